From an optimization exercise on the open Yosys and OpenROAD flow, aimed at small area, a short achievable clock period and few clock cycles per item; shortcuts taken in it are not production practice.
Where RTL was checked, it was by simulation tests only, not by an equivalence proof against the original.
Order is by start time. A run may have started before the one above it ended, and the first run may already hold edits.
Not every run is shown, and edits may drop behaviour that the tests do not exercise.
Only the layout flow was run in runs 2 to 11, 13, 14 and 18; the RTL was not checked for function there.
Power and IR drop assume default switching activity.

[design/flow/run.sh]
#!/bin/bash
# synth_recipe.tcl (not shown) runs the flow's synth.tcl, then flattens the netlist and writes it again
# the make line also repeats each setting of config.mk as NAME=value (left out here)
make -C /OpenROAD-flow-scripts/flow DESIGN_CONFIG=/design/flow/config.mk WORK_HOME=/design/flow/orfs CLKGATE_MAP_FILE= SYNTH_SCRIPT=/design/flow/synth_recipe.tcl finish
[design/flow/config.mk]
export PLATFORM = sky130hd
export DESIGN_NAME = div
export DESIGN_NICKNAME = div
export VERILOG_FILES = /design/flow/design.v
export SDC_FILE = /design/flow/constraint.sdc
export NUM_CORES = 4
export LEC_CHECK = 0
export CAP_MARGIN = 20
export CORE_MARGIN = 2
export CORE_UTILIZATION = 45
export PLACE_DENSITY = 0.6
export SLEW_MARGIN = 20
[design/flow/constraint.sdc]
create_clock -name core_clock -period 20.0 [get_ports {i_clk}]
set_input_delay 4.0000 -clock core_clock [delete_from_list [all_inputs] [get_ports {i_clk}]]
set_output_delay 4.0000 -clock core_clock [all_outputs]
set_load 0.01 [all_outputs]
[design/flow/design.v]
module div#(
  parameter WIDTH = 64
)(
  input                     i_clk         ,
  input                     i_rst_n       ,
  input                     i_flush       ,
  input                     i_divw        ,
  input                     i_start       ,
  output                    o_busy        ,
  output logic              o_end_valid   ,
  input                     i_end_ready   ,
  input                     i_signed      ,
  input  logic [WIDTH-1:0]  i_dividend    ,
  input  logic [WIDTH-1:0]  i_divisor     ,
  output logic [WIDTH-1:0]  o_quotient    ,
  output logic [WIDTH-1:0]  o_remainder
);
  localparam CNT_W = $clog2(WIDTH);
  logic [CNT_W-1:0] cnt;
  wire cntneq0 = |cnt;
  assign o_busy = (cntneq0) | o_end_valid;
  always@(posedge i_clk or negedge i_rst_n)begin
    if(!i_rst_n)begin
      cnt <= {CNT_W{1'b0}};
    end else if(i_flush) begin
      cnt <= {CNT_W{1'b0}};
    end else if(i_start) begin
      cnt <= i_divw ? {1'b0,{(CNT_W-1){1'b1}}} : {CNT_W{1'b1}};  
    end else if(cntneq0) begin  
      cnt <= cnt - 1;
    end
  end
  always@(posedge i_clk or negedge i_rst_n)begin
    if(!i_rst_n)begin
      o_end_valid <= 1'b0;
    end else if(i_flush)begin
      o_end_valid <= 1'b0;
    end else if(cnt == {{(CNT_W-1){1'b0}},1'b1}) begin
      o_end_valid <= 1'b1;
    end else if(i_end_ready) begin
      o_end_valid <= 1'b0;
    end
  end
  wire [WIDTH-1:0] i_dividend_wrapper = i_divw ? {{(WIDTH/2){i_signed & i_dividend[WIDTH/2-1]}}, i_dividend[WIDTH/2-1:0]} : i_dividend;
  wire [WIDTH-1:0] i_divisor_wrapper  = i_divw ? {{(WIDTH/2){i_signed & i_divisor [WIDTH/2-1]}}, i_divisor [WIDTH/2-1:0]} : i_divisor ;
  wire dividend_positive = i_signed ? ~i_dividend_wrapper[WIDTH-1] : 1;
  wire divisor_positive  = i_signed ? ~i_divisor_wrapper [WIDTH-1] : 1;
  wire [WIDTH-1:0] i_dividend_abs = dividend_positive ? i_dividend_wrapper : ~i_dividend_wrapper + 1'b1;
  wire [WIDTH-1:0] i_divisor_abs  = divisor_positive  ? i_divisor_wrapper  : ~i_divisor_wrapper  + 1'b1;
  logic [WIDTH-1  :0] divisor_r;
  logic [2*WIDTH-1:0] dividend , dividend_r , dividend_r_shift ;
  logic [WIDTH-1  :0] quotient , quotient_r ;
  always@(posedge i_clk or negedge i_rst_n)begin
    if(!i_rst_n)begin
      dividend_r  <= {2*WIDTH{1'b0}};
      divisor_r   <= {  WIDTH{1'b0}};
      quotient_r  <= {  WIDTH{1'b0}};
    end else if(i_flush) begin
      dividend_r  <= {2*WIDTH{1'b0}};
      divisor_r   <= {  WIDTH{1'b0}};
      quotient_r  <= {  WIDTH{1'b0}};
    end else if(i_start) begin
      dividend_r  <= {{WIDTH{1'b0}}, i_dividend_abs};
      divisor_r   <= i_divisor_abs;
      quotient_r  <= {WIDTH{1'b0}};
    end else if(cntneq0) begin
      dividend_r  <= dividend ;
      quotient_r  <= quotient ;
    end
  end
  logic [WIDTH-1:0] div_sub, mask;
  logic sub_positive, sub_negative;
  assign dividend_r_shift = {dividend_r >> cnt};
  assign {sub_negative,div_sub} = dividend_r_shift[WIDTH:0] - {1'b0,divisor_r};
  assign sub_positive = ~sub_negative;
  assign mask = ~({WIDTH{1'b1}} << cnt);  
  assign dividend = sub_negative ? dividend_r : {{WIDTH{1'b0}}, {(div_sub<<cnt) | (dividend_r[WIDTH-1:0] & mask)}};
  for(genvar i=0; i<WIDTH; i++)begin
    assign quotient[i]  = (i == cnt) ? sub_positive : quotient_r[i];
  end
  wire divisor_zero = ~|i_divisor_wrapper;
  wire [WIDTH-1:0] quotient_res  = divisor_zero ? {WIDTH{1'b1}} : (~(dividend_positive^divisor_positive) ? quotient : ~quotient + 1'b1);
  wire [WIDTH-1:0] remainder_res = dividend_positive ? dividend[WIDTH-1:0] : ~dividend[WIDTH-1:0] + 1'b1;
  wire [WIDTH-1:0] quotient_w    = i_divw ? {{(WIDTH/2){quotient_res [WIDTH/2-1]}}, quotient_res [WIDTH/2-1:0]} : quotient_res ;
  wire [WIDTH-1:0] remainder_w   = i_divw ? {{(WIDTH/2){remainder_res[WIDTH/2-1]}}, remainder_res[WIDTH/2-1:0]} : remainder_res;
  assign o_quotient  = cntneq0 ? {WIDTH{1'b0}} : quotient_w ;
  assign o_remainder = cntneq0 ? {WIDTH{1'b0}} : remainder_w;
endmodule
==> flow_summary.json, run 1 <==
{
  "outcome": "complete, no violations",
  "critPathCaptureType": "output port",
  "hold_class": "register to register",
  "antenna_found_initial": 14,
  "initial_core_util": 0.4530,
  "place.gp.congestion": 1.138,
  "critPathMaxFanout": 52,
  "yosysUniqueCellTypes": 120,
  "final_common_cell": "nor2_1",
  "power.leakage_uw": 0.01458,
  "cts_hold_buf": 0,
  "critPathRequiredTime_ns": 16.00,
  "cts_max_level": 4,
  "placeableCoreArea_um2": 75570,
  "skew_ns": 0.02592,
  "synth_seq_cells": 199,
  "fin_nets": 5309,
  "fmax_mhz": 62.92,
  "dieArea_um2": 78300,
  "synth_fp_nets": 5307,
  "synth_top_family_by_area": "compound AO/OA/AOI/OAI gates",
  "total_power_uw": 4199,
  "rsz0062_at_grt": "no",
  "tns_ns": 0,
  "synth_xor_area_frac": 0.06319,
  "drt_wl_total_um": 199500,
  "root_buffer": "clkbuf_16",
  "hold_violations": 0,
  "synth_top_area_share": 0.1455,
  "cts_resized": 0,
  "drive_above_1_share": 0.06868,
  "die_h_um": 279.8,
  "num_rows": 101,
  "first_iter_violations": 7345,
  "syn_area_per_cell_um2": 6.718,
  "synth_compound_area_frac": 0.3561,
  "synth_edf_count": 0,
  "crit_type": "register to output port",
  "cts_max_path_buffers": 2,
  "finalMaxSlewViolations": 0,
  "finalCritPeriodShare": 0.7947,
  "final_cell_mix": "768 x nor2_1, 542 x nand2_1, 485 x a21oi_1",
  "grt_max_degree": 117,
  "dp.cells": 6057,
  "crit_path_start_kind": "register",
  "async_flop_share": 1.000,
  "synthCells": 5096,
  "ys_warn_count": 1,
  "cts_sinks": 199,
  "yosysSeqAreaShare": 0.1455,
  "fin_cells": 6096,
  "peakVddDrop_v": 0.00006779,
  "reg2reg_slack_ns": 10.10,
  "grt_pass1_wl_um": 283000,
  "fin_hold_ws_ns": 0.5278,
  "yosys.area.top_type": "dfrtp_1",
  "vias": 44530,
  "die_w_um": 279.8,
  "synthMuxAreaShare": 0.06878,
  "crit_arrival_ns": 11.89,
  "wire_per_inst_um": 32.73,
  "drv_cap": 0,
  "drc": 0,
  "clk_pin_slew_worst_paths_ns": 0.10,
  "insertion_delay_ns": 0.54,
  "holdPathStages": 2,
  "synth_adder_area_share": 0.02800,
  "cts_tree": "built",
  "yosys.area_share.simple": 0.2804,
  "slew_headroom": 0.05768,
  "reg2reg_depth": 22,
  "grt_usage": 0.4905,
  "hpwl_um": 155000,
  "firstDrtPassIters": 10,
  "globalRouteOverflowTotal": 0,
  "ios": 265,
  "ant_nets": 0,
  "synthToLayoutAreaGrowth_pct": 11.34,
  "portBuffers": 264,
  "power_density_nw_per_um2": 110.1,
  "synth-main-ff-cell": "dfrtp_1",
  "netlist_area_um2": 34230,
  "grt_pass1_vias": 40160,
  "setup_viol": 0,
  "fin_util": 0.5044,
  "via_per_inst": 7.305,
  "period_minus_slack_ns": 15.89,
  "cts_setup_buffers": 0,
  "cts_made_buffers": 17,
  "ys_top_cells_by_area": "dfrtp_1 15%, nor2_1 8.5%, a21oi_1 7.1%",
  "tightestPinTransition_ns": 1.404
}
final timing paths:
| check | end | startpoint |
|---|---|---|
| max | o_remainder[57] | cnt[0] |
| min | divisor_r[37] | divisor_r[37] |
| max reg2reg | dividend_r[59] | cnt[0] |
| min reg2reg | divisor_r[37] | divisor_r[37] |
| max in group asynchronous | cnt[0] | i_rst_n |
| min in group asynchronous | divisor_r[9] | i_rst_n |
where the power goes:
part / total [µW] / internal, µW / leakage (µW) / switching (µW)
Combinational: 3330 / 932 / 0.0116 / 2390
Sequential: 493 / 429 / 0.00268 / 63.9
Clock: 380 / 168 / 0.000285 / 212
Total: 4200 / 1530 / 0.0146 / 2670
critical path, cell delays in order, from the launching register on:
cell and delay (ns):
dfrtp_4 0.93, buf_4 0.74, mux2_2 0.30, mux2i_1 0.09
o21ai_0 0.42, mux2i_1 0.24, nor2_1 0.16, a21oi_1 0.06
o21ai_0 0.96, ha_1 0.54, nand3_1 0.20, and2_1 0.27
a21oi_2 0.62, o21ai_0 0.38, nand3_1 0.16, and4_1 0.55
mux2i_1 0.15, a211oi_1 1.14, o221ai_1 0.60, a21boi_1 0.44
nand4_1 0.24, nor4_1 0.86, a41oi_1 0.25, xor2_1 0.23
a21oi_1 0.19, clkdlybuf4s50_1 0.57
layer usage:
metal | track usage | wire length (µm) | up-vias
li1 | - | - | 19070
met1 | 0.6364 | 77470 | 21160
met2 | 0.6894 | 78880 | 3461
met3 | 0.1749 | 27680 | 825
met4 | 0.2967 | 15150 | 22
met5 | 0.01876 | 307 | -
cell type report:
class | instances | area (µm²)
Sequential cell | 199 | 4997
Multi-Input combinational cell | 4392 | 27370
Clock buffer | 18 | 429.2
Tap cell | 978 | 1224
Antenna cell | 7 | 17.52
Fill cell | 7812 | 37450
Inverter | 111 | 417.9
Clock inverter | 14 | 157.7
Timing Repair Buffer | 377 | 3502
sequential cells by signal (all words and copies together), names as in the netlist:
| register | flops |
|---|---|
| cnt | 6 |
| dividend_r | 64 |
| divisor_r | 64 |
| o_end_valid | 1 |
| quotient_r | 64 |
cells by family after synthesis:
| group | count (synthesis) |
|---|---|
| AO/OA/AOI/OAI | 1812 |
| adder cells (fa/ha/maj) | 76 |
| AND/OR/NAND/NOR | 2071 |
| buffers and inverters | 505 |
| flip-flops | 199 |
| multiplexers | 186 |
| XOR/XNOR | 247 |
cell usage after synthesis (all sizes together), types with 23 or more instances:
library cell,instances
a2111oi,28
a211oi,135
a21boi,33
a21o,48
a21oi,501
a221oi,38
a22oi,31
a31oi,82
and2,47
and3,46
and4,33
buf,106
clkbuf,288
dfrtp,199
ha,75
inv,109
mux2,28
mux2i,122
mux4,36
nand2,545
nand2b,24
nand3,124
nand4,79
nor2,777
nor2b,32
nor3,173
nor4,58
o2111ai,26
o211a,23
o211ai,59
o21a,49
o21ai,366
o22ai,46
o31ai,71
or3,49
or4,31
xnor2,112
xor2,135
stage by stage:
stage	worst slack [ns]	area, µm²
after floorplan	5.704	34230
after global placement	5.504	37480
after detailed placement	5.388	37490
after CTS	4.776	38080
after global routing	3.788	38110
final	4.106	38120
Testbench counts, summed over its fixed seeds: cycles 44,996, items 900.
==> inputs of run 2 (changes only) <==
==> design/flow/design.v (replaced) <==
module div_lzc64 (
  input  logic [63:0] a,
  output logic [6:0]  n       
);
  logic [1:0] z2 [32];
  logic [2:0] z4 [16];
  logic [3:0] z8 [8];
  logic [4:0] z16[4];
  logic [5:0] z32[2];
  for (genvar i = 0; i < 32; i++) begin : g2
    wire h = a[2*i+1], l = a[2*i];
    assign z2[i] = h ? 2'd0 : (l ? 2'd1 : 2'd2);
  end
  for (genvar i = 0; i < 16; i++) begin : g4
    wire [1:0] h = z2[2*i+1], l = z2[2*i];
    assign z4[i] = h[1] ? {l[1], ~l[1], l[0]} : {1'b0, h};
  end
  for (genvar i = 0; i < 8; i++) begin : g8
    wire [2:0] h = z4[2*i+1], l = z4[2*i];
    assign z8[i] = h[2] ? {l[2], ~l[2], l[1:0]} : {1'b0, h};
  end
  for (genvar i = 0; i < 4; i++) begin : g16
    wire [3:0] h = z8[2*i+1], l = z8[2*i];
    assign z16[i] = h[3] ? {l[3], ~l[3], l[2:0]} : {1'b0, h};
  end
  for (genvar i = 0; i < 2; i++) begin : g32
    wire [4:0] h = z16[2*i+1], l = z16[2*i];
    assign z32[i] = h[4] ? {l[4], ~l[4], l[3:0]} : {1'b0, h};
  end
  assign n = z32[1][5] ? {z32[0][5], ~z32[0][5], z32[0][4:0]} : {1'b0, z32[1]};
endmodule
module div#(
  parameter WIDTH = 64
)(
  input                     i_clk         ,
  input                     i_rst_n       ,
  input                     i_flush       ,
  input                     i_divw        ,
  input                     i_start       ,
  output                    o_busy        ,
  output logic              o_end_valid   ,
  input                     i_end_ready   ,
  input                     i_signed      ,
  input  logic [WIDTH-1:0]  i_dividend    ,
  input  logic [WIDTH-1:0]  i_divisor     ,
  output logic [WIDTH-1:0]  o_quotient    ,
  output logic [WIDTH-1:0]  o_remainder
);
  localparam K  = 2;           
  localparam WB = 66 + K;      
  localparam WT = WB + 1;      
  localparam [1:0] S_IDLE = 2'd0, S_PREP = 2'd1, S_ITER = 2'd2, S_FIX = 2'd3;
  logic [1:0] state;
  logic [5:0] cnt;
  logic       w_r, sx_r, sd_r, sq_r, fix_r;
  logic [63:0]   rem_r;      
  logic [63:0]   dvr_r;      
  logic [WB-1:0] b_r;        
  logic [63:0]   quo_r;
  assign o_busy      = (state != S_IDLE) | o_end_valid;
  assign o_quotient  = quo_r;
  assign o_remainder = rem_r;
  wire [63:0] x_in = i_divw ? {{32{i_signed & i_dividend[31]}}, i_dividend[31:0]} : i_dividend;
  wire [63:0] d_in = i_divw ? {{32{i_signed & i_divisor [31]}}, i_divisor [31:0]} : i_divisor;
  wire        dz = ~|dvr_r;
  wire [63:0] xa = sx_r ? ~rem_r : rem_r;    
  wire [63:0] da = sd_r ? ~dvr_r : dvr_r;    
  logic [6:0] lzx, lzd;
  div_lzc64 u_lzx (.a(xa), .n(lzx));
  div_lzc64 u_lzd (.a(da), .n(lzd));
  wire signed [8:0] s_ub = $signed({2'b0, lzd}) - $signed({2'b0, lzx}) + $signed({8'b0, sx_r});
  wire        q_zero = s_ub[8];             
  wire [7:0]  s_pos  = s_ub[7:0];
  wire [7:0]  n_steps = s_pos + 8'd1;
  wire [7:0]  n_iter  = (n_steps + 8'(K-1)) / K;
  wire [7:0]  s_use   = n_iter * K - 8'd1;
  wire [WB-1:0] d_ext = {{(WB-64){sd_r}}, dvr_r};
  wire [WB-1:0] d_sh  = d_ext << s_use[6:0];
  wire [WB-1:0] b_init = d_sh ^ {WB{~sd_r}};
  logic [63:0] r_st [K+1];
  logic [K-1:0] qb;
  assign r_st[0] = rem_r;
  for (genvar j = 0; j < K; j++) begin : g_st
    wire [WB-1:0] bj = $signed(b_r) >>> j;
    wire [WT-1:0] t  = {{(WT-64){1'b0}}, r_st[j]} + {bj[WB-1], bj} + {{(WT-1){1'b0}}, ~sd_r};
    assign qb[K-1-j] = ~t[WT-1];
    assign r_st[j+1] = t[WT-1] ? r_st[j] : t[63:0];
  end
  wire        neg_r = (state == S_FIX) ? sx_r : (sx_r & ~q_zero & ~dz);
  wire [63:0] r_neg = neg_r ? (~rem_r + 64'd1) : rem_r;
  wire        ext_r = w_r & ((state == S_FIX) | q_zero | dz);
  wire [63:0] r_fix = ext_r ? {{32{r_neg[31]}}, r_neg[31:0]} : r_neg;
  wire [63:0] q_neg = sq_r ? (~quo_r + 64'd1) : quo_r;
  wire [63:0] q_fix = w_r ? {{32{q_neg[31]}}, q_neg[31:0]} : q_neg;
  always_ff @(posedge i_clk or negedge i_rst_n) begin
    if (!i_rst_n) begin
      state       <= S_IDLE;
      o_end_valid <= 1'b0;
    end else if (i_flush) begin
      state       <= S_IDLE;
      o_end_valid <= 1'b0;
    end else begin
      case (state)
        S_IDLE: begin
          if (i_start) state <= S_PREP;
          if (i_end_ready) o_end_valid <= 1'b0;
        end
        S_PREP: begin
          if (q_zero | dz) begin
            state <= S_IDLE;
            o_end_valid <= 1'b1;
          end else state <= S_ITER;
        end
        S_ITER: begin
          if (cnt == 6'd1) begin
            if (fix_r) state <= S_FIX;
            else begin
              state <= S_IDLE;
              o_end_valid <= 1'b1;
            end
          end
        end
        S_FIX: begin
          state <= S_IDLE;
          o_end_valid <= 1'b1;
        end
      endcase
    end
  end
  always_ff @(posedge i_clk) begin
    case (state)
      S_IDLE: if (i_start) begin
        rem_r <= x_in;
        dvr_r <= d_in;
        w_r   <= i_divw;
        sx_r  <= i_signed & x_in[63];
        sd_r  <= i_signed & d_in[63];
        sq_r  <= i_signed & (x_in[63] ^ d_in[63]);
        fix_r <= i_divw | (i_signed & (x_in[63] | d_in[63]));
      end
      S_PREP: begin
        rem_r <= r_fix;
        quo_r <= {64{dz}};
        b_r   <= b_init;
        cnt   <= n_iter[5:0];
      end
      S_ITER: begin
        rem_r <= r_st[K];
        quo_r <= {quo_r[63-K:0], qb};
        b_r   <= $signed(b_r) >>> K;
        cnt   <= cnt - 6'd1;
      end
      S_FIX: begin
        rem_r <= r_fix;
        quo_r <= q_fix;
      end
    endcase
  end
endmodule
==> run 2 against run 1 <==
Against the previous run:
- still clean
- non-clock buffer count decreased by 61
- maximum frequency increased by 62%
- clock-buffer cell count up 26
- worst hold slack improved by 0.034 ns
- first-iteration DRC count decreased by 50%
- die area is 9.4% lower
- setup slack improved by 6.1 ns
- sequential share of layout area increased by 10 points
- clock skew grew 0.0038 ns
- register-to-register slack improved by 0.11 ns
- design area is 7.4% lower
==> flow_summary.json, run 2 <==
{
  "synth_fp_nets": 4355,
  "crit_type": "register to register",
  "fin_hold_ws_ns": 0.5618,
  "synthToLayoutAreaGrowth_pct": 13.99,
  "synth_common_cells": "460 x nand2_1, 439 x a21oi_1, 361 x o21ai_0, 335 x nor2_1, 271 x edfxtp_1",
  "vias": 32390,
  "die_w_um": 266.4,
  "yosysUniqueCellTypes": 83,
  "reg2reg_slack_ns": 10.21,
  "insertion_delay_ns": 0.61,
  "clk_pin_slew_worst_paths_ns": 0.06,
  "cts_resized": 0,
  "die_h_um": 266.4,
  "slew_headroom": 0.2670,
  "period_minus_slack_ns": 9.792,
  "globalRouteOverflowTotal": 0,
  "dp_slack_ns": 10.45,
  "ys_warn_count": 8,
  "critPathMaxStageDelay_ns": 0.93,
  "synth_seq_cells": 274,
  "drive_above_1_share": 0.05028,
  "synth_compound_area_frac": 0.2606,
  "synth-main-ff-cell": "edfxtp_1",
  "yosysSeqAreaShare": 0.2652,
  "synthMuxAreaShare": 0.06181,
  "dieArea_um2": 70950,
  "synth_top_area_share": 0.2627,
  "syn_area_per_cell_um2": 7.614,
  "cts_made_buffers": 37,
  "ios": 265,
  "regMostFlops": "b_r",
  "portBuffers": 264,
  "critPathRequiredTime_ns": 20.42,
  "crit_top_cell": "o21ai_0",
  "drv_cap": 0,
  "crit_arrival_ns": 10.21,
  "via_per_inst": 6.454,
  "num_rows": 96,
  "min_from": "o_end_valid",
  "reg2reg_depth": 25,
  "critPathSlowestCell": "nor2_1",
  "grt_pass1_wl_um": 190100,
  "finalMaxSlewViolations": 0,
  "place.gp.congestion": 1.052,
  "ys_top_cells_by_area": "edfxtp_1 26%, a21oi_1 7.1%, ha_1 5.9%",
  "hpwl_um": 97640,
  "grt_usage": 0.3494,
  "placeableCoreArea_um2": 68350,
  "synth_adder_area_share": 0.06261,
  "min_delay_worst_endpoint": "o_end_valid",
  "drt_wl_total_um": 127600,
  "setup_viol": 0,
  "wire_per_inst_um": 25.42,
  "cts_sinks": 274,
  "synth_top_family_by_area": "compound AO/OA/AOI/OAI gates",
  "initial_core_util": 0.4532,
  "firstDrtPassIters": 6,
  "yosys.area.top_type": "edfxtp_1",
  "cts_tree": "built",
  "ant_nets": 0,
  "rsz0062_at_grt": "no",
  "final_cell_mix": "459 x nand2_1, 436 x a21oi_1, 361 x o21ai_0",
  "grt_max_degree": 91,
  "root_buffer": "clkbuf_16",
  "tns_ns": 0,
  "grt_pass1_vias": 29770,
  "synth.most_common_cell": "nand2_1",
  "dp.cells": 4952,
  "setup_ws_ns": 10.21,
  "critPathCaptureType": "register",
  "hold_violations": 0,
  "hold_class": "register to register",
  "critPathMaxFanout": 64,
  "netlist_area_um2": 30970,
  "synthCells": 4068,
  "r2r_end": "rem_r[59]",
  "cts_max_level": 2,
  "holdPathStages": 2,
  "fmax_mhz": 102.1,
  "r2r_start": "rem_r[0]",
  "synth_edf_count": 271,
  "crit_path_start_kind": "register",
  "fin_cells": 5019,
  "cts_setup_buffers": 0,
  "skew_ns": 0.02969,
  "antennaDiodeCount": 0,
  "fillerInstances": 6692,
  "synth_xor_area_frac": 0.08192,
  "final_common_cell": "nand2_1",
  "tightestPinTransition_ns": 1.090,
  "async_flop_share": 0.01095,
  "finalCritPeriodShare": 0.4896,
  "fin_nets": 4396,
  "cts_hold_buf": 0,
  "largest_register_ff_count": 68,
  "yosys.area_share.simple": 0.2102,
  "cts_max_path_buffers": 3,
  "antenna_found_initial": 2,
  "first_iter_violations": 3687,
  "drc": 0,
  "outcome": "complete, no violations"
}
run 2: changes by cell type after synthesis, sizes merged, moves of 37 or more:
cell,before,now
dfrtp,199,3
a21oi,501,439
nor2,777,335
inv,109,157
buf,106,41
nor3,173,131
a211oi,135,63
nand2,545,461
xnor2,112,168
edfxtp,0,271
o31ai,71,34
nand3,124,162
ha,75,147
run 2: cell families after synthesis:
group / after synthesis
simple gates: 1394
fa+ha+maj: 152
xor+xnor: 285
flops: 274
compound gates: 1323
mux: 168
buf+inv: 472
run 2: worst max path at each step:
stage | slack [ns] | endpoint | depth (start not counted) | startpoint
2_1_floorplan | 13.14 | rem_r[2] | 29 | sd_r
3_3_place_gp | 10.54 | rem_r[63] | 25 | rem_r[0]
3_5_place_dp | 10.45 | rem_r[59] | 25 | rem_r[0]
4_1_cts | 10.41 | rem_r[59] | 25 | rem_r[0]
5_1_grt | 9.77 | rem_r[59] | 25 | rem_r[0]
6_report | 10.21 | rem_r[59] | 25 | rem_r[0]
run 2: stage by stage:
step                        util  instance area (µm²)
final                     0.5166                35310
after global routing      0.5166                35310
after CTS                 0.5166                35310
after detailed placement  0.4986                34080
after global placement    0.4985                34070
after floorplan                -                30970
run 2: layer usage:
| layer | GRT usage | vias to the layer above | routed length [µm] |
|---|---|---|---|
| li1 | - | 15140 | - |
| met1 | 0.4911 | 15440 | 55210 |
| met2 | 0.5388 | 1547 | 56090 |
| met3 | 0.04344 | 261 | 10200 |
| met4 | 0.1503 | 2 | 6049 |
| met5 | 0 | - | 13 |
run 2: critical path: cells and delay by family (launching register included):
kind                     cells  cell delay [ns]
flip-flops                   1             0.66
AND/OR/NAND/NOR              7             2.55
adder cells (fa/ha/maj)      3             1.24
AO/OA/AOI/OAI               12             3.93
buffers and inverters        3             1.11
run 2: layout make-up:
type	instances	area [µm²]	area share
repair buffers	316	3033	0.08590
inverters	158	593.1	0.01680
clock inverters	23	275.3	0.007796
flip-flops and latches	274	8213	0.2326
clock buffers	44	952.2	0.02697
multi-input cells	3322	21140	0.5987
well taps	882	1104	0.03126
Power of run 2 is not shown: default switching activity piles up to over one toggle a cycle in this logic, so the estimate is an artifact.
==> inputs of run 3 (changes only) <==
==> design/flow/design.v (replaced) <==
module div_lzc64 (
  input  logic [63:0] a,
  output logic [6:0]  n       
);
  logic [1:0] z2 [32];
  logic [2:0] z4 [16];
  logic [3:0] z8 [8];
  logic [4:0] z16[4];
  logic [5:0] z32[2];
  for (genvar i = 0; i < 32; i++) begin : g2
    wire h = a[2*i+1], l = a[2*i];
    assign z2[i] = h ? 2'd0 : (l ? 2'd1 : 2'd2);
  end
  for (genvar i = 0; i < 16; i++) begin : g4
    wire [1:0] h = z2[2*i+1], l = z2[2*i];
    assign z4[i] = h[1] ? {l[1], ~l[1], l[0]} : {1'b0, h};
  end
  for (genvar i = 0; i < 8; i++) begin : g8
    wire [2:0] h = z4[2*i+1], l = z4[2*i];
    assign z8[i] = h[2] ? {l[2], ~l[2], l[1:0]} : {1'b0, h};
  end
  for (genvar i = 0; i < 4; i++) begin : g16
    wire [3:0] h = z8[2*i+1], l = z8[2*i];
    assign z16[i] = h[3] ? {l[3], ~l[3], l[2:0]} : {1'b0, h};
  end
  for (genvar i = 0; i < 2; i++) begin : g32
    wire [4:0] h = z16[2*i+1], l = z16[2*i];
    assign z32[i] = h[4] ? {l[4], ~l[4], l[3:0]} : {1'b0, h};
  end
  assign n = z32[1][5] ? {z32[0][5], ~z32[0][5], z32[0][4:0]} : {1'b0, z32[1]};
endmodule
module div#(
  parameter WIDTH = 64
)(
  input                     i_clk         ,
  input                     i_rst_n       ,
  input                     i_flush       ,
  input                     i_divw        ,
  input                     i_start       ,
  output                    o_busy        ,
  output logic              o_end_valid   ,
  input                     i_end_ready   ,
  input                     i_signed      ,
  input  logic [WIDTH-1:0]  i_dividend    ,
  input  logic [WIDTH-1:0]  i_divisor     ,
  output logic [WIDTH-1:0]  o_quotient    ,
  output logic [WIDTH-1:0]  o_remainder
);
  localparam WB = 67;          
  localparam WT = WB + 1;      
  logic       busy_r, prep_r, iter_r;
  logic [6:0] cnt;
  logic       last;
  logic       w_r, sx_r, sd_r, sq_r;
  logic [63:0]   rem_r;      
  logic [WB-1:0] b_r;        
  logic [63:0]   quo_r;
  assign o_busy      = busy_r;
  assign o_quotient  = quo_r;
  assign o_remainder = rem_r;
  wire [63:0] x_in = i_divw ? {{32{i_signed & i_dividend[31]}}, i_dividend[31:0]} : i_dividend;
  wire [63:0] d_in = i_divw ? {{32{i_signed & i_divisor [31]}}, i_divisor [31:0]} : i_divisor;
  wire [63:0] draw = b_r[63:0];
  wire        dz = ~|draw;
  wire [63:0] xa = rem_r ^ {sx_r, rem_r[63:1]};
  wire [63:0] da = draw  ^ {sd_r, draw[63:1]};
  logic [6:0] lzx, lzd;
  div_lzc64 u_lzx (.a(xa), .n(lzx));
  div_lzc64 u_lzd (.a(da), .n(lzd));
  wire signed [8:0] s_ub = $signed({2'b0, lzd}) - $signed({2'b0, lzx}) + $signed({8'b0, sx_r});
  wire        q_zero = s_ub[8];             
  wire [6:0]  s_pos  = s_ub[6:0];
  wire [63:0] nd = sd_r ? (draw - 64'd1) : ~draw;
  wire [WB-1:0] nd_sh = ~({{(WB-64){1'b0}}, ~nd} << s_pos);
  wire        neg_r = last & sx_r;
  wire        neg_q = last & sq_r;
  wire        ext   = last & w_r;
  wire [WT-1:0] t   = {{(WT-64){1'b0}}, rem_r} + {b_r[WB-1], b_r} + {{(WT-1){1'b0}}, ~neg_r};
  wire        ones  = &({{(WT-64){1'b0}}, rem_r} ^ {b_r[WB-1], b_r});
  wire        acc   = ~t[WT-1] | (neg_r & ones);
  wire [63:0] r_neg = ~rem_r + 64'd1;
  wire [63:0] q_neg = ~quo_r + 64'd1;
  wire [63:0] r_it  = acc ? (t[63:0] ^ {64{neg_r}}) : (neg_r ? r_neg : rem_r);
  wire [63:0] q_it  = neg_q ? (acc ? {~quo_r[62:0], 1'b1} : {q_neg[62:0], 1'b0}) : {quo_r[62:0], acc};
  wire [63:0] r_ext = ext ? {{32{r_it[31]}}, r_it[31:0]} : r_it;
  wire [63:0] q_ext = ext ? {{32{q_it[31]}}, q_it[31:0]} : q_it;
  wire        short = dz | q_zero;
  wire [63:0] r_short = w_r ? {{32{rem_r[31]}}, rem_r[31:0]} : rem_r;
  wire [63:0] r_abs   = sx_r ? r_neg : rem_r;
  always_ff @(posedge i_clk or negedge i_rst_n) begin
    if (!i_rst_n) begin
      busy_r      <= 1'b0;
      prep_r      <= 1'b0;
      iter_r      <= 1'b0;
      o_end_valid <= 1'b0;
    end else if (i_flush) begin
      busy_r      <= 1'b0;
      prep_r      <= 1'b0;
      iter_r      <= 1'b0;
      o_end_valid <= 1'b0;
    end else begin
      prep_r <= i_start;
      if (i_start) busy_r <= 1'b1;
      else if (o_end_valid & i_end_ready) busy_r <= 1'b0;
      if (prep_r) iter_r <= ~short;
      else if (iter_r & last) iter_r <= 1'b0;
      if ((prep_r & short) | (iter_r & last)) o_end_valid <= 1'b1;
      else if (i_end_ready) o_end_valid <= 1'b0;
    end
  end
  always_ff @(posedge i_clk) begin
    if (!busy_r) begin
      rem_r <= x_in;
      b_r   <= {{(WB-64){i_signed & d_in[63]}}, d_in};
      w_r   <= i_divw;
      sx_r  <= i_signed & x_in[63];
      sd_r  <= i_signed & d_in[63];
      sq_r  <= i_signed & (x_in[63] ^ d_in[63]);
    end else if (prep_r) begin
      rem_r <= short ? r_short : r_abs;
      quo_r <= {64{dz}};
      b_r   <= nd_sh;
      cnt   <= s_pos;
      last  <= (s_pos == 7'd0);
    end else if (iter_r) begin
      rem_r <= r_ext;
      quo_r <= q_ext;
      b_r   <= $signed(b_r) >>> 1;
      cnt   <= cnt - 7'd1;
      last  <= (cnt == 7'd1);
    end
  end
endmodule
==> run 3 against run 2 <==
Against the previous run:
- utilization is 0.63 points higher
- via count is 0.77% higher
- synthesized cell count is 8.6% lower
- non-clock buffer count is 11 higher
- sequential cell count is 63 lower
- die area is 6.1% lower
- setup slack better by 1.0 ns
- worst hold slack better by 0.066 ns
- synthesized area is 6.2% lower
- first-iteration DRC count is 28% higher
- critical path type unchanged
==> flow_summary.json, run 3 <==
{
  "critPathMaxFanout": 58,
  "hold_violations": 0,
  "synthCells": 3718,
  "insertion_delay_ns": 0.63,
  "slew_headroom": 0.2003,
  "fmax_mhz": 113.8,
  "initial_core_util": 0.4531,
  "netlist_area_um2": 29050,
  "cts_sinks": 211,
  "fin_util": 0.5229,
  "dieArea_um2": 66610,
  "largest_register_ff_count": 67,
  "fillerInstances": 6351,
  "ys_warn_count": 7,
  "crit_type": "register to register",
  "grt_pass1_wl_um": 213800,
  "fin_hold_ws_ns": 0.6275,
  "synthToLayoutAreaGrowth_pct": 15.40,
  "drv_cap": 0,
  "num_rows": 93,
  "antenna_found_initial": 4,
  "die_w_um": 258.1,
  "setup_viol": 0,
  "postPlaceCellArea_um2": 32560,
  "ios": 265,
  "crit_path_start_kind": "register",
  "grt_max_degree": 67,
  "tns_ns": 0,
  "synth_seq_cells": 211,
  "drc": 0,
  "placeableCoreArea_um2": 64120,
  "cts_tree": "built",
  "hpwl_um": 117600,
  "cts_max_path_buffers": 3,
  "reg2reg_slack_ns": 11.22,
  "fin_nets": 4221,
  "cts_hold_buf": 0,
  "synth_edf_count": 207,
  "ys_top_cells_by_area": "edfxtp_1 21%, ha_1 9.3%, xnor2_1 7.8%",
  "async_flop_share": 0.01896,
  "rsz0062_at_grt": "no",
  "critPathRequiredTime_ns": 20.31,
  "place.gp.congestion": 1.102,
  "crit_arrival_ns": 9.10,
  "cts_made_buffers": 29,
  "hold_class": "register to register",
  "yosys.area.top_type": "edfxtp_1",
  "reg.largest.list": "b_r (67), quo_r (64), rem_r (64)",
  "ant_nets": 0,
  "outcome": "complete, no violations",
  "synth_fp_nets": 4072,
  "die_h_um": 258.1,
  "critPathCaptureType": "register",
  "finalMaxSlewViolations": 0,
  "cts_max_level": 1,
  "wire_per_inst_um": 31.62,
  "skew_ns": 0.02961,
  "vias": 32640,
  "yosysUniqueCellTypes": 109,
  "cts_resized": 0,
  "drt_wl_total_um": 150200,
  "tightestPinTransition_ns": 1.195,
  "portBuffers": 264,
  "yosysSeqAreaShare": 0.2174,
  "via_per_inst": 6.870,
  "clk_pin_slew_worst_paths_ns": 0.07,
  "syn_area_per_cell_um2": 7.814,
  "root_buffer": "clkbuf_16",
  "first_iter_violations": 4727,
  "post-route-cell-area_um2": 33520,
  "grt_pass1_vias": 30310,
  "grt_usage": 0.4351,
  "final_common_cell": "nor2_1",
  "cts_setup_buffers": 0,
  "synth_common_cells": "362 x nor2_1, 324 x nand2_1, 278 x a21oi_1, 258 x xnor2_1, 241 x o21ai_0",
  "period_minus_slack_ns": 8.784,
  "regMostFlops": "b_r",
  "synth.most_common_cell": "nor2_1",
  "final_cell_mix": "360 x nor2_1, 322 x nand2_1, 278 x a21oi_1",
  "firstDrtPassIters": 7,
  "finalCritPeriodShare": 0.4392,
  "globalRouteOverflowTotal": 0,
  "drive_above_1_share": 0.06067,
  "synth-main-ff-cell": "edfxtp_1",
  "synth_top_area_share": 0.2140
}
run 3: cell count changes after synthesis, moves of 79 or more:
cell,before,now
a21oi_1,439,278
clkbuf_1,266,159
inv_1,155,234
o21ai_0,361,241
nand2_1,460,324
xnor2_1,168,258
run 3: layout make-up:
type	instances	area [µm²]	area share
timing repair buffer	327	3115	0.09293
sequential	211	6321	0.1885
tap	855	1070	0.03191
clock inverter	23	198.9	0.005934
inverter	240	900.9	0.02687
antenna	6	15.01	0.0004479
clock buffer	31	733.2	0.02187
multi-input combinational	3058	21170	0.6315
run 3: cells by family (layout without fill, tap and decap cells):
logic type | after synthesis | count (layout) | synth area share
adders and majority gates | 219 | 219 | 0.09484
xor gates and xnor gates | 298 | 298 | 0.09031
buffers and inverters | 449 | 621 | 0.05887
other | 0 | 6 | 0
muxes | 133 | 133 | 0.05965
and+or+nand+nor | 1188 | 1188 | 0.1942
DFF | 211 | 211 | 0.2174
AOI/OAI and AO/OA | 1220 | 1220 | 0.2847
run 3: final timing paths:
kind,from,end,cells past startpoint
worst max-delay path,b_r[28],b_r[37],19
worst min-delay path,iter_r,iter_r,2
worst max register to register,b_r[28],b_r[37],19
worst min register to register,iter_r,iter_r,2
max in group asynchronous,i_rst_n,busy_r,1
min in group asynchronous,i_rst_n,iter_r,1
run 3: worst max-delay path, cell delays in order (launching register included):
cell,delay [ns]
edfxtp_1,0.56
clkinv_1,0.39
ha_1,0.43
nor4_1,0.49
nand2_1,0.21
nor3_1,0.44
o311ai_0,0.21
o21ai_0,0.43
a22oi_1,0.21
o32ai_1,0.21
inv_1,0.12
fa_1,0.48
xnor2_1,0.69
xnor2_2,0.19
buf_4,0.62
nand2_1,0.46
o22ai_1,0.94
a21oi_1,0.17
a2111oi_0,0.91
o221ai_1,0.23
run 3: per-stage QoR:
| stage | setup slack [ns] | cells |
|---|---|---|
| 6_report | 11.22 | 4751 |
| 5_1_grt | 11.09 | 4746 |
| 4_1_cts | 11.76 | 4745 |
| 3_5_place_dp | 11.79 | 4691 |
| 3_3_place_gp | 11.62 | 4691 |
| 2_1_floorplan | 12.23 | 3718 |
run 3: metal layers:
layer,up-vias,part of all wire,GRT usage,wire length (µm)
li1,14260,-,-,-
met2,2273,0.41,0.6358,62130
met4,6,0.079,0.2864,11940
met1,15540,0.39,0.5662,58380
met3,562,0.12,0.1108,17680
met5,-,0.00058,0.007123,87
Power of run 3 is left out for the same reason.
==> inputs of run 4 (changes only) <==
==> design/flow/flow/run.sh (new file) <==
#!/bin/bash
set -euo pipefail
bash standard.sh SETUP_SLACK_MARGIN=14.5 finish > standard_flow.log 2>&1
==> design/flow/standard.sh (new file) <==
#!/bin/bash
# synth_recipe.tcl (not shown) runs the flow's synth.tcl, then flattens the netlist and writes it again
# the make line also repeats each setting of config.mk as NAME=value (left out here)
make -C /OpenROAD-flow-scripts/flow DESIGN_CONFIG=/design/flow/config.mk WORK_HOME=/design/flow/orfs CLKGATE_MAP_FILE= SYNTH_SCRIPT=/design/flow/synth_recipe.tcl "${@:-finish}"
removed: design/flow/run.sh
==> run 4 against run 3 <==
Against the previous run:
- utilization rose by 9.9 points
- global-route usage grew 5.3 points
- register-to-register slack improved by 3.0 ns
- clock-buffer cell count up 6
- design area is 19% higher
- synthesized area is the same
- critical endpoint is now b_r[40]
- highest routed layer unchanged
==> flow_summary.json, run 4 <==
{
  "finalMaxSlewViolations": 0,
  "dieArea_um2": 66610,
  "holdPathStages": 2,
  "min_from": "o_end_valid",
  "period_minus_slack_ns": 5.825,
  "die_w_um": 258.1,
  "hold_violations": 0,
  "insertion_delay_ns": 0.66,
  "async_flop_share": 0.01896,
  "cts_tree": "built",
  "wire_per_inst_um": 33.40,
  "cts_sinks": 211,
  "drt_wl_total_um": 171800,
  "cts_made_buffers": 29,
  "vias": 36240,
  "cts_max_level": 1,
  "dp_slack_ns": 11.65,
  "synth-main-ff-cell": "edfxtp_1",
  "yosysSeqAreaShare": 0.2174,
  "critPathCaptureType": "register",
  "drc": 0,
  "cts_max_path_buffers": 3,
  "crit_type": "register to register",
  "final_cell_mix": "383 x buf_4, 330 x nor2_1, 294 x nand2_1",
  "firstDrtPassIters": 11,
  "r2r_start": "b_r[26]",
  "die_h_um": 258.1,
  "portBuffers": 264,
  "placeableCoreArea_um2": 64120,
  "r2r_end": "b_r[40]",
  "final_common_cell": "buf_4",
  "fin_hold_ws_ns": 0.6207,
  "hold_class": "register to register",
  "outcome": "complete, no violations",
  "root_buffer": "clkbuf_16",
  "critPathMaxFanout": 26,
  "via_per_inst": 7.047,
  "num_rows": 93,
  "ys_warn_count": 7,
  "slew_headroom": 0.1939,
  "fmax_mhz": 171.7,
  "synth_top_area_share": 0.2140,
  "tns_ns": 0,
  "synth_fp_nets": 4072,
  "reg2reg_depth": 23,
  "grt_usage": 0.4878,
  "synth_edf_count": 207,
  "synth_common_cells": "362 x nor2_1, 324 x nand2_1, 278 x a21oi_1, 258 x xnor2_1, 241 x o21ai_0",
  "largest_register_ff_count": 67,
  "min_delay_worst_endpoint": "o_end_valid",
  "hpwl_um": 120300,
  "ant_nets": 0,
  "synthCells": 3718,
  "yosysUniqueCellTypes": 109,
  "regMostFlops": "b_r",
  "initial_core_util": 0.4531,
  "first_iter_violations": 6427,
  "globalRouteOverflowTotal": 0,
  "fin_cells": 5143,
  "yosys.area.top_type": "edfxtp_1",
  "antenna_found_initial": 10,
  "cts_hold_buf": 0,
  "fillerInstances": 5666,
  "grt_pass1_wl_um": 236800,
  "drive_above_1_share": 0.2278,
  "synthToLayoutAreaGrowth_pct": 37.16,
  "synth_seq_cells": 211,
  "syn_area_per_cell_um2": 7.814,
  "grt_max_degree": 76,
  "setup_ws_ns": 14.18,
  "place.gp.congestion": 1.120,
  "dp.cells": 4689,
  "reg.largest.list": "b_r (67), quo_r (64), rem_r (64)",
  "tightestPinTransition_ns": 1.201,
  "fin_nets": 4612,
  "finalCritPeriodShare": 0.2912,
  "rsz0062_at_grt": "yes",
  "drv_cap": 0,
  "setup_viol": 0,
  "crit_arrival_ns": 6.26,
  "crit_path_start_kind": "register",
  "clk_pin_slew_worst_paths_ns": 0.07,
  "critPathRequiredTime_ns": 20.43,
  "synth.most_common_cell": "nor2_1",
  "skew_ns": 0.01729,
  "ios": 265,
  "ys_top_cells_by_area": "edfxtp_1 21%, ha_1 9.3%, xnor2_1 7.8%",
  "reg2reg_slack_ns": 14.18,
  "grt_pass1_vias": 32690,
  "netlist_area_um2": 29050
}
run 4: changes by cell type in the layout (fill, tap and decap cells not counted), sizes merged, moves of 4 or more:
cell	before	now
bufinv	2	6
bufbuf	0	11
inv	243	238
clkinv	16	12
clkdlybuf4s50	264	130
buf	63	436
dlygate4sd2	0	131
clkbuf	31	43
run 4: cell families after synthesis:
group / Yosys count / synth area share
compound gates: 1220 / 0.2847
xor+xnor: 298 / 0.09031
fa+ha+maj: 219 / 0.09484
buf+inv: 449 / 0.05887
flops: 211 / 0.2174
mux: 133 / 0.05965
simple gates: 1188 / 0.1942
run 4: layout make-up:
class,instances,area [µm²],area share
Sequential cell,211,6321,0.1586
Inverter,240,945.9,0.02374
Tap cell,855,1070,0.02685
Timing Repair inverter,2,17.52,0.0004396
Clock inverter,17,252.7,0.006343
Timing Repair Buffer,715,6739,0.1691
Multi-Input combinational cell,3059,23730,0.5955
Antenna cell,7,17.52,0.0004396
Clock buffer,37,755.7,0.01897
run 4: worst max path at each step:
stage,start,end,cells past startpoint
after detailed placement,b_r[28],b_r[37],19
after global routing,b_r[29],b_r[64],24
final,b_r[26],b_r[40],23
after CTS,b_r[15],b_r[37],19
after floorplan,sd_r,rem_r[0],23
after global placement,b_r[28],b_r[37],19
run 4: worst max-delay path: stages (launching register included):
cell and delay (ns):
edfxtp_1 0.54, inv_2 0.18, ha_4 0.23, nor4_4 0.35, nand2_2 0.14, nor3_4 0.23
o311ai_2 0.16, o21ai_4 0.22, a22oi_2 0.13, o32ai_2 0.17, inv_1 0.11, fa_2 0.45
xnor2_4 0.18, buf_12 0.16, and3_1 0.28, xnor2_2 0.12, buf_4 0.16, buf_12 0.15
nor2_1 0.41, nand2_1 0.14, o211a_1 0.19, o221ai_4 0.35, nor2_1 0.11, nor3_2 0.34
run 4: repair_timing:
item,in CTS,in global routing
resized for setup,512,222
endpoints found under the setup margin,335,207
buffers inserted,255,115
cloned,16,5
pin swaps,60,66
run 4: routing by layer:
metal	global-route usage	routed length, µm	vias to the layer above
met5	0	110	-
met1	0.6126	62880	17180
li1	-	-	15080
met2	0.6891	67420	3029
met4	0.3428	16670	8
met3	0.1791	24690	952
run 4: metrics by stage:
step | util | area (µm²)
3_3_place_gp | 0.5094 | 32660
2_1_floorplan | - | 29190
5_1_grt | 0.6214 | 39840
6_report | 0.6215 | 39850
4_1_cts | 0.5877 | 37680
3_5_place_dp | 0.5095 | 32660
Power of run 4 is left out for the same reason.
==> inputs of run 5 (changes only) <==
--- a/design/flow/design.v
+++ b/design/flow/design.v
@@ -47,8 +47,8 @@
   output logic [WIDTH-1:0]  o_remainder
 );
-  localparam WB = 67;          
+  localparam WB = 68;          
   localparam WT = WB + 1;      
-  logic       busy_r, prep_r, iter_r;
-  logic [6:0] cnt;
+  logic       busy_r, prep_r, iter_r, fix_r;
+  logic [5:0] cnt;
   logic       last;
   logic       w_r, sx_r, sd_r, sq_r;
@@ -70,19 +70,24 @@
   wire signed [8:0] s_ub = $signed({2'b0, lzd}) - $signed({2'b0, lzx}) + $signed({8'b0, sx_r});
   wire        q_zero = s_ub[8];             
-  wire [6:0]  s_pos  = s_ub[6:0];
+  wire [6:0]  s_use  = s_ub[6:0] | 7'd1;    
   wire [63:0] nd = sd_r ? (draw - 64'd1) : ~draw;
-  wire [WB-1:0] nd_sh = ~({{(WB-64){1'b0}}, ~nd} << s_pos);
-  wire        neg_r = last & sx_r;
+  wire [WB-1:0] nd_sh = ~({{(WB-64){1'b0}}, ~nd} << s_use);
+  wire [WB-1:0] b1 = $signed(b_r) >>> 1;
+  wire [WT-1:0] t0 = {{(WT-64){1'b0}}, rem_r} + {b_r[WB-1], b_r} + {{(WT-1){1'b0}}, 1'b1};
+  wire          a0 = ~t0[WT-1];
+  wire [63:0]   r1 = a0 ? t0[63:0] : rem_r;
+  wire [WT-1:0] t1 = {{(WT-64){1'b0}}, r1} + {b1[WB-1], b1} + {{(WT-1){1'b0}}, 1'b1};
+  wire          a1 = ~t1[WT-1];
+  wire [63:0]   r2 = a1 ? t1[63:0] : r1;
   wire        neg_q = last & sq_r;
   wire        ext   = last & w_r;
-  wire [WT-1:0] t   = {{(WT-64){1'b0}}, rem_r} + {b_r[WB-1], b_r} + {{(WT-1){1'b0}}, ~neg_r};
-  wire        ones  = &({{(WT-64){1'b0}}, rem_r} ^ {b_r[WB-1], b_r});
-  wire        acc   = ~t[WT-1] | (neg_r & ones);
+  wire [63:0] q_neg = ~quo_r + 64'd1;
+  wire [63:0] q_it  = ~neg_q ? {quo_r[61:0], a0, a1} :
+                      a1     ? {~quo_r[61:0], ~a0, 1'b1} :
+                      a0     ? {~quo_r[61:0], 2'b10} : {q_neg[61:0], 2'b00};
+  wire [63:0] r_ext = ext ? {{32{r2[31]}}, r2[31:0]} : r2;
+  wire [63:0] q_ext = ext ? {{32{q_it[31]}}, q_it[31:0]} : q_it;
   wire [63:0] r_neg = ~rem_r + 64'd1;
-  wire [63:0] q_neg = ~quo_r + 64'd1;
-  wire [63:0] r_it  = acc ? (t[63:0] ^ {64{neg_r}}) : (neg_r ? r_neg : rem_r);
-  wire [63:0] q_it  = neg_q ? (acc ? {~quo_r[62:0], 1'b1} : {q_neg[62:0], 1'b0}) : {quo_r[62:0], acc};
-  wire [63:0] r_ext = ext ? {{32{r_it[31]}}, r_it[31:0]} : r_it;
-  wire [63:0] q_ext = ext ? {{32{q_it[31]}}, q_it[31:0]} : q_it;
+  wire [63:0] r_fix = w_r ? {{32{r_neg[31]}}, r_neg[31:0]} : r_neg;
   wire        short = dz | q_zero;
   wire [63:0] r_short = w_r ? {{32{rem_r[31]}}, rem_r[31:0]} : rem_r;
@@ -93,4 +98,5 @@
       prep_r      <= 1'b0;
       iter_r      <= 1'b0;
+      fix_r       <= 1'b0;
       o_end_valid <= 1'b0;
     end else if (i_flush) begin
@@ -98,4 +104,5 @@
       prep_r      <= 1'b0;
       iter_r      <= 1'b0;
+      fix_r       <= 1'b0;
       o_end_valid <= 1'b0;
     end else begin
@@ -105,5 +112,6 @@
       if (prep_r) iter_r <= ~short;
       else if (iter_r & last) iter_r <= 1'b0;
-      if ((prep_r & short) | (iter_r & last)) o_end_valid <= 1'b1;
+      fix_r <= iter_r & last & sx_r;
+      if ((prep_r & short) | (iter_r & last & ~sx_r) | fix_r) o_end_valid <= 1'b1;
       else if (i_end_ready) o_end_valid <= 1'b0;
     end
@@ -121,12 +129,14 @@
       quo_r <= {64{dz}};
       b_r   <= nd_sh;
-      cnt   <= s_pos;
-      last  <= (s_pos == 7'd0);
+      cnt   <= s_use[6:1];
+      last  <= (s_use[6:1] == 6'd0);
     end else if (iter_r) begin
       rem_r <= r_ext;
       quo_r <= q_ext;
-      b_r   <= $signed(b_r) >>> 1;
-      cnt   <= cnt - 7'd1;
-      last  <= (cnt == 7'd1);
+      b_r   <= $signed(b_r) >>> 2;
+      cnt   <= cnt - 6'd1;
+      last  <= (cnt == 6'd1);
+    end else if (fix_r) begin
+      rem_r <= r_fix;
     end
   end
==> design/flow/flow/run.sh (replaced) <==
#!/bin/bash
set -euo pipefail
bash standard.sh SETUP_SLACK_MARGIN=13.5 finish > standard_flow.log 2>&1
==> run 5 against run 4 <==
Against the previous run:
- sequential share of layout area decreased by 0.42 points
- clock-buffer cell count decreased by 2
- utilization decreased by 3.7 points
- largest cell class unchanged
- highest routed layer unchanged
==> flow_summary.json, run 5 <==
{
  "outcome": "complete, no violations",
  "r2r_end": "b_r[33]",
  "drive_above_1_share": 0.1649,
  "hold_class": "register to register",
  "globalRouteOverflowTotal": 0,
  "grt_pass1_wl_um": 240400,
  "initial_core_util": 0.4565,
  "async_flop_share": 0.02358,
  "placeableCoreArea_um2": 70390,
  "reg.largest.list": "b_r (68), quo_r (64), rem_r (64)",
  "synth_fp_nets": 4723,
  "critPathMaxStageDelay_ns": 0.79,
  "wire_per_inst_um": 30.56,
  "reg2reg_slack_ns": 13.35,
  "grt_max_degree": 72,
  "synth_seq_cells": 212,
  "final_cell_mix": "426 x a21oi_1, 411 x nand2_1, 335 x nor2_1",
  "synth.most_common_cell": "a21oi_1",
  "syn_area_per_cell_um2": 7.438,
  "synth_edf_count": 207,
  "ios": 265,
  "critPathSlowestCell": "a2111oi_1",
  "clk_pin_slew_worst_paths_ns": 0.07,
  "yosysSeqAreaShare": 0.1973,
  "ys_top_cells_by_area": "edfxtp_1 19%, ha_1 10%, a21oi_1 7.1%",
  "hpwl_um": 127200,
  "place.gp.congestion": 1.044,
  "fin_nets": 5068,
  "via_per_inst": 6.930,
  "min_from": "fix_r",
  "finalCritPeriodShare": 0.3324,
  "num_rows": 97,
  "die_w_um": 271.2,
  "dieArea_um2": 73560,
  "drt_wl_total_um": 172100,
  "synthCells": 4320,
  "fillerInstances": 6610,
  "r2r_start": "rem_r[18]",
  "ant_nets": 0,
  "drv_cap": 0,
  "ys_warn_count": 7,
  "grt_pass1_vias": 34880,
  "setup_viol": 0,
  "largest_register_ff_count": 68,
  "regMostFlops": "b_r",
  "cts_tree": "built",
  "crit_arrival_ns": 7.06,
  "skew_ns": 0.04249,
  "synth_common_cells": "457 x a21oi_1, 424 x nand2_1, 358 x nor2_1, 306 x o21ai_0, 265 x ha_1",
  "firstDrtPassIters": 8,
  "fmax_mhz": 150.4,
  "period_minus_slack_ns": 6.648,
  "hold_violations": 0,
  "vias": 39030,
  "first_iter_violations": 5933,
  "root_buffer": "clkbuf_16",
  "holdPathStages": 4,
  "cts_hold_buf": 0,
  "finalMaxSlewViolations": 0,
  "cts_made_buffers": 29,
  "synth-main-ff-cell": "edfxtp_1",
  "portBuffers": 264,
  "min_delay_worst_endpoint": "o_end_valid",
  "yosys.area.top_type": "edfxtp_1",
  "rsz0062_at_grt": "yes",
  "dp.cells": 5348,
  "netlist_area_um2": 32130,
  "cts_sinks": 212,
  "cts_max_level": 1,
  "cts_max_path_buffers": 3,
  "critPathRequiredTime_ns": 20.41,
  "critPathMaxFanout": 50,
  "final_common_cell": "a21oi_1",
  "critPathCaptureType": "register",
  "tightestPinTransition_ns": 1.137,
  "reg2reg_depth": 21,
  "tns_ns": 0,
  "insertion_delay_ns": 0.66,
  "crit_start": "rem_r[18]",
  "fin_cells": 5632,
  "grt_usage": 0.4363,
  "yosysUniqueCellTypes": 99,
  "synthToLayoutAreaGrowth_pct": 27.97,
  "crit_type": "register to register",
  "drc": 0,
  "synth_top_area_share": 0.1935,
  "antenna_found_initial": 11,
  "crit_chain": "inv_4, ha_1, nor4_4, nand4_1, buf_4, a21oi_4, o21ai_2, o2111ai_2, o31a_1, ha_2, inv_2, fa_2, ha_4, buf_16, a2111oi_1, nor3_1, a31o_2, o21a_1, mux2i_1, o21ai_0, a221oi_1",
  "slew_headroom": 0.2412,
  "crit_path_start_kind": "register",
  "die_h_um": 271.2
}
-- run 5: changes by cell type in the layout (fill, tap and decap cells not counted), moves of 32 or more --
cell             before  now
clkdlybuf4s50_1     130  264
inv_1               193  234
xnor2_1             250  218
nand2_1             294  411
a21oi_1             253  426
o21ai_0             200  257
nor3_1               83  139
buf_4               383  249
dlygate4sd2_1       131    0
mux2i_1              55   89
-- run 5: logic make-up (layout without fill, tap and decap cells) --
kind of cell    count (synthesis)  in the layout  synth area share
fa+ha+maj                     268            268            0.1051
buf+inv                       507            870           0.06098
mux                           133            133           0.04692
compound gates               1476           1477            0.2963
xor+xnor                      284            284           0.07784
simple gates                 1440           1444            0.2156
flops                         212            212            0.1973
other cells                     0              4                 0
-- run 5: per-stage QoR --
step	instance area [µm²]	util	hold slack, ns	setup slack [ns]
after floorplan	32140	-	0.5559	13.58
after global placement	35740	0.5077	0.6013	10.78
after detailed placement	35740	0.5077	0.6262	10.53
after CTS	38680	0.5496	0.6409	13.46
after global routing	41110	0.5840	0.6913	13.24
final	41120	0.5842	0.6457	13.35
-- run 5: cell type report --
| cell class | instances | area (µm²) | area share |
|---|---|---|---|
| multi-input cells | 3606 | 26250 | 0.6384 |
| flip-flops and latches | 212 | 6349 | 0.1544 |
| repair buffers | 564 | 5398 | 0.1313 |
| well taps | 940 | 1176 | 0.02860 |
| inverters | 252 | 952.2 | 0.02316 |
| clock buffers | 35 | 748.2 | 0.01820 |
| clock inverters | 19 | 236.5 | 0.005751 |
| diodes | 4 | 10.01 | 0.0002434 |
-- run 5: critical path: cells and delay by family, from the launching register on --
kind,cells,cell delay (ns)
buffers and inverters,4,0.55
adders and majority gates,4,1.46
muxes,1,0.23
AOI/OAI and AO/OA,9,2.87
and+or+nand+nor,3,0.62
DFF,1,0.60
-- run 5: worst max path at each step --
stage | to | slack, ns | cells past startpoint
final | b_r[33] | 13.35 | 21
after global routing | rem_r[63] | 13.24 | 26
after CTS | quo_r[40] | 13.46 | 25
after detailed placement | quo_r[61] | 10.53 | 23
after global placement | quo_r[59] | 10.78 | 23
after floorplan | quo_r[28] | 13.58 | 24
-- run 5: metal layers --
metal,GRT usage,vias up,part of all wire
met1,0.6056,18550,0.39
met5,0,-,0.00038
met2,0.6190,2901,0.40
met3,0.1291,563,0.14
met4,0.1995,10,0.062
li1,-,17010,-
-- run 5: repair_timing --
action	CTS	global route
gates cloned	6	9
setup endpoints to repair	264	257
pin swaps	23	54
buffers inserted	95	116
resized for setup	240	291
endpoints found under the hold margin	0	0
Power of run 5 is left out for the same reason.
==> inputs of run 6 (changes only) <==
==> design/flow/flow/run.sh (replaced) <==
#!/bin/bash
set -euo pipefail
bash standard.sh SETUP_SLACK_MARGIN=12.5 finish > standard_flow.log 2>&1
==> run 6 against run 5 <==
Against the previous run:
- utilization shrank 5.2 points
- non-clock buffer count is 187 lower
- design area fell by 8.8%
- highest routed layer unchanged
- routed wire length fell by 6.7%
- critical path depth grew 4
- register-to-register slack worse by 0.84 ns
- final cell count is 3.4% lower
- still clean
- via count is 4.8% lower
- maximum frequency is 11% lower
==> flow_summary.json, run 6 <==
{
  "synth_common_cells": "457 x a21oi_1, 424 x nand2_1, 358 x nor2_1, 306 x o21ai_0, 265 x ha_1",
  "reg2reg_slack_ns": 12.51,
  "skew_ns": 0.01764,
  "crit_path_start_kind": "register",
  "outcome": "complete, no violations",
  "final_common_cell": "a21oi_1",
  "fin_nets": 4880,
  "synthToLayoutAreaGrowth_pct": 16.67,
  "regMostFlops": "b_r",
  "reg2reg_depth": 25,
  "first_iter_violations": 5644,
  "cts_max_level": 1,
  "synth_fp_nets": 4723,
  "hold_violations": 0,
  "yosysUniqueCellTypes": 99,
  "root_buffer": "clkbuf_16",
  "placeableCoreArea_um2": 70390,
  "ys_top_cells_by_area": "edfxtp_1 19%, ha_1 10%, a21oi_1 7.1%",
  "hold_class": "register to register",
  "period_minus_slack_ns": 7.487,
  "synth.most_common_cell": "a21oi_1",
  "async_flop_share": 0.02358,
  "critPathMaxStageDelay_ns": 0.83,
  "r2r_start": "rem_r[31]",
  "dieArea_um2": 73560,
  "hpwl_um": 125100,
  "place.gp.congestion": 1.081,
  "critPathRequiredTime_ns": 20.25,
  "cts_hold_buf": 0,
  "slew_headroom": 0.2779,
  "num_rows": 97,
  "synth-main-ff-cell": "edfxtp_1",
  "vias": 37170,
  "endpoint": "b_r[45]",
  "portBuffers": 264,
  "crit_type": "register to register",
  "fillerInstances": 6979,
  "grt_pass1_vias": 33640,
  "setup_viol": 0,
  "grt_usage": 0.4156,
  "synth_seq_cells": 212,
  "syn_area_per_cell_um2": 7.438,
  "firstDrtPassIters": 7,
  "synth_edf_count": 207,
  "crit_start": "rem_r[31]",
  "tightestPinTransition_ns": 1.079,
  "clk_pin_slew_worst_paths_ns": 0.07,
  "ios": 265,
  "min_from": "fix_r",
  "die_w_um": 271.2,
  "grt_max_degree": 75,
  "r2r_end": "b_r[45]",
  "critPathSlowestCell": "nor2_1",
  "final_cell_mix": "450 x a21oi_1, 420 x nand2_1, 346 x nor2_1",
  "critPathMaxFanout": 11,
  "grt_pass1_wl_um": 230200,
  "rsz0062_at_grt": "no",
  "largest_register_ff_count": 68,
  "initial_core_util": 0.4565,
  "fin_hold_ws_ns": 0.6263,
  "drive_above_1_share": 0.07443,
  "cts_max_path_buffers": 3,
  "critPathCaptureType": "register",
  "tns_ns": 0,
  "finalCritPeriodShare": 0.3744,
  "insertion_delay_ns": 0.64,
  "yosys.area.top_type": "edfxtp_1",
  "cts_sinks": 212,
  "ant_nets": 0,
  "yosysSeqAreaShare": 0.1973,
  "drv_cap": 0,
  "via_per_inst": 6.830,
  "drc": 0,
  "crit_arrival_ns": 7.74,
  "drt_wl_total_um": 160600,
  "antenna_found_initial": 6,
  "fmax_mhz": 133.6,
  "cts_made_buffers": 30,
  "netlist_area_um2": 32130,
  "cts_tree": "built",
  "reg.largest.list": "b_r (68), quo_r (64), rem_r (64)",
  "ys_warn_count": 7,
  "synth_top_area_share": 0.1935,
  "crit_top_cell": "o21ai_0",
  "die_h_um": 271.2,
  "finalMaxSlewViolations": 0,
  "globalRouteOverflowTotal": 0,
  "fin_util": 0.5325,
  "synthCells": 4320,
  "wire_per_inst_um": 29.51
}
==> run 6: cell counts after synthesis <==
Identical to the previous run, type by type.
==> run 6: repair_timing <==
| item | in CTS | in global routing |
|---|---|---|
| resized for setup | 48 | 38 |
| hold endpoints to repair | 0 | 0 |
| cloned | 1 | 3 |
| endpoints found under the setup margin | 242 | 242 |
| setup buffers | 6 | 31 |
| pin swaps | 4 | 8 |
==> run 6: cell type report <==
class | instances | area, µm² | area share
antenna | 2 | 5.005 | 0.0001335
multi-input combinational | 3604 | 24430 | 0.6516
clock buffer | 37 | 777.0 | 0.02073
timing repair buffer | 377 | 3572 | 0.09529
tap | 940 | 1176 | 0.03137
sequential | 212 | 6349 | 0.1694
clock inverter | 19 | 231.5 | 0.006175
inverter | 252 | 949.7 | 0.02533
==> run 6: how the worst min path moves through the flow <==
stage,to,cells after the start
2_1_floorplan,o_end_valid,4
3_3_place_gp,o_end_valid,4
3_5_place_dp,o_end_valid,4
4_1_cts,o_end_valid,4
5_1_grt,o_end_valid,4
6_report,o_end_valid,4
==> run 6: cells by family after synthesis <==
logic type / count (synthesis) / synth area share
compound gates: 1476 / 0.2963
simple gates: 1440 / 0.2156
buf+inv: 507 / 0.06098
xor+xnor: 284 / 0.07784
fa+ha+maj: 268 / 0.1051
flops: 212 / 0.1973
mux: 133 / 0.04692
==> run 6: metal layers <==
metal	vias to the layer above	track usage	wire (µm)
met1	17600	0.5904	66160
met5	-	0	62
li1	16620	-	-
met3	387	0.1000	21400
met2	2558	0.6013	65120
met4	8	0.1670	7905
==> run 6: worst max-delay path: cells and delay by family, from the launching register on <==
| family | cells | cell delay (ns) |
|---|---|---|
| XOR/XNOR | 2 | 0.36 |
| flip-flops | 1 | 0.58 |
| AO/OA/AOI/OAI | 9 | 1.89 |
| buffers and inverters | 4 | 0.73 |
| adder cells (fa/ha/maj) | 3 | 1.00 |
| AND/OR/NAND/NOR | 7 | 2.52 |
==> run 6: through the flow <==
step                      std cells  setup WS, ns  cell area, µm²
after floorplan                4320         13.02           32130
after global placement         5341         10.92           35690
after detailed placement       5343         10.77           35700
after CTS                      5406         12.48           36980
after global routing           5441         12.50           37480
final                          5443         12.51           37490
Power of run 6 is left out for the same reason.
==> inputs of run 7 (changes only) <==
--- a/design/flow/design.v
+++ b/design/flow/design.v
@@ -71,11 +71,10 @@
   wire        q_zero = s_ub[8];             
   wire [6:0]  s_use  = s_ub[6:0] | 7'd1;    
-  wire [63:0] nd = sd_r ? (draw - 64'd1) : ~draw;
-  wire [WB-1:0] nd_sh = ~({{(WB-64){1'b0}}, ~nd} << s_use);
+  wire [WB-1:0] nd_sh = $signed(b_r << s_use) ^ {WB{~sd_r}};
   wire [WB-1:0] b1 = $signed(b_r) >>> 1;
-  wire [WT-1:0] t0 = {{(WT-64){1'b0}}, rem_r} + {b_r[WB-1], b_r} + {{(WT-1){1'b0}}, 1'b1};
+  wire [WT-1:0] t0 = {{(WT-64){1'b0}}, rem_r} + {b_r[WB-1], b_r} + {{(WT-1){1'b0}}, ~sd_r};
   wire          a0 = ~t0[WT-1];
   wire [63:0]   r1 = a0 ? t0[63:0] : rem_r;
-  wire [WT-1:0] t1 = {{(WT-64){1'b0}}, r1} + {b1[WB-1], b1} + {{(WT-1){1'b0}}, 1'b1};
+  wire [WT-1:0] t1 = {{(WT-64){1'b0}}, r1} + {b1[WB-1], b1} + {{(WT-1){1'b0}}, ~sd_r};
   wire          a1 = ~t1[WT-1];
   wire [63:0]   r2 = a1 ? t1[63:0] : r1;
@@ -120,5 +119,4 @@
     if (!busy_r) begin
       rem_r <= x_in;
-      b_r   <= {{(WB-64){i_signed & d_in[63]}}, d_in};
       w_r   <= i_divw;
       sx_r  <= i_signed & x_in[63];
@@ -128,5 +126,4 @@
       rem_r <= short ? r_short : r_abs;
       quo_r <= {64{dz}};
-      b_r   <= nd_sh;
       cnt   <= s_use[6:1];
       last  <= (s_use[6:1] == 6'd0);
@@ -134,5 +131,4 @@
       rem_r <= r_ext;
       quo_r <= q_ext;
-      b_r   <= $signed(b_r) >>> 2;
       cnt   <= cnt - 6'd1;
       last  <= (cnt == 6'd1);
@@ -141,3 +137,8 @@
     end
   end
+  always_ff @(posedge i_clk) begin
+    if (!busy_r)     b_r <= {{(WB-64){i_signed & d_in[63]}}, d_in};
+    else if (prep_r) b_r <= nd_sh;
+    else             b_r <= $signed(b_r) >>> 2;
+  end
 endmodule
==> design/flow/flow/run.sh (replaced) <==
#!/bin/bash
set -euo pipefail
bash standard.sh SETUP_SLACK_MARGIN=13 finish > standard_flow.log 2>&1
==> run 7 against run 6 <==
Against the previous run:
- design area fell by 4.0%
- utilization rose by 1.6 points
- global-route usage fell by 3.1 points
- worst hold slack improved by 0.024 ns
- still clean on timing, DRC and antenna
- maximum frequency rose by 7.4%
- setup slack improved by 0.52 ns
- clock skew rose by 0.0026 ns
- largest cell class unchanged
- critical endpoint is now b_r[67]
- synthesized area fell by 7.4%
- via count fell by 12%
- critical path depth fell by 4
- sequential share of layout area fell by 1.1 points
==> flow_summary.json, run 7 <==
{
  "place.gp.congestion": 1.062,
  "fin_nets": 4602,
  "holdPathStages": 2,
  "antenna_found_initial": 4,
  "finalMaxSlewViolations": 0,
  "num_rows": 94,
  "cts_made_buffers": 28,
  "grt_max_degree": 77,
  "cts_tree": "built",
  "ios": 265,
  "critPathCaptureType": "register",
  "yosys.area.top_type": "edfxtp_1",
  "crit_path_start_kind": "register",
  "die_w_um": 261.2,
  "wire_per_inst_um": 27.01,
  "synth_seq_cells": 212,
  "reg2reg_depth": 21,
  "synth_common_cells": "482 x a21oi_1, 393 x nor2_1, 354 x nand2_1, 284 x o21ai_0, 247 x xnor2_1",
  "grt_usage": 0.3847,
  "hold_violations": 0,
  "cts_sinks": 212,
  "syn_area_per_cell_um2": 7.382,
  "crit_arrival_ns": 7.35,
  "synthToLayoutAreaGrowth_pct": 20.91,
  "vias": 32850,
  "reg2reg_slack_ns": 13.03,
  "firstDrtPassIters": 8,
  "placeableCoreArea_um2": 65630,
  "reg.largest.list": "b_r (68), quo_r (64), rem_r (64)",
  "grt_pass1_vias": 30600,
  "met3_length_um": 12900,
  "outcome": "complete, no violations",
  "drv_cap": 0,
  "r2r_start": "rem_r[31]",
  "r2r_end": "b_r[67]",
  "regMostFlops": "b_r",
  "synthCells": 4032,
  "synth_edf_count": 140,
  "final_cell_mix": "469 x a21oi_1, 383 x nor2_1, 349 x nand2_1",
  "largest_register_ff_count": 68,
  "cts_max_level": 1,
  "yosysUniqueCellTypes": 104,
  "insertion_delay_ns": 0.63,
  "yosysSeqAreaShare": 0.1905,
  "finalCritPeriodShare": 0.3485,
  "drt_wl_total_um": 138300,
  "via_per_inst": 6.418,
  "netlist_area_um2": 29770,
  "critPathMaxFanout": 36,
  "die_h_um": 261.2,
  "crit_type": "register to register",
  "dr_wl_met2_um": 61070,
  "cts_max_path_buffers": 3,
  "first_iter_violations": 3889,
  "drive_above_1_share": 0.09593,
  "root_buffer": "clkbuf_16",
  "synth-main-ff-cell": "edfxtp_1",
  "min_from": "b_r[66]",
  "synth_fp_nets": 4403,
  "critPathRequiredTime_ns": 20.38,
  "slew_headroom": 0.2763,
  "hold_class": "register to register",
  "tns_ns": 0,
  "fin_util": 0.5484,
  "post-route-cell-area_um2": 35990,
  "grt_pass1_wl_um": 198000,
  "globalRouteOverflowTotal": 0,
  "drc": 0,
  "synth.most_common_cell": "a21oi_1",
  "fin_hold_ws_ns": 0.6501,
  "portBuffers": 264,
  "setup_viol": 0,
  "async_flop_share": 0.02358,
  "clk_pin_slew_worst_paths_ns": 0.07,
  "fmax_mhz": 143.5,
  "ant_nets": 0,
  "skew_ns": 0.02027,
  "dieArea_um2": 68220,
  "hpwl_um": 103700,
  "tightestPinTransition_ns": 1.076,
  "ys_top_cells_by_area": "edfxtp_1 14%, ha_1 9.7%, a21oi_1 8.1%",
  "synth_top_area_share": 0.1412,
  "period_minus_slack_ns": 6.969,
  "postPlaceCellArea_um2": 33230,
  "rsz0062_at_grt": "yes",
  "min_delay_worst_endpoint": "b_r[64]",
  "met1_length_um": 55340,
  "final_common_cell": "a21oi_1",
  "ys_warn_count": 7,
  "initial_core_util": 0.4536,
  "top_layer": "met5"
}
-- run 7: cell count changes after synthesis, moves of 34 or more --
cell / change
nand2_1: -70
ha_1: -34
nor3_1: -67
mux2i_1: +140
edfxtp_1: -67
nor2_1: +35
dfxtp_1: +67
-- run 7: layout make-up --
class,instances,area (µm²)
Timing Repair Buffer,410,4204
Clock inverter,10,111.4
Multi-Input combinational cell,3337,23080
Antenna cell,2,5.005
Clock buffer,42,900.9
Inverter,242,925.9
Fill cell,6532,29640
Tap cell,864,1081
Sequential cell,212,5682
-- run 7: how the worst max path moves through the flow --
stage	to	startpoint	slack, ns	cells past startpoint
floorplan	quo_r[45]	sd_r	13.00	32
global placement	rem_r[54]	sd_r	10.67	30
detailed placement	rem_r[54]	sd_r	10.47	28
CTS	b_r[33]	rem_r[31]	12.96	23
global route	b_r[43]	rem_r[33]	12.95	18
finish	b_r[67]	rem_r[31]	13.03	21
-- run 7: critical path, cell delays in order (launching register included) --
cell	delay, ns
edfxtp_1	0.33
buf_4	0.30
inv_4	0.16
ha_1	0.43
nor4_4	0.39
nand2_1	0.15
nand4b_1	0.25
o21ai_0	0.29
o21ai_0	0.29
a31oi_2	0.45
ha_1	0.25
inv_1	0.05
fa_1	0.47
xor2_4	0.33
and3_1	0.39
xnor3_4	0.45
buf_8	0.25
nor4_2	0.52
mux2i_1	0.13
o22ai_1	0.29
xnor2_1	0.11
o21ai_0	0.38
-- run 7: repair_timing --
action / in CTS / in global routing
endpoints found under the setup margin: 264 / 239
pin swaps: 8 / 26
buffers inserted: 18 / 34
hold buffers: 0 / 0
gates cloned: 7 / 9
gates resized for setup: 91 / 127
-- run 7: kinds of logic (layout without fill, tap and decap cells) --
| group | count (synthesis) | count (layout) | synth area share |
|---|---|---|---|
| DFF | 212 | 212 | 0.1905 |
| AOI/OAI and AO/OA | 1241 | 1241 | 0.2547 |
| buffers and inverters | 487 | 704 | 0.06477 |
| adders and majority gates | 236 | 236 | 0.1005 |
| and+or+nand+nor | 1257 | 1260 | 0.1991 |
| xor gates and xnor gates | 338 | 339 | 0.1006 |
| other | 0 | 2 | 0 |
| muxes | 261 | 261 | 0.08987 |
-- run 7: per-layer routing --
metal,GRT usage,up-vias
met4,0.2077,4
met5,0,-
met1,0.4970,15540
li1,-,15090
met2,0.6098,1794
met3,0.06823,418
-- run 7: stage by stage --
| step | cells | worst slack [ns] |
|---|---|---|
| 4_1_cts | 5073 | 12.96 |
| 5_1_grt | 5118 | 12.95 |
| 3_5_place_dp | 4996 | 10.47 |
| 3_3_place_gp | 4996 | 10.67 |
| 2_1_floorplan | 4032 | 13.00 |
| 6_report | 5119 | 13.03 |
Power of run 7 is left out for the same reason.
==> inputs of run 8 (changes only) <==
==> design/flow/flow/run.sh (replaced) <==
#!/bin/bash
set -euo pipefail
bash standard.sh SETUP_SLACK_MARGIN=14 finish > standard_flow.log 2>&1
==> run 8 against run 7 <==
Against the previous run:
- synthesized cell count unchanged
- worst hold slack got worse by 0.0071 ns
- final cell count increased by 5.1%
- first-iteration DRC count increased by 13%
- critical path depth increased by 11
- die area unchanged
- design area increased by 16%
- routed wire length increased by 12%
- non-clock buffer count increased by 250
- largest cell class unchanged
==> flow_summary.json, run 8 <==
{
  "outcome": "complete, no violations",
  "antenna_found_initial": 4,
  "reg.largest.list": "b_r (68), quo_r (64), rem_r (64)",
  "netlist_area_um2": 29770,
  "wire_per_inst_um": 28.89,
  "firstDrtPassIters": 6,
  "synth_seq_cells": 212,
  "vias": 35580,
  "synth_fp_nets": 4403,
  "finalCritPeriodShare": 0.3304,
  "grt_max_degree": 82,
  "synth.most_common_cell": "a21oi_1",
  "drv_cap": 0,
  "synth_common_cells": "482 x a21oi_1, 393 x nor2_1, 354 x nand2_1, 284 x o21ai_0, 247 x xnor2_1",
  "ys_warn_count": 7,
  "num_rows": 94,
  "slew_headroom": 0.08392,
  "final_common_cell": "a21oi_1",
  "globalRouteOverflowTotal": 0,
  "drc": 0,
  "placeableCoreArea_um2": 65630,
  "seqCellArea_um2": 5708,
  "crit_top_cell": "fa_2",
  "hold_class": "register to register",
  "rsz0062_at_grt": "yes",
  "fmax_mhz": 151.3,
  "place.gp.congestion": 1.031,
  "critPathRequiredTime_ns": 20.38,
  "tightestPinTransition_ns": 1.371,
  "grt_usage": 0.4155,
  "portBuffers": 264,
  "grt_pass1_vias": 31930,
  "finalMaxSlewViolations": 0,
  "drt_wl_total_um": 155400,
  "largest_register_ff_count": 68,
  "root_buffer": "clkbuf_16",
  "cts_made_buffers": 29,
  "hold_violations": 0,
  "cts_sinks": 212,
  "cts_hold_buf": 0,
  "period_minus_slack_ns": 6.608,
  "synthToLayoutAreaGrowth_pct": 40.23,
  "tns_ns": 0,
  "die_h_um": 261.2,
  "async_flop_share": 0.02358,
  "drive_above_1_share": 0.2465,
  "ys_top_cells_by_area": "edfxtp_1 14%, ha_1 9.7%, a21oi_1 8.1%",
  "critPathSlowestCell": "edfxtp_1",
  "cts_max_path_buffers": 3,
  "dieArea_um2": 68220,
  "skew_ns": 0.02809,
  "final_cell_mix": "385 x a21oi_1, 363 x nor2_1, 334 x nand2_1",
  "die_w_um": 261.2,
  "synth-main-ff-cell": "edfxtp_1",
  "insertion_delay_ns": 0.66,
  "yosysUniqueCellTypes": 104,
  "yosys.area.top_type": "edfxtp_1",
  "grt_pass1_wl_um": 210900,
  "crit_arrival_ns": 6.99,
  "via_per_inst": 6.613,
  "crit_type": "register to register",
  "initial_core_util": 0.4536,
  "clk_pin_slew_worst_paths_ns": 0.07,
  "critPathMaxStageDelay_ns": 0.40,
  "met3_length_um": 17450,
  "hpwl_um": 106000,
  "yosysSeqAreaShare": 0.1905,
  "top_layer": "met5",
  "critPathCaptureType": "register",
  "dr_wl_met2_um": 66840,
  "fin_nets": 4860,
  "cts_max_level": 1,
  "crit_path_start_kind": "register",
  "cts_tree": "built",
  "setup_viol": 0,
  "critPathMaxFanout": 6,
  "synthCells": 4032,
  "ios": 265,
  "synth_top_area_share": 0.1412,
  "first_iter_violations": 4397,
  "syn_area_per_cell_um2": 7.382,
  "ant_nets": 0,
  "multi_input_area_um2": 26070,
  "regMostFlops": "b_r",
  "synth_edf_count": 140,
  "fillerInstances": 5749,
  "met1_length_um": 59450
}
==> run 8: cell types whose count changed in the layout (fill, tap and decap cells not counted), sizes merged, moves of 2 or more <==
cell	before	now
buf	134	380
bufinv	1	5
or2	6	10
clkbuf	50	44
diode	2	4
clkinvlp	0	5
nor2	395	397
inv	245	247
==> run 8: cell families after synthesis <==
| logic type | count (synthesis) | share of synthesized area |
|---|---|---|
| xor gates and xnor gates | 338 | 0.1006 |
| DFF | 212 | 0.1905 |
| adders and majority gates | 236 | 0.1005 |
| and+or+nand+nor | 1257 | 0.1991 |
| buffers and inverters | 487 | 0.06477 |
| muxes | 261 | 0.08987 |
| AOI/OAI and AO/OA | 1241 | 0.2547 |
==> run 8: cell type report <==
class	count	share of cell area
diodes	4	0.0002398
clock buffers	33	0.01876
clock inverters	21	0.006265
inverters	242	0.02272
multi-input cells	3343	0.6246
flip-flops and latches	212	0.1367
well taps	864	0.02590
repair buffers	660	0.1645
repair inverters	1	0.0002098
==> run 8: through the flow <==
step | cell area, µm² | setup slack [ns] | instances | util | hold WS, ns
2_1_floorplan | 29990 | 13.59 | 4032 | - | 0.4860
3_3_place_gp | 33350 | 11.35 | 4996 | 0.5082 | 0.6229
3_5_place_dp | 33350 | 11.23 | 4996 | 0.5082 | 0.6131
4_1_cts | 38110 | 13.60 | 5231 | 0.5808 | 0.6448
5_1_grt | 41730 | 13.30 | 5376 | 0.6359 | 0.6771
6_report | 41740 | 13.39 | 5380 | 0.6360 | 0.6429
==> run 8: worst paths after layout <==
check                             start         to  slack, ns  cells after the start
worst max-delay path               sd_r  rem_r[62]      13.39                     32
worst min-delay path             cnt[0]     cnt[0]       0.64                      1
worst max register to register     sd_r  rem_r[62]      13.39                     32
worst min register to register   cnt[0]     cnt[0]       0.64                      1
max in group asynchronous       i_rst_n     prep_r      16.14                      1
min in group asynchronous       i_rst_n     busy_r       3.60                      1
==> run 8: worst max-delay path: cells and delay by family, from the launching register on <==
kind / cells / cell delay (ns)
flops: 1 / 0.40
buf+inv: 8 / 0.98
fa+ha+maj: 4 / 1.08
simple gates: 7 / 1.16
compound gates: 13 / 2.65
==> run 8: timing repair <==
action / in CTS / in global routing
setup endpoints to repair: 267 / 261
cloned: 28 / 15
gates resized for setup: 472 / 470
setup buffers: 153 / 130
pin swaps: 150 / 163
==> run 8: routing by layer <==
metal,vias up,global-route usage
li1,15660,-
met1,16790,0.5337
met2,2430,0.6552
met3,691,0.08449
met4,6,0.2230
met5,-,0
Power of run 8 is left out for the same reason.
==> inputs of run 9 (changes only) <==
--- a/design/flow/design.v
+++ b/design/flow/design.v
@@ -47,5 +47,5 @@
   output logic [WIDTH-1:0]  o_remainder
 );
-  localparam WB = 68;          
+  localparam WB = 66;          
   localparam WT = WB + 1;      
   logic       busy_r, prep_r, iter_r, fix_r;
@@ -68,5 +68,7 @@
   div_lzc64 u_lzx (.a(xa), .n(lzx));
   div_lzc64 u_lzd (.a(da), .n(lzd));
-  wire signed [8:0] s_ub = $signed({2'b0, lzd}) - $signed({2'b0, lzx}) + $signed({8'b0, sx_r});
+  wire        px = sx_r & ~|(~rem_r[63:1] & rem_r[62:0]);
+  wire        pd = sd_r & ~|(~draw[63:1]  & draw[62:0]);
+  wire signed [8:0] s_ub = $signed({2'b0, lzd}) - $signed({2'b0, lzx}) + $signed({8'b0, px}) - $signed({8'b0, pd});
   wire        q_zero = s_ub[8];             
   wire [6:0]  s_use  = s_ub[6:0] | 7'd1;    
==> design/flow/flow/run.sh (replaced) <==
#!/bin/bash
set -euo pipefail
bash standard.sh SETUP_SLACK_MARGIN=13.5 finish > standard_flow.log 2>&1
==> run 9 against run 8 <==
Against the previous run:
- still clean
- worst hold slack worse by 0.13 ns
- clock skew is 0.038 ns higher
- clock-buffer cell count is 12 higher
- die area is 0.25% lower
==> flow_summary.json, run 9 <==
{
  "critPathRequiredTime_ns": 20.46,
  "wire_per_inst_um": 29.98,
  "largest_register_ff_count": 66,
  "async_flop_share": 0.02381,
  "cts_tree": "built",
  "hpwl_um": 109600,
  "grt_pass1_wl_um": 223700,
  "grt_max_degree": 72,
  "grt_pass1_vias": 33690,
  "yosysUniqueCellTypes": 92,
  "rsz0062_at_grt": "yes",
  "slew_headroom": 0.06137,
  "fillerInstances": 5452,
  "period_minus_slack_ns": 7.007,
  "drive_above_1_share": 0.2914,
  "setup_viol": 0,
  "skew_ns": 0.06587,
  "synthToLayoutAreaGrowth_pct": 47.21,
  "crit_arrival_ns": 7.46,
  "synth.most_common_cell": "nand2_1",
  "finalMaxSlewViolations": 0,
  "critPathMaxStageDelay_ns": 0.49,
  "cts_sinks": 210,
  "outcome": "complete, no violations",
  "num_rows": 94,
  "drt_wl_total_um": 164600,
  "finalCritPeriodShare": 0.3504,
  "drc": 0,
  "drv_cap": 0,
  "final_common_cell": "nand2_1",
  "crit_type": "register to register",
  "hold_class": "register to register",
  "critPathSlowestCell": "mux2i_2",
  "synth_seq_cells": 210,
  "yosysSeqAreaShare": 0.1896,
  "hold_violations": 0,
  "firstDrtPassIters": 12,
  "fmax_mhz": 142.7,
  "critPathCaptureType": "register",
  "place.gp.congestion": 1.078,
  "final_cell_mix": "400 x nand2_1, 360 x buf_4, 290 x nor2_1",
  "clk_pin_slew_worst_paths_ns": 0.07,
  "regMostFlops": "b_r",
  "die_h_um": 260.9,
  "ios": 265,
  "cts_max_level": 1,
  "synth-main-ff-cell": "edfxtp_1",
  "crit_top_cell": "nor2_1",
  "insertion_delay_ns": 0.67,
  "fin_nets": 4980,
  "cts_max_path_buffers": 3,
  "synth_top_area_share": 0.1416,
  "globalRouteOverflowTotal": 0,
  "synth_edf_count": 140,
  "grt_usage": 0.4417,
  "root_buffer": "clkbuf_16",
  "netlist_area_um2": 29690,
  "tns_ns": 0,
  "reg.largest.list": "b_r (66), quo_r (64), rem_r (64)",
  "ys_top_cells_by_area": "edfxtp_1 14%, ha_1 10%, a21oi_1 6.2%",
  "via_per_inst": 6.820,
  "yosys.area.top_type": "edfxtp_1",
  "tightestPinTransition_ns": 1.405,
  "vias": 37430,
  "synth_common_cells": "424 x nand2_1, 366 x a21oi_1, 347 x nor2_1, 277 x o21ai_0, 240 x ha_1",
  "dieArea_um2": 68050,
  "ys_warn_count": 7,
  "die_w_um": 260.9,
  "ant_nets": 0,
  "portBuffers": 264,
  "placeableCoreArea_um2": 65510,
  "critPathMaxFanout": 15,
  "initial_core_util": 0.4532,
  "synth_fp_nets": 4390,
  "cts_made_buffers": 29,
  "syn_area_per_cell_um2": 7.406,
  "synthCells": 4009,
  "antenna_found_initial": 3,
  "first_iter_violations": 5481,
  "crit_path_start_kind": "register"
}
run 9: cell types whose count changed after synthesis, moves of 24 or more:
cell      previous run  this run
clkbuf_1           168       205
xnor2_1            247       187
xor2_1              88       118
nor2_1             393       347
a32oi_1              2        29
buf_2               43        10
mux2i_1            240       169
nand2_1            354       424
nand3_1            113        77
a21boi_0             4        28
a21oi_1            482       366
nor2b_1             30        67
run 9: metrics by stage:
stage,util,hold slack [ns],setup slack (ns),instances,cell area (µm²)
6_report,0.6672,0.5174,12.99,5488,43710
5_1_grt,0.6671,0.5218,12.87,5487,43700
4_1_cts,0.6032,0.5100,13.33,5304,39520
3_5_place_dp,0.5081,0.4975,11.07,4987,33290
3_3_place_gp,0.5081,0.4731,11.25,4987,33280
2_1_floorplan,-,0.4955,13.50,4009,29800
run 9: kinds of logic (layout without fill, tap and decap cells):
logic type,after synthesis,after routing,share of synthesized area
other,0,2,0
and+or+nand+nor,1276,1281,0.2022
muxes,186,186,0.06342
DFF,210,210,0.1896
AOI/OAI and AO/OA,1327,1330,0.2905
xor gates and xnor gates,305,305,0.08997
buffers and inverters,459,1064,0.05908
adders and majority gates,246,246,0.1052
run 9: area by class of cell:
cell class                      count  area [µm²]  share of cell area
Clock inverter                      9       66.31            0.001517
Timing Repair Buffer              786        8242              0.1886
Antenna cell                        2       5.005           0.0001145
Tap cell                          864        1081             0.02473
Sequential cell                   210        5717              0.1308
Clock buffer                       45       880.8             0.02015
Multi-Input combinational cell   3348       26780              0.6128
Inverter                          224       930.9             0.02130
run 9: repair_timing:
| action | in CTS | in global routing |
|---|---|---|
| hold buffers | 0 | 0 |
| setup endpoints to repair | 263 | 259 |
| buffers inserted | 231 | 167 |
| pin swaps | 161 | 230 |
| resized for setup | 599 | 624 |
| gates cloned | 32 | 15 |
run 9: worst paths after layout:
path / start / to / slack [ns] / cells after the start
worst max register to register: b_r[43] / b_r[55] / 12.99 / 33
worst min-delay path: b_r[24] / b_r[22] / 0.52 / 2
min in group asynchronous: i_rst_n / busy_r / 3.64 / 1
worst max-delay path: b_r[43] / b_r[55] / 12.99 / 33
worst min register to register: b_r[24] / b_r[22] / 0.52 / 2
max in group asynchronous: i_rst_n / busy_r / 16.09 / 1
run 9: critical path, delay by kind of cell, from the launching register on:
family | cells | cell delay (ns)
adder cells (fa/ha/maj) | 4 | 1.30
multiplexers | 3 | 0.88
buffers and inverters | 8 | 1.18
XOR/XNOR | 1 | 0.19
AO/OA/AOI/OAI | 6 | 1.16
flip-flops | 1 | 0.33
AND/OR/NAND/NOR | 11 | 1.80
run 9: metal layers:
layer / vias to the layer above / GRT usage / wire, µm
met5: - / 0 / 0
met4: 0 / 0.2654 / 13750
met3: 829 / 0.1250 / 22210
met2: 2884 / 0.6466 / 67110
met1: 17670 / 0.5740 / 61490
li1: 16040 / - / -
Power of run 9 is left out for the same reason.
==> inputs of run 10 (changes only) <==
==> design/flow/flow/run.sh (replaced) <==
#!/bin/bash
set -euo pipefail
bash standard.sh SETUP_SLACK_MARGIN=13 'BUFFER_PORTS_ARGS=-buffer_cell sky130_fd_sc_hd__buf_2' finish > standard_flow.log 2>&1
==> run 10 against run 9 <==
Against the previous run:
- via count is 5.8% lower
- setup slack lost 0.013 ns
- clock skew is 0.047 ns lower
- worst hold slack worse by 0.012 ns
- final cell count shrank 3.8%
- design area shrank 15%
- sequential cell count unchanged
- non-clock buffer count shrank 207
==> flow_summary.json, run 10 <==
{
  "cts_max_level": 1,
  "crit_path_start_kind": "register",
  "critPathCaptureType": "register",
  "rsz0062_at_grt": "yes",
  "regMostFlops": "b_r",
  "ys_warn_count": 7,
  "hpwl_um": 111500,
  "reg2reg_slack_ns": 12.98,
  "place.gp.congestion": 1.036,
  "initial_core_util": 0.4532,
  "die_w_um": 260.9,
  "via_per_inst": 6.673,
  "synth.most_common_cell": "nand2_1",
  "drive_above_1_share": 0.2291,
  "critPathMaxStageDelay_ns": 0.48,
  "final_common_cell": "nand2_1",
  "grt_max_degree": 114,
  "drc": 0,
  "dieArea_um2": 68050,
  "ios": 265,
  "synth-main-ff-cell": "edfxtp_1",
  "synth_common_cells": "424 x nand2_1, 366 x a21oi_1, 347 x nor2_1, 277 x o21ai_0, 240 x ha_1",
  "placeableCoreArea_um2": 65510,
  "synthCells": 4009,
  "min_delay_worst_endpoint": "b_r[18]",
  "drv_cap": 0,
  "insertion_delay_ns": 0.65,
  "crit_type": "register to register",
  "fmax_mhz": 142.4,
  "grt_pass1_vias": 31250,
  "critPathRequiredTime_ns": 20.48,
  "setup_viol": 0,
  "r2r_start": "b_r[13]",
  "drt_wl_total_um": 154000,
  "globalRouteOverflowTotal": 0,
  "portBuffers": 264,
  "tns_ns": 0,
  "cts_max_path_buffers": 3,
  "crit_top_cell": "ha_4",
  "reg.largest.list": "b_r (66), quo_r (64), rem_r (64)",
  "grt_usage": 0.4223,
  "slew_headroom": 0.2452,
  "clk_pin_slew_worst_paths_ns": 0.06,
  "finalCritPeriodShare": 0.3510,
  "root_buffer": "clkbuf_16",
  "finalMaxSlewViolations": 0,
  "dp_slack_ns": 10.27,
  "yosysSeqAreaShare": 0.1896,
  "ant_nets": 0,
  "hold_violations": 0,
  "fillerInstances": 6325,
  "crit_arrival_ns": 7.50,
  "outcome": "complete, no violations",
  "holdPathStages": 2,
  "synth_fp_nets": 4390,
  "wire_per_inst_um": 29.16,
  "setup_ws_ns": 12.98,
  "synthToLayoutAreaGrowth_pct": 24.88,
  "reg2reg_depth": 30,
  "antenna_found_initial": 1,
  "critPathMaxFanout": 31,
  "final_cell_mix": "417 x nand2_1, 340 x a21oi_1, 325 x nor2_1",
  "grt_pass1_wl_um": 212600,
  "yosys.area.top_type": "edfxtp_1",
  "vias": 35240,
  "fin_nets": 4771,
  "skew_ns": 0.01845,
  "first_iter_violations": 5087,
  "cts_sinks": 210,
  "critPathSlowestCell": "fa_4",
  "period_minus_slack_ns": 7.020,
  "tightestPinTransition_ns": 1.129,
  "min_from": "b_r[20]",
  "hold_class": "register to register",
  "fin_util": 0.5660,
  "async_flop_share": 0.02381,
  "syn_area_per_cell_um2": 7.406,
  "num_rows": 94,
  "die_h_um": 260.9,
  "r2r_end": "b_r[41]",
  "yosysUniqueCellTypes": 92,
  "firstDrtPassIters": 8,
  "cts_made_buffers": 30,
  "largest_register_ff_count": 66,
  "ys_top_cells_by_area": "edfxtp_1 14%, ha_1 10%, a21oi_1 6.2%",
  "cts_tree": "built",
  "synth_top_area_share": 0.1416,
  "synth_edf_count": 140,
  "synth_seq_cells": 210,
  "netlist_area_um2": 29690
}
run 10: cell counts after synthesis:
Identical to the previous run, type by type.
run 10: repair_timing:
action | 4_1_cts | 5_1_grt
hold buffers | 0 | 0
setup endpoints to repair | 262 | 244
gates resized for setup | 208 | 268
cloned | 14 | 8
pin swaps | 41 | 85
buffers inserted | 86 | 123
run 10: logic make-up (layout without fill, tap and decap cells):
kind of cell / Yosys count / count (layout) / synth area share
other: 0 / 4 / 0
xor gates and xnor gates: 305 / 305 / 0.08997
muxes: 186 / 186 / 0.06342
and+or+nand+nor: 1276 / 1278 / 0.2022
AOI/OAI and AO/OA: 1327 / 1330 / 0.2905
DFF: 210 / 210 / 0.1896
adders and majority gates: 246 / 246 / 0.1052
buffers and inverters: 459 / 858 / 0.05908
run 10: cell type report:
| class | count | area [µm²] | area share |
|---|---|---|---|
| Clock inverter | 11 | 102.6 | 0.002767 |
| Multi-Input combinational cell | 3345 | 24030 | 0.6482 |
| Clock buffer | 44 | 895.9 | 0.02416 |
| Tap cell | 864 | 1081 | 0.02916 |
| Sequential cell | 210 | 5692 | 0.1535 |
| Timing Repair Buffer | 579 | 4365 | 0.1177 |
| Antenna cell | 4 | 10.01 | 0.0002700 |
| Inverter | 224 | 897.1 | 0.02420 |
run 10: how the worst max path moves through the flow:
stage,cells past startpoint,startpoint,end,slack (ns)
4_1_cts,31,rem_r[31],rem_r[44],12.91
3_3_place_gp,25,rem_r[0],rem_r[35],10.46
6_report,30,b_r[13],b_r[41],12.98
3_5_place_dp,25,rem_r[0],rem_r[35],10.27
2_1_floorplan,26,rem_r[62],rem_r[10],13.00
5_1_grt,30,rem_r[39],b_r[51],12.89
run 10: per-stage QoR:
stage	area, µm²	hold WS [ns]	std cells
after CTS	34880	0.5060	5146
final	37080	0.5052	5281
after global placement	31950	0.4699	4991
after detailed placement	31960	0.4917	4991
after floorplan	29710	0.4955	4009
after global routing	37070	0.5811	5277
run 10: routing by layer:
metal	part of all wire	routed length, µm	track usage
met1	0.40	61060	0.5754
met2	0.42	63930	0.6306
met3	0.12	18710	0.08615
met4	0.067	10260	0.2111
met5	0.00037	57	0
run 10: critical path, delay by kind of cell (launching register included):
family	cells	cell delay (ns)
flops	1	0.43
simple gates	12	2.66
xor+xnor	1	0.38
fa+ha+maj	4	1.16
buf+inv	5	0.80
compound gates	8	1.38
Power of run 10 is left out for the same reason.
==> inputs of run 11 (changes only) <==
--- a/design/flow/design.v
+++ b/design/flow/design.v
@@ -30,4 +30,25 @@
   assign n = z32[1][5] ? {z32[0][5], ~z32[0][5], z32[0][4:0]} : {1'b0, z32[1]};
 endmodule
+module div_qz #(
+  parameter W = 64
+)(
+  input  logic [W-1:0] x,
+  input  logic [W-1:0] d,
+  input  logic         sg,
+  output logic         qz
+);
+  wire         sx = sg & x[W-1];
+  wire         sd = sg & d[W-1];
+  wire [W-1:0] xa = x ^ {sx, x[W-1:1]};
+  wire [W-1:0] da = d ^ {sd, d[W-1:1]};
+  logic [W:0]  td;                          
+  always_comb begin
+    td[W] = 1'b0;
+    for (int i = W-1; i >= 0; i--) td[i] = td[i+1] | da[i];
+  end
+  wire         qz1 = td[0] & ~|(xa & ~td[W:1]);
+  wire         qz2 = td[1] & ~|(xa & ~{1'b0, td[W:2]});
+  assign qz = ~|d | (sx ? qz2 : qz1);
+endmodule
 module div#(
   parameter WIDTH = 64
@@ -52,5 +73,5 @@
   logic [5:0] cnt;
   logic       last;
-  logic       w_r, sx_r, sd_r, sq_r;
+  logic       w_r, uw_r, sx_r, sd_r, sq_r;
   logic [63:0]   rem_r;      
   logic [WB-1:0] b_r;        
@@ -59,14 +80,21 @@
   assign o_quotient  = quo_r;
   assign o_remainder = rem_r;
-  wire [63:0] x_in = i_divw ? {{32{i_signed & i_dividend[31]}}, i_dividend[31:0]} : i_dividend;
-  wire [63:0] d_in = i_divw ? {{32{i_signed & i_divisor [31]}}, i_divisor [31:0]} : i_divisor;
+  wire [63:0] x_out = i_divw ? {{32{i_dividend[31]}}, i_dividend[31:0]} : i_dividend;
+  wire [63:0] d_in  = i_divw ? {{32{i_signed & i_divisor [31]}}, i_divisor [31:0]} : i_divisor;
+  wire        sx_in = i_signed & x_out[63];
+  wire        sd_in = i_signed & d_in[63];
+  wire        qz64, qz32;
+  div_qz #(64) u_qz64 (.x(i_dividend), .d(i_divisor), .sg(i_signed), .qz(qz64));
+  div_qz #(32) u_qz32 (.x(i_dividend[31:0]), .d(i_divisor[31:0]), .sg(i_signed), .qz(qz32));
+  wire        qz_in = i_divw ? qz32 : qz64;
   wire [63:0] draw = b_r[63:0];
   wire        dz = ~|draw;
-  wire [63:0] xa = rem_r ^ {sx_r, rem_r[63:1]};
+  wire [63:0] xr = {rem_r[63:32] & {32{~uw_r}}, rem_r[31:0]};
+  wire [63:0] xa = xr ^ {sx_r, xr[63:1]};
   wire [63:0] da = draw  ^ {sd_r, draw[63:1]};
   logic [6:0] lzx, lzd;
   div_lzc64 u_lzx (.a(xa), .n(lzx));
   div_lzc64 u_lzd (.a(da), .n(lzd));
-  wire        px = sx_r & ~|(~rem_r[63:1] & rem_r[62:0]);
+  wire        px = sx_r & ~|(~xr[63:1] & xr[62:0]);
   wire        pd = sd_r & ~|(~draw[63:1]  & draw[62:0]);
   wire signed [8:0] s_ub = $signed({2'b0, lzd}) - $signed({2'b0, lzx}) + $signed({8'b0, px}) - $signed({8'b0, pd});
@@ -92,6 +120,5 @@
   wire [63:0] r_fix = w_r ? {{32{r_neg[31]}}, r_neg[31:0]} : r_neg;
   wire        short = dz | q_zero;
-  wire [63:0] r_short = w_r ? {{32{rem_r[31]}}, rem_r[31:0]} : rem_r;
-  wire [63:0] r_abs   = sx_r ? r_neg : rem_r;
+  wire [63:0] r_abs   = sx_r ? r_neg : xr;
   always_ff @(posedge i_clk or negedge i_rst_n) begin
     if (!i_rst_n) begin
@@ -108,5 +135,5 @@
       o_end_valid <= 1'b0;
     end else begin
-      prep_r <= i_start;
+      prep_r <= i_start & ~qz_in;
       if (i_start) busy_r <= 1'b1;
       else if (o_end_valid & i_end_ready) busy_r <= 1'b0;
@@ -114,5 +141,5 @@
       else if (iter_r & last) iter_r <= 1'b0;
       fix_r <= iter_r & last & sx_r;
-      if ((prep_r & short) | (iter_r & last & ~sx_r) | fix_r) o_end_valid <= 1'b1;
+      if ((i_start & qz_in) | (prep_r & short) | (iter_r & last & ~sx_r) | fix_r) o_end_valid <= 1'b1;
       else if (i_end_ready) o_end_valid <= 1'b0;
     end
@@ -120,11 +147,13 @@
   always_ff @(posedge i_clk) begin
     if (!busy_r) begin
-      rem_r <= x_in;
+      rem_r <= x_out;
+      quo_r <= {64{~|d_in}};
+      uw_r  <= i_divw & ~i_signed;
       w_r   <= i_divw;
-      sx_r  <= i_signed & x_in[63];
-      sd_r  <= i_signed & d_in[63];
-      sq_r  <= i_signed & (x_in[63] ^ d_in[63]);
+      sx_r  <= sx_in;
+      sd_r  <= sd_in;
+      sq_r  <= sx_in ^ sd_in;
     end else if (prep_r) begin
-      rem_r <= short ? r_short : r_abs;
+      if (!short) rem_r <= r_abs;
       quo_r <= {64{dz}};
       cnt   <= s_use[6:1];
==> run 11 against run 10 <==
Against the previous run:
- still clean
- via count rose by 11%
- worst hold slack better by 0.15 ns
- sequential cell count is 1 higher
- register-to-register slack lost 0.06 ns
- synthesized cell count increased by 12%
- design area rose by 5.0%
- clock-buffer cell count shrank 7
- final cell count rose by 8.6%
- synthesized area grew 9.3%
- sequential share of layout area is 0.56 points lower
- critical path depth rose by 3
- non-clock buffer count down 80
- highest routed layer unchanged
==> flow_summary.json, run 11 <==
{
  "first_iter_violations": 5998,
  "globalRouteOverflowTotal": 0,
  "synth.most_common_cell": "a21oi_1",
  "placeableCoreArea_um2": 71490,
  "grt_usage": 0.4282,
  "critical_path_cell_count": 33,
  "synth_common_cells": "487 x a21oi_1, 373 x nand2_1, 369 x nor2_1, 362 x o21ai_0, 288 x inv_1",
  "met3_length_um": 21520,
  "drive_above_1_share": 0.1913,
  "synth_seq_cells": 211,
  "drt_wl_total_um": 170500,
  "synth_top_area_share": 0.1304,
  "dieArea_um2": 74300,
  "place.gp.congestion": 1.049,
  "hpwl_um": 123300,
  "num_rows": 98,
  "cts_max_level": 1,
  "synth_fp_nets": 4857,
  "die_w_um": 272.6,
  "ys_top_cells_by_area": "edfxtp_1 13%, ha_1 9.3%, a21oi_1 7.5%",
  "synthCells": 4475,
  "fin_nets": 5142,
  "critPathMaxFanout": 7,
  "drv_cap": 0,
  "insertion_delay_ns": 0.65,
  "top_layer": "met5",
  "skew_ns": 0.02789,
  "critPathCaptureType": "register",
  "grt_max_degree": 103,
  "r2r_start": "sd_r",
  "async_flop_share": 0.02370,
  "initial_core_util": 0.4541,
  "syn_area_per_cell_um2": 7.254,
  "ios": 265,
  "grt_pass1_vias": 35310,
  "cpLargestDelayFamily": "compound AO/OA/AOI/OAI gates",
  "tns_ns": 0,
  "reg2reg_depth": 33,
  "critPathMaxStageDelay_ns": 0.59,
  "clk_pin_slew_worst_paths_ns": 0.07,
  "hold_class": "register to register",
  "synthToLayoutAreaGrowth_pct": 19.98,
  "fin_util": 0.5448,
  "synth-main-ff-cell": "edfxtp_1",
  "largest_register_ff_count": 66,
  "fin_cells": 5737,
  "met1_length_um": 64960,
  "vias": 39240,
  "netlist_area_um2": 32460,
  "crit_buf_inv": 12,
  "tightestPinTransition_ns": 1.168,
  "setup_viol": 0,
  "crit_path_start_kind": "register",
  "root_buffer": "clkbuf_16",
  "cts_max_path_buffers": 3,
  "reg2reg_slack_ns": 12.92,
  "finalCritPeriodShare": 0.3539,
  "fmax_mhz": 141.3,
  "hold_violations": 0,
  "antenna_found_initial": 7,
  "via_per_inst": 6.840,
  "critPathRequiredTime_ns": 20.40,
  "cts_made_buffers": 30,
  "yosys.area.top_type": "edfxtp_1",
  "wire_per_inst_um": 29.71,
  "cts_tree": "built",
  "portBuffers": 264,
  "dr_wl_met2_um": 70650,
  "fin_hold_ws_ns": 0.6564,
  "drc": 0,
  "reg.largest.list": "b_r (66), quo_r (64), rem_r (64)",
  "holdPathStages": 2,
  "min_delay_worst_endpoint": "b_r[5]",
  "final_common_cell": "a21oi_1",
  "finalMaxSlewViolations": 0,
  "critPathSlowestCell": "a2111oi_4",
  "firstDrtPassIters": 10,
  "outcome": "complete, no violations",
  "final_cell_mix": "463 x a21oi_1, 370 x nand2_1, 352 x nor2_1",
  "regMostFlops": "b_r",
  "rsz0062_at_grt": "yes",
  "crit_arrival_ns": 7.48,
  "die_h_um": 272.6,
  "ys_warn_count": 9,
  "synth_edf_count": 141,
  "ant_nets": 0,
  "period_minus_slack_ns": 7.078,
  "r2r_end": "rem_r[41]",
  "yosysSeqAreaShare": 0.1744,
  "grt_pass1_wl_um": 238400,
  "crit_type": "register to register",
  "min_from": "b_r[7]",
  "cts_sinks": 211,
  "crit_top_cell": "buf_4",
  "yosysUniqueCellTypes": 112,
  "slew_headroom": 0.2193,
  "dp.cells": 5496
}
## run 11: repair_timing
item                                   CTS  global route
setup endpoints to repair              256           226
endpoints found under the hold margin    0             0
cloned                                  12            11
pin swaps                               34            47
gates resized for setup                147           214
hold buffers                             0             0
setup buffers                           74            85
## run 11: cell families (layout without fill, tap and decap cells)
kind of cell,Yosys count,after routing,share of synthesized area
buf+inv,550,847,0.06603
compound gates,1565,1567,0.3055
mux,174,174,0.05624
simple gates,1375,1385,0.2056
xor+xnor,353,353,0.09571
other cells,0,3,0
flops,211,211,0.1744
fa+ha+maj,247,247,0.09659
## run 11: stage by stage
stage | worst slack (ns) | area, µm²
2_1_floorplan | 10.97 | 32730
3_3_place_gp | 10.43 | 34770
3_5_place_dp | 10.22 | 34770
4_1_cts | 12.90 | 37240
5_1_grt | 12.86 | 38940
6_report | 12.92 | 38950
## run 11: cell type report
class / instances / area (µm²)
multi-input combinational: 3726 / 26270
clock buffer: 37 / 839.6
fill: 7038 / 32540
clock inverter: 19 / 242.7
antenna: 3 / 7.507
inverter: 292 / 1120
timing repair buffer: 499 / 3516
tap: 950 / 1189
sequential: 211 / 5759
## run 11: routing by layer
metal | up-vias | track usage
met1 | 18480 | 0.5550
met4 | 10 | 0.2431
met2 | 2797 | 0.6464
met5 | - | 0
li1 | 17210 | -
met3 | 747 | 0.1076
## run 11: worst max path at each step
stage                     end    from
finish              rem_r[41]    sd_r
CTS                 rem_r[63]    sd_r
global route        rem_r[57]    sd_r
floorplan           rem_r[10]  b_r[3]
detailed placement  rem_r[42]    sd_r
global placement    rem_r[42]    sd_r
## run 11: tightest hold or removal path: cells and delay by family, from the launching register on
family / cells / cell delay, ns
flip-flops: 1 / 0.40
multiplexers: 1 / 0.14
AO/OA/AOI/OAI: 1 / 0.07
Power of run 11 is left out for the same reason.
==> inputs of run 12 (changes only) <==
--- a/design/flow/design.v
+++ b/design/flow/design.v
@@ -30,25 +30,4 @@
   assign n = z32[1][5] ? {z32[0][5], ~z32[0][5], z32[0][4:0]} : {1'b0, z32[1]};
 endmodule
-module div_qz #(
-  parameter W = 64
-)(
-  input  logic [W-1:0] x,
-  input  logic [W-1:0] d,
-  input  logic         sg,
-  output logic         qz
-);
-  wire         sx = sg & x[W-1];
-  wire         sd = sg & d[W-1];
-  wire [W-1:0] xa = x ^ {sx, x[W-1:1]};
-  wire [W-1:0] da = d ^ {sd, d[W-1:1]};
-  logic [W:0]  td;                          
-  always_comb begin
-    td[W] = 1'b0;
-    for (int i = W-1; i >= 0; i--) td[i] = td[i+1] | da[i];
-  end
-  wire         qz1 = td[0] & ~|(xa & ~td[W:1]);
-  wire         qz2 = td[1] & ~|(xa & ~{1'b0, td[W:2]});
-  assign qz = ~|d | (sx ? qz2 : qz1);
-endmodule
 module div#(
   parameter WIDTH = 64
@@ -68,10 +47,10 @@
   output logic [WIDTH-1:0]  o_remainder
 );
-  localparam WB = 66;          
+  localparam WB = 68;          
   localparam WT = WB + 1;      
   logic       busy_r, prep_r, iter_r, fix_r;
   logic [5:0] cnt;
   logic       last;
-  logic       w_r, uw_r, sx_r, sd_r, sq_r;
+  logic       w_r, sx_r, sd_r, sq_r;
   logic [63:0]   rem_r;      
   logic [WB-1:0] b_r;        
@@ -80,27 +59,18 @@
   assign o_quotient  = quo_r;
   assign o_remainder = rem_r;
-  wire [63:0] x_out = i_divw ? {{32{i_dividend[31]}}, i_dividend[31:0]} : i_dividend;
-  wire [63:0] d_in  = i_divw ? {{32{i_signed & i_divisor [31]}}, i_divisor [31:0]} : i_divisor;
-  wire        sx_in = i_signed & x_out[63];
-  wire        sd_in = i_signed & d_in[63];
-  wire        qz64, qz32;
-  div_qz #(64) u_qz64 (.x(i_dividend), .d(i_divisor), .sg(i_signed), .qz(qz64));
-  div_qz #(32) u_qz32 (.x(i_dividend[31:0]), .d(i_divisor[31:0]), .sg(i_signed), .qz(qz32));
-  wire        qz_in = i_divw ? qz32 : qz64;
+  wire [63:0] x_in = i_divw ? {{32{i_signed & i_dividend[31]}}, i_dividend[31:0]} : i_dividend;
+  wire [63:0] d_in = i_divw ? {{32{i_signed & i_divisor [31]}}, i_divisor [31:0]} : i_divisor;
   wire [63:0] draw = b_r[63:0];
   wire        dz = ~|draw;
-  wire [63:0] xr = {rem_r[63:32] & {32{~uw_r}}, rem_r[31:0]};
-  wire [63:0] xa = xr ^ {sx_r, xr[63:1]};
+  wire [63:0] xa = rem_r ^ {sx_r, rem_r[63:1]};
   wire [63:0] da = draw  ^ {sd_r, draw[63:1]};
   logic [6:0] lzx, lzd;
   div_lzc64 u_lzx (.a(xa), .n(lzx));
   div_lzc64 u_lzd (.a(da), .n(lzd));
-  wire        px = sx_r & ~|(~xr[63:1] & xr[62:0]);
-  wire        pd = sd_r & ~|(~draw[63:1]  & draw[62:0]);
-  wire signed [8:0] s_ub = $signed({2'b0, lzd}) - $signed({2'b0, lzx}) + $signed({8'b0, px}) - $signed({8'b0, pd});
+  wire [8:0]  s_ub = {2'b0, lzd} - {2'b0, lzx} + {8'b0, sx_r};
   wire        q_zero = s_ub[8];             
   wire [6:0]  s_use  = s_ub[6:0] | 7'd1;    
-  wire [WB-1:0] nd_sh = $signed(b_r << s_use) ^ {WB{~sd_r}};
-  wire [WB-1:0] b1 = $signed(b_r) >>> 1;
+  wire [WB-1:0] nd_sh = (b_r << s_use) ^ {WB{~sd_r}};
+  wire [WB-1:0] b1 = {b_r[WB-1], b_r[WB-1:1]};
   wire [WT-1:0] t0 = {{(WT-64){1'b0}}, rem_r} + {b_r[WB-1], b_r} + {{(WT-1){1'b0}}, ~sd_r};
   wire          a0 = ~t0[WT-1];
@@ -120,5 +90,6 @@
   wire [63:0] r_fix = w_r ? {{32{r_neg[31]}}, r_neg[31:0]} : r_neg;
   wire        short = dz | q_zero;
-  wire [63:0] r_abs   = sx_r ? r_neg : xr;
+  wire [63:0] r_short = w_r ? {{32{rem_r[31]}}, rem_r[31:0]} : rem_r;
+  wire [63:0] r_abs   = sx_r ? r_neg : rem_r;
   always_ff @(posedge i_clk or negedge i_rst_n) begin
     if (!i_rst_n) begin
@@ -135,5 +106,5 @@
       o_end_valid <= 1'b0;
     end else begin
-      prep_r <= i_start & ~qz_in;
+      prep_r <= i_start;
       if (i_start) busy_r <= 1'b1;
       else if (o_end_valid & i_end_ready) busy_r <= 1'b0;
@@ -141,5 +112,5 @@
       else if (iter_r & last) iter_r <= 1'b0;
       fix_r <= iter_r & last & sx_r;
-      if ((i_start & qz_in) | (prep_r & short) | (iter_r & last & ~sx_r) | fix_r) o_end_valid <= 1'b1;
+      if ((prep_r & short) | (iter_r & last & ~sx_r) | fix_r) o_end_valid <= 1'b1;
       else if (i_end_ready) o_end_valid <= 1'b0;
     end
@@ -147,13 +118,11 @@
   always_ff @(posedge i_clk) begin
     if (!busy_r) begin
-      rem_r <= x_out;
-      quo_r <= {64{~|d_in}};
-      uw_r  <= i_divw & ~i_signed;
+      rem_r <= x_in;
       w_r   <= i_divw;
-      sx_r  <= sx_in;
-      sd_r  <= sd_in;
-      sq_r  <= sx_in ^ sd_in;
+      sx_r  <= i_signed & x_in[63];
+      sd_r  <= i_signed & d_in[63];
+      sq_r  <= i_signed & (x_in[63] ^ d_in[63]);
     end else if (prep_r) begin
-      if (!short) rem_r <= r_abs;
+      rem_r <= short ? r_short : r_abs;
       quo_r <= {64{dz}};
       cnt   <= s_use[6:1];
@@ -171,5 +140,5 @@
     if (!busy_r)     b_r <= {{(WB-64){i_signed & d_in[63]}}, d_in};
     else if (prep_r) b_r <= nd_sh;
-    else             b_r <= $signed(b_r) >>> 2;
+    else             b_r <= {{2{b_r[WB-1]}}, b_r[WB-1:2]};
   end
 endmodule
==> design/flow/flow/run.sh (replaced) <==
#!/bin/bash
set -euo pipefail
bash standard.sh SETUP_SLACK_MARGIN=13 finish > standard_flow.log 2>&1
==> run 12 against run 11 <==
Against the previous run:
- utilization up 0.36 points
- synthesized cell count fell by 9.9%
- register-to-register slack better by 0.11 ns
- highest routed layer unchanged
- first-iteration DRC count is 35% lower
- routed wire length is 19% lower
- sequential share of layout area increased by 1.0 points
- still clean on timing, DRC and antenna
- design area is 7.6% lower
- synthesized area shrank 8.3%
- sequential cell count increased by 1
- maximum frequency increased by 1.6%
- largest cell class unchanged
- die area down 8.2%
==> flow_summary.json, run 12 <==
{
  "critPathRequiredTime_ns": 20.38,
  "ios": 265,
  "slew_headroom": 0.2763,
  "crit_start": "rem_r[31]",
  "reg2reg_depth": 21,
  "crit_buf_inv": 4,
  "grt_usage": 0.3847,
  "hpwl_um": 103700,
  "grt_pass1_wl_um": 198000,
  "drc": 0,
  "r2r_start": "rem_r[31]",
  "final_common_cell": "a21oi_1",
  "rsz0062_at_grt": "yes",
  "hold_class": "register to register",
  "async_flop_share": 0.02358,
  "hold_violations": 0,
  "drv_cap": 0,
  "vias": 32850,
  "netlist_area_um2": 29770,
  "insertion_delay_ns": 0.63,
  "reg2reg_slack_ns": 13.03,
  "synth_edf_count": 140,
  "period_minus_slack_ns": 6.969,
  "finalCritPeriodShare": 0.3485,
  "portBuffers": 264,
  "synth_top_area_share": 0.1412,
  "reg.largest.list": "b_r (68), quo_r (64), rem_r (64)",
  "critPathMaxStageDelay_ns": 0.52,
  "via_per_inst": 6.418,
  "yosysUniqueCellTypes": 104,
  "fmax_mhz": 143.5,
  "firstDrtPassIters": 8,
  "crit_arrival_ns": 7.35,
  "finalMaxSlewViolations": 0,
  "wire_per_inst_um": 27.01,
  "cts_sinks": 212,
  "tightestPinTransition_ns": 1.076,
  "die_h_um": 261.2,
  "synthCells": 4032,
  "place.gp.congestion": 1.062,
  "dieArea_um2": 68220,
  "cts_hold_buf": 0,
  "initial_core_util": 0.4536,
  "r2r_end": "b_r[67]",
  "crit_chain": "buf_4, inv_4, ha_1, nor4_4, nand2_1, nand4b_1, o21ai_0, o21ai_0, a31oi_2, ha_1, inv_1, fa_1, xor2_4, and3_1, xnor3_4, buf_8, nor4_2, mux2i_1, o22ai_1, xnor2_1, o21ai_0",
  "ant_nets": 0,
  "antenna_found_initial": 4,
  "clk_pin_slew_worst_paths_ns": 0.07,
  "grt_pass1_vias": 30600,
  "drt_wl_total_um": 138300,
  "placeableCoreArea_um2": 65630,
  "largest_register_ff_count": 68,
  "tns_ns": 0,
  "root_buffer": "clkbuf_16",
  "crit_type": "register to register",
  "critPathSlowestCell": "nor4_2",
  "outcome": "complete, no violations",
  "setup_viol": 0,
  "crit_top_cell": "o21ai_0",
  "grt_max_degree": 77,
  "num_rows": 94,
  "cts_max_path_buffers": 3,
  "regMostFlops": "b_r",
  "fin_nets": 4602,
  "critPathMaxFanout": 36,
  "yosysSeqAreaShare": 0.1905,
  "first_iter_violations": 3889,
  "synth.most_common_cell": "a21oi_1",
  "fin_hold_ws_ns": 0.6501,
  "synth_fp_nets": 4403,
  "ys_top_cells_by_area": "edfxtp_1 14%, ha_1 9.7%, a21oi_1 8.1%",
  "syn_area_per_cell_um2": 7.382,
  "yosys.area.top_type": "edfxtp_1",
  "synth_seq_cells": 212,
  "cpLargestDelayFamily": "simple AND/OR/NAND/NOR gates",
  "critPathCaptureType": "register",
  "cts_max_level": 1,
  "crit_path_start_kind": "register",
  "synth-main-ff-cell": "edfxtp_1",
  "min_delay_worst_endpoint": "b_r[64]",
  "holdPathStages": 2,
  "min_from": "b_r[66]",
  "ys_warn_count": 7,
  "cts_tree": "built",
  "drive_above_1_share": 0.09593,
  "synth_common_cells": "482 x a21oi_1, 393 x nor2_1, 354 x nand2_1, 284 x o21ai_0, 247 x xnor2_1",
  "critical_path_cell_count": 21,
  "globalRouteOverflowTotal": 0,
  "cts_made_buffers": 28,
  "final_cell_mix": "469 x a21oi_1, 383 x nor2_1, 349 x nand2_1",
  "skew_ns": 0.02027,
  "synthToLayoutAreaGrowth_pct": 20.91,
  "die_w_um": 261.2
}
## run 12: changes by cell type in the layout (fill, tap and decap cells not counted), sizes merged, moves of 46 or more
cell | before | now
mux2i | 155 | 241
nor3 | 162 | 88
clkdlybuf4s50 | 0 | 264
inv | 291 | 245
o21ai | 376 | 291
buf | 490 | 134
## run 12: cells by family after synthesis
family                     count (synthesis)  share of synthesized area
AOI/OAI and AO/OA                       1241                     0.2547
adders and majority gates                236                     0.1005
DFF                                      212                     0.1905
buffers and inverters                    487                    0.06477
xor gates and xnor gates                 338                     0.1006
and+or+nand+nor                         1257                     0.1991
muxes                                    261                    0.08987
## run 12: worst max-delay path by stage
stage,to,slack (ns)
after floorplan,quo_r[45],13.00
after global placement,rem_r[54],10.67
after detailed placement,rem_r[54],10.47
after CTS,b_r[33],12.96
after global routing,b_r[43],12.95
final,b_r[67],13.03
## run 12: worst reg2reg max path: stages (launching register included)
cell      delay, ns
edfxtp_1       0.33
buf_4          0.30
inv_4          0.17
ha_1           0.43
nor4_4         0.39
nand2_1        0.16
nand4b_1       0.25
o21ai_0        0.29
o21ai_0        0.29
a31oi_2        0.45
ha_1           0.25
inv_1          0.06
fa_1           0.47
xor2_4         0.33
and3_1         0.39
xnor3_4        0.45
buf_8          0.25
nor4_2         0.53
mux2i_1        0.13
o22ai_1        0.29
xnor2_1        0.12
o21ai_0        0.38
## run 12: cell type report
cell class	count	area [µm²]
multi-input cells	3337	23080
well taps	864	1081
clock buffers	42	900.9
repair buffers	410	4204
fillers	6532	29640
flip-flops and latches	212	5682
diodes	2	5.005
clock inverters	10	111.4
inverters	242	925.9
## run 12: timing repair
action / in CTS / in global routing
setup buffers: 18 / 34
resized for setup: 91 / 127
setup endpoints to repair: 264 / 239
pin swaps: 8 / 26
endpoints found under the hold margin: 0 / 0
gates cloned: 7 / 9
## run 12: metrics by stage
stage	setup slack (ns)	util	instance area (µm²)	std cells
6_report	13.03	0.5484	35990	5119
5_1_grt	12.95	0.5484	35990	5118
4_1_cts	12.96	0.5324	34940	5073
3_5_place_dp	10.47	0.5063	33230	4996
3_3_place_gp	10.67	0.5063	33230	4996
2_1_floorplan	13.00	-	29770	4032
## run 12: routing by layer
metal	track usage	vias up	wire, µm
li1	-	15090	-
met1	0.4970	15540	55340
met5	0	-	27
met4	0.2077	4	8937
met2	0.6098	1794	61070
met3	0.06823	418	12900
Testbench counts for the RTL of run 12, summed over its fixed seeds: cycles 6,959, items 900.
Power of run 12 is left out for the same reason.
==> inputs of run 13 (changes only) <==
--- a/design/flow/design.v
+++ b/design/flow/design.v
@@ -47,10 +47,10 @@
   output logic [WIDTH-1:0]  o_remainder
 );
-  localparam WB = 68;          
+  localparam WB = 66;          
   localparam WT = WB + 1;      
   logic       busy_r, prep_r, iter_r, fix_r;
   logic [5:0] cnt;
   logic       last;
-  logic       w_r, sx_r, sd_r, sq_r;
+  logic       w_r, uw_r, sx_r, sd_r, sq_r;
   logic [63:0]   rem_r;      
   logic [WB-1:0] b_r;        
@@ -59,14 +59,28 @@
   assign o_quotient  = quo_r;
   assign o_remainder = rem_r;
-  wire [63:0] x_in = i_divw ? {{32{i_signed & i_dividend[31]}}, i_dividend[31:0]} : i_dividend;
-  wire [63:0] d_in = i_divw ? {{32{i_signed & i_divisor [31]}}, i_divisor [31:0]} : i_divisor;
+  wire [63:0] x_out = i_divw ? {{32{i_dividend[31]}}, i_dividend[31:0]} : i_dividend;
+  wire [63:0] d_in  = i_divw ? {{32{i_signed & i_divisor [31]}}, i_divisor [31:0]} : i_divisor;
+  wire        sx_in = i_signed & x_out[63];
+  wire        sd_in = i_signed & d_in[63];
+  wire [63:0] xa_in = x_out ^ {sx_in, x_out[63:1]};
+  wire [63:0] da_in = d_in  ^ {sd_in, d_in[63:1]};
+  logic [64:0] td_in;                       
+  always_comb begin
+    td_in[64] = 1'b0;
+    for (int i = 63; i >= 0; i--) td_in[i] = td_in[i+1] | da_in[i];
+  end
+  wire [63:0] td_n  = sx_in ? {2'b0, td_in[63:2]} : {1'b0, td_in[63:1]};
+  wire        qz_in = ~|d_in | ((sx_in ? td_in[1] : td_in[0]) & ~|(xa_in & ~td_n));
   wire [63:0] draw = b_r[63:0];
   wire        dz = ~|draw;
-  wire [63:0] xa = rem_r ^ {sx_r, rem_r[63:1]};
+  wire [63:0] xr = {rem_r[63:32] & {32{~uw_r}}, rem_r[31:0]};
+  wire [63:0] xa = xr ^ {sx_r, xr[63:1]};
   wire [63:0] da = draw  ^ {sd_r, draw[63:1]};
   logic [6:0] lzx, lzd;
   div_lzc64 u_lzx (.a(xa), .n(lzx));
   div_lzc64 u_lzd (.a(da), .n(lzd));
-  wire [8:0]  s_ub = {2'b0, lzd} - {2'b0, lzx} + {8'b0, sx_r};
+  wire        px = sx_r & ~|(~xr[63:1] & xr[62:0]);
+  wire        pd = sd_r & ~|(~draw[63:1]  & draw[62:0]);
+  wire [8:0]  s_ub = {2'b0, lzd} - {2'b0, lzx} + {8'b0, px} - {8'b0, pd};
   wire        q_zero = s_ub[8];             
   wire [6:0]  s_use  = s_ub[6:0] | 7'd1;    
@@ -90,6 +104,5 @@
   wire [63:0] r_fix = w_r ? {{32{r_neg[31]}}, r_neg[31:0]} : r_neg;
   wire        short = dz | q_zero;
-  wire [63:0] r_short = w_r ? {{32{rem_r[31]}}, rem_r[31:0]} : rem_r;
-  wire [63:0] r_abs   = sx_r ? r_neg : rem_r;
+  wire [63:0] r_abs   = sx_r ? r_neg : xr;
   always_ff @(posedge i_clk or negedge i_rst_n) begin
     if (!i_rst_n) begin
@@ -106,5 +119,5 @@
       o_end_valid <= 1'b0;
     end else begin
-      prep_r <= i_start;
+      prep_r <= i_start & ~qz_in;
       if (i_start) busy_r <= 1'b1;
       else if (o_end_valid & i_end_ready) busy_r <= 1'b0;
@@ -112,5 +125,5 @@
       else if (iter_r & last) iter_r <= 1'b0;
       fix_r <= iter_r & last & sx_r;
-      if ((prep_r & short) | (iter_r & last & ~sx_r) | fix_r) o_end_valid <= 1'b1;
+      if ((i_start & qz_in) | (prep_r & short) | (iter_r & last & ~sx_r) | fix_r) o_end_valid <= 1'b1;
       else if (i_end_ready) o_end_valid <= 1'b0;
     end
@@ -118,11 +131,13 @@
   always_ff @(posedge i_clk) begin
     if (!busy_r) begin
-      rem_r <= x_in;
+      rem_r <= x_out;
+      quo_r <= {64{~|d_in}};
+      uw_r  <= i_divw & ~i_signed;
       w_r   <= i_divw;
-      sx_r  <= i_signed & x_in[63];
-      sd_r  <= i_signed & d_in[63];
-      sq_r  <= i_signed & (x_in[63] ^ d_in[63]);
+      sx_r  <= sx_in;
+      sd_r  <= sd_in;
+      sq_r  <= sx_in ^ sd_in;
     end else if (prep_r) begin
-      rem_r <= short ? r_short : r_abs;
+      if (!short) rem_r <= r_abs;
       quo_r <= {64{dz}};
       cnt   <= s_use[6:1];
==> design/flow/flow/run.sh (replaced) <==
#!/bin/bash
set -euo pipefail
bash standard.sh SETUP_SLACK_MARGIN=13 'BUFFER_PORTS_ARGS=-buffer_cell sky130_fd_sc_hd__buf_2' finish > standard_flow.log 2>&1
==> run 13 against run 12 <==
Against the previous run:
- critical path depth increased by 3
- final cell count increased by 9.1%
- via count increased by 15%
- sequential cell count decreased by 1
- critical endpoint is now b_r[64]
- synthesized cell count increased by 5.6%
- setup slack got worse by 0.27 ns
- clock skew increased by 0.026 ns
- routed wire length increased by 18%
- largest cell class unchanged
- synthesized area increased by 5.5%
- global-route usage increased by 3.4 points
- utilization increased by 3.0 points
- non-clock buffer count increased by 168
==> flow_summary.json, run 13 <==
{
  "ys_warn_count": 7,
  "firstDrtPassIters": 7,
  "cts_tree": "built",
  "postPlaceCellArea_um2": 33680,
  "synth_top_area_share": 0.1348,
  "cts_max_path_buffers": 3,
  "cts_hold_buf": 0,
  "tns_ns": 0,
  "synth_edf_count": 141,
  "crit_arrival_ns": 7.74,
  "netlist_area_um2": 31400,
  "critPathSlowestCell": "a221oi_1",
  "cts_sinks": 211,
  "skew_ns": 0.04622,
  "vias": 37890,
  "portBuffers": 264,
  "crit_buf_inv": 6,
  "critPathCaptureType": "register",
  "wire_per_inst_um": 29.12,
  "synth_xor_area_frac": 0.1007,
  "final_common_cell": "nor2_1",
  "fmax_mhz": 138.1,
  "synth_compound_area_frac": 0.2865,
  "setup_viol": 0,
  "yosysUniqueCellTypes": 101,
  "dp_slack_ns": 10.66,
  "hold_class": "register to register",
  "crit_chain": "buf_4, inv_1, o22ai_1, a221oi_1, nand4_1, nor4_2, ha_4, or3_4, nor4_4, nand4b_1, buf_6, or2_4, fa_2, xor2_4, buf_12, buf_4, clkbuf_16, a21oi_4, a21oi_4, mux2i_2, mux2i_1, a32oi_2, mux2i_1, nand3_1",
  "initial_core_util": 0.4562,
  "cts_max_level": 1,
  "place.gp.congestion": 1.102,
  "die_h_um": 268.2,
  "async_flop_share": 0.02370,
  "finalMaxSlewViolations": 0,
  "die_w_um": 268.2,
  "synth_common_cells": "432 x o21ai_0, 388 x a21oi_1, 385 x nor2_1, 359 x nand2_1, 241 x ha_1",
  "synthMuxAreaShare": 0.07371,
  "synth_top_family_by_area": "compound AO/OA/AOI/OAI gates",
  "crit_type": "register to register",
  "synth_seq_cells": 211,
  "grt_pass1_vias": 33930,
  "crit_path_start_kind": "register",
  "cpLargestDelayFamily": "simple AND/OR/NAND/NOR gates",
  "hold_violations": 0,
  "globalRouteOverflowTotal": 0,
  "via_per_inst": 6.787,
  "cts_made_buffers": 30,
  "syn_area_per_cell_um2": 7.376,
  "insertion_delay_ns": 0.66,
  "antenna_found_initial": 3,
  "outcome": "complete, no violations",
  "fin_nets": 5009,
  "ant_nets": 0,
  "tightestPinTransition_ns": 1.334,
  "num_rows": 96,
  "largest_register_ff_count": 66,
  "ys_top_cells_by_area": "edfxtp_1 13%, ha_1 9.6%, o21ai_0 6.9%",
  "synth_fp_nets": 4639,
  "drc": 0,
  "regMostFlops": "b_r",
  "ios": 265,
  "grt_pass1_wl_um": 223500,
  "critPathMaxStageDelay_ns": 0.75,
  "fillerInstances": 6502,
  "multi_input_area_um2": 26390,
  "rsz0062_at_grt": "yes",
  "yosys.area.top_type": "edfxtp_1",
  "dieArea_um2": 71910,
  "yosysSeqAreaShare": 0.1803,
  "root_buffer": "clkbuf_16",
  "synthCells": 4257,
  "grt_max_degree": 73,
  "slew_headroom": 0.1036,
  "critPathMaxFanout": 13,
  "synthToLayoutAreaGrowth_pct": 26.77,
  "drive_above_1_share": 0.2385,
  "placeableCoreArea_um2": 68830,
  "critPathRequiredTime_ns": 20.49,
  "hpwl_um": 116300,
  "post-route-cell-area_um2": 39810,
  "yosys.area_share.simple": 0.1995,
  "clk_pin_slew_worst_paths_ns": 0.06,
  "finalCritPeriodShare": 0.3622,
  "drt_wl_total_um": 162600,
  "first_iter_violations": 5535,
  "grt_usage": 0.4184,
  "final_cell_mix": "366 x nor2_1, 343 x nand2_1, 338 x o21ai_0",
  "synth-main-ff-cell": "edfxtp_1",
  "period_minus_slack_ns": 7.243,
  "setup_ws_ns": 12.76,
  "seqCellArea_um2": 5736,
  "drv_cap": 0,
  "synth_adder_area_share": 0.09985,
  "reg.largest.list": "b_r (66), quo_r (64), rem_r (64)",
  "synth.most_common_cell": "o21ai_0"
}
[run 13: metal layers]
layer  vias up  wire [µm]  track usage
li1      16540          -            -
met1     17930      59970       0.5293
met2      2713      67110       0.6255
met3       715      22270       0.1189
met4         2      13190       0.2618
met5         -         10            0
[run 13: repair_timing]
item | CTS | global route
resized for setup | 237 | 452
gates cloned | 12 | 12
pin swaps | 40 | 107
endpoints found under the setup margin | 260 | 251
buffers inserted | 104 | 116
[run 13: cells by family (layout without fill, tap and decap cells)]
logic type,Yosys count,in the layout
other,0,2
adder cells (fa/ha/maj),247,247
AO/OA/AOI/OAI,1429,1433
AND/OR/NAND/NOR,1329,1330
buffers and inverters,481,869
flip-flops,211,211
XOR/XNOR,361,361
multiplexers,199,199
[run 13: final cells by class]
type | instances | share of cell area
diodes | 2 | 0.0001257
repair buffers | 578 | 0.1152
clock inverters | 17 | 0.004998
inverters | 236 | 0.02285
clock buffers | 38 | 0.02062
multi-input cells | 3570 | 0.6629
well taps | 931 | 0.02926
flip-flops and latches | 211 | 0.1441
[run 13: path summary, 6_finish.rpt]
check                           depth (start not counted)    start  slack, ns  endpoint
worst min-delay path                                    2  b_r[64]       0.61   b_r[62]
worst max register to register                         24  b_r[30]      12.76   b_r[64]
min in group asynchronous                               1  i_rst_n       3.19    iter_r
worst max-delay path                                   24  b_r[30]      12.76   b_r[64]
worst min register to register                          2  b_r[64]       0.61   b_r[62]
max in group asynchronous                               1  i_rst_n      16.60    prep_r
[run 13: tightest hold or removal path: stages (launching register included)]
cell and delay (ns):
dfxtp_1 0.40, nand2_1 0.10, nand3_1 0.07
[run 13: through the flow]
| stage | utilization | hold WS, ns | std cells |
|---|---|---|---|
| after floorplan | - | 0.4902 | 4257 |
| after global placement | 0.4894 | 0.5775 | 5282 |
| after detailed placement | 0.4894 | 0.5854 | 5282 |
| after CTS | 0.5348 | 0.5902 | 5453 |
| after global routing | 0.5783 | 0.6238 | 5581 |
| final | 0.5784 | 0.6054 | 5583 |
Power of run 13 is left out for the same reason.
==> inputs of run 14 (changes only) <==
==> design/flow/flow/run.sh (replaced) <==
#!/bin/bash
set -euo pipefail
bash standard.sh SETUP_SLACK_MARGIN=12.5 'BUFFER_PORTS_ARGS=-buffer_cell sky130_fd_sc_hd__buf_2' finish > standard_flow.log 2>&1
==> run 14 against run 13 <==
Against the previous run:
- die area is the same
- synthesized area is the same
- setup slack lost 0.49 ns
- via count shrank 3.3%
- non-clock buffer count shrank 114
- sequential share of layout area grew 1.0 points
- maximum frequency shrank 6.4%
- utilization shrank 4.2 points
==> flow_summary.json, run 14 <==
{
  "finalCritPeriodShare": 0.3869,
  "cts_max_level": 1,
  "synth_seq_cells": 211,
  "rsz0062_at_grt": "yes",
  "fin_nets": 4896,
  "tns_ns": 0,
  "critPathRequiredTime_ns": 20.46,
  "yosys.area.top_type": "edfxtp_1",
  "seqCellArea_um2": 5694,
  "num_rows": 96,
  "antenna_found_initial": 4,
  "cts_made_buffers": 30,
  "vias": 36630,
  "critPathMaxStageDelay_ns": 0.70,
  "yosysSeqAreaShare": 0.1803,
  "synth_common_cells": "432 x o21ai_0, 388 x a21oi_1, 385 x nor2_1, 359 x nand2_1, 241 x ha_1",
  "via_per_inst": 6.694,
  "drive_above_1_share": 0.1717,
  "drc": 0,
  "outcome": "complete, no violations",
  "regMostFlops": "b_r",
  "drt_wl_total_um": 154300,
  "crit_type": "register to register",
  "critPathMaxFanout": 52,
  "ys_warn_count": 7,
  "ys_top_cells_by_area": "edfxtp_1 13%, ha_1 9.6%, o21ai_0 6.9%",
  "placeableCoreArea_um2": 68830,
  "ant_nets": 0,
  "tightestPinTransition_ns": 1.228,
  "synth_top_area_share": 0.1348,
  "async_flop_share": 0.02370,
  "skew_ns": 0.03133,
  "multi_input_area_um2": 25000,
  "synth_edf_count": 141,
  "syn_area_per_cell_um2": 7.376,
  "hold_violations": 0,
  "cts_max_path_buffers": 3,
  "reg.largest.list": "b_r (66), quo_r (64), rem_r (64)",
  "synth-main-ff-cell": "edfxtp_1",
  "yosysUniqueCellTypes": 101,
  "place.gp.congestion": 1.070,
  "synthCells": 4257,
  "cts_tree": "built",
  "grt_pass1_wl_um": 217400,
  "first_iter_violations": 5092,
  "clk_pin_slew_worst_paths_ns": 0.06,
  "dieArea_um2": 71910,
  "dp.cells": 5289,
  "ios": 265,
  "insertion_delay_ns": 0.64,
  "final_common_cell": "o21ai_0",
  "crit_arrival_ns": 8.19,
  "die_w_um": 268.2,
  "crit_path_start_kind": "register",
  "globalRouteOverflowTotal": 0,
  "drv_cap": 0,
  "final_cell_mix": "401 x o21ai_0, 375 x nor2_1, 365 x a21oi_1",
  "firstDrtPassIters": 9,
  "crit_buf_inv": 3,
  "slew_headroom": 0.1751,
  "setup_viol": 0,
  "fillerInstances": 6802,
  "portBuffers": 264,
  "largest_register_ff_count": 66,
  "synthToLayoutAreaGrowth_pct": 17.48,
  "wire_per_inst_um": 28.19,
  "grt_pass1_vias": 32970,
  "synth.most_common_cell": "o21ai_0",
  "cts_sinks": 211,
  "hold_class": "register to register",
  "initial_core_util": 0.4562,
  "crit_top_cell": "a21oi_1",
  "root_buffer": "clkbuf_16",
  "period_minus_slack_ns": 7.738,
  "grt_usage": 0.4052,
  "critPathCaptureType": "register",
  "cpLargestDelayFamily": "compound AO/OA/AOI/OAI gates",
  "die_h_um": 268.2,
  "finalMaxSlewViolations": 0,
  "cts_hold_buf": 0,
  "netlist_area_um2": 31400,
  "setup_ws_ns": 12.26,
  "fmax_mhz": 129.2,
  "fin_cells": 5472,
  "grt_max_degree": 106,
  "hpwl_um": 116700,
  "critPathSlowestCell": "a21oi_1",
  "dp_slack_ns": 10.02,
  "synth_fp_nets": 4639
}
-- run 14: cell type report --
class                      instances  share of cell area
antenna                            4           0.0002713
clock buffer                      39             0.02238
clock inverter                    16            0.003629
inverter                         236             0.02428
multi-input combinational       3571              0.6777
sequential                       211              0.1543
tap                              931             0.03158
timing repair buffer             464             0.08581
-- run 14: worst register-to-register path, cell delays in order, from the launching register on --
cell and delay (ns):
dfxtp_2 0.51, inv_1 0.27, ha_1 0.41, nor4_4 0.36, o21ai_0 0.19, o22ai_2 0.23
a21oi_1 0.09, o31ai_1 0.33, nand2_1 0.19, ha_1 0.31, ha_1 0.30, or3_1 0.44
nor4_1 0.22, nand4b_1 0.13, buf_4 0.18, or2_4 0.26, fa_2 0.45, xor2_4 0.30
clkbuf_8 0.43, a21oi_1 0.18, a21oi_2 0.40, a21oi_1 0.13, a21oi_1 0.70, a32oi_1 0.28
mux2i_1 0.21, o211ai_1 0.10
-- run 14: cells by family (layout without fill, tap and decap cells) --
group	Yosys count	count (layout)	synth area share
AO/OA/AOI/OAI	1429	1435	0.2865
XOR/XNOR	361	361	0.1007
adder cells (fa/ha/maj)	247	247	0.09985
buffers and inverters	481	755	0.05949
flip-flops	211	211	0.1803
multiplexers	199	199	0.07371
other	0	4	0
AND/OR/NAND/NOR	1329	1329	0.1995
-- run 14: layer usage --
layer,track usage,vias to the layer above,wire length [µm]
li1,-,16270,-
met1,0.5253,17300,59580
met2,0.6025,2489,63700
met3,0.09851,574,18880
met4,0.2541,0,12110
met5,0,-,0
-- run 14: worst paths after layout --
kind	slack (ns)	end	from	depth (start not counted)
worst max register to register	12.26	b_r[56]	b_r[47]	25
max in group asynchronous	16.60	prep_r	i_rst_n	1
worst min register to register	0.58	b_r[62]	b_r[64]	2
min in group asynchronous	3.20	busy_r	i_rst_n	1
worst min-delay path	0.58	b_r[62]	b_r[64]	2
worst max-delay path	12.26	b_r[56]	b_r[47]	25
-- run 14: what timing repair did --
action                                  CTS  global route
setup buffers                            27            82
gates resized for setup                  93           174
endpoints found under the hold margin     0             0
pin swaps                                12            44
gates cloned                              5             8
endpoints found under the setup margin  227           205
-- run 14: per-stage QoR --
| stage | utilization | hold WS [ns] | instance area (µm²) |
|---|---|---|---|
| 4_1_cts | 0.5138 | 0.5684 | 35360 |
| 6_report | 0.5360 | 0.5839 | 36890 |
| 3_5_place_dp | 0.4902 | 0.5600 | 33740 |
| 3_3_place_gp | 0.4900 | 0.5567 | 33730 |
| 2_1_floorplan | - | 0.4902 | 31500 |
| 5_1_grt | 0.5359 | 0.6078 | 36880 |
Power of run 14 is left out for the same reason.
==> inputs of run 15 (changes only) <==
==> design/flow/design.v: back to that of run 12 <==
==> design/flow/flow/run.sh (replaced) <==
#!/bin/bash
set -euo pipefail
bash standard.sh SETUP_SLACK_MARGIN=13 finish > standard_flow.log 2>&1
--- a/design/flow/config.mk
+++ b/design/flow/config.mk
@@ -8,5 +8,5 @@
 export CAP_MARGIN = 20
 export CORE_MARGIN = 2
-export CORE_UTILIZATION = 45
-export PLACE_DENSITY = 0.6
+export CORE_UTILIZATION = 50
+export PLACE_DENSITY = 0.65
 export SLEW_MARGIN = 20
==> run 15 against run 14 <==
Against the previous run:
- synthesized area shrank 5.2%
- synthesized cell count shrank 5.3%
- global-route usage grew 0.70 points
- highest routed layer is now met5
==> flow_summary.json, run 15 <==
{
  "num_rows": 89,
  "crit_path_start_kind": "register",
  "final_cell_mix": "465 x a21oi_1, 381 x nor2_1, 348 x nand2_1",
  "yosysUniqueCellTypes": 104,
  "placeableCoreArea_um2": 58910,
  "period_minus_slack_ns": 6.923,
  "cts_tree": "built",
  "drv_cap": 0,
  "met3_length_um": 13680,
  "portBuffers": 264,
  "clk_pin_slew_worst_paths_ns": 0.07,
  "slew_headroom": 0.2068,
  "cts_made_buffers": 28,
  "synth_fp_nets": 4403,
  "ios": 265,
  "dr_wl_met2_um": 58110,
  "largest_register_ff_count": 68,
  "critPathMaxFanout": 61,
  "synth.most_common_cell": "a21oi_1",
  "synth_edf_count": 140,
  "critPathRequiredTime_ns": 20.50,
  "setup_viol": 0,
  "drive_above_1_share": 0.08880,
  "grt_pass1_vias": 30550,
  "via_per_inst": 6.611,
  "dieArea_um2": 61500,
  "synth-main-ff-cell": "edfxtp_1",
  "cts_max_path_buffers": 3,
  "rsz0062_at_grt": "yes",
  "syn_area_per_cell_um2": 7.382,
  "ant_nets": 0,
  "die_w_um": 248.0,
  "hpwl_um": 99460,
  "synth_common_cells": "482 x a21oi_1, 393 x nor2_1, 354 x nand2_1, 284 x o21ai_0, 247 x xnor2_1",
  "place.gp.congestion": 1.066,
  "top_layer": "met5",
  "grt_max_degree": 83,
  "drc": 0,
  "finalMaxSlewViolations": 0,
  "final_common_cell": "a21oi_1",
  "regMostFlops": "b_r",
  "crit_type": "register to register",
  "firstDrtPassIters": 6,
  "reg.largest.list": "b_r (68), quo_r (64), rem_r (64)",
  "crit_arrival_ns": 7.42,
  "ys_top_cells_by_area": "edfxtp_1 14%, ha_1 9.7%, a21oi_1 8.1%",
  "synth_seq_cells": 212,
  "antenna_found_initial": 1,
  "die_h_um": 248.0,
  "synthToLayoutAreaGrowth_pct": 19.00,
  "first_iter_violations": 3735,
  "cts_max_level": 1,
  "insertion_delay_ns": 0.65,
  "globalRouteOverflowTotal": 0,
  "cts_sinks": 212,
  "hold_class": "register to register",
  "outcome": "complete, no violations",
  "critPathCaptureType": "register",
  "vias": 33110,
  "ys_warn_count": 7,
  "finalCritPeriodShare": 0.3462,
  "initial_core_util": 0.5053,
  "synth_top_area_share": 0.1412,
  "fmax_mhz": 144.4,
  "grt_usage": 0.4122,
  "tns_ns": 0,
  "wire_per_inst_um": 26.43,
  "async_flop_share": 0.02358,
  "cts_hold_buf": 0,
  "yosys.area.top_type": "edfxtp_1",
  "met1_length_um": 51810,
  "drt_wl_total_um": 132300,
  "hold_violations": 0,
  "skew_ns": 0.02874,
  "netlist_area_um2": 29770,
  "synthCells": 4032,
  "grt_pass1_wl_um": 191600,
  "yosysSeqAreaShare": 0.1905,
  "tightestPinTransition_ns": 1.187,
  "fillerInstances": 5531,
  "fin_nets": 4584,
  "root_buffer": "clkbuf_16"
}
## run 15: cell count changes in the layout (fill, tap and decap cells not counted), moves of 26 or more
| cell | change |
|---|---|
| xnor2_1 | +46 |
| o21ai_0 | -134 |
| a221oi_1 | -29 |
| o211ai_1 | -59 |
| dfxtp_1 | +26 |
| xor2_1 | -74 |
| mux2i_1 | +85 |
| a21oi_1 | +100 |
| buf_2 | -263 |
| nand2b_1 | -56 |
| clkdlybuf4s50_1 | +264 |
| nor3_1 | -31 |
| buf_4 | -70 |
## run 15: cells by family (layout without fill, tap and decap cells)
kind of cell,count (synthesis),after routing,synth area share
mux,261,261,0.08987
buf+inv,487,684,0.06477
other cells,0,1,0
fa+ha+maj,236,236,0.1005
flops,212,212,0.1905
xor+xnor,338,338,0.1006
compound gates,1241,1241,0.2547
simple gates,1257,1262,0.1991
## run 15: final timing paths
kind / from / endpoint / depth (start not counted) / slack, ns
setup reg to reg: rem_r[12] / b_r[34] / 20 / 13.08
min in group asynchronous: i_rst_n / prep_r / 1 / 3.60
max in group asynchronous: i_rst_n / busy_r / 1 / 16.18
setup / recovery: rem_r[12] / b_r[34] / 20 / 13.08
hold reg to reg: b_r[66] / b_r[64] / 2 / 0.62
hold / removal: b_r[66] / b_r[64] / 2 / 0.62
## run 15: per-layer routing
layer | vias to the layer above | global-route usage
li1 | 15070 | -
met1 | 15560 | 0.5357
met2 | 2026 | 0.6498
met3 | 454 | 0.07083
met4 | 2 | 0.2230
met5 | - | 0
## run 15: final cells by class
cell class	count	area, µm²	area share
antenna	1	2.502	0.00007065
tap	773	967.2	0.02731
clock inverter	14	137.6	0.003886
sequential	212	5678	0.1603
inverter	242	939.7	0.02653
timing repair inverter	1	11.26	0.0003179
timing repair buffer	390	3913	0.1105
clock buffer	37	798.3	0.02254
multi-input combinational	3338	22970	0.6486
## run 15: timing repair
| action | 4_1_cts | 5_1_grt |
|---|---|---|
| cloned | 8 | 3 |
| resized for setup | 74 | 120 |
| setup buffers | 16 | 38 |
| setup endpoints to repair | 264 | 256 |
| pin swaps | 10 | 29 |
## run 15: worst max-delay path, stage by stage, from the launching register on
cell	delay [ns]
edfxtp_1	0.46
inv_1	0.19
ha_1	0.29
nor4_2	0.50
and2_2	0.35
nand3_1	0.22
a21oi_4	0.32
o21ai_1	0.26
a31oi_4	0.34
ha_1	0.22
inv_1	0.06
fa_1	0.43
xor2_2	0.43
and3_1	0.30
xnor3_2	0.28
buf_6	0.27
nor4_1	0.87
mux2i_1	0.26
or3_1	0.37
a31oi_1	0.22
a21oi_1	0.06
## run 15: per-stage QoR
stage          hold slack [ns]  cells  cell area, µm²    util  setup WS [ns]
6_report                0.6180   5008           35420  0.6013          13.08
5_1_grt                 0.6289   5007           35420  0.6012          12.80
4_1_cts                 0.6135   4966           34590  0.5872          13.01
3_5_place_dp            0.6013   4891           33010  0.5603          10.61
3_3_place_gp            0.6010   4891           33000  0.5603          10.77
2_1_floorplan           0.4860   4032           29770       -          13.00
Testbench counts for the RTL of run 15, summed over its fixed seeds: cycles 6,959, items 900.
Power of run 15 is left out for the same reason.
==> inputs of run 16 (changes only) <==
==> design/flow/flow/run.sh (replaced) <==
#!/bin/bash
set -euo pipefail
bash standard.sh SETUP_SLACK_MARGIN=13 TNS_END_PERCENT=0 'BUFFER_PORTS_ARGS=-buffer_cell sky130_fd_sc_hd__buf_2' finish > standard_flow.log 2>&1
--- a/design/flow/config.mk
+++ b/design/flow/config.mk
@@ -8,5 +8,5 @@
 export CAP_MARGIN = 20
 export CORE_MARGIN = 2
-export CORE_UTILIZATION = 50
-export PLACE_DENSITY = 0.65
+export CORE_UTILIZATION = 45
+export PLACE_DENSITY = 0.6
 export SLEW_MARGIN = 20
==> run 16 against run 15 <==
Against the previous run:
- setup slack got worse by 0.062 ns
- synthesized area stayed put
- register-to-register slack got worse by 0.06 ns
- design area down 4.3%
- critical path depth is 3 higher
- synthesized cell count is the same
- routed wire length grew 1.1%
==> flow_summary.json, run 16 <==
{
  "outcome": "complete, no violations",
  "wire_per_inst_um": 26.35,
  "cts_tree": "built",
  "fin_nets": 4563,
  "dieArea_um2": 68220,
  "placeableCoreArea_um2": 65630,
  "reg2reg_slack_ns": 13.01,
  "num_rows": 94,
  "die_w_um": 261.2,
  "cts_max_level": 1,
  "antenna_found_initial": 3,
  "ys_warn_count": 7,
  "grt_pass1_wl_um": 191900,
  "insertion_delay_ns": 0.62,
  "via_per_inst": 6.404,
  "cts_sinks": 212,
  "fin_hold_ws_ns": 0.5609,
  "regMostFlops": "b_r",
  "antennaDiodeCount": 0,
  "clk_pin_slew_worst_paths_ns": 0.07,
  "reg2reg_depth": 23,
  "root_buffer": "clkbuf_16",
  "synth.most_common_cell": "a21oi_1",
  "holdPathStages": 2,
  "reg.largest.list": "b_r (68), quo_r (64), rem_r (64)",
  "synthCells": 4032,
  "syn_area_per_cell_um2": 7.382,
  "crit_path_start_kind": "register",
  "skew_ns": 0.02416,
  "rsz0062_at_grt": "yes",
  "hold_class": "register to register",
  "finalCritPeriodShare": 0.3493,
  "largest_register_ff_count": 68,
  "vias": 32520,
  "min_from": "b_r[11]",
  "slew_headroom": 0.2648,
  "r2r_start": "rem_r[31]",
  "r2r_end": "b_r[62]",
  "synth_top_area_share": 0.1412,
  "crit_type": "register to register",
  "synthToLayoutAreaGrowth_pct": 13.89,
  "hpwl_um": 101400,
  "fin_cells": 5078,
  "firstDrtPassIters": 6,
  "yosys.area.top_type": "edfxtp_1",
  "setup_viol": 0,
  "first_iter_violations": 3856,
  "synth_seq_cells": 212,
  "tightestPinTransition_ns": 1.102,
  "critPathCaptureType": "register",
  "final_common_cell": "a21oi_1",
  "portBuffers": 264,
  "period_minus_slack_ns": 6.986,
  "yosysUniqueCellTypes": 104,
  "synth_fp_nets": 4403,
  "synth_common_cells": "482 x a21oi_1, 393 x nor2_1, 354 x nand2_1, 284 x o21ai_0, 247 x xnor2_1",
  "final_cell_mix": "474 x a21oi_1, 384 x nor2_1, 350 x nand2_1",
  "cts_made_buffers": 28,
  "place.gp.congestion": 1.032,
  "globalRouteOverflowTotal": 0,
  "dp.cells": 4992,
  "die_h_um": 261.2,
  "crit_arrival_ns": 7.44,
  "grt_pass1_vias": 30060,
  "crit_start": "rem_r[31]",
  "grt_max_degree": 79,
  "fillerInstances": 6623,
  "critPathMaxFanout": 35,
  "synth_edf_count": 140,
  "drv_cap": 0,
  "hold_violations": 0,
  "finalMaxSlewViolations": 0,
  "drt_wl_total_um": 133800,
  "async_flop_share": 0.02358,
  "cts_max_path_buffers": 3,
  "netlist_area_um2": 29770,
  "min_delay_worst_endpoint": "b_r[9]",
  "synth-main-ff-cell": "edfxtp_1",
  "ant_nets": 0,
  "fmax_mhz": 143.2,
  "ys_top_cells_by_area": "edfxtp_1 14%, ha_1 9.7%, a21oi_1 8.1%",
  "initial_core_util": 0.4536,
  "critPathRequiredTime_ns": 20.45,
  "cts_hold_buf": 0,
  "drc": 0,
  "yosysSeqAreaShare": 0.1905,
  "grt_usage": 0.3715,
  "ios": 265,
  "tns_ns": 0,
  "drive_above_1_share": 0.1398
}
-- run 16: cells by family after synthesis --
logic type               count (synthesis)  share of synthesized area
adder cells (fa/ha/maj)                236                     0.1005
flip-flops                             212                     0.1905
multiplexers                           261                    0.08987
XOR/XNOR                               338                     0.1006
AND/OR/NAND/NOR                       1257                     0.1991
AO/OA/AOI/OAI                         1241                     0.2547
buffers and inverters                  487                    0.06477
-- run 16: layout make-up --
type / instances / area (µm²) / share of cell area
inverters: 242 / 940.9 / 0.02775
repair buffers: 368 / 2302 / 0.06791
multi-input cells: 3340 / 22960 / 0.6772
clock buffers: 31 / 711.9 / 0.02100
flip-flops and latches: 212 / 5678 / 0.1675
clock inverters: 21 / 230.2 / 0.006791
well taps: 864 / 1081 / 0.03189
-- run 16: critical path, stage by stage, from the launching register on --
cell	delay, ns
edfxtp_1	0.32
buf_4	0.29
inv_4	0.16
ha_1	0.44
nor4_4	0.40
nand2_1	0.16
nand4b_1	0.27
o21ai_0	0.22
o21ai_0	0.25
a31oi_2	0.41
ha_1	0.24
inv_1	0.05
fa_1	0.47
xor2_4	0.34
and3_1	0.40
xnor3_4	0.43
buf_6	0.25
mux2i_1	0.25
mux2i_1	0.40
o21ai_0	0.18
a21oi_1	0.30
xnor2_1	0.12
mux2i_1	0.29
a22oi_1	0.14
-- run 16: worst max path at each step --
stage | endpoint | slack, ns | cells past startpoint
after floorplan | quo_r[45] | 13.00 | 32
after global placement | rem_r[62] | 11.13 | 25
after detailed placement | rem_r[62] | 11.19 | 26
after CTS | b_r[67] | 12.80 | 20
after global routing | quo_r[13] | 12.92 | 27
final | b_r[62] | 13.01 | 23
-- run 16: routing by layer --
metal / wire, µm / part of all wire / vias to the layer above / global-route usage
met2: 58960 / 0.44 / 1700 / 0.5951
met1: 53520 / 0.40 / 15380 / 0.4775
met5: 26 / 0.00019 / - / 0
met4: 8336 / 0.062 / 2 / 0.1869
met3: 12960 / 0.097 / 416 / 0.07065
li1: - / - / 15020 / -
-- run 16: metrics by stage --
stage               worst slack (ns)  area (µm²)  utilization
floorplan                      13.00       29770            -
detailed placement             11.19       31880       0.4857
global placement               11.13       31870       0.4857
CTS                            12.80       33170       0.5054
finish                         13.01       33900       0.5166
global route                   12.92       33900       0.5166
-- run 16: what timing repair did --
| action | CTS | global route |
|---|---|---|
| buffers inserted | 7 | 17 |
| gates resized for setup | 49 | 109 |
| cloned | 5 | 4 |
| endpoints found under the setup margin | 264 | 258 |
| pin swaps | 4 | 13 |
Power of run 16 is left out for the same reason.
==> inputs of run 17 (changes only) <==
==> design/flow/flow/run.sh (replaced) <==
#!/bin/bash
set -euo pipefail
bash standard.sh SETUP_SLACK_MARGIN=13.5 TNS_END_PERCENT=0 'BUFFER_PORTS_ARGS=-buffer_cell sky130_fd_sc_hd__buf_2' finish > standard_flow.log 2>&1
==> run 17 against run 16 <==
Against the previous run:
- sequential cell count is the same
- die area is the same
- register-to-register slack gained 0.21 ns
- clock skew shrank 0.0016 ns
- synthesized area is the same
- routed wire length grew 1.3%
- non-clock buffer count grew 39
- sequential share of layout area shrank 0.38 points
- first-iteration DRC count shrank 4.1%
- clock-buffer cell count is the same
- critical path depth shrank 2
==> flow_summary.json, run 17 <==
{
  "num_rows": 94,
  "synth_seq_cells": 212,
  "grt_max_degree": 79,
  "dp_slack_ns": 11.19,
  "die_h_um": 261.2,
  "min_from": "b_r[11]",
  "grt_pass1_wl_um": 193600,
  "skew_ns": 0.02261,
  "synthToLayoutAreaGrowth_pct": 16.54,
  "ant_nets": 0,
  "final_cell_mix": "458 x a21oi_1, 380 x nor2_1, 346 x nand2_1",
  "vias": 32810,
  "synth_top_area_share": 0.1412,
  "drv_cap": 0,
  "critPathMaxFanout": 35,
  "dp.cells": 4992,
  "setup_ws_ns": 13.22,
  "critPathRequiredTime_ns": 20.45,
  "yosysSeqAreaShare": 0.1905,
  "yosysUniqueCellTypes": 104,
  "rsz0062_at_grt": "yes",
  "async_flop_share": 0.02358,
  "finalMaxSlewViolations": 0,
  "hpwl_um": 101400,
  "place.gp.congestion": 1.032,
  "ios": 265,
  "globalRouteOverflowTotal": 0,
  "crit_start": "rem_r[61]",
  "yosys.area.top_type": "edfxtp_1",
  "ys_top_cells_by_area": "edfxtp_1 14%, ha_1 9.7%, a21oi_1 8.1%",
  "hold_violations": 0,
  "first_iter_violations": 3698,
  "die_w_um": 261.2,
  "outcome": "complete, no violations",
  "crit_path_start_kind": "register",
  "largest_register_ff_count": 68,
  "fin_hold_ws_ns": 0.5582,
  "tightestPinTransition_ns": 1.101,
  "clk_pin_slew_worst_paths_ns": 0.07,
  "crit_buf_inv": 3,
  "period_minus_slack_ns": 6.776,
  "cpLargestDelayFamily": "simple AND/OR/NAND/NOR gates",
  "crit_chain": "inv_1, ha_1, nor3_1, nand2_1, nor2_1, a211oi_1, a31oi_2, ha_1, inv_1, fa_1, xor2_4, and3_2, xnor3_4, buf_6, mux2i_2, mux2i_2, o21ai_0, a21oi_1, xnor2_1, mux2i_1, a22oi_1",
  "fmax_mhz": 147.6,
  "grt_usage": 0.3754,
  "drc": 0,
  "synth.most_common_cell": "a21oi_1",
  "placeableCoreArea_um2": 65630,
  "grt_pass1_vias": 30260,
  "slew_headroom": 0.2650,
  "via_per_inst": 6.411,
  "r2r_start": "rem_r[61]",
  "synth-main-ff-cell": "edfxtp_1",
  "ys_warn_count": 7,
  "synth_edf_count": 140,
  "reg.largest.list": "b_r (68), quo_r (64), rem_r (64)",
  "hold_class": "register to register",
  "dieArea_um2": 68220,
  "netlist_area_um2": 29770,
  "initial_core_util": 0.4536,
  "critPathSlowestCell": "edfxtp_1",
  "antenna_found_initial": 5,
  "setup_viol": 0,
  "root_buffer": "clkbuf_16",
  "firstDrtPassIters": 8,
  "critPathMaxStageDelay_ns": 0.56,
  "finalCritPeriodShare": 0.3388,
  "syn_area_per_cell_um2": 7.382,
  "final_common_cell": "a21oi_1",
  "fin_cells": 5118,
  "synth_fp_nets": 4403,
  "crit_type": "register to register",
  "tns_ns": 0,
  "fin_nets": 4602,
  "cts_tree": "built",
  "wire_per_inst_um": 26.47,
  "drive_above_1_share": 0.1651,
  "insertion_delay_ns": 0.63,
  "cts_max_path_buffers": 3,
  "critPathCaptureType": "register",
  "cts_made_buffers": 28,
  "cts_max_level": 1,
  "synth_common_cells": "482 x a21oi_1, 393 x nor2_1, 354 x nand2_1, 284 x o21ai_0, 247 x xnor2_1",
  "cts_hold_buf": 0,
  "drt_wl_total_um": 135500,
  "synthCells": 4032,
  "crit_arrival_ns": 7.23,
  "portBuffers": 264,
  "cts_sinks": 212,
  "regMostFlops": "b_r"
}
-- run 17: worst register-to-register path, stage by stage (launching register included) --
cell	delay, ns
edfxtp_1	0.56
inv_1	0.25
ha_1	0.38
nor3_1	0.50
nand2_1	0.22
nor2_1	0.47
a211oi_1	0.20
a31oi_2	0.39
ha_1	0.25
inv_1	0.06
fa_1	0.47
xor2_4	0.34
and3_2	0.36
xnor3_4	0.40
buf_6	0.26
mux2i_2	0.26
mux2i_2	0.31
o21ai_0	0.16
a21oi_1	0.26
xnor2_1	0.13
mux2i_1	0.28
a22oi_1	0.14
-- run 17: stage by stage --
step             util  area [µm²]
2_1_floorplan       -       29770
4_1_cts        0.5127       33650
3_3_place_gp   0.4857       31870
5_1_grt        0.5285       34690
6_report       0.5286       34690
3_5_place_dp   0.4857       31880
-- run 17: kinds of logic after synthesis --
| family | after synthesis | synth area share |
|---|---|---|
| AOI/OAI and AO/OA | 1241 | 0.2547 |
| xor gates and xnor gates | 338 | 0.1006 |
| adders and majority gates | 236 | 0.1005 |
| buffers and inverters | 487 | 0.06477 |
| DFF | 212 | 0.1905 |
| muxes | 261 | 0.08987 |
| and+or+nand+nor | 1257 | 0.1991 |
-- run 17: area by class of cell --
| class | instances | area (µm²) |
|---|---|---|
| well taps | 864 | 1081 |
| diodes | 1 | 2.502 |
| clock buffers | 31 | 711.9 |
| multi-input cells | 3339 | 23310 |
| flip-flops and latches | 212 | 5678 |
| repair buffers | 407 | 2716 |
| clock inverters | 21 | 230.2 |
| inverters | 242 | 945.9 |
| repair inverters | 1 | 8.758 |
| fillers | 6549 | 30940 |
-- run 17: layer usage --
metal	GRT usage	part of all wire
met1	0.4830	0.40
met5	0	0.00020
met3	0.07046	0.098
met4	0.1946	0.064
met2	0.5988	0.44
-- run 17: worst paths after layout --
path                            endpoint  slack, ns  depth (start not counted)
worst max-delay path             b_r[62]      13.22                         21
worst min-delay path              b_r[9]       0.56                          2
worst max register to register   b_r[62]      13.22                         21
worst min register to register    b_r[9]       0.56                          2
max in group asynchronous         prep_r      16.60                          1
min in group asynchronous         busy_r       3.22                          1
-- run 17: repair_timing --
action,in CTS,in global routing
setup endpoints to repair,267,261
buffers inserted,18,40
resized for setup,114,144
pin swaps,14,32
gates cloned,8,6
Power of run 17 is left out for the same reason.
==> inputs of run 18 (changes only) <==
--- a/design/flow/design.v
+++ b/design/flow/design.v
@@ -47,5 +47,5 @@
   output logic [WIDTH-1:0]  o_remainder
 );
-  localparam WB = 68;          
+  localparam WB = 66;          
   localparam WT = WB + 1;      
   logic       busy_r, prep_r, iter_r, fix_r;
@@ -68,5 +68,7 @@
   div_lzc64 u_lzx (.a(xa), .n(lzx));
   div_lzc64 u_lzd (.a(da), .n(lzd));
-  wire [8:0]  s_ub = {2'b0, lzd} - {2'b0, lzx} + {8'b0, sx_r};
+  wire        px = sx_r & ~|(~rem_r[63:1] & rem_r[62:0]);
+  wire        pd = sd_r & ~|(~draw[63:1]  & draw[62:0]);
+  wire [8:0]  s_ub = {2'b0, lzd} - {2'b0, lzx} + {8'b0, px} - {8'b0, pd};
   wire        q_zero = s_ub[8];             
   wire [6:0]  s_use  = s_ub[6:0] | 7'd1;    
==> run 18 against run 17 <==
Against the previous run:
- clock-buffer cell count up 11
- design area grew 5.6%
- register-to-register slack got worse by 0.22 ns
- critical path type unchanged
- critical endpoint is now rem_r[60]
- highest routed layer unchanged
==> flow_summary.json, run 18 <==
{
  "outcome": "complete, no violations",
  "cts_made_buffers": 29,
  "ant_nets": 0,
  "placeableCoreArea_um2": 65510,
  "vias": 35250,
  "crit_path_start_kind": "register",
  "cts_sinks": 210,
  "crit_start": "sd_r",
  "r2r_end": "rem_r[60]",
  "drc": 0,
  "insertion_delay_ns": 0.66,
  "critPathMaxFanout": 17,
  "fin_nets": 4781,
  "cts_max_path_buffers": 3,
  "crit_type": "register to register",
  "grt_pass1_vias": 31860,
  "tns_ns": 0,
  "place.gp.congestion": 1.031,
  "finalCritPeriodShare": 0.3497,
  "grt_pass1_wl_um": 216000,
  "critPathRequiredTime_ns": 20.35,
  "r2r_start": "sd_r",
  "via_per_inst": 6.663,
  "grt_usage": 0.4287,
  "initial_core_util": 0.4532,
  "yosysUniqueCellTypes": 92,
  "synth_top_area_share": 0.1416,
  "critPathMaxStageDelay_ns": 0.55,
  "num_rows": 94,
  "yosysSeqAreaShare": 0.1896,
  "synth_common_cells": "424 x nand2_1, 366 x a21oi_1, 347 x nor2_1, 277 x o21ai_0, 240 x ha_1",
  "finalMaxSlewViolations": 0,
  "skew_ns": 0.05297,
  "dieArea_um2": 68050,
  "endpoint": "rem_r[60]",
  "final_cell_mix": "416 x nand2_1, 348 x a21oi_1, 326 x nor2_1",
  "setup_viol": 0,
  "drt_wl_total_um": 154200,
  "synth_edf_count": 140,
  "crit_arrival_ns": 7.34,
  "hpwl_um": 110500,
  "rsz0062_at_grt": "yes",
  "die_h_um": 260.9,
  "regMostFlops": "b_r",
  "critPathSlowestCell": "a2111o_1",
  "synth-main-ff-cell": "edfxtp_1",
  "ys_warn_count": 7,
  "root_buffer": "clkbuf_16",
  "synth.most_common_cell": "nand2_1",
  "reg2reg_depth": 29,
  "grt_max_degree": 76,
  "hold_class": "register to register",
  "synthToLayoutAreaGrowth_pct": 23.44,
  "synth_fp_nets": 4390,
  "final_common_cell": "nand2_1",
  "portBuffers": 264,
  "drv_cap": 0,
  "globalRouteOverflowTotal": 0,
  "yosys.area.top_type": "edfxtp_1",
  "first_iter_violations": 5302,
  "slew_headroom": 0.09005,
  "synth_seq_cells": 210,
  "reg.largest.list": "b_r (66), quo_r (64), rem_r (64)",
  "ys_top_cells_by_area": "edfxtp_1 14%, ha_1 10%, a21oi_1 6.2%",
  "antenna_found_initial": 5,
  "critPathCaptureType": "register",
  "ios": 265,
  "drive_above_1_share": 0.2155,
  "period_minus_slack_ns": 6.995,
  "firstDrtPassIters": 8,
  "reg2reg_slack_ns": 13.01,
  "cts_max_level": 1,
  "syn_area_per_cell_um2": 7.406,
  "synthCells": 4009,
  "largest_register_ff_count": 66,
  "fmax_mhz": 143.0,
  "wire_per_inst_um": 29.14,
  "async_flop_share": 0.02381,
  "netlist_area_um2": 29690,
  "hold_violations": 0,
  "cts_tree": "built",
  "cts_hold_buf": 0,
  "tightestPinTransition_ns": 1.352,
  "die_w_um": 260.9,
  "clk_pin_slew_worst_paths_ns": 0.06
}
-- run 18: cell count changes after synthesis, sizes merged, moves of 36 or more --
cell    previous run  this run
nor2             394       348
xnor2            248       187
mux2i            241       169
buf               76        30
a21oi            482       366
nor2b             30        67
nand2            354       424
clkbuf           169       205
-- run 18: repair_timing --
action,CTS,global route
hold endpoints to repair,0,0
pin swaps,52,57
cloned,16,5
buffers inserted,153,70
gates resized for setup,255,122
setup endpoints to repair,263,262
-- run 18: critical path: cells and delay by family (launching register included) --
family / cells / cell delay [ns]
adder cells (fa/ha/maj): 3 / 1.02
AO/OA/AOI/OAI: 14 / 3.46
flip-flops: 1 / 0.40
buffers and inverters: 7 / 1.06
AND/OR/NAND/NOR: 5 / 0.72
-- run 18: worst min path at each step --
stage               startpoint      end  slack (ns)  cells after the start
finish                 b_r[24]  b_r[22]        0.49                      2
global route           b_r[24]  b_r[22]        0.50                      2
CTS                    b_r[24]  b_r[22]        0.49                      2
detailed placement     b_r[24]  b_r[22]        0.47                      2
global placement       b_r[24]  b_r[22]        0.47                      2
floorplan              b_r[64]  b_r[62]        0.50                      2
-- run 18: layout make-up --
cell class | instances | area, µm²
clock inverter | 12 | 73.82
timing repair buffer | 585 | 4360
clock buffer | 42 | 794.5
multi-input combinational | 3350 | 23720
sequential | 210 | 5687
antenna | 3 | 7.507
fill | 6330 | 28860
inverter | 224 | 925.9
tap | 864 | 1081
-- run 18: logic make-up (layout without fill, tap and decap cells) --
logic type               Yosys count  in the layout  share of synthesized area
AND/OR/NAND/NOR                 1276           1280                     0.2022
other                              0              3                          0
flip-flops                       210            210                     0.1896
buffers and inverters            459            863                    0.05908
multiplexers                     186            186                    0.06342
adder cells (fa/ha/maj)          246            246                     0.1052
AO/OA/AOI/OAI                   1327           1333                     0.2905
XOR/XNOR                         305            305                    0.08997
-- run 18: layer usage --
layer,part of all wire,track usage,vias up
met5,0.000084,0,-
met4,0.069,0.2397,2
met3,0.12,0.1045,531
met2,0.42,0.6318,2436
met1,0.39,0.5707,16640
li1,-,-,15650
-- run 18: metrics by stage --
stage               hold slack (ns)  area, µm²  std cells    util  setup WS [ns]
finish                       0.4871      36650       5290  0.5594          13.01
global route                 0.5011      36650       5289  0.5594          12.89
CTS                          0.4867      35570       5212  0.5430          13.14
detailed placement           0.4737      31990       4989  0.4883          10.36
global placement             0.4719      31990       4989  0.4883          10.32
floorplan                    0.4955      29790       4009       -          13.45
Power of run 18 is left out for the same reason.
==> inputs of run 19 (changes only) <==
--- a/design/flow/design.v
+++ b/design/flow/design.v
@@ -47,5 +47,5 @@
   output logic [WIDTH-1:0]  o_remainder
 );
-  localparam WB = 66;          
+  localparam WB = 68;          
   localparam WT = WB + 1;      
   logic       busy_r, prep_r, iter_r, fix_r;
@@ -68,7 +68,5 @@
   div_lzc64 u_lzx (.a(xa), .n(lzx));
   div_lzc64 u_lzd (.a(da), .n(lzd));
-  wire        px = sx_r & ~|(~rem_r[63:1] & rem_r[62:0]);
-  wire        pd = sd_r & ~|(~draw[63:1]  & draw[62:0]);
-  wire [8:0]  s_ub = {2'b0, lzd} - {2'b0, lzx} + {8'b0, px} - {8'b0, pd};
+  wire [8:0]  s_ub = {2'b0, lzd} - {2'b0, lzx} + {8'b0, sx_r};
   wire        q_zero = s_ub[8];             
   wire [6:0]  s_use  = s_ub[6:0] | 7'd1;    
==> design/flow/flow/run.sh (replaced) <==
#!/bin/bash
set -euo pipefail
bash standard.sh SETUP_SLACK_MARGIN=14 TNS_END_PERCENT=0 'BUFFER_PORTS_ARGS=-buffer_cell sky130_fd_sc_hd__buf_2' finish > standard_flow.log 2>&1
==> run 19 against run 18 <==
Against the previous run:
- register-to-register slack improved by 0.25 ns
- highest routed layer unchanged
- critical endpoint is now rem_r[57]
- via count decreased by 6.8%
- design area decreased by 5.3%
- sequential cell count increased by 2
- critical path depth decreased by 2
==> flow_summary.json, run 19 <==
{
  "outcome": "complete, no violations",
  "hold_class": "register to register",
  "cts_max_level": 1,
  "antennaDiodeCount": 0,
  "rsz0062_at_grt": "yes",
  "ys_warn_count": 7,
  "dp_slack_ns": 10.87,
  "crit_type": "register to register",
  "final_common_cell": "a21oi_1",
  "wire_per_inst_um": 27.02,
  "tightestPinTransition_ns": 1.212,
  "setup_viol": 0,
  "critPathCaptureType": "register",
  "drv_cap": 0,
  "netlist_area_um2": 29770,
  "period_minus_slack_ns": 6.745,
  "portBuffers": 264,
  "grt_pass1_vias": 30520,
  "hold_violations": 0,
  "ios": 265,
  "postPlaceCellArea_um2": 31930,
  "setup_ws_ns": 13.26,
  "clk_pin_slew_worst_paths_ns": 0.06,
  "synthCells": 4032,
  "drt_wl_total_um": 138500,
  "holdPathStages": 2,
  "synth_top_area_share": 0.1412,
  "finalMaxSlewViolations": 0,
  "async_flop_share": 0.02358,
  "slew_headroom": 0.1858,
  "placeableCoreArea_um2": 65630,
  "synth-main-ff-cell": "edfxtp_1",
  "critPathRequiredTime_ns": 20.37,
  "regMostFlops": "b_r",
  "final_cell_mix": "470 x a21oi_1, 382 x nor2_1, 349 x nand2_1",
  "cts_max_path_buffers": 3,
  "cts_sinks": 212,
  "grt_max_degree": 78,
  "grt_pass1_wl_um": 199800,
  "grt_usage": 0.3895,
  "synthToLayoutAreaGrowth_pct": 16.62,
  "crit_path_start_kind": "register",
  "insertion_delay_ns": 0.64,
  "cts_made_buffers": 30,
  "num_rows": 94,
  "finalCritPeriodShare": 0.3372,
  "dieArea_um2": 68220,
  "fin_nets": 4609,
  "initial_core_util": 0.4536,
  "reg2reg_depth": 27,
  "drc": 0,
  "die_w_um": 261.2,
  "synth_edf_count": 140,
  "root_buffer": "clkbuf_16",
  "post-route-cell-area_um2": 34710,
  "synth_fp_nets": 4403,
  "cts_tree": "built",
  "yosys.area.top_type": "edfxtp_1",
  "drive_above_1_share": 0.1610,
  "synth_common_cells": "482 x a21oi_1, 393 x nor2_1, 354 x nand2_1, 284 x o21ai_0, 247 x xnor2_1",
  "place.gp.congestion": 1.040,
  "ys_top_cells_by_area": "edfxtp_1 14%, ha_1 9.7%, a21oi_1 8.1%",
  "hpwl_um": 104500,
  "critPathMaxFanout": 24,
  "via_per_inst": 6.410,
  "largest_register_ff_count": 68,
  "syn_area_per_cell_um2": 7.382,
  "tns_ns": 0,
  "globalRouteOverflowTotal": 0,
  "reg.largest.list": "b_r (68), quo_r (64), rem_r (64)",
  "synth_seq_cells": 212,
  "yosysUniqueCellTypes": 104,
  "synth.most_common_cell": "a21oi_1",
  "yosysSeqAreaShare": 0.1905,
  "antenna_found_initial": 5,
  "ant_nets": 0,
  "first_iter_violations": 3715,
  "die_h_um": 261.2,
  "cts_hold_buf": 0,
  "skew_ns": 0.02664,
  "vias": 32860,
  "fmax_mhz": 148.3,
  "firstDrtPassIters": 6,
  "crit_arrival_ns": 7.11
}
-- run 19: cell types whose count changed in the layout (fill, tap and decap cells not counted), moves of 35 or more --
| cell | change |
|---|---|
| nand3_1 | +40 |
| xnor2_1 | +55 |
| a21oi_1 | +122 |
| inv_1 | +42 |
| mux2i_1 | +73 |
| buf_4 | -145 |
| nor2b_1 | -35 |
| nand2_1 | -67 |
| nor2_1 | +56 |
-- run 19: metrics by stage --
stage                     hold slack, ns    util  std cells
after floorplan                   0.4860       -       4032
final                             0.6515  0.5290       5126
after global routing              0.6723  0.5290       5126
after CTS                         0.6320  0.5235       5116
after global placement            0.6186  0.4866       4997
after detailed placement          0.6185  0.4866       4997
-- run 19: kinds of logic (layout without fill, tap and decap cells) --
logic type / after synthesis / count (layout) / share of synthesized area
multiplexers: 261 / 261 / 0.08987
XOR/XNOR: 338 / 338 / 0.1006
buffers and inverters: 487 / 713 / 0.06477
AND/OR/NAND/NOR: 1257 / 1261 / 0.1991
AO/OA/AOI/OAI: 1241 / 1241 / 0.2547
flip-flops: 212 / 212 / 0.1905
adder cells (fa/ha/maj): 236 / 236 / 0.1005
-- run 19: area by class of cell --
type,instances,area [µm²]
clock inverters,11,86.33
inverters,242,930.9
multi-input cells,3337,23170
repair buffers,415,2840
fillers,6549,30910
well taps,864,1081
clock buffers,45,920.9
flip-flops and latches,212,5683
-- run 19: worst paths after layout --
kind / start / end / slack, ns
setup / recovery: sd_r / rem_r[57] / 13.26
hold / removal: b_r[65] / b_r[63] / 0.65
setup reg to reg: sd_r / rem_r[57] / 13.26
hold reg to reg: b_r[65] / b_r[63] / 0.65
max in group asynchronous: i_rst_n / prep_r / 16.59
min in group asynchronous: i_rst_n / iter_r / 3.21
-- run 19: what timing repair did --
item / in CTS / in global routing
pin swaps: 31 / 15
setup buffers: 49 / 10
endpoints found under the setup margin: 268 / 262
cloned: 14 / 0
resized for setup: 161 / 63
-- run 19: critical path, cell delays in order (launching register included) --
cell	delay, ns
edfxtp_1	0.39
buf_12	0.14
inv_12	0.08
fa_2	0.34
inv_1	0.08
fa_2	0.20
nor2b_1	0.06
o2111a_2	0.30
o31ai_4	0.24
a211oi_2	0.12
or3_4	0.46
o211ai_4	0.24
nand2b_4	0.13
buf_12	0.17
buf_4	0.17
mux2_1	0.34
ha_1	0.38
a21oi_1	0.11
o21ai_0	0.29
o211ai_1	0.18
a21o_1	0.26
a21oi_1	0.39
nor2_4	0.13
o41ai_4	0.32
a31oi_1	0.18
xor2_1	0.34
a21oi_1	0.12
a211o_1	0.30
-- run 19: layer usage --
metal | vias up | part of all wire | track usage
met2 | 1767 | 0.44 | 0.6186
met5 | - | 0.00029 | 0
li1 | 15120 | - | -
met4 | 6 | 0.061 | 0.2020
met3 | 426 | 0.092 | 0.06252
met1 | 15540 | 0.41 | 0.5095
Testbench counts for the RTL of run 19, summed over its fixed seeds: cycles 6,959, items 900.
Power of run 19 is left out for the same reason.
==> inputs of run 20 (changes only) <==
==> design/flow/flow/run.sh (replaced) <==
#!/bin/bash
set -euo pipefail
bash standard.sh SETUP_SLACK_MARGIN=13 'BUFFER_PORTS_ARGS=-buffer_cell sky130_fd_sc_hd__buf_2' finish > standard_flow.log 2>&1
==> run 20 against run 19 <==
Against the previous run:
- first-iteration DRC count decreased by 0.94%
- sequential cell count unchanged
- via count decreased by 1.0%
- die area unchanged
- synthesized area unchanged
- highest routed layer unchanged
- clock skew about the same
- global-route usage decreased by 1.7 points
==> flow_summary.json, run 20 <==
{
  "hold_class": "register to register",
  "setup_viol": 0,
  "hold_violations": 0,
  "place.gp.congestion": 1.032,
  "fillerInstances": 6615,
  "fmax_mhz": 144.6,
  "hpwl_um": 101400,
  "synth_edf_count": 140,
  "fin_cells": 5079,
  "root_buffer": "clkbuf_16",
  "crit_start": "rem_r[31]",
  "cts_max_level": 1,
  "portBuffers": 264,
  "ios": 265,
  "crit_type": "register to register",
  "clk_pin_slew_worst_paths_ns": 0.07,
  "via_per_inst": 6.404,
  "crit_arrival_ns": 7.32,
  "crit_path_start_kind": "register",
  "rsz0062_at_grt": "no",
  "synthToLayoutAreaGrowth_pct": 13.91,
  "seqCellArea_um2": 5678,
  "critPathMaxFanout": 13,
  "cts_made_buffers": 28,
  "finalCritPeriodShare": 0.3459,
  "synth_top_area_share": 0.1412,
  "synth_seq_cells": 212,
  "drv_cap": 0,
  "grt_pass1_wl_um": 192300,
  "r2r_start": "rem_r[31]",
  "multi_input_area_um2": 22970,
  "tightestPinTransition_ns": 1.099,
  "reg2reg_depth": 20,
  "syn_area_per_cell_um2": 7.382,
  "dp.cells": 4992,
  "firstDrtPassIters": 8,
  "fin_nets": 4563,
  "initial_core_util": 0.4536,
  "finalMaxSlewViolations": 0,
  "die_w_um": 261.2,
  "async_flop_share": 0.02358,
  "yosysSeqAreaShare": 0.1905,
  "grt_max_degree": 79,
  "synth.most_common_cell": "a21oi_1",
  "regMostFlops": "b_r",
  "yosys.area.top_type": "edfxtp_1",
  "drc": 0,
  "cts_tree": "built",
  "num_rows": 94,
  "cts_sinks": 212,
  "reg.largest.list": "b_r (68), quo_r (64), rem_r (64)",
  "final_cell_mix": "471 x a21oi_1, 383 x nor2_1, 350 x nand2_1",
  "synth_fp_nets": 4403,
  "drive_above_1_share": 0.1412,
  "outcome": "complete, no violations",
  "fin_hold_ws_ns": 0.5608,
  "final_common_cell": "a21oi_1",
  "slew_headroom": 0.2664,
  "endpoint": "b_r[67]",
  "critPathRequiredTime_ns": 20.40,
  "ys_top_cells_by_area": "edfxtp_1 14%, ha_1 9.7%, a21oi_1 8.1%",
  "r2r_end": "b_r[67]",
  "drt_wl_total_um": 133700,
  "cts_max_path_buffers": 3,
  "fin_util": 0.5167,
  "wire_per_inst_um": 26.33,
  "placeableCoreArea_um2": 65630,
  "synth_common_cells": "482 x a21oi_1, 393 x nor2_1, 354 x nand2_1, 284 x o21ai_0, 247 x xnor2_1",
  "largest_register_ff_count": 68,
  "antenna_found_initial": 5,
  "tns_ns": 0,
  "netlist_area_um2": 29770,
  "insertion_delay_ns": 0.63,
  "critPathCaptureType": "register",
  "ant_nets": 0,
  "die_h_um": 261.2,
  "first_iter_violations": 3680,
  "reg2reg_slack_ns": 13.08,
  "skew_ns": 0.02694,
  "synth-main-ff-cell": "edfxtp_1",
  "yosysUniqueCellTypes": 104,
  "synthCells": 4032,
  "period_minus_slack_ns": 6.918,
  "dieArea_um2": 68220,
  "grt_pass1_vias": 30150,
  "ys_warn_count": 7,
  "vias": 32530,
  "globalRouteOverflowTotal": 0,
  "grt_usage": 0.3720
}
## run 20: worst min path at each step
stage | start | endpoint | slack, ns | depth (start not counted)
6_report | b_r[11] | b_r[9] | 0.56 | 2
4_1_cts | b_r[11] | b_r[9] | 0.57 | 2
3_3_place_gp | b_r[11] | b_r[9] | 0.55 | 2
3_5_place_dp | b_r[9] | b_r[7] | 0.56 | 2
5_1_grt | b_r[11] | b_r[9] | 0.59 | 2
2_1_floorplan | b_r[66] | b_r[64] | 0.49 | 2
## run 20: through the flow
stage / instance area [µm²] / setup WS, ns
floorplan: 29770 / 13.00
global placement: 31870 / 11.13
detailed placement: 31880 / 11.19
CTS: 33320 / 12.99
global route: 33910 / 12.99
finish: 33910 / 13.08
## run 20: cells by family after synthesis
family	after synthesis	synth area share
and+or+nand+nor	1257	0.1991
muxes	261	0.08987
DFF	212	0.1905
AOI/OAI and AO/OA	1241	0.2547
adders and majority gates	236	0.1005
buffers and inverters	487	0.06477
xor gates and xnor gates	338	0.1006
## run 20: final cells by class
| type | instances | area share |
|---|---|---|
| Timing Repair Buffer | 369 | 0.06749 |
| Clock buffer | 31 | 0.02100 |
| Multi-Input combinational cell | 3339 | 0.6776 |
| Tap cell | 864 | 0.03188 |
| Clock inverter | 21 | 0.006790 |
| Inverter | 242 | 0.02775 |
| Antenna cell | 1 | 0.00007380 |
| Sequential cell | 212 | 0.1675 |
## run 20: timing repair
| action | 4_1_cts | 5_1_grt |
|---|---|---|
| buffers inserted | 13 | 12 |
| setup endpoints to repair | 264 | 237 |
| resized for setup | 69 | 96 |
| pin swaps | 7 | 11 |
| hold buffers | 0 | 0 |
| cloned | 5 | 3 |
## run 20: per-layer routing
metal,up-vias,wire [µm],global-route usage,share of wire
met5,-,53,0,0.00040
li1,15020,-,-,-
met2,1641,59400,0.5974,0.44
met4,6,7916,0.1861,0.059
met1,15460,53990,0.4784,0.40
met3,402,12370,0.06872,0.093
## run 20: critical path, cell delays in order (launching register included)
cell      delay (ns)
edfxtp_1        0.32
buf_4           0.29
inv_4           0.16
ha_1            0.44
nor4_4          0.38
nand2_1         0.15
nand4b_1        0.26
o21ai_0         0.23
o21ai_0         0.26
a31oi_2         0.41
ha_1            0.24
inv_1           0.05
fa_1            0.47
xor2_4          0.34
and3_1          0.40
xnor3_2         0.51
nor4_1          0.85
mux2i_1         0.16
o22ai_1         0.31
xnor2_1         0.10
o21ai_0         0.32
Power of run 20 is left out for the same reason.
==> inputs of run 21 (changes only) <==
==> design/flow/flow/run.sh (replaced) <==
#!/bin/bash
set -euo pipefail
bash standard.sh SETUP_SLACK_MARGIN=13.5 TNS_END_PERCENT=0 'BUFFER_PORTS_ARGS=-buffer_cell sky130_fd_sc_hd__buf_1' finish > standard_flow.log 2>&1
--- a/design/flow/config.mk
+++ b/design/flow/config.mk
@@ -9,4 +9,5 @@
 export CORE_MARGIN = 2
 export CORE_UTILIZATION = 45
+export CTS_BUF_LIST = sky130_fd_sc_hd__clkbuf_8
 export PLACE_DENSITY = 0.6
 export SLEW_MARGIN = 20
==> run 21 against run 20 <==
Against the previous run:
- non-clock buffer count is 90 higher
- register-to-register slack better by 0.14 ns
- worst hold slack worse by 0.0045 ns
- design area is 4.6% higher
- sequential share of layout area is 0.71 points lower
- clock skew is 0.046 ns higher
- clock-buffer cell count is 20 higher
- routed wire length is 4.2% higher
- first-iteration DRC count is 12% higher
- critical endpoint is now b_r[62]
- maximum frequency is 2.1% higher
==> flow_summary.json, run 21 <==
{
  "outcome": "complete, no violations",
  "critPathMaxFanout": 71,
  "synth_fp_nets": 4403,
  "cts_max_path_buffers": 3,
  "synthCells": 4032,
  "reg2reg_slack_ns": 13.22,
  "cts_max_level": 2,
  "drive_above_1_share": 0.1286,
  "critPathCaptureType": "register",
  "final_cell_mix": "443 x a21oi_1, 381 x nor2_1, 341 x nand2_1",
  "cts_hold_buf": 0,
  "die_h_um": 261.2,
  "place.gp.congestion": 1.040,
  "ant_nets": 0,
  "finalMaxSlewViolations": 0,
  "crit_type": "register to register",
  "critPathRequiredTime_ns": 20.56,
  "ys_top_cells_by_area": "edfxtp_1 14%, ha_1 9.7%, a21oi_1 8.1%",
  "holdPathStages": 2,
  "grt_pass1_wl_um": 201200,
  "skew_ns": 0.07298,
  "hold_class": "register to register",
  "reg.largest.list": "b_r (68), quo_r (64), rem_r (64)",
  "tns_ns": 0,
  "synth_top_area_share": 0.1412,
  "ys_warn_count": 7,
  "crit_arrival_ns": 7.34,
  "synth-main-ff-cell": "edfxtp_1",
  "yosys.area.top_type": "edfxtp_1",
  "setup_ws_ns": 13.22,
  "rsz0062_at_grt": "yes",
  "fin_cells": 5198,
  "dp_slack_ns": 10.68,
  "min_delay_worst_endpoint": "b_r[13]",
  "clk_pin_slew_worst_paths_ns": 0.06,
  "num_rows": 94,
  "insertion_delay_ns": 0.72,
  "syn_area_per_cell_um2": 7.382,
  "vias": 33620,
  "period_minus_slack_ns": 6.775,
  "finalCritPeriodShare": 0.3388,
  "ios": 265,
  "cts_tree": "built",
  "die_w_um": 261.2,
  "fin_nets": 4668,
  "drv_cap": 0,
  "r2r_start": "rem_r[60]",
  "cts_made_buffers": 45,
  "first_iter_violations": 4113,
  "wire_per_inst_um": 26.82,
  "dieArea_um2": 68220,
  "grt_usage": 0.3919,
  "globalRouteOverflowTotal": 0,
  "drt_wl_total_um": 139400,
  "fmax_mhz": 147.6,
  "slew_headroom": 0.05285,
  "async_flop_share": 0.02358,
  "antenna_found_initial": 6,
  "firstDrtPassIters": 6,
  "hpwl_um": 102300,
  "grt_max_degree": 80,
  "setup_viol": 0,
  "drc": 0,
  "initial_core_util": 0.4536,
  "dp.cells": 4982,
  "regMostFlops": "b_r",
  "reg2reg_depth": 22,
  "placeableCoreArea_um2": 65630,
  "root_buffer": "clkbuf_8",
  "synthToLayoutAreaGrowth_pct": 19.11,
  "synth_seq_cells": 212,
  "r2r_end": "b_r[62]",
  "fillerInstances": 6506,
  "yosysSeqAreaShare": 0.1905,
  "final_common_cell": "a21oi_1",
  "min_from": "b_r[15]",
  "synth_edf_count": 140,
  "hold_violations": 0,
  "crit_path_start_kind": "register",
  "via_per_inst": 6.468,
  "synth.most_common_cell": "a21oi_1",
  "largest_register_ff_count": 68,
  "tightestPinTransition_ns": 1.410,
  "netlist_area_um2": 29770,
  "synth_common_cells": "482 x a21oi_1, 393 x nor2_1, 354 x nand2_1, 284 x o21ai_0, 247 x xnor2_1",
  "yosysUniqueCellTypes": 104,
  "grt_pass1_vias": 31380,
  "portBuffers": 264,
  "cts_sinks": 212
}
[run 21: cell counts after synthesis]
No cell type changed its count.
[run 21: logic make-up after synthesis]
family	after synthesis	share of synthesized area
simple gates	1257	0.1991
compound gates	1241	0.2547
buf+inv	487	0.06477
xor+xnor	338	0.1006
mux	261	0.08987
fa+ha+maj	236	0.1005
flops	212	0.1905
[run 21: final cells by class]
cell class,instances,area (µm²),area share
multi-input cells,3336,23640,0.6667
diodes,3,7.507,0.0002117
inverters,242,942.2,0.02657
repair buffers,459,3156,0.08900
well taps,864,1081,0.03049
repair inverters,1,8.758,0.0002470
clock inverters,30,234.0,0.006599
flip-flops and latches,212,5687,0.1604
clock buffers,51,701.9,0.01980
[run 21: critical path, cell delays in order (launching register included)]
cell and delay [ns]:
edfxtp_1 0.56, inv_1 0.25, ha_1 0.38, nor4_1 0.45, nand2_1 0.16, nor2_1 0.50
a211oi_1 0.23, a31oi_2 0.36, ha_1 0.24, inv_1 0.06, fa_1 0.47, xor2_4 0.34
xor2_4 0.19, buf_12 0.39, mux2i_1 0.18, mux2i_1 0.25, mux2i_1 0.19, mux2i_1 0.42
o21ai_0 0.17, a21oi_1 0.20, xnor2_1 0.14, mux2i_1 0.32, a22oi_1 0.14
[run 21: stage by stage]
step / instance area (µm²) / util / hold WS, ns
2_1_floorplan: 29770 / - / 0.4860
3_3_place_gp: 31470 / 0.4795 / 0.5553
3_5_place_dp: 31470 / 0.4795 / 0.5639
4_1_cts: 34560 / 0.5266 / 0.5717
5_1_grt: 35450 / 0.5402 / 0.5946
6_report: 35460 / 0.5402 / 0.5563
[run 21: worst max path at each step]
stage	from	to	slack, ns	depth (start not counted)
3_3_place_gp	sd_r	rem_r[43]	10.86	27
5_1_grt	rem_r[60]	b_r[62]	13.15	22
4_1_cts	sd_r	rem_r[53]	13.44	31
3_5_place_dp	sd_r	rem_r[37]	10.68	27
2_1_floorplan	sd_r	quo_r[45]	13.00	32
6_report	rem_r[60]	b_r[62]	13.22	22
[run 21: routing by layer]
layer / routed length [µm] / share of wire / track usage / up-vias
met2: 59830 / 0.43 / 0.6033 / 1993
met5: 27 / 0.00019 / 0 / -
met1: 54940 / 0.39 / 0.4991 / 15860
li1: - / - / - / 15240
met3: 13890 / 0.10 / 0.08053 / 527
met4: 10700 / 0.077 / 0.2519 / 4
[run 21: repair_timing]
item | 4_1_cts | 5_1_grt
gates resized for setup | 241 | 125
gates cloned | 19 | 2
endpoints found under the setup margin | 264 | 253
pin swaps | 55 | 79
buffers inserted | 70 | 40
Power of run 21 is left out for the same reason.
==> inputs of run 22 (changes only) <==
==> design/flow/flow/run.sh (replaced) <==
#!/bin/bash
set -euo pipefail
bash standard.sh SETUP_SLACK_MARGIN=13.5 TNS_END_PERCENT=0 'BUFFER_PORTS_ARGS=-buffer_cell sky130_fd_sc_hd__buf_2' finish > standard_flow.log 2>&1
--- a/design/flow/config.mk
+++ b/design/flow/config.mk
@@ -8,6 +8,5 @@
 export CAP_MARGIN = 20
 export CORE_MARGIN = 2
-export CORE_UTILIZATION = 45
-export CTS_BUF_LIST = sky130_fd_sc_hd__clkbuf_8
-export PLACE_DENSITY = 0.6
+export CORE_UTILIZATION = 50
+export PLACE_DENSITY = 0.65
 export SLEW_MARGIN = 20
==> run 22 against run 21 <==
Against the previous run:
- final cell count down 3.4%
- die area shrank 9.9%
- sequential cell count unchanged
- still clean
==> flow_summary.json, run 22 <==
{
  "outcome": "complete, no violations",
  "first_iter_violations": 3979,
  "hpwl_um": 101200,
  "synth_top_family_by_area": "compound AO/OA/AOI/OAI gates",
  "fillerInstances": 5623,
  "insertion_delay_ns": 0.61,
  "synth_top_area_share": 0.1412,
  "via_per_inst": 6.605,
  "cts_hold_buf": 0,
  "synth-main-ff-cell": "edfxtp_1",
  "drv_cap": 0,
  "crit_arrival_ns": 6.99,
  "portBuffers": 264,
  "syn_area_per_cell_um2": 7.382,
  "ys_top_cells_by_area": "edfxtp_1 14%, ha_1 9.7%, a21oi_1 8.1%",
  "finalCritPeriodShare": 0.3321,
  "grt_pass1_wl_um": 194600,
  "multi_input_area_um2": 23250,
  "crit_start": "sd_r",
  "wire_per_inst_um": 26.95,
  "cts_max_path_buffers": 3,
  "r2r_start": "sd_r",
  "yosysSeqAreaShare": 0.1905,
  "setup_viol": 0,
  "grt_pass1_vias": 30570,
  "tns_ns": 0,
  "grt_max_degree": 84,
  "synthMuxAreaShare": 0.08987,
  "finalMaxSlewViolations": 0,
  "synth.most_common_cell": "a21oi_1",
  "ys_warn_count": 7,
  "die_w_um": 248.0,
  "critPathMaxStageDelay_ns": 0.40,
  "drt_wl_total_um": 135300,
  "final_cell_mix": "462 x a21oi_1, 380 x nor2_1, 347 x nand2_1",
  "skew_ns": 0.02719,
  "initial_core_util": 0.5053,
  "vias": 33160,
  "synth_seq_cells": 212,
  "synth_compound_area_frac": 0.2547,
  "hold_class": "register to register",
  "cts_max_level": 1,
  "tightestPinTransition_ns": 1.186,
  "synthToLayoutAreaGrowth_pct": 16.10,
  "cts_tree": "built",
  "critPathRequiredTime_ns": 20.35,
  "place.gp.congestion": 1.034,
  "firstDrtPassIters": 6,
  "seqCellArea_um2": 5689,
  "critPathSlowestCell": "or3_4",
  "fin_cells": 5020,
  "period_minus_slack_ns": 6.642,
  "placeableCoreArea_um2": 58910,
  "reg.largest.list": "b_r (68), quo_r (64), rem_r (64)",
  "netlist_area_um2": 29770,
  "drc": 0,
  "hold_violations": 0,
  "fin_nets": 4596,
  "dp.cells": 4895,
  "antenna_found_initial": 0,
  "critPathCaptureType": "register",
  "critPathMaxFanout": 10,
  "final_common_cell": "a21oi_1",
  "regMostFlops": "b_r",
  "synth_adder_area_share": 0.1005,
  "grt_usage": 0.4190,
  "num_rows": 89,
  "largest_register_ff_count": 68,
  "ant_nets": 0,
  "crit_type": "register to register",
  "synth_fp_nets": 4403,
  "min_from": "b_r[66]",
  "cpLargestDelayFamily": "compound AO/OA/AOI/OAI gates",
  "cts_made_buffers": 28,
  "root_buffer": "clkbuf_16",
  "cts_sinks": 212,
  "yosys.area.top_type": "edfxtp_1",
  "slew_headroom": 0.2024,
  "async_flop_share": 0.02358,
  "crit_buf_inv": 7,
  "yosys.area_share.simple": 0.1991,
  "die_h_um": 248.0,
  "clk_pin_slew_worst_paths_ns": 0.07,
  "antennaDiodeCount": 0,
  "crit_path_start_kind": "register",
  "yosysUniqueCellTypes": 104,
  "synth_common_cells": "482 x a21oi_1, 393 x nor2_1, 354 x nand2_1, 284 x o21ai_0, 247 x xnor2_1",
  "dieArea_um2": 61500,
  "drive_above_1_share": 0.1615,
  "fmax_mhz": 150.6,
  "synth_xor_area_frac": 0.1006,
  "crit_top_cell": "buf_12",
  "globalRouteOverflowTotal": 0,
  "synthCells": 4032,
  "fin_util": 0.5866,
  "rsz0062_at_grt": "yes",
  "synth_edf_count": 140,
  "ios": 265,
  "fin_hold_ws_ns": 0.5674
}
==> run 22: cell counts after synthesis <==
Identical to the previous run, type by type.
==> run 22: area by class of cell <==
| cell class | instances | area share |
|---|---|---|
| tap | 773 | 0.02799 |
| timing repair inverter | 1 | 0.0002534 |
| timing repair buffer | 402 | 0.07875 |
| clock buffer | 37 | 0.02274 |
| inverter | 242 | 0.02719 |
| multi-input combinational | 3338 | 0.6729 |
| sequential | 212 | 0.1646 |
| clock inverter | 15 | 0.005540 |
==> run 22: cell families (layout without fill, tap and decap cells) <==
group | after synthesis | count (layout)
multiplexers | 261 | 261
AND/OR/NAND/NOR | 1257 | 1262
XOR/XNOR | 338 | 338
AO/OA/AOI/OAI | 1241 | 1241
adder cells (fa/ha/maj) | 236 | 236
flip-flops | 212 | 212
buffers and inverters | 487 | 697
==> run 22: what timing repair did <==
item	4_1_cts	5_1_grt
pin swaps	21	24
setup buffers	27	30
endpoints found under the setup margin	262	260
gates cloned	10	6
resized for setup	154	95
==> run 22: metrics by stage <==
stage,setup slack (ns),cell area (µm²)
6_report,13.36,34560
3_5_place_dp,11.28,31730
2_1_floorplan,13.00,29770
4_1_cts,13.37,33850
3_3_place_gp,11.34,31720
5_1_grt,13.23,34560
==> run 22: final timing paths <==
check | depth (start not counted) | slack [ns] | end
worst max-delay path | 30 | 13.36 | rem_r[33]
worst min register to register | 2 | 0.57 | b_r[64]
worst min-delay path | 2 | 0.57 | b_r[64]
max in group asynchronous | 1 | 16.57 | busy_r
worst max register to register | 30 | 13.36 | rem_r[33]
min in group asynchronous | 1 | 3.24 | prep_r
==> run 22: worst register-to-register path: cells and delay by family (launching register included) <==
family / cells / cell delay, ns
AO/OA/AOI/OAI: 12 / 2.69
AND/OR/NAND/NOR: 8 / 1.50
buffers and inverters: 7 / 1.05
adder cells (fa/ha/maj): 3 / 0.78
flip-flops: 1 / 0.38
==> run 22: layer usage <==
metal / vias up / global-route usage / part of all wire
met5: - / 0 / 0
met4: 0 / 0.2371 / 0.067
met3: 445 / 0.08045 / 0.11
met2: 2010 / 0.6479 / 0.44
met1: 15610 / 0.5457 / 0.39
li1: 15100 / - / -
Power of run 22 is left out for the same reason.
==> inputs of run 23 (changes only) <==
==> design/flow/flow/run.sh (replaced) <==
#!/bin/bash
set -euo pipefail
bash standard.sh SETUP_SLACK_MARGIN=14 TNS_END_PERCENT=0 'BUFFER_PORTS_ARGS=-buffer_cell sky130_fd_sc_hd__buf_2' finish > standard_flow.log 2>&1
--- a/design/flow/config.mk
+++ b/design/flow/config.mk
@@ -8,5 +8,5 @@
 export CAP_MARGIN = 20
 export CORE_MARGIN = 2
-export CORE_UTILIZATION = 50
-export PLACE_DENSITY = 0.65
+export CORE_UTILIZATION = 55
+export PLACE_DENSITY = 0.68
 export SLEW_MARGIN = 20
==> run 23 against run 22 <==
Against the previous run:
- design area is 0.17% lower
- routed wire length is 2.5% lower
- worst hold slack better by 0.066 ns
- via count is 1.0% higher
- largest cell class unchanged
- highest routed layer is now met5
- non-clock buffer count is 13 lower
- final cell count is 1.8% lower
- still clean on timing, DRC and antenna
- global-route usage is 3.1 points higher
- critical path depth is 10 lower
- sequential cell count stayed put
- clock-buffer cell count is 3 lower
- die area is 8.9% lower
- utilization is 5.6 points higher
==> flow_summary.json, run 23 <==
{
  "synth_top_area_share": 0.1412,
  "rsz0062_at_grt": "yes",
  "fin_hold_ws_ns": 0.6335,
  "wire_per_inst_um": 26.76,
  "hold_violations": 0,
  "place.gp.congestion": 1.066,
  "fin_cells": 4931,
  "cts_max_path_buffers": 3,
  "yosysUniqueCellTypes": 104,
  "seqCellArea_um2": 5687,
  "grt_max_degree": 152,
  "finalMaxSlewViolations": 0,
  "reg2reg_slack_ns": 13.30,
  "async_flop_share": 0.02358,
  "portBuffers": 264,
  "endpoint": "b_r[41]",
  "ios": 265,
  "setup_viol": 0,
  "period_minus_slack_ns": 6.698,
  "slew_headroom": 0.2147,
  "min_from": "fix_r",
  "synthToLayoutAreaGrowth_pct": 15.89,
  "tns_ns": 0,
  "initial_core_util": 0.5542,
  "via_per_inst": 6.793,
  "fillerInstances": 4921,
  "hold_class": "register to register",
  "synth_common_cells": "482 x a21oi_1, 393 x nor2_1, 354 x nand2_1, 284 x o21ai_0, 247 x xnor2_1",
  "antennaDiodeCount": 0,
  "hpwl_um": 98040,
  "first_iter_violations": 4247,
  "regMostFlops": "b_r",
  "skew_ns": 0.03109,
  "cts_max_level": 1,
  "globalRouteOverflowTotal": 0,
  "critPathRequiredTime_ns": 20.47,
  "dp.cells": 4816,
  "yosys.area.top_type": "edfxtp_1",
  "grt_pass1_wl_um": 193400,
  "synth.most_common_cell": "a21oi_1",
  "placeableCoreArea_um2": 53710,
  "netlist_area_um2": 29770,
  "final_cell_mix": "456 x a21oi_1, 378 x nor2_1, 348 x nand2_1",
  "insertion_delay_ns": 0.62,
  "multi_input_area_um2": 23310,
  "fmax_mhz": 149.3,
  "drv_cap": 0,
  "grt_usage": 0.4504,
  "synth-main-ff-cell": "edfxtp_1",
  "final_common_cell": "a21oi_1",
  "critPathMaxFanout": 19,
  "antenna_found_initial": 5,
  "finalCritPeriodShare": 0.3349,
  "cts_made_buffers": 29,
  "dieArea_um2": 56000,
  "synth_edf_count": 140,
  "largest_register_ff_count": 68,
  "crit_arrival_ns": 7.17,
  "r2r_end": "b_r[41]",
  "crit_start": "rem_r[0]",
  "ys_warn_count": 7,
  "fin_util": 0.6423,
  "outcome": "complete, no violations",
  "synthCells": 4032,
  "cts_sinks": 212,
  "ys_top_cells_by_area": "edfxtp_1 14%, ha_1 9.7%, a21oi_1 8.1%",
  "cts_tree": "built",
  "num_rows": 85,
  "fin_nets": 4583,
  "yosysSeqAreaShare": 0.1905,
  "r2r_start": "rem_r[0]",
  "ant_nets": 0,
  "root_buffer": "clkbuf_16",
  "reg2reg_depth": 20,
  "crit_type": "register to register",
  "synth_fp_nets": 4403,
  "crit_path_start_kind": "register",
  "cts_hold_buf": 0,
  "synth_seq_cells": 212,
  "reg.largest.list": "b_r (68), quo_r (64), rem_r (64)",
  "grt_pass1_vias": 31350,
  "die_h_um": 236.6,
  "drt_wl_total_um": 132000,
  "vias": 33490,
  "drive_above_1_share": 0.1617,
  "die_w_um": 236.6,
  "firstDrtPassIters": 6,
  "syn_area_per_cell_um2": 7.382,
  "critPathCaptureType": "register",
  "drc": 0,
  "tightestPinTransition_ns": 1.175,
  "clk_pin_slew_worst_paths_ns": 0.06
}
-- run 23: changes by cell type in the layout (fill, tap and decap cells not counted), moves of 4 or more --
| cell | delta |
|---|---|
| buf_4 | -11 |
| a21oi_1 | -6 |
| ha_1 | -5 |
| ha_4 | +5 |
| a21oi_2 | +4 |
| buf_6 | -4 |
| nor4_1 | +4 |
| nor4_2 | -4 |
| o21ai_1 | +4 |
-- run 23: critical path, cell delays in order, from the launching register on --
cell and delay, ns:
edfxtp_1 0.50, inv_1 0.11, ha_1 0.37, nor4_1 0.50
and2_1 0.40, nor2b_1 0.13, o21bai_1 0.41, a31oi_1 0.21
o21ai_0 0.76, ha_1 0.43, inv_1 0.11, a21oi_1 0.07
o21ai_0 0.30, nor3b_4 0.45, nor3b_2 0.08, buf_4 0.23
nor2_4 0.47, a31oi_1 0.31, or3_1 0.37, a31oi_1 0.24
a21oi_1 0.06
-- run 23: area by class of cell --
| class | instances | share of cell area |
|---|---|---|
| Tap cell | 696 | 0.02524 |
| Clock inverter | 20 | 0.007508 |
| Timing Repair Buffer | 389 | 0.07678 |
| Clock buffer | 34 | 0.02249 |
| Timing Repair inverter | 1 | 0.0002539 |
| Sequential cell | 212 | 0.1648 |
| Inverter | 242 | 0.02724 |
| Multi-Input combinational cell | 3337 | 0.6756 |
-- run 23: layer usage --
metal / share of wire / global-route usage / up-vias
met4: 0.077 / 0.2879 / 8
met1: 0.38 / 0.5687 / 15590
met2: 0.43 / 0.6955 / 2238
met5: 0.00039 / 0 / -
met3: 0.12 / 0.09991 / 590
li1: - / - / 15070
-- run 23: through the flow --
stage,cell area (µm²),setup WS (ns)
2_1_floorplan,29830,13.48
3_3_place_gp,31620,11.74
3_5_place_dp,31640,11.68
4_1_cts,33950,13.50
5_1_grt,34500,13.22
6_report,34500,13.30
-- run 23: cells by family (layout without fill, tap and decap cells) --
logic type	Yosys count	in the layout	synth area share
compound gates	1241	1241	0.2547
xor+xnor	338	338	0.1006
fa+ha+maj	236	236	0.1005
buf+inv	487	686	0.06477
flops	212	212	0.1905
mux	261	261	0.08987
simple gates	1257	1261	0.1991
-- run 23: timing repair --
item                       CTS  global route
setup endpoints to repair  267           264
resized for setup          166            92
buffers inserted            32            14
gates cloned                14             0
hold endpoints to repair     0             0
pin swaps                   24            25
-- run 23: worst min path at each step --
stage	end	slack, ns	cells after the start
floorplan	b_r[64]	0.49	2
global placement	b_r[64]	0.58	2
detailed placement	b_r[64]	0.58	2
CTS	o_end_valid	0.63	3
global route	o_end_valid	0.66	3
finish	o_end_valid	0.63	3
Power of run 23 is left out for the same reason.
==> inputs of run 24 (changes only) <==
--- a/design/flow/config.mk
+++ b/design/flow/config.mk
@@ -8,5 +8,5 @@
 export CAP_MARGIN = 20
 export CORE_MARGIN = 2
-export CORE_UTILIZATION = 55
-export PLACE_DENSITY = 0.68
+export CORE_UTILIZATION = 50
+export PLACE_DENSITY = 0.65
 export SLEW_MARGIN = 20
==> run 24 against run 23 <==
Against the previous run:
- still clean
- global-route usage is 2.4 points lower
- synthesized cell count did not move
- clock skew down 0.0057 ns
- die area is 9.8% higher
- critical path depth rose by 10
- sequential cell count did not move
- worst hold slack lost 0.021 ns
- sequential share of layout area decreased by 0.47 points
- synthesized area stayed put
- critical path type unchanged
- critical endpoint is now rem_r[63]
- highest routed layer unchanged
==> flow_summary.json, run 24 <==
{
  "final_common_cell": "a21oi_1",
  "ant_nets": 0,
  "antennaDiodeCount": 0,
  "ys_warn_count": 7,
  "regMostFlops": "b_r",
  "finalMaxSlewViolations": 0,
  "synth_edf_count": 140,
  "synth.most_common_cell": "a21oi_1",
  "drv_cap": 0,
  "globalRouteOverflowTotal": 0,
  "clk_pin_slew_worst_paths_ns": 0.06,
  "synth_fp_nets": 4403,
  "synth_seq_cells": 212,
  "yosysSeqAreaShare": 0.1905,
  "yosys.area.top_type": "edfxtp_1",
  "synth-main-ff-cell": "edfxtp_1",
  "cts_tree": "built",
  "netlist_area_um2": 29770,
  "outcome": "complete, no violations",
  "vias": 33670,
  "skew_ns": 0.02541,
  "grt_max_degree": 84,
  "crit_path_start_kind": "register",
  "met3_usage": 0.07991,
  "critPathRequiredTime_ns": 20.45,
  "seqCellArea_um2": 5699,
  "grt_pass1_vias": 30940,
  "synth_top_area_share": 0.1412,
  "synthCells": 4032,
  "grt_util_met1": 0.5413,
  "critPathCaptureType": "register",
  "yosys.area_share.simple": 0.1991,
  "largest_register_ff_count": 68,
  "ys_top_cells_by_area": "edfxtp_1 14%, ha_1 9.7%, a21oi_1 8.1%",
  "initial_core_util": 0.5053,
  "crit_type": "register to register",
  "cts_made_buffers": 27,
  "fillerInstances": 5636,
  "via_per_inst": 6.617,
  "synth_compound_area_frac": 0.2547,
  "grt_usage": 0.4260,
  "drc": 0,
  "tightestPinTransition_ns": 1.182,
  "yosysUniqueCellTypes": 104,
  "root_buffer": "clkbuf_16",
  "die_h_um": 248.0,
  "finalCritPeriodShare": 0.3281,
  "portBuffers": 264,
  "critPathSlowestCell": "nor2_1",
  "wire_per_inst_um": 27.08,
  "hold_violations": 0,
  "rsz0062_at_grt": "yes",
  "hpwl_um": 102300,
  "slew_headroom": 0.2107,
  "async_flop_share": 0.02358,
  "hold_class": "register to register",
  "grt_pass1_wl_um": 196800,
  "reg.largest.list": "b_r (68), quo_r (64), rem_r (64)",
  "tns_ns": 0,
  "first_iter_violations": 3889,
  "syn_area_per_cell_um2": 7.382,
  "crit_arrival_ns": 7.01,
  "busiest_layer": "met2",
  "critPathMaxStageDelay_ns": 0.51,
  "dieArea_um2": 61500,
  "antenna_found_initial": 1,
  "num_rows": 89,
  "drt_wl_total_um": 137800,
  "synth_top_family_by_area": "compound AO/OA/AOI/OAI gates",
  "place.gp.congestion": 1.084,
  "cts_sinks": 212,
  "fin_nets": 4665,
  "multi_input_area_um2": 23690,
  "cts_hold_buf": 0,
  "synth_adder_area_share": 0.1005,
  "synth_xor_area_frac": 0.1006,
  "setup_viol": 0,
  "die_w_um": 248.0,
  "crit_top_cell": "fa_2",
  "critPathMaxFanout": 8,
  "fmax_mhz": 152.4,
  "synth_common_cells": "482 x a21oi_1, 393 x nor2_1, 354 x nand2_1, 284 x o21ai_0, 247 x xnor2_1",
  "insertion_delay_ns": 0.61,
  "synthToLayoutAreaGrowth_pct": 19.53,
  "cts_max_level": 1,
  "drive_above_1_share": 0.1907,
  "placeableCoreArea_um2": 58910,
  "met2_usage": 0.6675,
  "synthMuxAreaShare": 0.08987,
  "ios": 265,
  "firstDrtPassIters": 6,
  "period_minus_slack_ns": 6.562,
  "cts_max_path_buffers": 3,
  "final_cell_mix": "450 x a21oi_1, 384 x nor2_1, 344 x nand2_1"
}
run 24: cell count changes in the layout (fill, tap and decap cells not counted), sizes merged:
| cell | before | now |
|---|---|---|
| buf | 383 | 466 |
| clkinvlp | 3 | 1 |
| nor2 | 396 | 394 |
| bufinv | 6 | 0 |
| clkbuf | 35 | 47 |
| bufbuf | 5 | 4 |
| clkinv | 9 | 4 |
| nor2b | 30 | 31 |
run 24: critical path: cells and delay by family (launching register included):
| kind | cells | cell delay (ns) |
|---|---|---|
| flip-flops | 1 | 0.41 |
| adder cells (fa/ha/maj) | 4 | 1.11 |
| AO/OA/AOI/OAI | 12 | 2.50 |
| buffers and inverters | 7 | 0.80 |
| AND/OR/NAND/NOR | 7 | 1.57 |
run 24: final cells by class:
| cell class | instances | area share |
|---|---|---|
| Clock buffer | 43 | 0.02215 |
| Clock inverter | 7 | 0.001618 |
| Tap cell | 773 | 0.02718 |
| Sequential cell | 212 | 0.1602 |
| Inverter | 242 | 0.02627 |
| Timing Repair Buffer | 474 | 0.09667 |
| Multi-Input combinational cell | 3336 | 0.6657 |
| Timing Repair inverter | 1 | 0.0002462 |
run 24: final timing paths:
check | from | to | slack, ns | cells past startpoint
setup / recovery | sd_r | rem_r[63] | 13.44 | 30
hold / removal | b_r[11] | b_r[9] | 0.61 | 2
setup reg to reg | sd_r | rem_r[63] | 13.44 | 30
hold reg to reg | b_r[11] | b_r[9] | 0.61 | 2
max in group asynchronous | i_rst_n | prep_r | 16.61 | 1
min in group asynchronous | i_rst_n | busy_r | 3.22 | 1
run 24: what timing repair did:
item,in CTS,in global routing
gates cloned,13,3
pin swaps,51,52
resized for setup,209,156
setup buffers,67,45
setup endpoints to repair,268,263
run 24: metal layers:
layer,share of wire,routed length [µm]
met1,0.39,53390
met2,0.43,59690
met3,0.10,14360
met4,0.075,10340
met5,0.00011,15
run 24: metrics by stage:
step / util / std cells / instance area (µm²) / hold slack, ns / setup WS (ns)
CTS: 0.5862 / 5040 / 34530 / 0.5956 / 13.50
global placement: 0.5405 / 4910 / 31840 / 0.5516 / 10.77
floorplan: - / 4032 / 29830 / 0.4860 / 13.48
finish: 0.6040 / 5088 / 35580 / 0.6124 / 13.44
detailed placement: 0.5405 / 4910 / 31840 / 0.5820 / 10.61
global route: 0.6040 / 5088 / 35580 / 0.6044 / 13.23
run 24: kinds of logic after synthesis:
family          after synthesis
simple gates               1257
compound gates             1241
buf+inv                     487
xor+xnor                    338
mux                         261
fa+ha+maj                   236
flops                       212
Power of run 24 is left out for the same reason.
==> inputs of run 25 (changes only) <==
==> design/flow/flow/run.sh (replaced) <==
#!/bin/bash
set -euo pipefail
bash standard.sh SETUP_SLACK_MARGIN=13 TNS_END_PERCENT=0 'BUFFER_PORTS_ARGS=-buffer_cell sky130_fd_sc_hd__buf_2' finish > standard_flow.log 2>&1
==> run 25 against run 24 <==
Against the previous run:
- still clean
- design area down 5.4%
- register-to-register slack worse by 0.45 ns
- worst hold slack got worse by 0.040 ns
- maximum frequency fell by 6.4%
- sequential cell count unchanged
- via count decreased by 2.3%
- utilization shrank 3.3 points
- sequential share of layout area up 0.86 points
- clock skew is 0.0019 ns lower
- global-route usage fell by 1.3 points
- critical endpoint is now rem_r[57]
==> flow_summary.json, run 25 <==
{
  "rsz0062_at_grt": "yes",
  "portBuffers": 264,
  "cts_made_buffers": 28,
  "crit_arrival_ns": 7.35,
  "place.gp.congestion": 1.034,
  "insertion_delay_ns": 0.61,
  "dieArea_um2": 61500,
  "crit_path_start_kind": "register",
  "outcome": "complete, no violations",
  "setup_viol": 0,
  "critPathSlowestCell": "nor2_1",
  "netlist_area_um2": 29770,
  "cts_tree": "built",
  "firstDrtPassIters": 8,
  "met3_length_um": 14080,
  "skew_ns": 0.02353,
  "finalCritPeriodShare": 0.3504,
  "critPathRequiredTime_ns": 20.34,
  "largest_register_ff_count": 68,
  "finalMaxSlewViolations": 0,
  "wire_per_inst_um": 26.74,
  "drc": 0,
  "antenna_found_initial": 5,
  "fmax_mhz": 142.7,
  "first_iter_violations": 3905,
  "cts_sinks": 212,
  "root_buffer": "clkbuf_16",
  "drv_cap": 0,
  "slew_headroom": 0.2224,
  "regMostFlops": "b_r",
  "synth_top_area_share": 0.1412,
  "critPathMaxFanout": 40,
  "initial_core_util": 0.5053,
  "clk_pin_slew_worst_paths_ns": 0.07,
  "post-route-cell-area_um2": 33650,
  "dp_slack_ns": 11.28,
  "crit_start": "sd_r",
  "cts_max_path_buffers": 3,
  "hold_class": "register to register",
  "ios": 265,
  "tns_ns": 0,
  "synth_fp_nets": 4403,
  "async_flop_share": 0.02358,
  "grt_pass1_vias": 30160,
  "top_layer": "met5",
  "ys_top_cells_by_area": "edfxtp_1 14%, ha_1 9.7%, a21oi_1 8.1%",
  "vias": 32890,
  "drt_wl_total_um": 133000,
  "met1_length_um": 51990,
  "grt_usage": 0.4128,
  "reg.largest.list": "b_r (68), quo_r (64), rem_r (64)",
  "critPathCaptureType": "register",
  "drive_above_1_share": 0.1375,
  "synth-main-ff-cell": "edfxtp_1",
  "synth_edf_count": 140,
  "r2r_start": "sd_r",
  "num_rows": 89,
  "dr_wl_met2_um": 58200,
  "cts_max_level": 1,
  "synth.most_common_cell": "a21oi_1",
  "antennaDiodeCount": 0,
  "fin_nets": 4552,
  "grt_max_degree": 84,
  "hpwl_um": 101200,
  "synth_seq_cells": 212,
  "placeableCoreArea_um2": 58910,
  "synthToLayoutAreaGrowth_pct": 13.06,
  "critPathMaxStageDelay_ns": 0.48,
  "min_from": "b_r[66]",
  "syn_area_per_cell_um2": 7.382,
  "hold_violations": 0,
  "die_h_um": 248.0,
  "ant_nets": 0,
  "globalRouteOverflowTotal": 0,
  "postPlaceCellArea_um2": 31730,
  "final_common_cell": "a21oi_1",
  "setup_ws_ns": 12.99,
  "final_cell_mix": "471 x a21oi_1, 384 x nor2_1, 352 x nand2_1",
  "yosys.area.top_type": "edfxtp_1",
  "die_w_um": 248.0,
  "fin_util": 0.5713,
  "yosysUniqueCellTypes": 104,
  "grt_pass1_wl_um": 191600,
  "fillerInstances": 5728,
  "ys_warn_count": 7,
  "yosysSeqAreaShare": 0.1905,
  "tightestPinTransition_ns": 1.156,
  "period_minus_slack_ns": 7.008,
  "cts_hold_buf": 0,
  "synth_common_cells": "482 x a21oi_1, 393 x nor2_1, 354 x nand2_1, 284 x o21ai_0, 247 x xnor2_1",
  "via_per_inst": 6.609,
  "synthCells": 4032,
  "crit_type": "register to register"
}
-- run 25: changes by cell type in the layout (fill, tap and decap cells not counted), sizes merged --
cell | previous run | this run
nor2b | 31 | 30
inv | 245 | 241
bufbuf | 4 | 0
bufinv | 0 | 5
clkbuf | 47 | 40
clkinv | 4 | 8
nor2 | 394 | 395
clkinvlp | 1 | 3
buf | 466 | 356
nand2b | 19 | 21
-- run 25: layout make-up --
type,instances,area (µm²),share of cell area
multi-input combinational,3338,22890,0.6801
sequential,212,5679,0.1687
timing repair buffer,359,2202,0.06543
tap,773,967.2,0.02874
inverter,242,940.9,0.02796
clock buffer,37,785.8,0.02335
clock inverter,15,191.4,0.005688
-- run 25: critical path: cells and delay by family (launching register included) --
family                     cells  cell delay [ns]
DFF                            1             0.38
buffers and inverters          5             0.90
and+or+nand+nor                6             1.59
muxes                          1             0.33
AOI/OAI and AO/OA             11             2.53
adders and majority gates      3             0.97
-- run 25: path summary, 6_finish.rpt --
path                                   to  slack [ns]  cells after the start
min in group asynchronous          prep_r        3.23                      1
max in group asynchronous          busy_r       16.59                      1
worst min-delay path              b_r[64]        0.57                      2
worst min register to register    b_r[64]        0.57                      2
worst max-delay path            rem_r[57]       12.99                     26
worst max register to register  rem_r[57]       12.99                     26
-- run 25: per-layer routing --
metal / GRT usage / vias to the layer above
met5: 0 / -
met4: 0.2216 / 4
met3: 0.07807 / 473
met2: 0.6434 / 1995
met1: 0.5387 / 15380
li1: - / 15040
-- run 25: cell families (layout without fill, tap and decap cells) --
group,count (synthesis),count (layout),synth area share
and+or+nand+nor,1257,1262,0.1991
AOI/OAI and AO/OA,1241,1241,0.2547
buffers and inverters,487,653,0.06477
xor gates and xnor gates,338,338,0.1006
muxes,261,261,0.08987
adders and majority gates,236,236,0.1005
DFF,212,212,0.1905
-- run 25: through the flow --
step	cells	hold WS [ns]
floorplan	4032	0.4860
global route	4976	0.6314
global placement	4895	0.5452
detailed placement	4895	0.5379
finish	4976	0.5729
CTS	4962	0.5543
-- run 25: timing repair --
item | CTS | global route
pin swaps | 6 | 6
endpoints found under the setup margin | 255 | 256
endpoints found under the hold margin | 0 | 0
gates resized for setup | 41 | 102
buffers inserted | 10 | 11
cloned | 5 | 3
Power of run 25 is left out for the same reason.

-- port drivers added, routing unchanged --
The results above use ideal ports. As a check the final layouts listed here were re-extracted and re-timed, cells and wires unchanged. Step 1: set_driving_cell puts a clkbuf_16 on i_clk and a buf_2 on each other input, an assumption about the parent block. Step 2, shift: input delay + t, output delay - t, t = (earliest + latest rising clock arrival at the registers) / 2. This alone moves slack from input paths to output paths. Slacks: ideal / step 1 / step 2; pairs: ideal / step 1.
run	t (ns)	setup WS [ns]	worst register clock-pin slew, ns
run 1	0.605	4.106 / 4.028 / 4.633	0.10 / 0.10
run 2	0.662	10.208 / 10.208 / 10.208	0.06 / 0.06
run 3	0.687	11.216 / 11.216 / 11.216	0.07 / 0.07
run 4	0.724	14.175 / 14.175 / 13.747	0.07 / 0.07
run 5	0.697	13.352 / 13.352 / 12.902	0.08 / 0.08
run 6	0.694	12.513 / 12.513 / 12.513	0.07 / 0.07
run 7	0.682	13.031 / 13.031 / 13.031	0.07 / 0.07
run 8	0.711	13.393 / 13.393 / 13.393	0.07 / 0.07
run 9	0.709	12.993 / 12.993 / 12.903	0.07 / 0.07
run 10	0.710	12.980 / 12.980 / 12.980	0.07 / 0.07
run 11	0.701	12.922 / 12.922 / 12.547	0.08 / 0.08
run 12	0.682	13.031 / 13.031 / 13.031	0.07 / 0.07
run 13	0.709	12.756 / 12.756 / 12.323	0.07 / 0.07
run 14	0.688	12.262 / 12.262 / 11.912	0.07 / 0.07
run 15	0.697	13.077 / 13.077 / 13.077	0.07 / 0.07
run 16	0.676	13.015 / 13.015 / 13.015	0.07 / 0.07
run 17	0.678	13.224 / 13.224 / 13.224	0.07 / 0.07
run 18	0.705	13.006 / 13.006 / 13.006	0.06 / 0.06
run 19	0.693	13.255 / 13.255 / 13.255	0.07 / 0.07
run 20	0.678	13.082 / 13.082 / 13.082	0.07 / 0.07
run 21	0.744	13.225 / 13.225 / 13.225	0.07 / 0.07
run 22	0.659	13.358 / 13.358 / 13.358	0.07 / 0.07
run 23	0.667	13.302 / 13.302 / 13.302	0.07 / 0.07
run 24	0.662	13.439 / 13.439 / 13.439	0.07 / 0.07
run 25	0.661	12.992 / 12.992 / 12.992	0.07 / 0.07
After both steps every run listed still meets setup and hold. For run 5, which loses most, drivers alone change the setup slack by 0.000 ns; drivers and shift together by -0.450 ns.
